Background: an optimization exercise with open tools, aiming at small area. Do not read the settings as production practice.
The RTL was checked by simulation tests, not by an equivalence proof against the original design.
The runs stand in the order in which they began. Some may have run side by side, so a run need not build on the results above it, and the first need not be the original design.
Some runs may be left out. An edit can pass the tests and still lose a function that they never use.
No driver is modelled on the clock port, so clocking that relies on it looks cheaper here than on a real chip.
Power is estimated from default activity; no workload was simulated.

**flow/run.sh**
```bash
#!/bin/bash
# synth_recipe.tcl (not shown) runs the flow's synth.tcl, then flattens the netlist and writes it again
# the make line also repeats each setting of config.mk as NAME=value (left out here)
make -C /OpenROAD-flow-scripts/flow DESIGN_CONFIG=/design/flow/config.mk WORK_HOME=/design/flow/orfs CLKGATE_MAP_FILE= SYNTH_SCRIPT=/design/flow/synth_recipe.tcl finish
```
**flow/config.mk**
```make
export PLATFORM = sky130hd
export DESIGN_NAME = topROM
export DESIGN_NICKNAME = topROM
export VERILOG_FILES = /design/flow/design.v
export SDC_FILE = /design/flow/constraint.sdc
export NUM_CORES = 4
export LEC_CHECK = 0
export CAP_MARGIN = 20
export CORE_MARGIN = 2
export CORE_UTILIZATION = 40
export SLEW_MARGIN = 20
```
**flow/constraint.sdc**
```tcl
create_clock -name core_clock -period 20.0 [get_ports {CLK}]
set_input_delay 4.0000 -clock core_clock [delete_from_list [all_inputs] [get_ports {CLK}]]
set_output_delay 4.0000 -clock core_clock [all_outputs]
set_load 0.01 [all_outputs]
```
**flow/design.v**
```verilog
module cntdiv_n #(TOPVALUE = 50_000_000) (clk, rst, clkout, rise);
	input logic clk, rst;
	output logic clkout;
	output logic rise;  
	localparam BITS = (TOPVALUE/2 > 1) ? $clog2(TOPVALUE/2) : 1;
	logic [BITS - 1 : 0] rCounter;
	assign rise = (rCounter == TOPVALUE/2-1) && !clkout;
	always @(posedge clk, posedge rst) begin
		if (rst) begin
			rCounter <= 0;
			clkout <= 0;
		end else begin
			rCounter <= rCounter + 1'b1;
			if (rCounter == TOPVALUE/2-1) begin
				clkout <= ~clkout;
				rCounter <= 0;
			end	
		end	
	end	
endmodule
module vga_ctrl_640x480_60Hz (rst, clk,rgb_in,HS, VS, hcount,vcount,rgb_out,blank);
	input logic rst, clk;
   input logic [11:0] rgb_in;
   output logic HS, VS;
	output logic [10:0] hcount;
	output logic [10:0] vcount;
	output logic [11:0] rgb_out;  
	output logic blank;
	localparam logic [10:0] HMAX  = 11'd800;  
	localparam logic [10:0] VMAX  = 11'd525;  
	localparam logic [10:0] HLINES = 11'd640;  
	localparam logic [10:0] HFP   = 11'd655;  
	localparam logic [10:0] HSP   = 11'd751;  
	localparam logic [10:0] VLINES = 11'd480;  
	localparam logic [10:0] VFP   = 11'd489;  
	localparam logic [10:0] VSP   = 11'd491;  
	localparam logic SPP = 1'b0;
	logic [10:0] hcounter;
	logic [10:0] vcounter;
	logic video_enable;
	logic clk_25MHz;
	logic pix_en;
	cntdiv_n #(2) cntdiv_0 (clk,rst, clk_25MHz, pix_en);
	assign hcount = hcounter;
	assign vcount = vcounter;
	always_ff @(posedge clk) begin
		 if (pix_en) blank <= ~video_enable;
	end
	always_ff @(posedge clk, posedge rst) begin
		 if (rst == 1'b1) begin
			  hcounter <= 11'b0;
		 end else if (!pix_en) begin
		 end else if (hcounter == HMAX) begin
			  hcounter <= 11'b0;
		 end else begin
			  hcounter <= hcounter + 1'b1;
		 end
	end
	always_ff @(posedge clk, posedge rst) begin
		 if (rst == 1'b1) begin
			  vcounter <= 11'b0;
		 end else if (pix_en && hcounter == HMAX) begin
			  if (vcounter == VMAX) begin
					vcounter <= 11'b0;
			  end else begin
					vcounter <= vcounter + 1'b1;
			  end
		 end
	end
	always_ff @(posedge clk) begin
		 if (!pix_en) begin
		 end else if (hcounter >= HFP && hcounter < HSP) begin
			  HS <= SPP;
		 end else begin
			  HS <= ~SPP;
		 end
	end
	always_ff @(posedge clk) begin
		 if (!pix_en) begin
		 end else if (vcounter >= VFP && vcounter < VSP) begin
			  VS <= SPP;
		 end else begin
			  VS <= ~SPP;
		 end
	end
	assign video_enable = (hcounter < HLINES && vcounter < VLINES) ? 1'b1 : 1'b0;
	always_ff @(posedge clk) begin
		 if (!pix_en) begin
		 end else if (video_enable == 1'b0) begin
			  rgb_out <= 12'b000000000000;
		 end else begin
			  rgb_out <= rgb_in;
		 end
	end
endmodule
module display #(
    parameter logic [10:0] LW = 10,
    parameter logic [10:0] DW = 50,
    parameter logic [10:0] DL = 100,
    parameter logic [10:0] POSX = 0,
    parameter logic [10:0] POSY = 0
)(
    input logic [10:0] HCOUNT,
    input logic [10:0] VCOUNT,
    input logic [3:0] VALUE,
    output logic PAINT
);
logic [7:0] segments;
localparam logic [10:0] SHX1 = POSX;
localparam logic [10:0] SHX2 = POSX + DW;
localparam logic [10:0] SHY1 = POSY;
localparam logic [10:0] SHY2 = POSY + LW;
localparam logic [10:0] SHY3 = POSY + DL / 11'd2 - LW / 11'd2;
localparam logic [10:0] SHY4 = POSY + DL / 11'd2 + LW / 11'd2;
localparam logic [10:0] SHY5 = POSY + DL - LW;
localparam logic [10:0] SHY6 = POSY + DL;
localparam logic [10:0] SVY1 = POSY;
localparam logic [10:0] SVY2 = POSY + DL / 11'd2 + LW / 11'd2;
localparam logic [10:0] SVY3 = POSY + DL / 11'd2 - LW / 11'd2;
localparam logic [10:0] SVY4 = POSY + DL;
localparam logic [10:0] SVX1 = POSX;
localparam logic [10:0] SVX2 = POSX + LW;
localparam logic [10:0] SVX3 = POSX + DW - LW;
localparam logic [10:0] SVX4 = POSX + DW;
always_comb begin
  case (VALUE)					 
		4'b0000: segments = 8'b11111100;
		4'b0001: segments = 8'b01100000;
		4'b0010: segments = 8'b11011010;
		4'b0011: segments = 8'b11110010;
		4'b0100: segments = 8'b01100110;
		4'b0101: segments = 8'b10110110;
		4'b0110: segments = 8'b10111110;
		4'b0111: segments = 8'b11100000;
		4'b1000: segments = 8'b11111110;
		4'b1001: segments = 8'b11100110;
		4'b1010: segments = 8'b11101110;
		4'b1011: segments = 8'b00111100;
		4'b1100: segments = 8'b10011100;
		4'b1101: segments = 8'b01111100;
		4'b1110: segments = 8'b10011110;
		4'b1111: segments = 8'b10001110;
		default: segments = 8'b00000000;
  endcase
end
always_comb begin
  PAINT = 1'b0;
  if (segments[7] == 1'b1 && HCOUNT >= SHX1 && HCOUNT <= SHX2 && VCOUNT >= SHY1 && VCOUNT <= SHY2)
		PAINT = 1'b1;
  else if (segments[1] == 1'b1 && HCOUNT >= SHX1 && HCOUNT <= SHX2 && VCOUNT >= SHY3 && VCOUNT <= SHY4)
		PAINT = 1'b1;
  else if (segments[4] == 1'b1 && HCOUNT >= SHX1 && HCOUNT <= SHX2 && VCOUNT >= SHY5 && VCOUNT <= SHY6)
		PAINT = 1'b1;
  else if (segments[6] == 1'b1 && HCOUNT >= SVX3 && HCOUNT <= SVX4 && VCOUNT >= SVY1 && VCOUNT <= SVY2)
		PAINT = 1'b1;
  else if (segments[5] == 1'b1 && HCOUNT >= SVX3 && HCOUNT <= SVX4 && VCOUNT >= SVY3 && VCOUNT <= SVY4)
		PAINT = 1'b1;
  else if (segments[2] == 1'b1 && HCOUNT >= SVX1 && HCOUNT <= SVX2 && VCOUNT >= SVY1 && VCOUNT <= SVY2)
		PAINT = 1'b1;
  else if (segments[3] == 1'b1 && HCOUNT >= SVX1 && HCOUNT <= SVX2 && VCOUNT >= SVY3 && VCOUNT <= SVY4)
		PAINT = 1'b1;
end
endmodule
module display34segm #(
    parameter logic [10:0] SG_WD = 5,  
    parameter logic [10:0] DL = 100    
)(
    input  logic [10:0] posx,        
    input  logic [10:0] posy,        
    input  logic [33:0] segments,    
    input  logic [10:0] HCOUNT,      
    input  logic [10:0] VCOUNT,      
    output logic PAINT               
);
localparam logic [10:0] v_bar = (DL - 11'd5 * SG_WD) / 11'd4;  
localparam logic [10:0] h_bar = v_bar + SG_WD;         
localparam logic [10:0] DIAG_SZ = v_bar;               
logic [10:0] RX1, RX2, RX3, RX4, RX5, RX6;
logic [10:0] RY1, RY2, RY3, RY4, RY5, RY6, RY7, RY8, RY9, RY10;
always_comb begin
  RX1 = posx;
  RX2 = RX1 + SG_WD;
  RX3 = RX2 + h_bar;
  RX4 = RX3 + SG_WD;
  RX5 = RX4 + h_bar;
  RX6 = RX5 + SG_WD;
  RY1 = posy;
  RY2 = RY1 + SG_WD;
  RY3 = RY2 + v_bar;
  RY4 = RY3 + SG_WD;
  RY5 = RY4 + v_bar;
  RY6 = RY5 + SG_WD;
  RY7 = RY6 + v_bar;
  RY8 = RY7 + SG_WD;
  RY9 = RY8 + v_bar;
  RY10 = RY9 + SG_WD;
end
always_comb begin
    PAINT = 1'b0;  
    if ((segments[33] && (HCOUNT >= RX2) && (HCOUNT <= RX3) && (VCOUNT > RY1) && (VCOUNT < RY2)) ||
        (segments[32] && (HCOUNT >= RX4) && (HCOUNT <= RX5) && (VCOUNT > RY1) && (VCOUNT < RY2)) ||
        (segments[31] && (HCOUNT >= RX2) && (HCOUNT <= RX3) && (VCOUNT > RY5) && (VCOUNT < RY6)) ||
        (segments[30] && (HCOUNT >= RX4) && (HCOUNT <= RX5) && (VCOUNT > RY5) && (VCOUNT < RY6)) ||
        (segments[29] && (HCOUNT >= RX2) && (HCOUNT <= RX3) && (VCOUNT > RY9) && (VCOUNT < RY10)) ||
        (segments[28] && (HCOUNT >= RX4) && (HCOUNT <= RX5) && (VCOUNT > RY9) && (VCOUNT < RY10))) begin
        PAINT = 1'b1;
    end
    else if ((segments[27] && (HCOUNT > RX1) && (HCOUNT < RX2) && (VCOUNT >= RY2) && (VCOUNT <= RY3)) ||
             (segments[26] && (HCOUNT > RX1) && (HCOUNT < RX2) && (VCOUNT >= RY4) && (VCOUNT <= RY5)) ||
             (segments[25] && (HCOUNT > RX1) && (HCOUNT < RX2) && (VCOUNT >= RY6) && (VCOUNT <= RY7)) ||
             (segments[24] && (HCOUNT > RX1) && (HCOUNT < RX2) && (VCOUNT >= RY8) && (VCOUNT <= RY9)) ||
             (segments[23] && (HCOUNT > RX3) && (HCOUNT < RX4) && (VCOUNT >= RY2) && (VCOUNT <= RY3)) ||
             (segments[22] && (HCOUNT > RX3) && (HCOUNT < RX4) && (VCOUNT >= RY4) && (VCOUNT <= RY5)) ||
             (segments[21] && (HCOUNT > RX3) && (HCOUNT < RX4) && (VCOUNT >= RY6) && (VCOUNT <= RY7)) ||
             (segments[20] && (HCOUNT > RX3) && (HCOUNT < RX4) && (VCOUNT >= RY8) && (VCOUNT <= RY9)) ||
             (segments[19] && (HCOUNT > RX5) && (HCOUNT < RX6) && (VCOUNT >= RY2) && (VCOUNT <= RY3)) ||
             (segments[18] && (HCOUNT > RX5) && (HCOUNT < RX6) && (VCOUNT >= RY4) && (VCOUNT <= RY5)) ||
             (segments[17] && (HCOUNT > RX5) && (HCOUNT < RX6) && (VCOUNT >= RY6) && (VCOUNT <= RY7)) ||
             (segments[16] && (HCOUNT > RX5) && (HCOUNT < RX6) && (VCOUNT >= RY8) && (VCOUNT <= RY9))) begin
        PAINT = 1'b1;
    end
    else if ((segments[15] && ((VCOUNT - RY2) <= (HCOUNT - RX2)) && ((VCOUNT - RY2) > ((HCOUNT - RX2) - SG_WD)) &&
              (HCOUNT > RX2) && (VCOUNT <= RY2 + DIAG_SZ) && (VCOUNT > RY2)) ||
             (segments[14] && ((VCOUNT - RY2) <= (HCOUNT - RX4)) && ((VCOUNT - RY2) > ((HCOUNT - RX4) - SG_WD)) &&
              (HCOUNT >= RX4) && (VCOUNT <= RY2 + DIAG_SZ) && (VCOUNT > RY2)) ||
             (segments[13] && ((VCOUNT - RY4) <= (HCOUNT - RX2)) && ((VCOUNT - RY4) > ((HCOUNT - RX2) - SG_WD)) &&
              (HCOUNT > RX2) && (VCOUNT < RY4 + DIAG_SZ) && (VCOUNT > RY4)) ||
             (segments[12] && ((VCOUNT - RY4) <= (HCOUNT - RX4)) && ((VCOUNT - RY4) > ((HCOUNT - RX4) - SG_WD)) &&
              (HCOUNT >= RX4) && (VCOUNT <= RY4 + DIAG_SZ) && (VCOUNT > RY4)) ||
             (segments[11] && ((VCOUNT - RY6) <= (HCOUNT - RX2)) && ((VCOUNT - RY6) > ((HCOUNT - RX2) - SG_WD)) &&
              (HCOUNT >= RX2) && (VCOUNT <= RY6 + DIAG_SZ) && (VCOUNT > RY6)) ||
             (segments[10] && ((VCOUNT - RY6) <= (HCOUNT - RX4)) && ((VCOUNT - RY6) > ((HCOUNT - RX4) - SG_WD)) &&
              (HCOUNT >= RX4) && (VCOUNT <= RY6 + DIAG_SZ) && (VCOUNT > RY6)) ||
             (segments[9] && ((VCOUNT - RY8) <= (HCOUNT - RX2)) && ((VCOUNT - RY8) > ((HCOUNT - RX2) - SG_WD)) &&
              (HCOUNT >= RX2) && (VCOUNT <= RY8 + DIAG_SZ) && (VCOUNT > RY8)) ||
             (segments[8] && ((VCOUNT - RY8) <= (HCOUNT - RX4)) && ((VCOUNT - RY8) > ((HCOUNT - RX4) - SG_WD)) &&
              (HCOUNT >= RX4) && (VCOUNT <= RY8 + DIAG_SZ) && (VCOUNT > RY8))) begin
        PAINT = 1'b1;
    end
    else if ((segments[7] && (((VCOUNT - RY2) - DIAG_SZ) >= -((HCOUNT - RX2))) &&
              (((VCOUNT - RY2) - DIAG_SZ - SG_WD) < -((HCOUNT - RX2))) && (VCOUNT > RY2) && (VCOUNT <= (RY2 + DIAG_SZ))) ||
             (segments[6] && (((VCOUNT - RY2) - DIAG_SZ) >= -((HCOUNT - RX4))) &&
              (((VCOUNT - RY2) - DIAG_SZ - SG_WD) < -((HCOUNT - RX4))) && (VCOUNT > RY2) && (VCOUNT <= (RY2 + DIAG_SZ))) ||
             (segments[5] && (((VCOUNT - RY4) - DIAG_SZ) >= -((HCOUNT - RX2))) &&
              (((VCOUNT - RY4) - DIAG_SZ - SG_WD) < -((HCOUNT - RX2))) && (VCOUNT > RY4) && (VCOUNT <= (RY4 + DIAG_SZ))) ||
             (segments[4] && (((VCOUNT - RY4) - DIAG_SZ) >= -((HCOUNT - RX4))) &&
              (((VCOUNT - RY4) - DIAG_SZ - SG_WD) < -((HCOUNT - RX4))) && (VCOUNT > RY4) && (VCOUNT <= (RY4 + DIAG_SZ))) ||
             (segments[3] && (((VCOUNT - RY6) - DIAG_SZ) >= -((HCOUNT - RX2))) &&
              (((VCOUNT - RY6) - DIAG_SZ - SG_WD) < -((HCOUNT - RX2))) && (VCOUNT > RY6) && (VCOUNT <= (RY6 + DIAG_SZ))) ||
             (segments[2] && (((VCOUNT - RY6) - DIAG_SZ) >= -((HCOUNT - RX4))) &&
              (((VCOUNT - RY6) - DIAG_SZ - SG_WD) < -((HCOUNT - RX4))) && (VCOUNT > RY6) && (VCOUNT <= (RY6 + DIAG_SZ))) ||
             (segments[1] && (((VCOUNT - RY8) - DIAG_SZ) >= -((HCOUNT - RX2))) &&
              (((VCOUNT - RY8) - DIAG_SZ - SG_WD) < -((HCOUNT - RX2))) && (VCOUNT > RY8) && (VCOUNT <= (RY8 + DIAG_SZ))) ||
             (segments[0] && (((VCOUNT - RY8) - DIAG_SZ) >= -((HCOUNT - RX4))) &&
              (((VCOUNT - RY8) - DIAG_SZ - SG_WD) < -((HCOUNT - RX4))) && (VCOUNT > RY8) && (VCOUNT <= (RY8 + DIAG_SZ)))) begin
        PAINT = 1'b1;
    end
end
endmodule
module ROM0 (
    input logic [3:0] addRom,
    output logic [31:0] dataRom
);
    logic [31:0] rom [15:0];
    initial begin
        rom[0]  = 32'b00000000000000000000000000000000;
        rom[1]  = 32'b00000000000000000000000000000000;
        rom[2]  = 32'b00000000000000000000000000000000;
        rom[3]  = 32'b00000000000111111110000000000000;
        rom[4]  = 32'b00000000001111111111000000000000;
        rom[5]  = 32'b00000000000111111110000000000000;
        rom[6]  = 32'b00000000000000000000000000000000;
        rom[7]  = 32'b00000000000000000000000000000000;
        rom[8]  = 32'b00000000000000000000000000000000;
        rom[9]  = 32'b00000000000000000000000000000000;
        rom[10] = 32'b00000000000000000000000000000000;
        rom[11] = 32'b00000000000000000000000000000000;
        rom[12] = 32'b00000000000000000000000000000000;
        rom[13] = 32'b00000000000000000000000000000000;
        rom[14] = 32'b00000000000000000000000000000000;
        rom[15] = 32'b00000000000000000000000000000000;
    end
    assign dataRom = rom[addRom];
endmodule
module ROM1 (
    input logic [3:0] addRom,
    output logic [31:0] dataRom
);
    logic [31:0] rom [15:0];
    initial begin
        rom[0]  = 32'b00000000000000000000000000000000;
        rom[1]  = 32'b00000000000000000000000000000000;
        rom[2]  = 32'b00000000000000000000000000000000;
        rom[3]  = 32'b00000000000111111110000000000000;
        rom[4]  = 32'b00000000001111111111000000000000;
        rom[5]  = 32'b00000000000111111110000000000000;
        rom[6]  = 32'b00000000000000000000000000000000;
        rom[7]  = 32'b00000000000000000000000000000000;
        rom[8]  = 32'b00000000000000000000000000000000;
        rom[9]  = 32'b00000000000000000000000000000000;
        rom[10] = 32'b00000000000000000000000000000000;
        rom[11] = 32'b00000000000000000000000000000000;
        rom[12] = 32'b00000000000000000000000000000000;
        rom[13] = 32'b00000000000000000000000000000000;
        rom[14] = 32'b00000000000000000000000000000000;
        rom[15] = 32'b00000000000000000000000000000000;
    end
    assign dataRom = rom[addRom];
endmodule
module ROM2 (
    input logic [3:0] addRom,
    output logic [31:0] dataRom
);
    logic [31:0] rom [15:0];
    initial begin
        rom[0]  = 32'b00000000000000000000000000000000;
        rom[1]  = 32'b00000000000000000000000000000000;
        rom[2]  = 32'b00000000000011111111000000000000;
        rom[3]  = 32'b00000000011111111111111000000000;
        rom[4]  = 32'b00000000111111111111111100000000;
        rom[5]  = 32'b00000000111111111111110000000000;
        rom[6]  = 32'b00000000001111111111000000000000;
        rom[7]  = 32'b01111111110011111111000000000000;
        rom[8]  = 32'b01111111111111111111000000000000;
        rom[9]  = 32'b00000111011111111110000000000000;
        rom[10] = 32'b00000000011110011110000000000000;
        rom[11] = 32'b00000000011110011110000000000000;
        rom[12] = 32'b00000000011110011110000000000000;
        rom[13] = 32'b00000000011110011110000000000000;
        rom[14] = 32'b00000011111100111111100000000000;
        rom[15] = 32'b00000000000000000000000000000000;
    end
    assign dataRom = rom[addRom];
endmodule
module ROM3 (
    input logic [3:0] addRom,
    output logic [31:0] dataRom
);
    logic [31:0] rom [15:0];
    initial begin
        rom[0]  = 32'b00000000000000000000000000000000;
        rom[1]  = 32'b00000000000000000000000000000000;
        rom[2]  = 32'b00000000000011111111000000000000;
        rom[3]  = 32'b00000000011111111111111000000000;
        rom[4]  = 32'b00000000111111111111111100000000;
        rom[5]  = 32'b00000000111111111111110000000000;
        rom[6]  = 32'b00000000001111111111000000000000;
        rom[7]  = 32'b00000000000011111111011111111100;
        rom[8]  = 32'b00000000011111111111111111111100;
        rom[9]  = 32'b00000000011111111110111100000000;
        rom[10] = 32'b00000000011110011110000000000000;
        rom[11] = 32'b00000000011110011110000000000000;
        rom[12] = 32'b00000000011110011110000000000000;
        rom[13] = 32'b00000000011110011110000000000000;
        rom[14] = 32'b00000011111100111111100000000000;
        rom[15] = 32'b00000000000000000000000000000000;
    end
    assign dataRom = rom[addRom];
endmodule
module image #(
    parameter logic [10:0] POSX = 0,
    parameter logic [10:0] POSY = 0
)(
    input logic [10:0] pix_x,
    input logic [10:0] pix_y,
    output logic paint
);
    logic [3:0] addRom_sig;  
    logic [31:0] dataRom_sig;  
    localparam int sizeColRom = 32;
    localparam int sizeRowRom = 16;
   ROM0 img0 (addRom_sig,dataRom_sig);
    always_comb begin
		  addRom_sig = 4'b0000;
		  paint = 1'b0;
        if ((pix_y >= POSY) && (pix_y < (POSY + sizeRowRom)) && 
            (pix_x >= POSX) && (pix_x < (POSX + sizeColRom))) 
        begin
            addRom_sig = 4'(pix_y - POSY);
            paint = dataRom_sig[5'(~(pix_x - POSX))];
        end
    end
endmodule
module imageROM1 #(
    parameter logic [10:0] POSX = 0,
    parameter logic [10:0] POSY = 0
)(
    input logic [10:0] pix_x,
    input logic [10:0] pix_y,
    output logic paint
);
    logic [3:0] addRom_sig;  
    logic [31:0] dataRom_sig;  
    localparam int sizeColRom = 32;
    localparam int sizeRowRom = 16;
    ROM1 img1 (addRom_sig,dataRom_sig);
    always_comb begin
		  addRom_sig = 4'b0000;
		  paint = 1'b0;
        if ((pix_y >= POSY) && (pix_y < (POSY + sizeRowRom)) && 
            (pix_x >= POSX) && (pix_x < (POSX + sizeColRom))) 
        begin
            addRom_sig = 4'(pix_y - POSY);
            paint = dataRom_sig[5'(~(pix_x - POSX))];
        end
    end
endmodule
module imageROM2 #(
    parameter logic [10:0] POSX = 0,
    parameter logic [10:0] POSY = 0
)(
    input logic [10:0] pix_x,
    input logic [10:0] pix_y,
    output logic paint
);
    logic [3:0] addRom_sig;  
    logic [31:0] dataRom_sig;  
    localparam int sizeColRom = 32;
    localparam int sizeRowRom = 16;
    ROM2 img2 (addRom_sig,dataRom_sig);
    always_comb begin
		  addRom_sig = 4'b0000;
		  paint = 1'b0;
        if ((pix_y >= POSY) && (pix_y < (POSY + sizeRowRom)) && 
            (pix_x >= POSX) && (pix_x < (POSX + sizeColRom))) 
        begin
            addRom_sig = 4'(pix_y - POSY);
            paint = dataRom_sig[5'(~(pix_x - POSX))];
        end
    end
endmodule
module imageROM3 #(
    parameter logic [10:0] POSX = 0,
    parameter logic [10:0] POSY = 0
)(
    input logic [10:0] pix_x,
    input logic [10:0] pix_y,
    output logic paint
);
    logic [3:0] addRom_sig;  
    logic [31:0] dataRom_sig;  
    localparam int sizeColRom = 32;
    localparam int sizeRowRom = 16;
    ROM3 img3 (addRom_sig,dataRom_sig);
    always_comb begin
		  addRom_sig = 4'b0000;
		  paint = 1'b0;
        if ((pix_y >= POSY) && (pix_y < (POSY + sizeRowRom)) && 
            (pix_x >= POSX) && (pix_x < (POSX + sizeColRom))) 
        begin
            addRom_sig = 4'(pix_y - POSY);
            paint = dataRom_sig[5'(~(pix_x - POSX))];
        end
    end
endmodule
module topROM #(FPGAFREQ = 2_000)(
    input logic CLK,
    input logic nRST,
    input logic nPBTON,
    output logic HS,
    output logic VS,
    output logic [11:0] RGB
);
    logic RST;
    logic PBTON;
    assign RST = ~nRST;
    assign PBTON = ~nPBTON;
    logic clkdiv0;
    logic tick0;
    logic [9:0] counter;
    logic [3:0] units, tens, hundreds;
    logic [11:0] rgb_aux;
    logic [10:0] hcount, vcount;
    logic blank;
    logic PAINTU, PAINTD, PAINTC,PAINTS, PAINT34SEG,PAINT134SEG, PAINT234SEG,PAINT334SEG,PAINT434SEG,paintImg1,paintImg2,paintImg3,paintImg4;
    cntdiv_n #(FPGAFREQ) cntDiv0(CLK, RST, clkdiv0, tick0);
    vga_ctrl_640x480_60Hz vga_ctrl_inst (
        .rst(RST),
        .clk(CLK),
        .rgb_in(rgb_aux),  
        .HS(HS),
        .VS(VS),
        .hcount(hcount),
        .vcount(vcount),
        .rgb_out(RGB),
        .blank(blank)
    );
    display #(5, 30, 40, 10, 5) displayU(hcount, vcount, units, PAINTU);
    display #(5, 30, 40, 50, 5)  displayD(hcount, vcount, tens, PAINTD);
    display #(5, 30, 40, 550, 5) displayC(hcount, vcount, hundreds, PAINTC);
	 display #(5, 30, 40, 600, 5) displayS(hcount, vcount, hundreds, PAINTS);
    display34segm #(4, 80) display134(60, 10, 34'hFFFFFFFFF, hcount, vcount, PAINT134SEG);
	 display34segm #(4, 80) display234(140, 5, 34'hFFFFFFFFF, hcount, vcount, PAINT234SEG);
	 display34segm #(4, 80) display334(400, 5, 34'hFFFFFFFFF, hcount, vcount, PAINT334SEG);
	 display34segm #(4, 80) display434(480, 5, 34'hFFFFFFFFF, hcount, vcount, PAINT434SEG);
    image #(.POSX(300), .POSY(100)) drawImg1 (
        .pix_x(hcount),
        .pix_y(vcount),
        .paint(paintImg1)
    );
	 imageROM1 #(.POSX(300), .POSY(50)) drawImg2 (
        .pix_x(hcount),
        .pix_y(vcount),
        .paint(paintImg2)
    );
	 imageROM2 #(.POSX(300), .POSY(20)) drawImg3 (
        .pix_x(hcount),
        .pix_y(vcount),
        .paint(paintImg3)
    );
	 imageROM3 #(.POSX(300), .POSY(10)) drawImg4 (
        .pix_x(hcount),
        .pix_y(vcount),
        .paint(paintImg4)
    );
    always_comb begin
        rgb_aux = 12'h020;  
        if (PAINTC)
            rgb_aux = 12'hFF0;  
        else if (PAINTD)
            rgb_aux = 12'h00F;  
		  else if (PAINTS)
            rgb_aux = 12'h00F;  
        else if (PAINTU)
            rgb_aux = 12'hF00;  
        else if (PAINT134SEG)
            rgb_aux = 12'h00F;  
		  else if (PAINT234SEG)
            rgb_aux = 12'h00F;  
		  else if (PAINT334SEG)
            rgb_aux = 12'h00F;  
		  else if (PAINT434SEG)
            rgb_aux = 12'h00F;  
        else if (paintImg1)
            rgb_aux = 12'hB4A;  
		  else if (paintImg2)
            rgb_aux = 12'hB4A;  
		  else if (paintImg3)
            rgb_aux = 12'hB4A;  
		  else if (paintImg4)
            rgb_aux = 12'hB4A;  
    end
    always_ff @(posedge CLK, posedge RST) begin
        if (RST)
            counter <= 0;
        else if (tick0 && PBTON)
            counter <= (counter == 999) ? 0 : counter + 1;
    end
    always_comb begin
        units    = 4'(counter % 10);
        tens     = 4'((counter / 10) % 10);
        hundreds = 4'(counter / 100);
    end
endmodule
```
==> results of run 1 <==
## final cells by class
class	count	area, um2
inverters	169	634
well taps	1265	1580
clock buffers	6	139
clock inverters	2	17.5
fillers	9608	53400
diodes	3	7.51
multi-input cells	4679	36200
repair buffers	195	1500
flip-flops and latches	53	1370
## sequential cells by signal, summed over array words and instances, names as in the netlist
| name | flops |
|---|---|
| cntDiv0.clkout | 1 |
| cntDiv0.rCounter | 10 |
| counter | 10 |
| vga_ctrl_inst.HS | 1 |
| vga_ctrl_inst.VS | 1 |
| vga_ctrl_inst.cntdiv_0.clkout | 1 |
| vga_ctrl_inst.hcounter | 11 |
| vga_ctrl_inst.rgb_out | 7 |
| vga_ctrl_inst.vcounter | 11 |
## critical path: cells and delay by family (launching register included)
family	cells	cell delay, ns
buffers and inverters	2	1.24
adder cells (fa/ha/maj)	2	0.80
AO/OA/AOI/OAI	7	2.33
flip-flops	1	0.91
AND/OR/NAND/NOR	9	2.71
XOR/XNOR	3	1.73
## worst max-delay path by stage
stage,startpoint,endpoint,slack (ns),depth (start not counted)
after floorplan,counter[8]$_DFFE_PN0P_,vga_ctrl_inst.rgb_out[2]$_SDFFCE_PP0N_,12.53,32
after global placement,vga_ctrl_inst.vcounter[1]$_DFFE_PN0P_,vga_ctrl_inst.rgb_out[1]$_SDFFCE_PP0N_,10.32,24
after detailed placement,vga_ctrl_inst.vcounter[1]$_DFFE_PN0P_,vga_ctrl_inst.rgb_out[1]$_SDFFCE_PP0N_,10.37,24
after CTS,vga_ctrl_inst.vcounter[1]$_DFFE_PN0P_,vga_ctrl_inst.rgb_out[1]$_SDFFCE_PP0N_,10.33,24
after global routing,vga_ctrl_inst.vcounter[1]$_DFFE_PN0P_,vga_ctrl_inst.rgb_out[1]$_SDFFCE_PP0N_,9.76,23
final,vga_ctrl_inst.vcounter[1]$_DFFE_PN0P_,vga_ctrl_inst.rgb_out[1]$_SDFFCE_PP0N_,10.03,23
## cell usage after synthesis (145+ instances only)
library cell     n
a21o_1         251
a21oi_1        432
ha_1          1148
inv_1          154
nand2_1        305
nand2b_1       210
nand3_1        145
nand4_1        159
nor2_1         292
nor2b_1        247
nor3_1         166
o21ai_0        374
xnor2_1        244
## stage by stage
step           utilization (%)  area (um2)  hold slack, ns  setup WS [ns]  cells
6_report                  43.7       41400           0.497          10.03   6372
3_5_place_dp              43.5       41300           0.484          10.37   6361
5_1_grt                   43.7       41400           0.518           9.76   6369
4_1_cts                   43.7       41400           0.496          10.33   6369
2_1_floorplan                -       38200           0.455          12.53   5026
3_3_place_gp              43.5       41200           0.484          10.32   6360
## cells by family (layout without fill, tap and decap cells)
family	Yosys count	count (layout)
AO/OA/AOI/OAI	1419	1419
buffers and inverters	294	372
XOR/XNOR	368	368
other	0	3
multiplexers	17	17
adder cells (fa/ha/maj)	1152	1152
flip-flops	53	53
AND/OR/NAND/NOR	1723	1723
## cell usage in the layout, fill, tap and decap left out, types with 11 or more instances in the layout
cell type           n
o41ai_1            12
a211oi_1           16
inv_1             154
xnor2_1           213
nor3b_1            12
nand4_1           159
and2_1             18
nand2_1           305
and3_1             20
xnor2_2            29
o31ai_1            22
nor4_1             43
a31oi_1            33
nor2b_1           247
o21bai_1           39
o21a_1             30
nand2b_1          210
a21oi_1           432
a21o_1            251
clkdlybuf4s50_1    15
or3_1              24
a41oi_1            18
buf_4             178
xor2_2             14
o22ai_1            19
nor2_1            291
mux2i_1            14
a221oi_1           34
dfrtp_1            43
ha_1             1148
o21ai_0           374
xor2_1            108
nand3b_1           22
nor3_1            165
nand3_1           145
or2_2              11
or4_1              11
## per-layer routing
metal	vias to the layer above	GRT usage, %	part of all wire, %
met2	2226	51.5	41
met1	19000	45.6	42
li1	19000	-	-
met4	2	19.7	7.0
met5	-	0	0.0075
met3	571	6.07	10
==> results.json, run 1 <==
{
  "grt_max_degree": 45,
  "final_nets": 6254,
  "synth_cells": 5026,
  "syn_area_per_cell_um2": 7.61,
  "relSlewSlack_pct": 21.5,
  "synth_top_area_cell": "ha_1",
  "cts.root.buffer_cell": "clkbuf_16",
  "r2r_start": "vga_ctrl_inst.vcounter[1]$_DFFE_PN0P_",
  "grt.overflow.total": 0,
  "hp-start": "cntDiv0.rCounter[0]$_DFF_PN0_",
  "synthAdderAreaFrac_pct": 37.7,
  "dp_hpwl_um": 134000,
  "syn2layout_area_growth_pct": 8.32,
  "cts.sinks": 53,
  "drive_gt1_share_pct": 5.53,
  "die_x_um": 313,
  "antenna_found_initial": 3,
  "std_cell_rows": 113,
  "cp_data_arrival_time_ns": 10.03,
  "critPathKind": "flop to flop",
  "min_period_ns": 9.97,
  "firstDrtPassIters": 8,
  "fp.dieH_um": 313,
  "vias": 40700,
  "synth_area_um2": 38200,
  "clk_pin_slew_ns": 0.08,
  "avgViaCountPerCell": 6.39,
  "ctsResizeCount": 0,
  "cts.path.max_buffers": 2,
  "ys_ff_latch": 53,
  "cp_common_cell": "nor2_1",
  "synth-edff-count": 9,
  "synthSimpleGateAreaFrac_pct": 23.7,
  "grt.total_usage_pct": 34.2,
  "coreArea_um2": 94900,
  "synthArstFlopShare_pct": 83.0,
  "synth_top_family_by_area": "adder cells",
  "path_cells": "clkinv_1 > ha_1 > a21oi_1 > nor2_1 > xnor2_1 > inv_1 > or3_1 > nor3_1 > xor2_1 > xor2_1 > ha_1 > o21ai_0 > nand2b_1 > a221oi_1 > nor2_1 > o41a_1 > a21oi_1 > a2111oi_1 > nand4_1 > nor4_2 > and3_1 > nor2_1 > o31a_1",
  "min_to": "cntDiv0.rCounter[0]$_DFF_PN0_",
  "hold_buffers": 0,
  "synth-xor-area-share_pct": 8.43,
  "critPathMaxStageDelay_ns": 1.08,
  "ys.warnings.count": 29,
  "fin_setup_tns_ns": 0,
  "yosysSeqAreaShare_pct": 3.59,
  "wl_per_cell_um": 27.2,
  "synth_mux_area_share_pct": 0.455,
  "start_util_pct": 40.3,
  "cpMaxStageDelayCell": "a2111oi_1",
  "dieArea_um2": 98100,
  "max_freq_mhz": 100,
  "synth.top_cell.area_share_pct": 37.6,
  "ant_nets": 0,
  "synth-compound-area-share_pct": 23.2,
  "ioPinCount": 17,
  "globalplace.congestion": 1.06,
  "synthTopCellsByArea": "ha_1 (38%), a21oi_1 (5.7%), xnor2_1 (5.6%), a21o_1 (4.9%), o21ai_0 (4.9%)",
  "setup_viol": 0,
  "cp_max_fo": 23,
  "startpoint_type": "flop",
  "worstMarginPinSlew_ns": 1.16,
  "syn_nets": 6177,
  "reg2reg_depth": 23,
  "r2r_slack_ns": 10.03,
  "fin_skew_ns": 0.0103,
  "cts_tree": "done",
  "grt_first_pass_wirelength_um": 255000,
  "hold_path.class": "flop to flop",
  "port_buffers": 16,
  "status": "finished clean",
  "drt-initial-drc-count": 4789,
  "cts_setup_buffers": 0,
  "grt_pass1_vias": 38100,
  "finalWirelength_um": 174000,
  "min_path_cells": 1,
  "htree_levels": 2,
  "cts_buffers": 5,
  "worstReg2RegEnd": "vga_ctrl_inst.rgb_out[1]$_SDFFCE_PP0N_",
  "drv_slew": 0,
  "cp-end-kind": "flop",
  "drc": 0,
  "clk_latency_ns": 0.31,
  "drv_cap": 0,
  "ys.flop_type": "dfrtp_1",
  "finalCritPeriodShare_pct": 49.8,
  "finalHoldViolations": 0,
  "cp.required_ns": 20.06,
  "synth_cell_type_count": 93,
  "rsz0062_at_grt": "false"
}
Power of run 1 is not shown: the default activity estimate is doubtful for this run.
==> run 2: changes to the inputs <==
==> flow/design.v (replaced) <==
module topROM #(parameter FPGAFREQ = 2_000)(
    input logic CLK,
    input logic nRST,
    input logic nPBTON,
    output logic HS,
    output logic VS,
    output logic [11:0] RGB
);
    logic [10:0] c;
    logic [9:0] v;
    logic [9:0] p;
    logic cwrap, vwrap;
    assign p = c[10:1];
    assign cwrap = c[10] & c[9] & c[6] & c[0];    
    assign vwrap = v[9] & v[3] & v[2] & v[0];     
    always_ff @(posedge CLK, negedge nRST) begin
        if (!nRST)
            c <= 11'd1601;
        else if (cwrap)
            c <= 11'd0;
        else
            c <= c + 11'd1;
    end
    always_ff @(posedge CLK, negedge nRST) begin
        if (!nRST)
            v <= 10'd525;
        else if (cwrap)
            v <= vwrap ? 10'd0 : v + 10'd1;
    end
    logic btn;       
    logic inc;       
    always_ff @(posedge CLK)
        btn <= ~nPBTON;
    generate
        if (FPGAFREQ == 2000) begin : g_lfsr
            logic [10:0] s;
            logic det;
            assign det = (s[9:0] == 10'b1111111100);
            always_ff @(posedge CLK, negedge nRST) begin
                if (!nRST)
                    s <= 11'd40;
                else
                    s <= {s[9:0], s[10] ^ s[1] ^ det};
            end
            assign inc = det & btn;
        end else begin : g_cnt
            localparam int HALF = FPGAFREQ / 2;
            localparam int PER = (HALF > 0) ? 2 * HALF : 2;
            logic [$clog2(PER+1)-1:0] k;
            logic pend;
            logic tick;
            assign tick = (k == PER'(HALF - 1));
            always_ff @(posedge CLK, negedge nRST) begin
                if (!nRST) begin
                    k <= '0;
                    pend <= 1'b0;
                end else begin
                    k <= (k == PER - 1) ? '0 : k + 1'b1;
                    if (tick)
                        pend <= ~nPBTON;
                    else if (c[0])
                        pend <= 1'b0;
                end
            end
            assign inc = pend & c[0] & ~tick;
        end
    endgenerate
    logic [3:0] d0, d1, d2;
    logic w0, w1, w2;
    assign w0 = d0[3] & d0[0];
    assign w1 = d1[3] & d1[0];
    assign w2 = d2[3] & d2[0];
    always_ff @(posedge CLK, negedge nRST) begin
        if (!nRST) begin
            d0 <= 4'd0;
            d1 <= 4'd0;
            d2 <= 4'd0;
        end else if (inc) begin
            d0 <= w0 ? 4'd0 : d0 + 4'd1;
            if (w0) begin
                d1 <= w1 ? 4'd0 : d1 + 4'd1;
                if (w1)
                    d2 <= w2 ? 4'd0 : d2 + 4'd1;
            end
        end
    end
    logic [3:0] dg;
    logic sa, sb, sc, sd, se, sf, sg;
    logic xf, xl, xr;
    logic ya, yg, yd, yu, yl;
    logic paint7;
    always_comb begin
        if (p < 10'd48)
            dg = d0;
        else if (p < 10'd96)
            dg = d1;
        else
            dg = d2;
    end
    assign sa = dg[3] | dg[1] | (dg[2] ~^ dg[0]);
    assign sb = ~dg[2] | (dg[1] ~^ dg[0]);
    assign sc = dg[2] | ~dg[1] | dg[0];
    assign sd = (~dg[2] & ~dg[0]) | (dg[1] & ~dg[0]) | (~dg[2] & dg[1]) | (dg[2] & ~dg[1] & dg[0]);
    assign se = ~dg[0] & (~dg[2] | dg[1]);
    assign sf = dg[3] | (~dg[1] & ~dg[0]) | (dg[2] & ~dg[1]) | (dg[2] & ~dg[0]);
    assign sg = dg[3] | (dg[2] ^ dg[1]) | (dg[1] & ~dg[0]);
    function automatic logic inr(input logic [9:0] x, input int lo, input int hi);
        logic ge, le;
        logic [9:0] kl, kh;
        kl = 10'(lo);
        kh = 10'(hi);
        ge = 1'b1;
        le = 1'b1;
        for (int i = 0; i < 10; i++) begin
            ge = kl[i] ? (x[i] & ge) : (x[i] | ge);
            le = kh[i] ? (~x[i] | le) : (~x[i] & le);
        end
        inr = ge & le;
    endfunction
    assign xf = inr(p, 10, 40) | inr(p, 50, 80) | inr(p, 550, 580) | inr(p, 600, 630);
    assign xl = inr(p, 10, 15) | inr(p, 50, 55) | inr(p, 550, 555) | inr(p, 600, 605);
    assign xr = inr(p, 35, 40) | inr(p, 75, 80) | inr(p, 575, 580) | inr(p, 625, 630);
    assign ya = inr(v, 5, 10);
    assign yg = inr(v, 23, 27);
    assign yd = inr(v, 40, 45);
    assign yu = inr(v, 5, 27);
    assign yl = inr(v, 23, 45);
    assign paint7 = (xf & ((sa & ya) | (sg & yg) | (sd & yd))) |
                    (xr & ((sb & yu) | (sc & yl))) |
                    (xl & ((sf & yu) | (se & yl)));
    logic b1, b2, b3, b4, band, yok;
    logic [5:0] lx;
    logic [6:0] ly;
    logic s34;
    assign b1 = inr(p, 60, 110);
    assign b2 = inr(p, 140, 190);
    assign b3 = inr(p, 400, 450);
    assign b4 = inr(p, 480, 530);
    assign band = b1 | b2 | b3 | b4;
    always_comb begin
        if (b1)
            lx = p[5:0] - 6'd60;
        else if (b2)
            lx = p[5:0] - 6'd12;
        else if (b3)
            lx = p[5:0] - 6'd16;
        else
            lx = p[5:0] - 6'd32;
    end
    assign ly = b1 ? v[6:0] - 7'd10 : v[6:0] - 7'd5;
    assign yok = b1 ? inr(v, 10, 90) : inr(v, 5, 85);
    always_comb begin
        logic hb, vb, dd;
        logic [4:0] a;
        logic [3:0] b;
        logic ca, cb, r0, r1, r2, r3;
        hb = ((lx >= 4 && lx <= 23) || (lx >= 27 && lx <= 46)) &&
             ((ly >= 1 && ly <= 3) || (ly >= 39 && ly <= 41) || (ly >= 77 && ly <= 79));
        vb = ((lx >= 1 && lx <= 3) || (lx >= 24 && lx <= 26) || (lx >= 47 && lx <= 49)) &&
             ((ly >= 4 && ly <= 19) || (ly >= 23 && ly <= 38) || (ly >= 42 && ly <= 57) || (ly >= 61 && ly <= 76));
        ca = lx >= 4 && lx <= 23;
        cb = lx >= 27 && lx <= 46;
        a = ca ? 5'(lx - 6'd4) : 5'(lx - 6'd27);
        r0 = ly >= 5 && ly <= 19;
        r1 = ly >= 24 && ly <= 38;
        r2 = ly >= 43 && ly <= 57;
        r3 = ly >= 62 && ly <= 76;
        b = r0 ? 4'(ly - 7'd4) : r1 ? 4'(ly - 7'd23) : r2 ? 4'(ly - 7'd42) : 4'(ly - 7'd61);
        dd = (ca | cb) && (r0 | r1 | r2 | r3) &&
             (((b <= a) && (a <= b + 5'd3) && (a >= 4) && !(ca && r1 && b == 15)) ||
              ((a + b >= 15) && (a + b <= 18) && (b <= 14)));
        s34 = band && yok && (hb || vb || dd);
    end
    logic [4:0] ix;
    logic img;
    assign ix = 5'(p - 10'd300);
    function automatic logic [31:0] row01(input logic [3:0] r);
        case (r)
            4'd3: row01 = 32'b00000000000111111110000000000000;
            4'd4: row01 = 32'b00000000001111111111000000000000;
            4'd5: row01 = 32'b00000000000111111110000000000000;
            default: row01 = 32'b0;
        endcase
    endfunction
    function automatic logic [31:0] row2(input logic [3:0] r);
        case (r)
            4'd2:  row2 = 32'b00000000000011111111000000000000;
            4'd3:  row2 = 32'b00000000011111111111111000000000;
            4'd4:  row2 = 32'b00000000111111111111111100000000;
            4'd5:  row2 = 32'b00000000111111111111110000000000;
            4'd6:  row2 = 32'b00000000001111111111000000000000;
            4'd7:  row2 = 32'b01111111110011111111000000000000;
            4'd8:  row2 = 32'b01111111111111111111000000000000;
            4'd9:  row2 = 32'b00000111011111111110000000000000;
            4'd10: row2 = 32'b00000000011110011110000000000000;
            4'd11: row2 = 32'b00000000011110011110000000000000;
            4'd12: row2 = 32'b00000000011110011110000000000000;
            4'd13: row2 = 32'b00000000011110011110000000000000;
            4'd14: row2 = 32'b00000011111100111111100000000000;
            default: row2 = 32'b0;
        endcase
    endfunction
    function automatic logic [31:0] row3(input logic [3:0] r);
        case (r)
            4'd2:  row3 = 32'b00000000000011111111000000000000;
            4'd3:  row3 = 32'b00000000011111111111111000000000;
            4'd4:  row3 = 32'b00000000111111111111111100000000;
            4'd5:  row3 = 32'b00000000111111111111110000000000;
            4'd6:  row3 = 32'b00000000001111111111000000000000;
            4'd7:  row3 = 32'b00000000000011111111011111111100;
            4'd8:  row3 = 32'b00000000011111111111111111111100;
            4'd9:  row3 = 32'b00000000011111111110111100000000;
            4'd10: row3 = 32'b00000000011110011110000000000000;
            4'd11: row3 = 32'b00000000011110011110000000000000;
            4'd12: row3 = 32'b00000000011110011110000000000000;
            4'd13: row3 = 32'b00000000011110011110000000000000;
            4'd14: row3 = 32'b00000011111100111111100000000000;
            default: row3 = 32'b0;
        endcase
    endfunction
    always_comb begin
        logic [31:0] w;
        w = 32'b0;
        if (inr(v, 100, 115))
            w = w | row01(4'(v - 10'd100));
        if (inr(v, 50, 65))
            w = w | row01(4'(v - 10'd50));
        if (inr(v, 20, 35))
            w = w | row2(4'(v - 10'd20));
        if (inr(v, 10, 25))
            w = w | row3(4'(v - 10'd10));
        img = inr(p, 300, 331) && w[~ix];
    end
    logic vis, red, yel, blue, bg;
    assign vis = (p < 10'd640) && (v < 10'd480);
    assign red = paint7 & (p < 10'd48);
    assign yel = paint7 & (p >= 10'd512) & (p < 10'd592);
    assign blue = s34 | (paint7 & ~(p < 10'd48) & ~((p >= 10'd512) & (p < 10'd592)));
    assign bg = ~(red | yel | blue | img);
    assign RGB[11] = vis & (red | yel | img);
    assign RGB[10] = vis & (red | yel);
    assign RGB[9]  = vis & (red | yel | img);
    assign RGB[8]  = vis & (red | yel | img);
    assign RGB[7]  = vis & yel;
    assign RGB[6]  = vis & (yel | img);
    assign RGB[5]  = vis & (yel | bg);
    assign RGB[4]  = vis & yel;
    assign RGB[3]  = vis & (blue | img);
    assign RGB[2]  = vis & blue;
    assign RGB[1]  = vis & (blue | img);
    assign RGB[0]  = vis & blue;
    assign HS = ~((p >= 10'd655) && (p <= 10'd750));
    assign VS = ~((v >= 10'd489) && (v <= 10'd490));
endmodule
==> results.json, run 2 <==
{
  "status": "finished clean",
  "finalHoldViolations": 0,
  "reg2reg_depth": 5,
  "avgViaCountPerCell": 6.31,
  "start_util_pct": 41.1,
  "startpoint_type": "flop",
  "final_nets": 927,
  "clk_pin_slew_ns": 0.07,
  "ant_nets": 0,
  "wl_per_cell_um": 18.1,
  "regArea_um2": 1130,
  "firstDrtPassIters": 5,
  "ys.warnings.count": 1,
  "ctsResizeCount": 0,
  "cts_tree": "done",
  "synth-edff-count": 0,
  "cp-end-kind": "primary output",
  "die_x_um": 132,
  "grt.overflow.total": 0,
  "worstMarginPinSlew_ns": 1.05,
  "synth_top_area_cell": "ha_1",
  "synth_cells": 876,
  "cts.root.buffer_cell": "clkbuf_16",
  "synth.top_cell.area_share_pct": 14.5,
  "cp_num_buf_inv": 4,
  "grt-busiest-layer": "met1",
  "dieArea_um2": 17400,
  "coreArea_um2": 15900,
  "drv_cap": 0,
  "final_common_cell": "nand2_1",
  "yosysSeqAreaShare_pct": 17.3,
  "reg_top3": "c x11, g_lfsr.s x11, v x10",
  "grt_first_pass_wirelength_um": 31800,
  "critPathMaxStageDelay_ns": 0.82,
  "ioPinCount": 17,
  "htree_levels": 2,
  "synth_cell_type_count": 86,
  "syn_nets": 955,
  "grt_pass1_vias": 5938,
  "synth_area_um2": 6560,
  "drc": 0,
  "grt.total_usage_pct": 21.6,
  "cts.sinks": 45,
  "ys.flop_type": "dfrtp_1",
  "grtUsageMet1_pct": 32.5,
  "finalCritPeriodShare_pct": 61.7,
  "grt_max_degree": 45,
  "critPathCapture": "RGB[1]",
  "synth.most_common_cell": "nand2_1",
  "syn_area_per_cell_um2": 7.49,
  "whs_ns": 0.374,
  "cts_setup_buffers": 0,
  "rsz0062_at_grt": "false",
  "final_cell_mix": "nand2_1 (91), ha_1 (76), nor2_1 (65)",
  "cts_buffers": 5,
  "yosys-top-cells-count": "nand2_1 (91), ha_1 (76), nor2_1 (65), o21ai_0 (57), a21oi_1 (54)",
  "cp.required_ns": 16.00,
  "fillCellCount": 1582,
  "std_cell_rows": 46,
  "fin_setup_tns_ns": 0,
  "synthTopCellsByArea": "ha_1 (15%), dfrtp_1 (13%), nand2_1 (5.2%), o21ai_0 (4.4%), a21oi_1 (4.1%)",
  "finalWirelength_um": 19300,
  "clk_latency_ns": 0.29,
  "dp_hpwl_um": 14200,
  "setup_viol": 0,
  "hold_path.class": "flop to flop",
  "startpoint": "c[1]$_DFF_PN0_",
  "cp_data_arrival_time_ns": 8.34,
  "max_freq_mhz": 81.0,
  "cpMaxStageDelayCell": "dfrtp_1",
  "globalplace.congestion": 0.991,
  "fp.dieH_um": 132,
  "drt-initial-drc-count": 964,
  "cts.path.max_buffers": 2,
  "antenna_found_initial": 0,
  "placed_cells": 1057,
  "port_buffers": 16,
  "multi_input_area_um2": 4990,
  "fin_util_pct": 43.6,
  "syn2layout_area_growth_pct": 5.93,
  "min_period_ns": 12.34,
  "hold_buffers": 0,
  "use_met3_pct": 3.04,
  "use_met2_pct": 32.3,
  "ys_ff_latch": 45,
  "cp_common_cell": "ha_1",
  "drv_slew": 0,
  "vias": 6721,
  "crit_cells": 28,
  "antenna_cells": 0,
  "crit_family": "compound AO/OA/AOI/OAI gates",
  "r2r_slack_ns": 17.37,
  "critPathKind": "flop to primary output",
  "worstReg2RegEnd": "v[7]$_DFFE_PN0P_",
  "fin_skew_ns": 0.00730,
  "r2r_start": "c[6]$_DFF_PN1_",
  "synthArstFlopShare_pct": 97.8,
  "fin_cells": 1065,
  "cp_max_fo": 23,
  "drive_gt1_share_pct": 6.36,
  "relSlewSlack_pct": 28.3
}
-- run 2: through the flow --
step | setup WS [ns] | cell area, um2
3_5_place_dp | 8.13 | 6770
5_1_grt | 7.00 | 6950
2_1_floorplan | 9.88 | 6560
6_report | 7.66 | 6950
4_1_cts | 7.76 | 6940
3_3_place_gp | 8.30 | 6770
-- run 2: area by class of cell --
class | count | share of cell area, %
Multi-Input combinational cell | 726 | 71.8
Clock buffer | 6 | 2.00
Clock inverter | 2 | 0.540
Inverter | 49 | 2.65
Timing Repair Buffer | 21 | 2.81
Sequential cell | 45 | 16.3
Tap cell | 216 | 3.89
-- run 2: cells by family (layout without fill, tap and decap cells) --
| logic type | after synthesis | after routing | share of synthesized area (%) |
|---|---|---|---|
| flops | 45 | 45 | 17.3 |
| fa+ha+maj | 76 | 76 | 14.5 |
| simple gates | 329 | 329 | 25.4 |
| buf+inv | 105 | 78 | 6.66 |
| compound gates | 272 | 272 | 29.0 |
| mux | 18 | 18 | 3.01 |
| xor+xnor | 31 | 31 | 4.14 |
-- run 2: worst min path at each step --
stage	start	endpoint	slack, ns	depth (start not counted)
after floorplan	g_lfsr.s[8]$_DFF_PN0_	g_lfsr.s[9]$_DFF_PN0_	0.35	0
after detailed placement	g_lfsr.s[4]$_DFF_PN0_	g_lfsr.s[5]$_DFF_PN1_	0.36	0
final	g_lfsr.s[7]$_DFF_PN0_	g_lfsr.s[8]$_DFF_PN0_	0.37	0
after global placement	g_lfsr.s[9]$_DFF_PN0_	g_lfsr.s[10]$_DFF_PN0_	0.36	0
after global routing	g_lfsr.s[7]$_DFF_PN0_	g_lfsr.s[8]$_DFF_PN0_	0.39	0
after CTS	g_lfsr.s[7]$_DFF_PN0_	g_lfsr.s[8]$_DFF_PN0_	0.38	0
-- run 2: routing by layer --
| metal | up-vias | wire length (um) | share of wire [%] |
|---|---|---|---|
| met1 | 3137 | 9300 | 48 |
| met2 | 343 | 8140 | 42 |
| met3 | 39 | 1440 | 7.5 |
| met5 | - | 0 | 0 |
| met4 | 0 | 415 | 2.2 |
| li1 | 3202 | - | - |
Power of run 2 is not shown: the default activity estimate is doubtful for this run.
==> run 3: changes to the inputs <==
==> flow/design.v (replaced) <==
module topROM #(parameter FPGAFREQ = 2_000)(
    input logic CLK,
    input logic nRST,
    input logic nPBTON,
    output logic HS,
    output logic VS,
    output logic [11:0] RGB
);
    logic [10:0] c;
    logic [9:0] v;
    logic [9:0] p;
    logic cwrap, vwrap;
    assign p = c[10:1];
    assign cwrap = c[10] & c[9] & c[6] & c[0];    
    assign vwrap = v[9] & v[3] & v[2] & v[0];     
    always_ff @(posedge CLK, negedge nRST) begin
        if (!nRST)
            c <= 11'd1601;
        else if (cwrap)
            c <= 11'd0;
        else
            c <= c + 11'd1;
    end
    always_ff @(posedge CLK, negedge nRST) begin
        if (!nRST)
            v <= 10'd525;
        else if (cwrap)
            v <= vwrap ? 10'd0 : v + 10'd1;
    end
    logic btn;       
    logic inc;       
    always_ff @(posedge CLK)
        btn <= ~nPBTON;
    generate
        if (FPGAFREQ == 2000) begin : g_lfsr
            logic [10:0] s;
            logic det;
            assign det = (s[9:0] == 10'b1111111100);
            always_ff @(posedge CLK, negedge nRST) begin
                if (!nRST)
                    s <= 11'd40;
                else
                    s <= {s[9:0], s[10] ^ s[1] ^ det};
            end
            assign inc = det & btn;
        end else begin : g_cnt
            localparam int HALF = FPGAFREQ / 2;
            localparam int PER = (HALF > 0) ? 2 * HALF : 2;
            logic [$clog2(PER+1)-1:0] k;
            logic pend;
            logic tick;
            assign tick = (k == PER'(HALF - 1));
            always_ff @(posedge CLK, negedge nRST) begin
                if (!nRST) begin
                    k <= '0;
                    pend <= 1'b0;
                end else begin
                    k <= (k == PER - 1) ? '0 : k + 1'b1;
                    if (tick)
                        pend <= ~nPBTON;
                    else if (c[0])
                        pend <= 1'b0;
                end
            end
            assign inc = pend & c[0] & ~tick;
        end
    endgenerate
    logic [3:0] d0, d1, d2;
    logic w0, w1, w2;
    assign w0 = d0[3] & d0[0];
    assign w1 = d1[3] & d1[0];
    assign w2 = d2[3] & d2[0];
    always_ff @(posedge CLK, negedge nRST) begin
        if (!nRST) begin
            d0 <= 4'd0;
            d1 <= 4'd0;
            d2 <= 4'd0;
        end else if (inc) begin
            d0 <= w0 ? 4'd0 : d0 + 4'd1;
            if (w0) begin
                d1 <= w1 ? 4'd0 : d1 + 4'd1;
                if (w1)
                    d2 <= w2 ? 4'd0 : d2 + 4'd1;
            end
        end
    end
    function automatic logic inr(input logic [9:0] x, input int lo, input int hi);
        logic ge, le;
        logic [9:0] kl, kh;
        kl = 10'(lo);
        kh = 10'(hi);
        ge = 1'b1;
        le = 1'b1;
        for (int i = 0; i < 10; i++) begin
            ge = kl[i] ? (x[i] & ge) : (x[i] | ge);
            le = kh[i] ? (~x[i] | le) : (~x[i] & le);
        end
        inr = ge & le;
    endfunction
    function automatic logic inr5(input logic [4:0] x, input int lo, input int hi);
        logic ge, le;
        logic [4:0] kl, kh;
        kl = 5'(lo);
        kh = 5'(hi);
        ge = 1'b1;
        le = 1'b1;
        for (int i = 0; i < 5; i++) begin
            ge = kl[i] ? (x[i] & ge) : (x[i] | ge);
            le = kh[i] ? (~x[i] | le) : (~x[i] & le);
        end
        inr5 = ge & le;
    endfunction
    logic [4:0] k, a;
    logic i1;            
    always_comb begin
        i1 = 1'b0;
        if (p < 10'd48)
            k = 5'd10;               
        else if (p < 10'd86)
            k = 5'd0;                
        else if (p < 10'd128) begin
            k = 5'd23;               
            i1 = 1'b1;
        end else if (p < 10'd164)
            k = 5'd16;               
        else if (p < 10'd256) begin
            k = 5'd7;                
            i1 = 1'b1;
        end else if (p < 10'd384)
            k = 5'd12;               
        else if (p < 10'd424)
            k = 5'd20;               
        else if (p < 10'd464) begin
            k = 5'd11;               
            i1 = 1'b1;
        end else if (p < 10'd504)
            k = 5'd4;                
        else if (p < 10'd544) begin
            k = 5'd27;               
            i1 = 1'b1;
        end else if (p < 10'd592)
            k = 5'd6;                
        else
            k = 5'd24;               
        a = p[4:0] - k;
    end
    logic [3:0] dg;
    logic sa, sb, sc, sd, se, sf, sg;
    logic xf, xl, xr, b7;
    logic ya, yg, yd, yu, yl;
    logic paint7;
    always_comb begin
        if (p < 10'd48)
            dg = d0;
        else if (p < 10'd96)
            dg = d1;
        else
            dg = d2;
    end
    assign sa = dg[3] | dg[1] | (dg[2] ~^ dg[0]);
    assign sb = ~dg[2] | (dg[1] ~^ dg[0]);
    assign sc = dg[2] | ~dg[1] | dg[0];
    assign sd = (~dg[2] & ~dg[0]) | (dg[1] & ~dg[0]) | (~dg[2] & dg[1]) | (dg[2] & ~dg[1] & dg[0]);
    assign se = ~dg[0] & (~dg[2] | dg[1]);
    assign sf = dg[3] | (~dg[1] & ~dg[0]) | (dg[2] & ~dg[1]) | (dg[2] & ~dg[0]);
    assign sg = dg[3] | (dg[2] ^ dg[1]) | (dg[1] & ~dg[0]);
    assign b7 = inr(p, 9, 41) | inr(p, 549, 581) | inr(p, 599, 631);
    assign xf = (b7 & (a != 5'd31)) | inr(p, 50, 80);
    assign xl = (b7 & (a <= 5'd5)) | inr(p, 50, 55);
    assign xr = (b7 & inr5(a, 25, 30)) | inr(p, 75, 80);
    assign ya = inr(v, 5, 10);
    assign yg = inr(v, 23, 27);
    assign yd = inr(v, 40, 45);
    assign yu = inr(v, 5, 27);
    assign yl = inr(v, 23, 45);
    assign paint7 = (xf & ((sa & ya) | (sg & yg) | (sd & yd))) |
                    (xr & ((sb & yu) | (sc & yl))) |
                    (xl & ((sf & yu) | (se & yl)));
    logic band, yok, y10;
    logic [6:0] vy;
    logic j0, j1, j3;
    logic [4:0] ky, b, e, f;
    logic cellcol, vbarcol, hrow, vrow, cellrow, dg1, dg2, s34;
    assign band = inr(p, 56, 111) | inr(p, 136, 191) | inr(p, 400, 455) | inr(p, 480, 535);
    assign y10 = p < 10'd128;                    
    assign yok = v < 10'd96;
    assign vy = y10 ? v[6:0] - 7'd5 : v[6:0];    
    always_comb begin
        j0 = 1'b0;
        j1 = 1'b0;
        j3 = 1'b0;
        if (vy < 7'd28) begin
            ky = 5'd9;           
            j0 = 1'b1;
        end else if (vy < 7'd47) begin
            ky = 5'd28;          
            j1 = 1'b1;
        end else if (vy < 7'd64)
            ky = 5'd15;          
        else begin
            ky = 5'd2;           
            j3 = 1'b1;
        end
        b = vy[4:0] - ky;
    end
    assign cellcol = a < 5'd20;
    assign vbarcol = inr5(a, 20, 22) | (a >= 5'd29);
    assign hrow = (j0 & (b >= 5'd29)) | ((j1 | j3) & inr5(b, 16, 18));
    assign vrow = ~b[4];
    assign cellrow = ~b[4] & (b[3:0] != 4'd0);
    assign e = a - b;
    assign f = a + b;
    assign dg1 = (e < 5'd4) & (a >= 5'd4) & ~(~i1 & j1 & (b == 5'd15));
    assign dg2 = inr5(f, 15, 18) & (b[3:0] != 4'd15);
    assign s34 = band & yok & ((cellcol & hrow) | (vbarcol & vrow) | (cellrow & (dg1 | dg2)));
    logic img;
    logic [4:0] ix;
    assign ix = a;
    assign img = inr(p, 300, 331) & (
            (((v == 10'd12)) & (inr5(ix, 12, 19))) |
            (((v == 10'd13) | (v == 10'd23)) & (inr5(ix, 9, 22))) |
            (((v == 10'd14)) & (inr5(ix, 8, 23))) |
            (((v == 10'd15) | (v == 10'd25)) & (inr5(ix, 8, 21))) |
            (((v == 10'd16) | (v == 10'd26) | (v == 10'd54) | (v == 10'd104)) & (inr5(ix, 10, 19))) |
            (((v == 10'd17)) & (inr5(ix, 12, 19) | inr5(ix, 21, 29))) |
            (((v == 10'd18)) & (inr5(ix, 9, 29))) |
            (((v == 10'd19)) & (inr5(ix, 9, 18) | inr5(ix, 20, 23))) |
            (((v == 10'd20) | (v == 10'd21) | (v == 10'd30) | (v == 10'd31) | (v == 10'd32) | (v == 10'd33)) & (inr5(ix, 9, 12) | inr5(ix, 15, 18))) |
            (((v == 10'd22)) & (inr5(ix, 9, 19))) |
            (((v == 10'd24)) & (inr5(ix, 6, 23))) |
            (((v == 10'd27)) & (inr5(ix, 1, 9) | inr5(ix, 12, 19))) |
            (((v == 10'd28)) & (inr5(ix, 1, 19))) |
            (((v == 10'd29)) & (inr5(ix, 5, 7) | inr5(ix, 9, 18))) |
            (((v == 10'd34)) & (inr5(ix, 6, 11) | inr5(ix, 14, 20))) |
            (((v == 10'd53) | (v == 10'd55) | (v == 10'd103) | (v == 10'd105)) & (inr5(ix, 11, 18))));
    logic vis, red, yel, blue, bg;
    assign vis = (p < 10'd640) && (v < 10'd480);
    assign red = paint7 & (p < 10'd48);
    assign yel = paint7 & (p >= 10'd512) & (p < 10'd592);
    assign blue = s34 | (paint7 & ~(p < 10'd48) & ~((p >= 10'd512) & (p < 10'd592)));
    assign bg = ~(red | yel | blue | img);
    assign RGB[11] = vis & (red | yel | img);
    assign RGB[10] = vis & (red | yel);
    assign RGB[9]  = vis & (red | yel | img);
    assign RGB[8]  = vis & (red | yel | img);
    assign RGB[7]  = vis & yel;
    assign RGB[6]  = vis & (yel | img);
    assign RGB[5]  = vis & (yel | bg);
    assign RGB[4]  = vis & yel;
    assign RGB[3]  = vis & (blue | img);
    assign RGB[2]  = vis & blue;
    assign RGB[1]  = vis & (blue | img);
    assign RGB[0]  = vis & blue;
    assign HS = ~((p >= 10'd655) && (p <= 10'd750));
    assign VS = ~((v >= 10'd489) && (v <= 10'd490));
endmodule
==> flow/flow/run.sh (new file) <==
#!/bin/bash
# Standard ORFS layout, with the combinational logic of the standard
# synthesis re-mapped by ABC for area. Registers (names, count, cell types)
# are left exactly as the standard synthesis made them.
set -euo pipefail
W=$(pwd)
F=$W/flow
LIB=$FLOW_HOME/platforms/$FLOW_PLATFORM/lib/sky130_fd_sc_hd__tt_025C_1v80.lib
R=$W/orfs/results/$FLOW_PLATFORM/topROM/base
YOSYS=$(command -v yosys || echo $FLOW_HOME/../tools/install/yosys/bin/yosys)

# 1. the standard synthesis, unchanged
bash standard.sh synth > $W/log_std_synth.txt 2>&1

# 2. re-map the combinational cells: each library cell is replaced by its
#    logic function, then ABC maps the logic again with an area script
python3 $F/gen_combmap.py $LIB $W/comb_map.v > $W/log_combmap.txt 2>&1
cp $R/1_2_yosys.v $W/std_1_2_yosys.v
$YOSYS -l $W/log_remap.txt -p "read_liberty -lib $LIB; read_verilog $W/std_1_2_yosys.v; hierarchy -top $FLOW_TOP; techmap -map $W/comb_map.v; techmap; opt -purge; abc -liberty $LIB $(cat $F/dontuse.txt) -script $F/remap.abc; opt_clean -purge; hilomap -singleton -hicell sky130_fd_sc_hd__conb_1 HI -locell sky130_fd_sc_hd__conb_1 LO; insbuf -buf sky130_fd_sc_hd__buf_4 A X; check -assert -mapped; tee -o $W/remap_stat.txt stat -liberty $LIB; write_verilog -noattr -nohex -nodec $W/remap_1_2_yosys.v" > /dev/null
cp $W/remap_1_2_yosys.v $R/1_2_yosys.v
rm -f $R/1_synth.odb

# 3. the rest of the standard layout from the re-mapped netlist
bash standard.sh finish > $W/log_std_finish.txt 2>&1
==> flow/flow/dontuse.txt (new file) <==
-dont_use sky130_fd_sc_hd__lpflow_bleeder_1 -dont_use sky130_fd_sc_hd__lpflow_clkbufkapwr_1 -dont_use sky130_fd_sc_hd__lpflow_clkbufkapwr_16 -dont_use sky130_fd_sc_hd__lpflow_clkbufkapwr_2 -dont_use sky130_fd_sc_hd__lpflow_clkbufkapwr_4 -dont_use sky130_fd_sc_hd__lpflow_clkbufkapwr_8 -dont_use sky130_fd_sc_hd__lpflow_clkinvkapwr_1 -dont_use sky130_fd_sc_hd__lpflow_clkinvkapwr_16 -dont_use sky130_fd_sc_hd__lpflow_clkinvkapwr_2 -dont_use sky130_fd_sc_hd__lpflow_clkinvkapwr_4 -dont_use sky130_fd_sc_hd__lpflow_clkinvkapwr_8 -dont_use sky130_fd_sc_hd__lpflow_decapkapwr_12 -dont_use sky130_fd_sc_hd__lpflow_decapkapwr_3 -dont_use sky130_fd_sc_hd__lpflow_decapkapwr_4 -dont_use sky130_fd_sc_hd__lpflow_decapkapwr_6 -dont_use sky130_fd_sc_hd__lpflow_decapkapwr_8 -dont_use sky130_fd_sc_hd__lpflow_inputiso0n_1 -dont_use sky130_fd_sc_hd__lpflow_inputiso0p_1 -dont_use sky130_fd_sc_hd__lpflow_inputiso1n_1 -dont_use sky130_fd_sc_hd__lpflow_inputiso1p_1 -dont_use sky130_fd_sc_hd__lpflow_inputisolatch_1 -dont_use sky130_fd_sc_hd__lpflow_isobufsrc_1 -dont_use sky130_fd_sc_hd__lpflow_isobufsrc_16 -dont_use sky130_fd_sc_hd__lpflow_isobufsrc_2 -dont_use sky130_fd_sc_hd__lpflow_isobufsrc_4 -dont_use sky130_fd_sc_hd__lpflow_isobufsrc_8 -dont_use sky130_fd_sc_hd__lpflow_isobufsrckapwr_16 -dont_use sky130_fd_sc_hd__lpflow_lsbuf_lh_hl_isowell_tap_1 -dont_use sky130_fd_sc_hd__lpflow_lsbuf_lh_hl_isowell_tap_2 -dont_use sky130_fd_sc_hd__lpflow_lsbuf_lh_hl_isowell_tap_4 -dont_use sky130_fd_sc_hd__lpflow_lsbuf_lh_isowell_4 -dont_use sky130_fd_sc_hd__lpflow_lsbuf_lh_isowell_tap_1 -dont_use sky130_fd_sc_hd__lpflow_lsbuf_lh_isowell_tap_2 -dont_use sky130_fd_sc_hd__lpflow_lsbuf_lh_isowell_tap_4 -dont_use sky130_fd_sc_hd__probe_p_8 -dont_use sky130_fd_sc_hd__probec_p_8 
==> flow/flow/gen_combmap.py (new file) <==
import re, sys
lib = open(sys.argv[1]).read()
out = []
# split into cells
for m in re.finditer(r'\n\s*cell\s*\(\s*"?([A-Za-z0-9_]+)"?\s*\)\s*\{', lib):
    name = m.group(1)
    start = m.end()
    depth = 1; i = start
    while depth:
        c = lib[i]
        if c == '{': depth += 1
        elif c == '}': depth -= 1
        i += 1
    body = lib[start:i]
    if re.search(r'\b(ff|latch|statetable|ff_bank)\s*\(', body): continue
    pins = []
    for pm in re.finditer(r'\n\s*pin\s*\(\s*"?([A-Za-z0-9_]+)"?\s*\)\s*\{', body):
        pn = pm.group(1); s = pm.end(); d = 1; j = s
        while d:
            c = body[j]
            if c == '{': d += 1
            elif c == '}': d -= 1
            j += 1
        pb = body[s:j]
        dm = re.search(r'direction\s*:\s*"?(\w+)"?', pb)
        fm = re.search(r'\bfunction\s*:\s*"([^"]*)"', pb)
        pins.append((pn, dm.group(1) if dm else None, fm.group(1) if fm else None))
    outs = [p for p in pins if p[1] == 'output']
    ins = [p for p in pins if p[1] == 'input']
    if not outs or any(p[2] is None for p in outs): continue
    if any(p[1] not in ('input','output') for p in pins): continue
    def conv(f):
        f = f.replace('!', '~').replace('+', '|').replace('*', '&')
        # juxtaposition AND: identifiers/parens separated by spaces without operator
        f = re.sub(r'([A-Za-z0-9_\)])\s+(?=[A-Za-z0-9_\(~])', r'\1 & ', f)
        return f
    ports = [p[0] for p in ins] + [p[0] for p in outs]
    s = 'module %s(%s);\n' % (name, ', '.join(ports))
    for p in ins: s += '  input %s;\n' % p[0]
    for p in outs: s += '  output %s;\n  assign %s = %s;\n' % (p[0], p[0], conv(p[2]))
    s += 'endmodule\n'
    out.append(s)
open(sys.argv[2], 'w').write(''.join(out))
print(len(out), 'cells')
==> flow/flow/remap.abc (new file) <==
strash
dc2
balance
rewrite
refactor
balance
rewrite
rewrite -z
balance
refactor -z
rewrite -z
balance
&get -n
&deepsyn -T 10
&put
dch -f
amap
topo
==> flow/standard.sh (new file) <==
#!/bin/bash
# synth_recipe.tcl (not shown) runs the flow's synth.tcl, then flattens the netlist and writes it again
# the make line also repeats each setting of config.mk as NAME=value (left out here)
make -C /OpenROAD-flow-scripts/flow DESIGN_CONFIG=/design/flow/config.mk WORK_HOME=/design/flow/orfs CLKGATE_MAP_FILE= SYNTH_SCRIPT=/design/flow/synth_recipe.tcl "${@:-finish}"
removed: flow/run.sh
==> results.json, run 3 <==
{
  "start_util_pct": 40.9,
  "std_cell_rows": 33,
  "coreArea_um2": 8180,
  "status": "finished clean",
  "cp-end-kind": "primary output",
  "syn_nets": 493,
  "max_freq_mhz": 86.8,
  "drv_slew": 0,
  "wl_met1_um": 4600,
  "finalHoldViolations": 0,
  "grt.overflow.total": 0,
  "grt_first_pass_wirelength_um": 16300,
  "grt_max_degree": 45,
  "final_common_cell": "nor2_1",
  "setup_viol": 0,
  "port_buffers": 16,
  "reg2reg_depth": 13,
  "cts.root.buffer_cell": "clkbuf_8",
  "finalWirelength_um": 9700,
  "drv_cap": 0,
  "wl_met2_um": 4080,
  "highest_layer": "met4",
  "grt_pass1_vias": 3369,
  "clk_latency_ns": 0.30,
  "ant_nets": 0,
  "cts_tree": "done",
  "synth_cells": 490,
  "wl_per_cell_um": 15.8,
  "ys.warnings.count": 1,
  "final_nets": 512,
  "ioPinCount": 17,
  "final_cell_mix": "nor2_1 (109), clkinv_1 (63), nand2_1 (52)",
  "critPathKind": "flop to primary output",
  "clk_pin_slew_ns": 0.09,
  "cp_max_fo": 10,
  "r2r_slack_ns": 17.08,
  "firstDrtPassIters": 6,
  "die_x_um": 95.4,
  "cp_data_arrival_time_ns": 7.52,
  "fin_setup_tns_ns": 0,
  "startpoint_type": "flop",
  "globalplace.congestion": 0.985,
  "cp_common_cell": "o21ai_0",
  "rsz0062_at_grt": "false",
  "dieArea_um2": 9100,
  "dp_hpwl_um": 7770,
  "synth_area_um2": 3340,
  "met3WireLength_um": 548,
  "syn_area_per_cell_um2": 6.82,
  "drive_gt1_share_pct": 3.92,
  "antenna_found_initial": 0,
  "cts_setup_buffers": 0,
  "fp.dieH_um": 95.4,
  "grt.total_usage_pct": 22.8,
  "reg_top3": "c x11, g_lfsr.s x11, v x10",
  "drt-initial-drc-count": 282,
  "critPathCapture": "RGB[5]",
  "antenna_cells": 0,
  "cpMaxStageDelayCell": "a2111oi_0",
  "hold_buffers": 0,
  "finalCritPeriodShare_pct": 57.6,
  "r2r_start": "c[10]$_DFF_PN1_",
  "path_cells": "clkinv_1 > nor2_1 > o21ai_0 > or3_1 > a31oi_1 > a31oi_1 > nor3_1 > nand2_1 > o21ai_0 > o21ai_0 > o21ai_0 > clkinv_1 > nor2_1 > o2111ai_1 > or4_1 > o2111ai_1 > o41a_1 > nor3_1 > nand2_1 > a21oi_1 > a2111oi_0 > nor4b_1 > or2_0 > clkdlybuf4s50_1",
  "min_period_ns": 11.52,
  "cp.required_ns": 16.00,
  "worstMarginPinSlew_ns": 1.05,
  "startpoint": "c[6]$_DFF_PN1_",
  "cts.sinks": 45,
  "cts.path.max_buffers": 2,
  "relSlewSlack_pct": 28.3,
  "vias": 3613,
  "fin_skew_ns": 0.00502,
  "drc": 0,
  "cts_buffers": 5,
  "worstReg2RegEnd": "v[9]$_DFFE_PN1P_",
  "syn2layout_area_growth_pct": 11.3,
  "ctsResizeCount": 0,
  "avgViaCountPerCell": 5.87,
  "hold_path.class": "flop to flop",
  "htree_levels": 2,
  "critPathMaxStageDelay_ns": 0.83
}
-- run 3: worst min path at each step --
stage / start / end / slack [ns] / cells after the start
2_1_floorplan: g_lfsr.s[0]$_DFF_PN0_ / g_lfsr.s[1]$_DFF_PN0_ / 0.35 / 0
3_3_place_gp: g_lfsr.s[8]$_DFF_PN0_ / g_lfsr.s[9]$_DFF_PN0_ / 0.36 / 0
3_5_place_dp: g_lfsr.s[0]$_DFF_PN0_ / g_lfsr.s[1]$_DFF_PN0_ / 0.36 / 0
4_1_cts: g_lfsr.s[0]$_DFF_PN0_ / g_lfsr.s[1]$_DFF_PN0_ / 0.38 / 0
5_1_grt: g_lfsr.s[0]$_DFF_PN0_ / g_lfsr.s[1]$_DFF_PN0_ / 0.39 / 0
6_report: g_lfsr.s[0]$_DFF_PN0_ / g_lfsr.s[1]$_DFF_PN0_ / 0.38 / 0
-- run 3: area by class of cell --
type	count	area [um2]
repair buffers	17	165
clock inverters	3	48.8
clock buffers	5	68.8
fillers	856	4460
inverters	63	236
well taps	105	131
flip-flops and latches	45	1130
multi-input cells	377	1930
-- run 3: metrics by stage --
step                      setup WS [ns]  util [%]  cells  instance area (um2)  hold slack [ns]
final                              8.48      45.5    615                 3720            0.378
after CTS                          8.52      45.5    615                 3720            0.380
after global routing               7.92      45.5    615                 3720            0.392
after detailed placement           8.87      44.0    607                 3600            0.362
after global placement             8.67      44.0    607                 3600            0.358
after floorplan                   10.91         -    490                 3340            0.345
-- run 3: critical path: cells and delay by family, from the launching register on --
family          cells  cell delay [ns]
flops               1             0.59
simple gates       10             2.62
compound gates     11             2.81
buf+inv             3             1.19
-- run 3: metal layers --
metal | vias up | track usage [%]
met2 | 142 | 33.2
met1 | 1666 | 33.1
met4 | 0 | 10.7
met5 | - | 0
met3 | 39 | 3.40
li1 | 1766 | -
Power of run 3 is not shown: the default activity estimate is doubtful for this run.
==> run 4: changes to the inputs <==
--- a/flow/design.v
+++ b/flow/design.v
@@ -13,7 +13,7 @@
     assign p = c[10:1];
     assign cwrap = c[10] & c[9] & c[6] & c[0];    
     assign vwrap = v[9] & v[3] & v[2] & v[0];     
-    always_ff @(posedge CLK, negedge nRST) begin
+    always_ff @(posedge CLK) begin
         if (!nRST)
             c <= 11'd1601;
         else if (cwrap)
@@ -21,7 +21,7 @@
         else
             c <= c + 11'd1;
     end
-    always_ff @(posedge CLK, negedge nRST) begin
+    always_ff @(posedge CLK) begin
         if (!nRST)
             v <= 10'd525;
         else if (cwrap)
@@ -36,7 +36,7 @@
             logic [10:0] s;
             logic det;
             assign det = (s[9:0] == 10'b1111111100);
-            always_ff @(posedge CLK, negedge nRST) begin
+            always_ff @(posedge CLK) begin
                 if (!nRST)
                     s <= 11'd40;
                 else
@@ -50,7 +50,7 @@
             logic pend;
             logic tick;
             assign tick = (k == PER'(HALF - 1));
-            always_ff @(posedge CLK, negedge nRST) begin
+            always_ff @(posedge CLK) begin
                 if (!nRST) begin
                     k <= '0;
                     pend <= 1'b0;
@@ -70,7 +70,7 @@
     assign w0 = d0[3] & d0[0];
     assign w1 = d1[3] & d1[0];
     assign w2 = d2[3] & d2[0];
-    always_ff @(posedge CLK, negedge nRST) begin
+    always_ff @(posedge CLK) begin
         if (!nRST) begin
             d0 <= 4'd0;
             d1 <= 4'd0;
==> flow/flow/run.sh (replaced) <==
#!/bin/bash
# Standard ORFS layout, with the combinational logic of the standard
# synthesis re-mapped by ABC for area. Registers (names, count, cell types)
# are left exactly as the standard synthesis made them.
set -euo pipefail
W=$(pwd)
F=$W/flow
LIB=$FLOW_HOME/platforms/$FLOW_PLATFORM/lib/sky130_fd_sc_hd__tt_025C_1v80.lib
R=$W/orfs/results/$FLOW_PLATFORM/topROM/base
YOSYS=$(command -v yosys || echo $FLOW_HOME/../tools/install/yosys/bin/yosys)

# 1. the standard synthesis, unchanged
bash standard.sh synth > $W/log_std_synth.txt 2>&1

# 2. re-map the combinational cells: each library cell is replaced by its
#    logic function, then ABC maps the logic again with an area script;
#    four runs with different seeds, keeping the smallest netlist
python3 $F/gen_combmap.py $LIB $W/comb_map.v > $W/log_combmap.txt 2>&1
cp $R/1_2_yosys.v $W/std_1_2_yosys.v
for s in 1 2 3 4; do
  sed "s/SEED/$s/" $F/remap.abc > $W/remap_$s.abc
  $YOSYS -l $W/log_remap_$s.txt -p "read_liberty -lib $LIB; read_verilog $W/std_1_2_yosys.v; hierarchy -top $FLOW_TOP; techmap -map $W/comb_map.v; techmap; opt -purge; abc -liberty $LIB $(cat $F/dontuse.txt) -script $W/remap_$s.abc; opt_clean -purge; hilomap -singleton -hicell sky130_fd_sc_hd__conb_1 HI -locell sky130_fd_sc_hd__conb_1 LO; insbuf -buf sky130_fd_sc_hd__buf_4 A X; check -assert -mapped; tee -o $W/remap_stat_$s.txt stat -liberty $LIB; write_verilog -noattr -nohex -nodec $W/remap_$s.v" > /dev/null 2>&1 &
done
wait
best=$(for s in 1 2 3 4; do [ -s $W/remap_$s.v ] && echo "$(grep 'Chip area' $W/remap_stat_$s.txt | awk '{print $NF}') $s"; done | sort -g | head -1 | awk '{print $2}')
echo "best seed $best" > $W/log_remap_best.txt
cp $W/remap_$best.v $R/1_2_yosys.v
rm -f $R/1_synth.odb

# 3. the rest of the standard layout from the re-mapped netlist, with the
#    smallest buffer on each port and no dummy loads in the clock tree
export BUFFER_PORTS_ARGS="-buffer_cell sky130_fd_sc_hd__buf_1"
export CTS_ARGS="-sink_clustering_enable -repair_clock_nets -dont_use_dummy_load"
bash standard.sh finish > $W/log_std_finish.txt 2>&1
==> flow/flow/remap.abc (replaced) <==
strash
dc2
balance
rewrite
refactor
balance
rewrite
rewrite -z
balance
refactor -z
rewrite -z
balance
&get -n
&deepsyn -T 60 -S SEED
&put
dch -f
amap
topo
==> results.json, run 4 <==
{
  "status": "finished clean",
  "hold_buffers": 0,
  "cts_setup_buffers": 0,
  "coreArea_um2": 7730,
  "fp.dieH_um": 93.5,
  "avgViaCountPerCell": 5.86,
  "critPathKind": "flop to primary output",
  "reg_top3": "c x11, g_lfsr.s x11, v x10",
  "start_util_pct": 41.5,
  "syn_area_per_cell_um2": 6.27,
  "fin_skew_ns": 0.0163,
  "globalplace.congestion": 0.976,
  "critPathMaxStageDelay_ns": 0.67,
  "port_buffers": 16,
  "ir_worst_vdd_uv": 40.0,
  "ioPinCount": 17,
  "cp_max_fo": 10,
  "min_period_ns": 10.19,
  "vias": 3689,
  "cp-end-kind": "primary output",
  "std_cell_rows": 32,
  "clk_latency_ns": 0.30,
  "syn2layout_area_growth_pct": 7.06,
  "final_common_cell": "nor2_1",
  "place_ws_ns": 10.35,
  "finalHoldViolations": 0,
  "drc": 0,
  "firstDrtPassIters": 5,
  "startpoint_type": "flop",
  "setup_viol": 0,
  "relSlewSlack_pct": 39.6,
  "antenna_cells": 0,
  "drv_cap": 0,
  "fin_util_pct": 44.4,
  "power_density_nw_per_um2": 86.6,
  "fin_setup_tns_ns": 0,
  "cts.sinks": 45,
  "cts.path.max_buffers": 2,
  "cts_tree": "done",
  "cp_data_arrival_time_ns": 6.19,
  "dieArea_um2": 8750,
  "drt-initial-drc-count": 383,
  "grt_max_degree": 17,
  "dp_hpwl_um": 7080,
  "grt.total_usage_pct": 21.6,
  "ctsResizeCount": 0,
  "power.leakage_nw": 1.10,
  "ys.warnings.count": 1,
  "drive_gt1_share_pct": 1.14,
  "cts_buffers": 5,
  "worstMarginPinSlew_ns": 0.897,
  "finalCritPeriodShare_pct": 51.0,
  "rsz0062_at_grt": "false",
  "syn_nets": 514,
  "clk_pin_slew_ns": 0.09,
  "grt.overflow.total": 0,
  "cp_num_buf_inv": 3,
  "wl_per_cell_um": 14.4,
  "power_w": 0.000297,
  "ant_nets": 0,
  "drv_slew": 0,
  "htree_levels": 2,
  "grt_first_pass_wirelength_um": 15500,
  "crit_family": "compound AO/OA/AOI/OAI gates",
  "synth_cells": 511,
  "setup_ws_ns": 9.81,
  "finalWirelength_um": 9090,
  "antenna_found_initial": 0,
  "cp.required_ns": 16.00,
  "hold_path.class": "flop to flop",
  "cpMaxStageDelayCell": "a2111oi_0",
  "cts.root.buffer_cell": "clkbuf_8",
  "final_cell_mix": "nor2_1 (125), clkinv_1 (68), nand2_1 (47)",
  "final_nets": 533,
  "max_freq_mhz": 98.1,
  "grt_pass1_vias": 3324,
  "synth_area_um2": 3210,
  "die_x_um": 93.5
}
run 4: stage by stage:
step / hold slack (ns) / instance area, um2 / instances
4_1_cts: 0.430 / 3430 / 630
3_3_place_gp: 0.412 / 3360 / 625
2_1_floorplan: 0.382 / 3210 / 511
3_5_place_dp: 0.412 / 3360 / 625
6_report: 0.426 / 3430 / 630
5_1_grt: 0.442 / 3430 / 630
run 4: worst paths after layout:
| check | slack [ns] | cells after the start | from | endpoint |
|---|---|---|---|---|
| max | 9.81 | 26 | c[6]$_SDFF_PN1_ | RGB[3] |
| min | 0.43 | 2 | g_lfsr.s[0]$_SDFF_PN0_ | g_lfsr.s[1]$_SDFF_PN0_ |
| max reg2reg | 17.02 | 14 | c[6]$_SDFF_PN1_ | v[8]$_SDFFE_PN0P_ |
| min reg2reg | 0.43 | 2 | g_lfsr.s[0]$_SDFF_PN0_ | g_lfsr.s[1]$_SDFF_PN0_ |
run 4: cell type report:
cell class                 instances  area, um2
clock buffer                       5       68.8
fill                             811       4300
inverter                          68        255
multi-input combinational        393       2010
sequential                        45        901
tap                              102        128
timing repair buffer              17       67.6
run 4: layer usage:
layer,wire (um),vias to the layer above,global-route usage (%),share of wire [%]
met1,4180,1633,29.1,46
li1,-,1852,-,-
met5,0,-,0,0
met3,652,24,3.63,7.2
met2,3990,180,34.1,44
met4,267,0,9.07,2.9
run 4: where the power goes:
| part | switching, W | internal [W] |
|---|---|---|
| registers | 0.0000106 | 0.0000957 |
| logic | 0.0000979 | 0.0000419 |
| clock network | 0.0000284 | 0.0000226 |
| total | 0.000137 | 0.000160 |
run 4: tightest hold or removal path, cell delays in order (launching register included):
cell and delay, ns:
dfxtp_1 0.31, clkinv_1 0.05, nor2_1 0.03
==> run 5: changes to the inputs <==
--- a/flow/flow/run.sh
+++ b/flow/flow/run.sh
@@ -30,5 +30,5 @@
 # 3. the rest of the standard layout from the re-mapped netlist, with the
 #    smallest buffer on each port and no dummy loads in the clock tree
 export BUFFER_PORTS_ARGS="-buffer_cell sky130_fd_sc_hd__buf_1"
-export CTS_ARGS="-sink_clustering_enable -repair_clock_nets -dont_use_dummy_load"
+export CTS_ARGS="-sink_clustering_enable -repair_clock_nets -dont_use_dummy_load -sink_clustering_size 50 -sink_clustering_max_diameter 500 -buf_list sky130_fd_sc_hd__clkbuf_8"
 bash standard.sh finish > $W/log_std_finish.txt 2>&1
==> results.json, run 5 <==
{
  "status": "finished clean",
  "coreArea_um2": 7730,
  "met3WireLength_um": 652,
  "avgViaCountPerCell": 5.86,
  "final_cell_mix": "nor2_1 (125), clkinv_1 (68), nand2_1 (47)",
  "cts_buffers": 5,
  "drt-initial-drc-count": 383,
  "finalHoldViolations": 0,
  "place_ws_ns": 10.35,
  "die_x_um": 93.5,
  "wl_met2_um": 3990,
  "final_common_cell": "nor2_1",
  "fin_setup_tns_ns": 0,
  "syn_nets": 514,
  "design_area_um2": 3430,
  "finalCritPeriodShare_pct": 51.0,
  "rsz0062_at_grt": "false",
  "power_density_nw_per_um2": 86.6,
  "synth_area_um2": 3210,
  "setup_viol": 0,
  "drive_gt1_share_pct": 1.14,
  "startpoint_type": "flop",
  "antenna_cells": 0,
  "highest_layer": "met4",
  "grt_first_pass_wirelength_um": 15500,
  "dieArea_um2": 8750,
  "min_path_cells": 2,
  "htree_levels": 2,
  "grt_max_degree": 17,
  "cts.root.buffer_cell": "clkbuf_8",
  "min_period_ns": 10.19,
  "ioPinCount": 17,
  "cts_tree": "done",
  "hold_path.class": "flop to flop",
  "cts.sinks": 45,
  "cp.required_ns": 16.00,
  "cts.path.max_buffers": 2,
  "drc": 0,
  "cp_max_fo": 10,
  "hold_buffers": 0,
  "drv_cap": 0,
  "wl_met1_um": 4180,
  "grt_pass1_vias": 3324,
  "grt.total_usage_pct": 21.6,
  "clk_pin_slew_ns": 0.09,
  "wl_per_cell_um": 14.4,
  "std_cell_rows": 32,
  "clk_latency_ns": 0.30,
  "reg_top3": "c x11, g_lfsr.s x11, v x10",
  "max_freq_mhz": 98.1,
  "ctsResizeCount": 0,
  "ys.warnings.count": 1,
  "vias": 3689,
  "critPathKind": "flop to primary output",
  "fin_util_pct": 44.4,
  "dp_hpwl_um": 7080,
  "power.leakage_nw": 1.10,
  "synth_cells": 511,
  "port_buffers": 16,
  "whs_ns": 0.426,
  "firstDrtPassIters": 5,
  "setup_ws_ns": 9.81,
  "drv_slew": 0,
  "r2r_slack_ns": 17.02,
  "globalplace.congestion": 0.976,
  "syn2layout_area_growth_pct": 7.06,
  "cts_setup_buffers": 0,
  "ir_worst_vdd_uv": 40.0,
  "dpl_cell_area_um2": 3360,
  "ant_nets": 0,
  "final_nets": 533,
  "relSlewSlack_pct": 39.6,
  "finalWirelength_um": 9090,
  "fillCellCount": 811,
  "start_util_pct": 41.5,
  "cp-end-kind": "primary output",
  "cp_data_arrival_time_ns": 6.19,
  "grt.overflow.total": 0,
  "antenna_found_initial": 0,
  "fin_skew_ns": 0.0163,
  "fp.dieH_um": 93.5,
  "reg2reg_depth": 14,
  "worstMarginPinSlew_ns": 0.897,
  "syn_area_per_cell_um2": 6.27
}
[run 5: cell counts in the layout (fill, tap and decap cells not counted)]
No cell type changed its count.
[run 5: where the power goes]
part / switching [W] / internal [W]
logic: 0.0000979 / 0.0000419
clock network: 0.0000284 / 0.0000226
registers: 0.0000106 / 0.0000957
[run 5: stage by stage]
step	instances	power, W
after floorplan	511	0.000209
after global placement	625	0.000244
after detailed placement	625	0.000243
after CTS	630	0.000294
after global routing	630	0.000319
final	630	0.000297
[run 5: area by class of cell]
type,count,area [um2],area share [%]
Multi-Input combinational cell,393,2010,58.6
Timing Repair Buffer,17,67.6,1.97
Tap cell,102,128,3.72
Sequential cell,45,901,26.2
Inverter,68,255,7.44
Clock buffer,5,68.8,2.01
[run 5: per-layer routing]
layer,up-vias,global-route usage [%]
met3,24,3.63
met1,1633,29.1
met5,-,0
met4,0,9.07
met2,180,34.1
li1,1852,-
[run 5: critical path: stages (launching register included)]
cell and delay, ns:
dfxtp_1 0.49, clkinv_1 0.35, nor2_1 0.28, nor2_1 0.07, a2111oi_0 0.67, nor2_1 0.19, a21oi_1 0.37, nor2_1 0.07
a21oi_1 0.16, nand2_1 0.08, o21ai_0 0.10, nand2_1 0.09, o21ai_0 0.11, nand2_1 0.10, o21ai_0 0.10, nand2_1 0.07
o21ai_0 0.11, nor2_1 0.06, a21oi_1 0.41, clkinv_1 0.31, a2111o_1 0.47, o221ai_1 0.21, a311oi_1 0.12, or4_1 0.44
o21ai_0 0.14, or2_0 0.17, buf_1 0.16
[run 5: final timing paths]
path | endpoint | start
worst max-delay path | RGB[3] | c[6]$_SDFF_PN1_
worst min-delay path | g_lfsr.s[1]$_SDFF_PN0_ | g_lfsr.s[0]$_SDFF_PN0_
worst max register to register | v[8]$_SDFFE_PN0P_ | c[6]$_SDFF_PN1_
worst min register to register | g_lfsr.s[1]$_SDFF_PN0_ | g_lfsr.s[0]$_SDFF_PN0_
==> run 6: changes to the inputs <==
--- a/flow/flow/run.sh
+++ b/flow/flow/run.sh
@@ -30,5 +30,5 @@
 # 3. the rest of the standard layout from the re-mapped netlist, with the
 #    smallest buffer on each port and no dummy loads in the clock tree
 export BUFFER_PORTS_ARGS="-buffer_cell sky130_fd_sc_hd__buf_1"
-export CTS_ARGS="-sink_clustering_enable -repair_clock_nets -dont_use_dummy_load -sink_clustering_size 50 -sink_clustering_max_diameter 500 -buf_list sky130_fd_sc_hd__clkbuf_8"
+export CTS_ARGS="-sink_clustering_enable -repair_clock_nets -dont_use_dummy_load -sink_clustering_size 50 -sink_clustering_max_diameter 500 -buf_list sky130_fd_sc_hd__clkbuf_16"
 bash standard.sh finish > $W/log_std_finish.txt 2>&1
==> results.json, run 6 <==
{
  "status": "finished clean",
  "finalHoldViolations": 0,
  "drv_cap": 0,
  "grt-busiest-layer": "met2",
  "startpoint_type": "flop",
  "clk_pin_slew_ns": 0.06,
  "synth_area_um2": 3210,
  "syn_nets": 514,
  "final_nets": 533,
  "pwr-share-seq_pct": 33.1,
  "synth_cells": 511,
  "hold_buffers": 0,
  "drc": 0,
  "cts.sinks": 45,
  "combPwrFrac_pct": 43.5,
  "ys.warnings.count": 1,
  "fin_skew_ns": 0.00930,
  "use_met3_pct": 3.87,
  "switching_share_pct": 43.3,
  "cp.required_ns": 16.00,
  "ant_nets": 0,
  "min_period_ns": 10.06,
  "finalWirelength_um": 9090,
  "cp_data_arrival_time_ns": 6.06,
  "fp.dieH_um": 93.5,
  "grt_pass1_vias": 3331,
  "worstMarginPinSlew_ns": 0.880,
  "cts_setup_buffers": 0,
  "grt_first_pass_wirelength_um": 15500,
  "grt.overflow.total": 0,
  "ir_worst_vdd_uv": 42.0,
  "antenna_cells": 0,
  "coreArea_um2": 7730,
  "drive_gt1_share_pct": 1.14,
  "ctsResizeCount": 0,
  "internal-power_w": 0.000182,
  "cts_buffers": 5,
  "globalplace.congestion": 0.976,
  "dp_hpwl_um": 7080,
  "power_density_nw_per_um2": 92.0,
  "final_cell_mix": "nor2_1 (125), clkinv_1 (68), nand2_1 (47)",
  "cts.root.buffer_cell": "clkbuf_16",
  "cp_max_fo": 10,
  "htree_levels": 2,
  "grt_max_degree": 17,
  "r2r_slack_ns": 17.05,
  "setup_ws_ns": 9.94,
  "grtUsageMet1_pct": 29.2,
  "drt-initial-drc-count": 478,
  "vias": 3669,
  "rsz0062_at_grt": "false",
  "power.leakage_nw": 1.13,
  "firstDrtPassIters": 7,
  "wl_per_cell_um": 14.4,
  "dieArea_um2": 8750,
  "drv_slew": 0,
  "max_freq_mhz": 99.4,
  "hold_path.class": "flop to flop",
  "cp-end-kind": "primary output",
  "final_common_cell": "nor2_1",
  "p_switching_w": 0.000139,
  "syn2layout_area_growth_pct": 8.82,
  "grt.total_usage_pct": 21.8,
  "reg_top3": "c x11, g_lfsr.s x11, v x10",
  "syn_area_per_cell_um2": 6.27,
  "port_buffers": 16,
  "fin_setup_tns_ns": 0,
  "die_x_um": 93.5,
  "antenna_found_initial": 0,
  "setup_viol": 0,
  "relSlewSlack_pct": 40.7,
  "place_ws_ns": 10.35,
  "clk_latency_ns": 0.28,
  "finalCritPeriodShare_pct": 50.3,
  "start_util_pct": 41.5,
  "critPathKind": "flop to primary output",
  "use_met2_pct": 34.2,
  "cts_tree": "done",
  "avgViaCountPerCell": 5.82,
  "cts.path.max_buffers": 2,
  "std_cell_rows": 32,
  "ioPinCount": 17,
  "p_clk_share_pct": 23.4
}
## run 6: worst paths after layout
path,startpoint,endpoint,cells after the start
setup reg to reg,c[6]$_SDFF_PN1_,v[8]$_SDFFE_PN0P_,14
hold / removal,g_lfsr.s[0]$_SDFF_PN0_,g_lfsr.s[1]$_SDFF_PN0_,2
hold reg to reg,g_lfsr.s[0]$_SDFF_PN0_,g_lfsr.s[1]$_SDFF_PN0_,2
setup / recovery,c[6]$_SDFF_PN1_,RGB[3],26
## run 6: layer usage
metal,vias up,share of wire (%)
met5,-,0
met1,1642,47
met3,22,6.5
li1,1847,-
met4,0,3.1
met2,158,44
## run 6: metrics by stage
| stage | instance area [um2] | std cells | hold WS, ns | power [W] | util, % |
|---|---|---|---|---|---|
| floorplan | 3210 | 511 | 0.382 | 0.000209 | - |
| global placement | 3360 | 625 | 0.412 | 0.000244 | 43.5 |
| detailed placement | 3360 | 625 | 0.412 | 0.000243 | 43.5 |
| CTS | 3490 | 630 | 0.425 | 0.000319 | 45.1 |
| global route | 3490 | 630 | 0.438 | 0.000345 | 45.1 |
| finish | 3490 | 630 | 0.422 | 0.000321 | 45.1 |
## run 6: power by group through the flow
stage / logic, W / registers, W / clock network (W)
finish: 0.000140 / 0.000106 / 0.0000750
global route: 0.000157 / 0.000107 / 0.0000798
CTS: 0.000136 / 0.000106 / 0.0000769
detailed placement: 0.000135 / 0.000108 / 0
global placement: 0.000136 / 0.000108 / 0
floorplan: 0.000105 / 0.000105 / 0
## run 6: critical path, stage by stage (launching register included)
cell and delay [ns]:
dfxtp_1 0.47, clkinv_1 0.33, nor2_1 0.28, nor2_1 0.07
a2111oi_0 0.63, nor2_1 0.18, a21oi_1 0.36, nor2_1 0.07
a21oi_1 0.16, nand2_1 0.08, o21ai_0 0.10, nand2_1 0.09
o21ai_0 0.11, nand2_1 0.10, o21ai_0 0.10, nand2_1 0.07
o21ai_0 0.11, nor2_1 0.06, a21oi_1 0.41, clkinv_1 0.30
a2111o_1 0.46, o221ai_1 0.20, a311oi_1 0.11, or4_1 0.44
o21ai_0 0.14, or2_0 0.17, buf_1 0.15
## run 6: area by class of cell
class                      instances  area (um2)
inverter                          68         255
timing repair buffer              17        67.6
tap                              102         128
fill                             803        4240
sequential                        45         901
clock buffer                       5         125
multi-input combinational        393        2010
==> run 7: changes to the inputs <==
--- a/flow/design.v
+++ b/flow/design.v
@@ -177,41 +177,38 @@
                     (xr & ((sb & yu) | (sc & yl))) |
                     (xl & ((sf & yu) | (se & yl)));
     logic band, yok, y10;
-    logic [6:0] vy;
     logic j0, j1, j3;
-    logic [4:0] ky, b, e, f;
+    logic [4:0] ky, b;
     logic cellcol, vbarcol, hrow, vrow, cellrow, dg1, dg2, s34;
     assign band = inr(p, 56, 111) | inr(p, 136, 191) | inr(p, 400, 455) | inr(p, 480, 535);
     assign y10 = p < 10'd128;                    
     assign yok = v < 10'd96;
-    assign vy = y10 ? v[6:0] - 7'd5 : v[6:0];    
     always_comb begin
         j0 = 1'b0;
         j1 = 1'b0;
         j3 = 1'b0;
-        if (vy < 7'd28) begin
-            ky = 5'd9;           
+        if (y10 ? (v < 10'd32) : (v < 10'd28)) begin
+            ky = y10 ? 5'd14 : 5'd9;         
             j0 = 1'b1;
-        end else if (vy < 7'd47) begin
-            ky = 5'd28;          
+        end else if (y10 ? (v < 10'd52) : (v < 10'd47)) begin
+            ky = y10 ? 5'd1 : 5'd28;         
             j1 = 1'b1;
-        end else if (vy < 7'd64)
-            ky = 5'd15;          
+        end else if (y10 ? (v < 10'd68) : (v < 10'd64))
+            ky = y10 ? 5'd20 : 5'd15;        
         else begin
-            ky = 5'd2;           
+            ky = y10 ? 5'd7 : 5'd2;          
             j3 = 1'b1;
         end
-        b = vy[4:0] - ky;
+        b = v[4:0] - ky;
     end
     assign cellcol = a < 5'd20;
     assign vbarcol = inr5(a, 20, 22) | (a >= 5'd29);
     assign hrow = (j0 & (b >= 5'd29)) | ((j1 | j3) & inr5(b, 16, 18));
     assign vrow = ~b[4];
     assign cellrow = ~b[4] & (b[3:0] != 4'd0);
-    assign e = a - b;
-    assign f = a + b;
-    assign dg1 = (e < 5'd4) & (a >= 5'd4) & ~(~i1 & j1 & (b == 5'd15));
-    assign dg2 = inr5(f, 15, 18) & (b[3:0] != 4'd15);
+    localparam logic [1023:0] DIAG = 1024'h40026006700e781e3c3c1e780ff007e003c007e00ff01e783c3c781e700060004000000000000000000000000000000000000000000000000000000000008000c002e006f00e781e3c3c1e780ff007e003c007e00ff01e783c3c781e7000600040000000;
+    assign dg1 = DIAG[{~i1 & j1, a, b[3:0]}];
+    assign dg2 = 1'b0;
     assign s34 = band & yok & ((cellcol & hrow) | (vbarcol & vrow) | (cellrow & (dg1 | dg2)));
     logic img;
     logic [4:0] ix;
==> flow/flow/run.sh (replaced) <==
#!/bin/bash
# Standard ORFS layout, with the combinational logic of the standard
# synthesis re-mapped by ABC for area. Registers (names, count, cell types)
# are left exactly as the standard synthesis made them.
set -euo pipefail
W=$(pwd)
F=$W/flow
LIB=$FLOW_HOME/platforms/$FLOW_PLATFORM/lib/sky130_fd_sc_hd__tt_025C_1v80.lib
R=$W/orfs/results/$FLOW_PLATFORM/topROM/base
YOSYS=$(command -v yosys || echo $FLOW_HOME/../tools/install/yosys/bin/yosys)

# 1. the standard synthesis, unchanged
bash standard.sh synth > $W/log_std_synth.txt 2>&1

# 2. re-map the combinational cells: each library cell is replaced by its
#    logic function, then ABC maps the logic again with an area script;
#    eight runs with different seeds, four at a time, keeping the smallest
#    netlist
python3 $F/gen_combmap.py $LIB $W/comb_map.v > $W/log_combmap.txt 2>&1
cp $R/1_2_yosys.v $W/std_1_2_yosys.v
for s in 1 2 3 4 5 6 7 8; do
  sed "s/SEED/$s/" $F/remap.abc > $W/remap_$s.abc
  $YOSYS -l $W/log_remap_$s.txt -p "read_liberty -lib $LIB; read_verilog $W/std_1_2_yosys.v; hierarchy -top $FLOW_TOP; techmap -map $W/comb_map.v; techmap; opt -purge; abc -liberty $LIB $(cat $F/dontuse.txt) -script $W/remap_$s.abc; opt_clean -purge; hilomap -singleton -hicell sky130_fd_sc_hd__conb_1 HI -locell sky130_fd_sc_hd__conb_1 LO; insbuf -buf sky130_fd_sc_hd__buf_4 A X; check -assert -mapped; tee -o $W/remap_stat_$s.txt stat -liberty $LIB; write_verilog -noattr -nohex -nodec $W/remap_$s.v" > /dev/null 2>&1 &
  if [ $s = 4 ]; then wait; fi
done
wait
best=$(for s in 1 2 3 4 5 6 7 8; do [ -s $W/remap_$s.v ] && echo "$(grep 'Chip area' $W/remap_stat_$s.txt | awk '{print $NF}') $s"; done | sort -g | head -1 | awk '{print $2}')
echo "best seed $best" > $W/log_remap_best.txt
cp $W/remap_$best.v $R/1_2_yosys.v
rm -f $R/1_synth.odb

# 3. the rest of the standard layout from the re-mapped netlist, with the
#    smallest buffer on each port and no dummy loads in the clock tree
export BUFFER_PORTS_ARGS="-buffer_cell sky130_fd_sc_hd__buf_1"
export CTS_ARGS="-sink_clustering_enable -repair_clock_nets -dont_use_dummy_load -buf_list {sky130_fd_sc_hd__clkbuf_4 sky130_fd_sc_hd__clkbuf_8}"
bash standard.sh finish > $W/log_std_finish.txt 2>&1
==> results.json, run 7 <==
{
  "grt.overflow.total": 0,
  "ir_worst_vdd_uv": 43.2,
  "grt_first_pass_wirelength_um": 14900,
  "fp.dieH_um": 92.4,
  "ctsResizeCount": 0,
  "final_common_cell": "nor2_1",
  "drv_slew": 0,
  "final_cell_mix": "nor2_1 (109), clkinv_1 (63), nand2_1 (56)",
  "std_cell_rows": 32,
  "critPathMaxStageDelay_ns": 0.58,
  "cp_common_cell": "nor2_1",
  "hold_buffers": 0,
  "rsz0062_at_grt": "false",
  "cts_tree": "done",
  "ys.warnings.count": 1,
  "avgViaCountPerCell": 5.87,
  "grt.total_usage_pct": 21.1,
  "fin_skew_ns": 0.0189,
  "wl_per_cell_um": 14.4,
  "cts_buffers": 5,
  "relSlewSlack_pct": 48.1,
  "fillCellCount": 823,
  "design_area_um2": 3350,
  "setup_viol": 0,
  "syn_nets": 494,
  "syn2layout_area_growth_pct": 7.25,
  "coreArea_um2": 7650,
  "ioPinCount": 17,
  "firstDrtPassIters": 7,
  "drc": 0,
  "dp_hpwl_um": 6890,
  "cts.path.max_buffers": 2,
  "drt-initial-drc-count": 326,
  "synth_cells": 491,
  "cpMaxStageDelayCell": "dfxtp_1",
  "globalplace.congestion": 0.957,
  "die_x_um": 92.4,
  "antenna_found_initial": 0,
  "finalWirelength_um": 8760,
  "max_freq_mhz": 108,
  "regArea_um2": 901,
  "hold_path.class": "flop to flop",
  "final_nets": 513,
  "clk_pin_slew_ns": 0.08,
  "cts.root.buffer_cell": "clkbuf_8",
  "fin_setup_tns_ns": 0,
  "cp-end-kind": "primary output",
  "cp_max_fo": 11,
  "cp_data_arrival_time_ns": 5.22,
  "cts_setup_buffers": 0,
  "status": "finished clean",
  "drive_gt1_share_pct": 1.18,
  "cp.required_ns": 16.00,
  "vias": 3582,
  "port_buffers": 16,
  "cp_num_buf_inv": 3,
  "drv_cap": 0,
  "cts.sinks": 45,
  "critPathKind": "flop to primary output",
  "path_cells": "clkinv_1 > nor2_1 > clkinv_1 > nand2_1 > a31oi_1 > nor3_1 > nor2_1 > o21ai_0 > nor2_1 > a21oi_1 > nand2_1 > o21ai_0 > nand2_1 > a31oi_1 > nor2_1 > o21a_1 > o32a_1 > o221ai_1 > a21oi_1 > o21ai_0 > or2_0 > nor2_1 > buf_1",
  "worstMarginPinSlew_ns": 0.770,
  "dpl_cell_area_um2": 3280,
  "synth_area_um2": 3120,
  "dieArea_um2": 8530,
  "ant_nets": 0,
  "power.leakage_nw": 1.08,
  "antenna_cells": 0,
  "crit_family": "compound AO/OA/AOI/OAI gates",
  "startpoint_type": "flop",
  "min_period_ns": 9.22,
  "clk_latency_ns": 0.29,
  "reg_top3": "c x11, g_lfsr.s x11, v x10",
  "multi_input_area_um2": 1950,
  "finalCritPeriodShare_pct": 46.1,
  "power_w": 0.000295,
  "grt_max_degree": 16,
  "finalHoldViolations": 0,
  "grt_pass1_vias": 3195,
  "power_density_nw_per_um2": 88.1,
  "htree_levels": 2,
  "syn_area_per_cell_um2": 6.36,
  "start_util_pct": 40.8
}
[run 7: layer usage]
metal / track usage (%) / vias to the layer above / wire [um]
li1: - / 1785 / -
met1: 28.1 / 1628 / 4060
met2: 35.5 / 148 / 3970
met3: 2.69 / 21 / 528
met4: 6.97 / 0 / 206
met5: 0 / - / 0
[run 7: layout make-up]
class	instances	share of cell area, %
clock buffers	5	2.05
inverters	63	7.06
multi-input cells	378	58.2
flip-flops and latches	45	26.9
well taps	102	3.81
repair buffers	17	2.02
[run 7: worst paths after layout]
check,endpoint,cells after the start,slack [ns],startpoint
max,RGB[5],23,10.78,v[3]$_SDFFE_PN1P_
min reg2reg,c[0]$_SDFF_PN1_,1,0.39,c[0]$_SDFF_PN1_
min,c[0]$_SDFF_PN1_,1,0.39,c[0]$_SDFF_PN1_
max reg2reg,v[8]$_SDFFE_PN0P_,10,16.95,c[10]$_SDFF_PN1_
[run 7: report_power, final]
part           switching, W  total (W)  internal (W)  leakage [nW]
Clock             0.0000270  0.0000496     0.0000225        0.0359
Combinational     0.0000960   0.000140     0.0000444         0.676
Sequential        0.0000103   0.000105     0.0000950         0.367
Total              0.000133   0.000295      0.000162          1.08
[run 7: worst reg2reg max path, cell delays in order (launching register included)]
cell and delay (ns):
dfxtp_1 0.51, clkinv_1 0.27, nor4_1 0.58, clkinv_1 0.30, nor2_1 0.20, clkinv_1 0.15
nor2_1 0.27, nand2_1 0.19, nor3b_1 0.31, nor2_1 0.07, nor3_1 0.12
[run 7: metrics by stage]
step           util, %  setup WS (ns)  hold slack (ns)  instances
2_1_floorplan        -          11.80            0.362        491
6_report          43.8          10.78            0.395        610
5_1_grt           43.8          10.27            0.428        610
3_5_place_dp      42.9          11.25            0.377        605
3_3_place_gp      42.9          11.15            0.371        605
4_1_cts           43.8          10.87            0.398        610
==> run 8: changes to the inputs <==
--- a/flow/flow/run.sh
+++ b/flow/flow/run.sh
@@ -24,7 +24,7 @@
   if [ $s = 4 ]; then wait; fi
 done
 wait
-best=$(for s in 1 2 3 4 5 6 7 8; do [ -s $W/remap_$s.v ] && echo "$(grep 'Chip area' $W/remap_stat_$s.txt | awk '{print $NF}') $s"; done | sort -g | head -1 | awk '{print $2}')
+best=$(for s in 1 2 3 4 5 6 7 8; do if [ -s $W/remap_$s.v ]; then echo "$(grep 'Chip area' $W/remap_stat_$s.txt | awk '{print $NF}') $s"; fi; done | sort -g | awk 'NR==1{print $2}')
 echo "best seed $best" > $W/log_remap_best.txt
 cp $W/remap_$best.v $R/1_2_yosys.v
 rm -f $R/1_synth.odb
==> results.json, run 8 <==
{
  "critPathKind": "flop to primary output",
  "grt_first_pass_wirelength_um": 15100,
  "final_nets": 522,
  "cts_buffers": 5,
  "fin_setup_tns_ns": 0,
  "finalHoldViolations": 0,
  "coreArea_um2": 7650,
  "pwr-share-seq_pct": 36.1,
  "avgViaCountPerCell": 5.80,
  "ir_worst_vdd_uv": 34.2,
  "ioPinCount": 17,
  "drive_gt1_share_pct": 1.16,
  "min_period_ns": 10.13,
  "ys.warnings.count": 1,
  "switching_share_pct": 45.4,
  "synth_cells": 500,
  "cp-end-kind": "primary output",
  "drv_cap": 0,
  "drt-initial-drc-count": 347,
  "cp.required_ns": 16.00,
  "synth_area_um2": 3140,
  "grt.overflow.total": 0,
  "die_x_um": 92.6,
  "htree_levels": 2,
  "grt.total_usage_pct": 21.4,
  "grt_max_degree": 18,
  "wl_per_cell_um": 14.2,
  "dieArea_um2": 8570,
  "power_density_nw_per_um2": 86.8,
  "reg_top3": "c x11, g_lfsr.s x11, v x10",
  "relSlewSlack_pct": 50.3,
  "status": "finished clean",
  "cp_data_arrival_time_ns": 6.13,
  "min_path_cells": 1,
  "syn2layout_area_growth_pct": 7.22,
  "combPwrFrac_pct": 46.8,
  "grt_pass1_vias": 3301,
  "hold_path.class": "flop to flop",
  "syn_nets": 503,
  "fp.dieH_um": 92.6,
  "cts.path.max_buffers": 2,
  "cts_setup_buffers": 0,
  "antenna_cells": 0,
  "p_switching_w": 0.000133,
  "final_cell_mix": "nor2_1 (111), clkinv_1 (68), nand2_1 (50)",
  "final_common_cell": "nor2_1",
  "ant_nets": 0,
  "start_util_pct": 41.0,
  "worstMarginPinSlew_ns": 0.746,
  "vias": 3590,
  "cts_tree": "done",
  "antenna_found_initial": 0,
  "ctsResizeCount": 0,
  "clk_latency_ns": 0.30,
  "std_cell_rows": 32,
  "finalCritPeriodShare_pct": 50.7,
  "syn_area_per_cell_um2": 6.28,
  "rsz0062_at_grt": "false",
  "drv_slew": 0,
  "cp_common_cell": "a21oi_1",
  "hold_buffers": 0,
  "startpoint_type": "flop",
  "max_freq_mhz": 98.7,
  "drc": 0,
  "internal-power_w": 0.000159,
  "p_clk_share_pct": 17.0,
  "reg2reg_depth": 10,
  "critPathMaxStageDelay_ns": 0.55,
  "dp_hpwl_um": 7010,
  "finalWirelength_um": 8800,
  "port_buffers": 16,
  "clk_pin_slew_ns": 0.09,
  "fin_skew_ns": 0.0340,
  "setup_viol": 0,
  "firstDrtPassIters": 5,
  "cts.sinks": 45,
  "cts.root.buffer_cell": "clkbuf_8",
  "power.leakage_nw": 1.12,
  "cpMaxStageDelayCell": "dfxtp_1",
  "power_w": 0.000292,
  "cp_max_fo": 10,
  "globalplace.congestion": 0.925
}
run 8: worst max-delay path: cells and delay by family, from the launching register on:
family | cells | cell delay (ns)
buf+inv | 4 | 0.88
flops | 1 | 0.55
compound gates | 15 | 2.96
simple gates | 10 | 1.47
run 8: layer usage:
metal / routed length (um) / track usage [%]
met5: 0 / 0
met4: 273 / 10.8
met3: 536 / 3.01
met2: 3910 / 33.6
met1: 4080 / 28.8
run 8: final timing paths:
path / start / to / slack [ns]
worst min register to register: c[0]$_SDFF_PN1_ / c[0]$_SDFF_PN1_ / 0.39
worst max register to register: c[10]$_SDFF_PN1_ / v[9]$_SDFFE_PN1P_ / 16.47
worst min-delay path: c[0]$_SDFF_PN1_ / c[0]$_SDFF_PN1_ / 0.39
worst max-delay path: v[3]$_SDFFE_PN1P_ / RGB[5] / 9.87
run 8: power by group through the flow:
stage	clock, W	sequential, W	combinational, W
floorplan	0	0.000104	0.000104
global placement	0	0.000107	0.000133
detailed placement	0	0.000107	0.000133
CTS	0.0000516	0.000105	0.000134
global route	0.0000550	0.000107	0.000155
finish	0.0000498	0.000106	0.000137
run 8: cell type report:
class	instances	area, um2
fill	848	4280
clock buffer	5	68.8
sequential	45	901
tap	102	128
inverter	68	255
multi-input combinational	382	1940
timing repair buffer	17	67.6
run 8: metrics by stage:
| stage | instances | hold WS [ns] | utilization (%) | setup slack [ns] | cell area, um2 |
|---|---|---|---|---|---|
| 2_1_floorplan | 500 | 0.362 | - | 11.28 | 3140 |
| 3_3_place_gp | 614 | 0.368 | 43.1 | 10.42 | 3300 |
| 3_5_place_dp | 614 | 0.375 | 43.1 | 10.33 | 3300 |
| 4_1_cts | 619 | 0.396 | 44.0 | 9.99 | 3360 |
| 5_1_grt | 619 | 0.407 | 44.0 | 9.17 | 3360 |
| 6_report | 619 | 0.393 | 44.0 | 9.87 | 3360 |
==> run 9: changes to the inputs <==
--- a/flow/design.v
+++ b/flow/design.v
@@ -117,26 +117,26 @@
         if (p < 10'd48)
             k = 5'd10;               
         else if (p < 10'd86)
+            k = 5'd9;                
+        else if (p < 10'd128) begin
             k = 5'd0;                
-        else if (p < 10'd128) begin
-            k = 5'd23;               
             i1 = 1'b1;
         end else if (p < 10'd164)
+            k = 5'd25;               
+        else if (p < 10'd256) begin
             k = 5'd16;               
-        else if (p < 10'd256) begin
-            k = 5'd7;                
             i1 = 1'b1;
         end else if (p < 10'd384)
             k = 5'd12;               
         else if (p < 10'd424)
+            k = 5'd29;               
+        else if (p < 10'd464) begin
             k = 5'd20;               
-        else if (p < 10'd464) begin
-            k = 5'd11;               
             i1 = 1'b1;
         end else if (p < 10'd504)
+            k = 5'd13;               
+        else if (p < 10'd544) begin
             k = 5'd4;                
-        else if (p < 10'd544) begin
-            k = 5'd27;               
             i1 = 1'b1;
         end else if (p < 10'd592)
             k = 5'd6;                
@@ -201,13 +201,20 @@
         end
         b = v[4:0] - ky;
     end
-    assign cellcol = a < 5'd20;
-    assign vbarcol = inr5(a, 20, 22) | (a >= 5'd29);
+    logic [4:0] u;
+    logic [2:0] m;
+    logic [3:0] t;
+    assign cellcol = (a >= 5'd23) | (a <= 5'd10);
+    assign vbarcol = inr5(a, 11, 13) | inr5(a, 20, 22);
     assign hrow = (j0 & (b >= 5'd29)) | ((j1 | j3) & inr5(b, 16, 18));
     assign vrow = ~b[4];
     assign cellrow = ~b[4] & (b[3:0] != 4'd0);
-    localparam logic [1023:0] DIAG = 1024'h40026006700e781e3c3c1e780ff007e003c007e00ff01e783c3c781e700060004000000000000000000000000000000000000000000000000000000000008000c002e006f00e781e3c3c1e780ff007e003c007e00ff01e783c3c781e7000600040000000;
-    assign dg1 = DIAG[{~i1 & j1, a, b[3:0]}];
+    assign u = a[4] ? 5'd0 - a : a;
+    assign m = b[2:0] ^ {3{~b[3]}};
+    assign t = u[3:0] - {1'b0, m};
+    assign dg1 = ((t == 4'd15) | (t <= 4'd2)) & cellcol &
+                 ~(inr5(a, 23, 26) & ((b[3:0] <= 4'd3) | (b[3:0] == 4'd15))) &
+                 ~(~i1 & j1 & (b[3:0] == 4'd15));
     assign dg2 = 1'b0;
     assign s34 = band & yok & ((cellcol & hrow) | (vbarcol & vrow) | (cellrow & (dg1 | dg2)));
     logic img;
==> results.json, run 9 <==
{
  "port_buffers": 16,
  "cts_tree": "done",
  "drc": 0,
  "cp.required_ns": 16.00,
  "final_common_cell": "nor2_1",
  "firstDrtPassIters": 5,
  "coreArea_um2": 7650,
  "finalHoldViolations": 0,
  "finalWirelength_um": 9130,
  "placed_cells": 619,
  "cp_data_arrival_time_ns": 6.00,
  "hold_path.class": "flop to flop",
  "drive_gt1_share_pct": 1.34,
  "synth_cells": 504,
  "ctsResizeCount": 0,
  "hold_buffers": 0,
  "ant_nets": 0,
  "cts_setup_buffers": 0,
  "min_to": "c[0]$_SDFF_PN1_",
  "cp_max_fo": 9,
  "vias": 3606,
  "grt_first_pass_wirelength_um": 15600,
  "fin_cells": 624,
  "startpoint_type": "flop",
  "fin_skew_ns": 0.0231,
  "antenna_cells": 0,
  "avgViaCountPerCell": 5.78,
  "htree_levels": 2,
  "grt_pass1_vias": 3320,
  "worstMarginPinSlew_ns": 0.731,
  "die_x_um": 92.6,
  "std_cell_rows": 32,
  "cts_buffers": 5,
  "hp-start": "c[0]$_SDFF_PN1_",
  "grt.overflow.total": 0,
  "drv_slew": 0,
  "power.leakage_nw": 1.12,
  "grt.total_usage_pct": 22.3,
  "critPathKind": "flop to primary output",
  "ioPinCount": 17,
  "min_path_cells": 1,
  "antenna_found_initial": 0,
  "wl_per_cell_um": 14.6,
  "syn2layout_area_growth_pct": 7.45,
  "relSlewSlack_pct": 51.1,
  "critPathMaxStageDelay_ns": 0.57,
  "cts.sinks": 45,
  "r2r_start": "c[6]$_SDFF_PN1_",
  "status": "finished clean",
  "drv_cap": 0,
  "fp.dieH_um": 92.6,
  "max_freq_mhz": 100,
  "reg2reg_depth": 12,
  "ir_worst_vdd_uv": 39.1,
  "power_density_nw_per_um2": 78.0,
  "final_cell_mix": "nor2_1 (115), clkinv_1 (71), o21ai_0 (49)",
  "start_util_pct": 41.1,
  "cp-end-kind": "primary output",
  "grt_max_degree": 16,
  "dieArea_um2": 8570,
  "synth_area_um2": 3140,
  "clk_pin_slew_ns": 0.08,
  "globalplace.congestion": 0.953,
  "syn_nets": 507,
  "final_nets": 527,
  "rsz0062_at_grt": "false",
  "syn_area_per_cell_um2": 6.23,
  "drt-initial-drc-count": 342,
  "setup_viol": 0,
  "fin_setup_tns_ns": 0,
  "min_period_ns": 10.00,
  "cts.root.buffer_cell": "clkbuf_8",
  "reg_top3": "c x11, g_lfsr.s x11, v x10",
  "cpMaxStageDelayCell": "nor2_1",
  "r2r_slack_ns": 17.00,
  "worstReg2RegEnd": "v[3]$_SDFFE_PN1P_",
  "finalCritPeriodShare_pct": 50.0,
  "cts.path.max_buffers": 2,
  "cp_common_cell": "nor2_1",
  "clk_latency_ns": 0.29,
  "ys.warnings.count": 1,
  "dp_hpwl_um": 7260
}
## run 9: where the power goes
group | switching (W) | total [W] | internal (W)
Combinational | 0.0000769 | 0.000111 | 0.0000342
Sequential | 0.00000833 | 0.000103 | 0.0000947
Clock | 0.0000263 | 0.0000489 | 0.0000225
Total | 0.000112 | 0.000263 | 0.000151
## run 9: critical path: cells and delay by family, from the launching register on
kind	cells	cell delay (ns)
AND/OR/NAND/NOR	11	2.22
AO/OA/AOI/OAI	13	1.98
buffers and inverters	6	1.09
flip-flops	1	0.40
## run 9: worst max path at each step
stage	to	slack [ns]	startpoint
6_report	RGB[3]	10.0	c[8]$_SDFF_PP0_
5_1_grt	RGB[1]	9.14	c[8]$_SDFF_PP0_
4_1_cts	RGB[3]	10.01	c[8]$_SDFF_PP0_
3_5_place_dp	RGB[3]	10.34	c[8]$_SDFF_PP0_
3_3_place_gp	RGB[3]	10.56	c[8]$_SDFF_PP0_
2_1_floorplan	RGB[3]	11.29	v[8]$_SDFFE_PN0P_
## run 9: per-layer routing
layer | global-route usage, % | wire [um] | vias up
li1 | - | - | 1821
met1 | 30.4 | 4320 | 1636
met2 | 36.3 | 4100 | 137
met3 | 3.42 | 584 | 12
met4 | 6.84 | 124 | 0
met5 | 0 | 0 | -
## run 9: area by class of cell
class                           instances  area (um2)
Fill cell                             835        4270
Multi-Input combinational cell        383        1930
Timing Repair Buffer                   18        75.1
Inverter                               71         267
Clock buffer                            5        68.8
Sequential cell                        45         901
Tap cell                              102         128
## run 9: stage by stage
step / total power (W) / hold slack, ns / util (%) / setup WS, ns / instance area [um2]
global route: 0.000285 / 0.416 / 44.1 / 9.14 / 3370
finish: 0.000263 / 0.403 / 44.1 / 10.0 / 3370
detailed placement: 0.000213 / 0.388 / 43.2 / 10.34 / 3300
floorplan: 0.000185 / 0.362 / - / 11.29 / 3140
CTS: 0.000263 / 0.407 / 44.1 / 10.01 / 3370
global placement: 0.000213 / 0.370 / 43.2 / 10.56 / 3300
==> run 10: changes to the inputs <==
==> flow/flow/run.sh (replaced) <==
#!/bin/bash
# Standard ORFS layout, with the combinational logic of the standard
# synthesis re-mapped by ABC for area. Registers (names, count, cell types)
# are left exactly as the standard synthesis made them.
set -euo pipefail
W=$(pwd)
F=$W/flow
LIB=$FLOW_HOME/platforms/$FLOW_PLATFORM/lib/sky130_fd_sc_hd__tt_025C_1v80.lib
R=$W/orfs/results/$FLOW_PLATFORM/topROM/base
YOSYS=$(command -v yosys || echo $FLOW_HOME/../tools/install/yosys/bin/yosys)

# 1. the standard synthesis, unchanged
bash standard.sh synth > $W/log_std_synth.txt 2>&1

# 2. re-map the combinational cells: each library cell is replaced by its
#    logic function, then ABC maps the logic again with an area script.
#    Runs with different seeds, four at a time; the first twelve start from
#    the standard netlist, the last four from the smallest of those. The
#    smallest netlist is kept.
python3 $F/gen_combmap.py $LIB $W/comb_map.v > $W/log_combmap.txt 2>&1
cp $R/1_2_yosys.v $W/std_1_2_yosys.v

remap() {  # remap SEED INPUT
  sed "s/SEED/$1/" $F/remap.abc > $W/remap_$1.abc
  $YOSYS -l $W/log_remap_$1.txt -p "read_liberty -lib $LIB; read_verilog $2; hierarchy -top $FLOW_TOP; techmap -map $W/comb_map.v; techmap; opt -purge; abc -liberty $LIB $(cat $F/dontuse.txt) -script $W/remap_$1.abc; opt_clean -purge; hilomap -singleton -hicell sky130_fd_sc_hd__conb_1 HI -locell sky130_fd_sc_hd__conb_1 LO; insbuf -buf sky130_fd_sc_hd__buf_4 A X; check -assert -mapped; tee -o $W/remap_stat_$1.txt stat -liberty $LIB; write_verilog -noattr -nohex -nodec $W/remap_$1.v" > /dev/null 2>&1 || true
}
smallest() {  # smallest SEEDS...
  for s in "$@"; do
    if [ -s $W/remap_$s.v ] && [ -s $W/remap_stat_$s.txt ]; then
      echo "$(grep 'Chip area' $W/remap_stat_$s.txt | awk '{print $NF}') $s"
    fi
  done | sort -g | awk 'NR==1{print $2}'
}

for batch in "1 2 3 4" "5 6 7 8" "9 10 11 12"; do
  for s in $batch; do remap $s $W/std_1_2_yosys.v & done
  wait
done
b1=$(smallest $(seq 1 12))
for s in 13 14 15 16; do remap $s $W/remap_$b1.v & done
wait
best=$(smallest $(seq 1 16))
echo "best of first twelve $b1, best $best" > $W/log_remap_best.txt
cp $W/remap_$best.v $R/1_2_yosys.v
rm -f $R/1_synth.odb

# 3. the rest of the standard layout from the re-mapped netlist, with the
#    smallest buffer on each port and no dummy loads in the clock tree
export BUFFER_PORTS_ARGS="-buffer_cell sky130_fd_sc_hd__buf_1"
export CTS_ARGS="-sink_clustering_enable -repair_clock_nets -dont_use_dummy_load -buf_list {sky130_fd_sc_hd__clkbuf_4 sky130_fd_sc_hd__clkbuf_8}"
bash standard.sh finish > $W/log_std_finish.txt 2>&1
==> flow/flow/remap.abc (replaced) <==
strash
dc2
balance
rewrite
refactor
balance
rewrite
rewrite -z
balance
refactor -z
rewrite -z
balance
&get -n
&deepsyn -T 40 -S SEED
&put
dch -f
amap
topo
==> results.json, run 10 <==
{
  "ioPinCount": 17,
  "placed_cells": 595,
  "grt_first_pass_wirelength_um": 14900,
  "cp.required_ns": 16.00,
  "wl_per_cell_um": 14.6,
  "synth_area_um2": 3100,
  "firstDrtPassIters": 5,
  "cp_max_fo": 12,
  "status": "finished clean",
  "ant_nets": 0,
  "drv_slew": 0,
  "drc": 0,
  "hold_path.class": "flop to flop",
  "coreArea_um2": 7610,
  "avgViaCountPerCell": 5.79,
  "synth_cells": 482,
  "port_buffers": 16,
  "critPathKind": "flop to primary output",
  "ctsResizeCount": 0,
  "relSlewSlack_pct": 44.5,
  "drt-initial-drc-count": 346,
  "fin_setup_tns_ns": 0,
  "start_util_pct": 40.7,
  "final_common_cell": "nor2_1",
  "dp_hpwl_um": 6900,
  "cts.path.max_buffers": 2,
  "cts_buffers": 5,
  "min_period_ns": 10.26,
  "drv_cap": 0,
  "power_density_nw_per_um2": 91.5,
  "syn_area_per_cell_um2": 6.42,
  "setup_viol": 0,
  "htree_levels": 2,
  "worstMarginPinSlew_ns": 0.826,
  "drive_gt1_share_pct": 1.00,
  "power.leakage_nw": 1.13,
  "vias": 3475,
  "reg_top3": "c x11, g_lfsr.s x11, v x10",
  "clk_latency_ns": 0.30,
  "antenna_cells": 0,
  "final_cell_mix": "nor2_1 (112), clkinv_1 (65), dfxtp_1 (45)",
  "cts.root.buffer_cell": "clkbuf_8",
  "cts.sinks": 45,
  "cts_setup_buffers": 0,
  "std_cell_rows": 32,
  "cp-end-kind": "primary output",
  "syn2layout_area_growth_pct": 7.07,
  "cp_data_arrival_time_ns": 6.26,
  "rsz0062_at_grt": "false",
  "finalWirelength_um": 8770,
  "fin_skew_ns": 0.0228,
  "syn_nets": 485,
  "clk_pin_slew_ns": 0.08,
  "grt_pass1_vias": 3115,
  "fin_cells": 600,
  "grt.total_usage_pct": 21.6,
  "antenna_found_initial": 0,
  "fin_util_pct": 43.6,
  "grt.overflow.total": 0,
  "finalCritPeriodShare_pct": 51.3,
  "fp.dieH_um": 92.0,
  "max_freq_mhz": 97.4,
  "ys.warnings.count": 1,
  "ir_worst_vdd_uv": 41.3,
  "power_w": 0.000303,
  "grt_max_degree": 21,
  "dieArea_um2": 8460,
  "globalplace.congestion": 0.975,
  "startpoint_type": "flop",
  "final_nets": 503,
  "die_x_um": 92.0,
  "hold_buffers": 0,
  "whs_ns": 0.413,
  "cts_tree": "done",
  "finalHoldViolations": 0
}
## run 10: changes by cell type in the layout (fill, tap and decap cells not counted), sizes merged, moves of 6 or more
cell and delta:
o21ai -16, o22ai -11, a21oi -9, a211oi +8, clkinv -6
## run 10: path summary, 6_finish.rpt
check                                      start           endpoint  slack [ns]  cells after the start
worst max-delay path             c[9]$_SDFF_PN1_             RGB[3]        9.74                     23
worst max register to register  c[10]$_SDFF_PN1_  v[8]$_SDFFE_PN0P_       17.18                      9
worst min register to register   c[0]$_SDFF_PN1_    c[0]$_SDFF_PN1_        0.41                      1
worst min-delay path             c[0]$_SDFF_PN1_    c[0]$_SDFF_PN1_        0.41                      1
## run 10: critical path: stages (launching register included)
cell and delay (ns):
dfxtp_1 0.36, nor2_1 0.16, clkinv_1 0.10, nor2_1 0.22
clkinv_1 0.36, nor3_1 0.74, nor2b_1 0.25, a22oi_1 0.25
nand2_1 0.14, clkinv_1 0.09, a22oi_1 0.10, o21ai_0 0.57
clkinv_1 0.26, o21ai_0 0.28, clkinv_1 0.18, a21oi_1 0.18
nor3_1 0.06, nor4_1 0.27, nor2_1 0.07, o22a_1 0.21
a2111oi_0 0.57, o21bai_1 0.24, or2_0 0.16, buf_1 0.15
## run 10: per-layer routing
metal	track usage (%)	vias up	share of wire [%]
met5	0	-	0
met4	10.7	0	3.7
met3	3.86	24	5.7
met2	34.7	131	46
met1	28.0	1563	45
li1	-	1757	-
## run 10: layout make-up
class	count	area [um2]
tap	102	128
fill	813	4290
timing repair buffer	16	60.1
inverter	65	244
sequential	45	901
clock buffer	5	68.8
multi-input combinational	367	1910
## run 10: per-stage QoR
step	instance area, um2	setup WS, ns
finish	3310	9.74
global route	3310	8.97
CTS	3310	9.88
detailed placement	3250	10.23
global placement	3250	10.31
floorplan	3100	11.20
## run 10: power breakdown
group | switching, W | internal (W)
registers | 0.0000106 | 0.0000966
clock network | 0.0000287 | 0.0000226
logic | 0.0000973 | 0.0000476
==> run 11: changes to the inputs <==
--- a/flow/flow/run.sh
+++ b/flow/flow/run.sh
@@ -14,9 +14,9 @@
 
 # 2. re-map the combinational cells: each library cell is replaced by its
 #    logic function, then ABC maps the logic again with an area script.
-#    Runs with different seeds, four at a time; the first twelve start from
-#    the standard netlist, the last four from the smallest of those. The
-#    smallest netlist is kept.
+#    Runs with different seeds, four at a time: eight start from the standard
+#    netlist, then four rounds of four start from the smallest netlist so
+#    far. The smallest netlist is kept.
 python3 $F/gen_combmap.py $LIB $W/comb_map.v > $W/log_combmap.txt 2>&1
 cp $R/1_2_yosys.v $W/std_1_2_yosys.v
 
@@ -32,15 +32,19 @@
   done | sort -g | awk 'NR==1{print $2}'
 }
 
-for batch in "1 2 3 4" "5 6 7 8" "9 10 11 12"; do
+for batch in "1 2 3 4" "5 6 7 8"; do
   for s in $batch; do remap $s $W/std_1_2_yosys.v & done
   wait
 done
-b1=$(smallest $(seq 1 12))
-for s in 13 14 15 16; do remap $s $W/remap_$b1.v & done
-wait
-best=$(smallest $(seq 1 16))
-echo "best of first twelve $b1, best $best" > $W/log_remap_best.txt
+best=$(smallest $(seq 1 8))
+echo "round 1: $best" > $W/log_remap_best.txt
+for round in 2 3 4 5; do
+  start=$best
+  for i in 1 2 3 4; do remap $((round * 10 + i)) $W/remap_$start.v & done
+  wait
+  best=$(smallest $start $((round * 10 + 1)) $((round * 10 + 2)) $((round * 10 + 3)) $((round * 10 + 4)))
+  echo "round $round: $best" >> $W/log_remap_best.txt
+done
 cp $W/remap_$best.v $R/1_2_yosys.v
 rm -f $R/1_synth.odb
 
==> results.json, run 11 <==
{
  "status": "finished clean",
  "wl_met1_um": 4410,
  "power.leakage_nw": 1.11,
  "synth_cells": 492,
  "min_period_ns": 10.26,
  "finalHoldViolations": 0,
  "cts.sinks": 45,
  "std_cell_rows": 32,
  "grt.overflow.total": 0,
  "drv_cap": 0,
  "final_cell_mix": "nor2_1 (125), clkinv_1 (71), o21ai_0 (45), dfxtp_1 (45), nand2_1 (40)",
  "cp-end-kind": "primary output",
  "drc": 0,
  "die_x_um": 92.5,
  "port_buffers": 16,
  "met3WireLength_um": 585,
  "grt_max_degree": 17,
  "ys.warnings.count": 1,
  "synth_area_um2": 3130,
  "placed_cells": 607,
  "dp_hpwl_um": 7610,
  "antenna_cells": 0,
  "syn_area_per_cell_um2": 6.36,
  "switching_share_pct": 42.3,
  "fp.dieH_um": 92.5,
  "drive_gt1_share_pct": 1.37,
  "clk_pin_slew_ns": 0.10,
  "grt_pass1_vias": 3237,
  "rsz0062_at_grt": "false",
  "dieArea_um2": 8550,
  "cp_data_arrival_time_ns": 6.26,
  "cts.path.max_buffers": 2,
  "cts_tree": "done",
  "start_util_pct": 40.9,
  "fin_cells": 612,
  "hold_buffers": 0,
  "avgViaCountPerCell": 5.88,
  "highest_layer": "met4",
  "fillCellCount": 860,
  "reg_top3": "c x11, g_lfsr.s x11, v x10",
  "cts_setup_buffers": 0,
  "hold_path.class": "flop to flop",
  "vias": 3601,
  "pwr-share-seq_pct": 38.9,
  "ctsResizeCount": 0,
  "fin_skew_ns": 0.0302,
  "relSlewSlack_pct": 53.6,
  "internal-power_w": 0.000157,
  "wl_per_cell_um": 15.5,
  "drt-initial-drc-count": 381,
  "ir_worst_vdd_uv": 47.2,
  "critPathKind": "flop to primary output",
  "coreArea_um2": 7650,
  "grt.total_usage_pct": 22.3,
  "setup_viol": 0,
  "cts_buffers": 5,
  "startpoint_type": "flop",
  "cp_max_fo": 12,
  "cp.required_ns": 16.00,
  "grt_first_pass_wirelength_um": 15500,
  "fin_setup_tns_ns": 0,
  "antenna_found_initial": 0,
  "drv_slew": 0,
  "final_nets": 515,
  "max_freq_mhz": 97.5,
  "clk_latency_ns": 0.30,
  "ant_nets": 0,
  "finalWirelength_um": 9510,
  "cts.root.buffer_cell": "clkbuf_8",
  "syn2layout_area_growth_pct": 7.48,
  "power_density_nw_per_um2": 80.8,
  "p_switching_w": 0.000115,
  "finalCritPeriodShare_pct": 51.3,
  "final_common_cell": "nor2_1",
  "wl_met2_um": 4260,
  "p_clk_share_pct": 17.9,
  "combPwrFrac_pct": 43.2,
  "ioPinCount": 17,
  "globalplace.congestion": 0.965,
  "firstDrtPassIters": 7,
  "worstMarginPinSlew_ns": 0.689,
  "syn_nets": 495,
  "htree_levels": 2
}
==> run 11: worst max-delay path, cell delays in order, from the launching register on <==
cell and delay (ns):
dfxtp_1 0.38, clkinv_1 0.14, nand2_1 0.16, nor2_1 0.43, clkinv_1 0.50, o21ai_0 0.46
nand2_1 0.12, o22a_1 0.19, nor2_1 0.18, a21oi_1 0.12, nand2_1 0.10, o221a_1 0.19
nor2_1 0.05, a21oi_1 0.49, clkinv_1 0.27, o21ai_0 0.26, o22ai_1 0.13, or4b_1 0.51
a311oi_1 0.27, a31oi_1 0.05, or4_1 0.45, o21ai_0 0.16, or2_0 0.18, buf_1 0.16
==> run 11: per-layer routing <==
| layer | vias to the layer above | global-route usage (%) |
|---|---|---|
| met5 | - | 0 |
| met4 | 0 | 7.71 |
| met3 | 26 | 2.85 |
| met2 | 159 | 36.6 |
| met1 | 1642 | 30.2 |
| li1 | 1774 | - |
==> run 11: final timing paths <==
kind / slack, ns / start / depth (start not counted) / end
max: 9.74 / c[9]$_SDFF_PN1_ / 23 / RGB[1]
min: 0.41 / g_lfsr.s[0]$_SDFF_PN0_ / 2 / g_lfsr.s[1]$_SDFF_PN0_
min reg2reg: 0.41 / g_lfsr.s[0]$_SDFF_PN0_ / 2 / g_lfsr.s[1]$_SDFF_PN0_
max reg2reg: 16.85 / c[10]$_SDFF_PN1_ / 15 / v[9]$_SDFFE_PN1P_
==> run 11: power by group through the flow <==
stage	sequential (W)	clock, W	combinational, W
floorplan	0.000104	0	0.0000857
global placement	0.000107	0	0.000114
detailed placement	0.000107	0	0.000113
CTS	0.000105	0.0000523	0.000113
global route	0.000107	0.0000548	0.000129
finish	0.000106	0.0000487	0.000117
==> run 11: stage by stage <==
step                util [%]  hold WS, ns  power [W]  instance area [um2]  setup WS [ns]
global placement        43.1        0.390   0.000221                 3290          10.46
floorplan                  -        0.375   0.000189                 3130          10.92
global route            44.0        0.421   0.000291                 3360           9.25
finish                  44.0        0.407   0.000272                 3360           9.74
detailed placement      43.1        0.391   0.000220                 3290          10.24
CTS                     44.0        0.413   0.000271                 3360           9.89
==> run 11: area by class of cell <==
type	count	area, um2	area share (%)
Timing Repair Buffer	18	75.1	2.23
Sequential cell	45	901	26.8
Clock buffer	5	68.8	2.05
Tap cell	102	128	3.79
Inverter	71	267	7.92
Multi-Input combinational cell	371	1920	57.2
==> run 12: changes to the inputs <==
--- a/flow/flow/run.sh
+++ b/flow/flow/run.sh
@@ -14,14 +14,15 @@
 
 # 2. re-map the combinational cells: each library cell is replaced by its
 #    logic function, then ABC maps the logic again with an area script.
-#    Runs with different seeds, four at a time: eight start from the standard
-#    netlist, then four rounds of four start from the smallest netlist so
-#    far. The smallest netlist is kept.
+#    Runs with different seeds, four at a time: sixteen start from the
+#    standard netlist, then four rounds of four start from the smallest
+#    netlist so far, half of them with another pre-optimisation script
+#    (remap2.abc). The smallest netlist is kept.
 python3 $F/gen_combmap.py $LIB $W/comb_map.v > $W/log_combmap.txt 2>&1
 cp $R/1_2_yosys.v $W/std_1_2_yosys.v
 
-remap() {  # remap SEED INPUT
-  sed "s/SEED/$1/" $F/remap.abc > $W/remap_$1.abc
+remap() {  # remap SEED INPUT [SCRIPT]
+  sed "s/SEED/$1/" $F/${3:-remap.abc} > $W/remap_$1.abc
   $YOSYS -l $W/log_remap_$1.txt -p "read_liberty -lib $LIB; read_verilog $2; hierarchy -top $FLOW_TOP; techmap -map $W/comb_map.v; techmap; opt -purge; abc -liberty $LIB $(cat $F/dontuse.txt) -script $W/remap_$1.abc; opt_clean -purge; hilomap -singleton -hicell sky130_fd_sc_hd__conb_1 HI -locell sky130_fd_sc_hd__conb_1 LO; insbuf -buf sky130_fd_sc_hd__buf_4 A X; check -assert -mapped; tee -o $W/remap_stat_$1.txt stat -liberty $LIB; write_verilog -noattr -nohex -nodec $W/remap_$1.v" > /dev/null 2>&1 || true
 }
 smallest() {  # smallest SEEDS...
@@ -32,15 +33,18 @@
   done | sort -g | awk 'NR==1{print $2}'
 }
 
-for batch in "1 2 3 4" "5 6 7 8"; do
+for batch in "1 2 3 4" "5 6 7 8" "9 10 11 12" "13 14 15 16"; do
   for s in $batch; do remap $s $W/std_1_2_yosys.v & done
   wait
 done
-best=$(smallest $(seq 1 8))
+best=$(smallest $(seq 1 16))
 echo "round 1: $best" > $W/log_remap_best.txt
 for round in 2 3 4 5; do
   start=$best
-  for i in 1 2 3 4; do remap $((round * 10 + i)) $W/remap_$start.v & done
+  remap $((round * 10 + 1)) $W/remap_$start.v &
+  remap $((round * 10 + 2)) $W/remap_$start.v remap2.abc &
+  remap $((round * 10 + 3)) $W/remap_$start.v &
+  remap $((round * 10 + 4)) $W/remap_$start.v remap2.abc &
   wait
   best=$(smallest $start $((round * 10 + 1)) $((round * 10 + 2)) $((round * 10 + 3)) $((round * 10 + 4)))
   echo "round $round: $best" >> $W/log_remap_best.txt
==> flow/flow/remap2.abc (new file) <==
strash
&get -n
&synch2
&dc2
&put
&get -n
&deepsyn -T 40 -S SEED
&put
dch -f
amap
topo
==> results.json, run 12 <==
{
  "cts_buffers": 5,
  "cts_setup_buffers": 0,
  "cts.root.buffer_cell": "clkbuf_8",
  "path_cells": "clkinv_1 > nor2_1 > o211ai_1 > a31oi_1 > o22ai_1 > a31oi_1 > clkinv_1 > nor2_1 > o21ai_0 > o21ai_0 > clkinv_1 > nand2_1 > nor2_1 > clkinv_1 > nor2_1 > o311ai_0 > o21ai_0 > o21ai_0 > nand2_1 > a2111oi_0 > nor2_1 > a21o_1 > buf_1",
  "ys.warnings.count": 1,
  "cts_tree": "done",
  "drt-initial-drc-count": 316,
  "globalplace.congestion": 0.934,
  "cpMaxStageDelayCell": "a2111oi_0",
  "reg2reg_depth": 12,
  "avgViaCountPerCell": 5.86,
  "wl_per_cell_um": 14.4,
  "vias": 3568,
  "clk_latency_ns": 0.30,
  "drc": 0,
  "clk_pin_slew_ns": 0.08,
  "critPathKind": "flop to primary output",
  "drv_slew": 0,
  "antenna_cells": 0,
  "design_area_um2": 3340,
  "drive_gt1_share_pct": 0.986,
  "min_period_ns": 10.15,
  "final_nets": 512,
  "syn_area_per_cell_um2": 6.36,
  "htree_levels": 2,
  "cp_common_cell": "nor2_1",
  "fin_cells": 609,
  "r2r_slack_ns": 16.94,
  "startpoint_type": "flop",
  "finalCritPeriodShare_pct": 50.8,
  "synth_cells": 491,
  "fin_util_pct": 43.7,
  "crit_family": "compound AO/OA/AOI/OAI gates",
  "cp.required_ns": 16.00,
  "worstMarginPinSlew_ns": 1.12,
  "relSlewSlack_pct": 23.2,
  "synth_area_um2": 3120,
  "grt_first_pass_wirelength_um": 15000,
  "r2r_start": "c[10]$_SDFF_PN1_",
  "coreArea_um2": 7650,
  "drv_cap": 0,
  "worstReg2RegEnd": "v[7]$_SDFFE_PN0P_",
  "status": "finished clean",
  "fp.dieH_um": 92.3,
  "max_freq_mhz": 98.5,
  "ctsResizeCount": 0,
  "syn2layout_area_growth_pct": 7.01,
  "ir_worst_vdd_uv": 36.6,
  "dpl_cell_area_um2": 3270,
  "min_to": "c[0]$_SDFF_PN1_",
  "cp-end-kind": "primary output",
  "port_buffers": 16,
  "setup_viol": 0,
  "final_common_cell": "nor2_1",
  "syn_nets": 494,
  "cts.path.max_buffers": 2,
  "power_density_nw_per_um2": 82.8,
  "min_path_cells": 1,
  "dp_hpwl_um": 6830,
  "std_cell_rows": 32,
  "reg_top3": "c x11, g_lfsr.s x11, v x10",
  "power.leakage_nw": 1.10,
  "cp_data_arrival_time_ns": 6.15,
  "finalWirelength_um": 8740,
  "antenna_found_initial": 0,
  "grt_max_degree": 18,
  "cp_max_fo": 10,
  "hold_path.class": "flop to flop",
  "finalHoldViolations": 0,
  "grt.total_usage_pct": 21.4,
  "placed_cells": 604,
  "ant_nets": 0,
  "rsz0062_at_grt": "false",
  "ioPinCount": 17,
  "cp_num_buf_inv": 5,
  "hold_buffers": 0,
  "hp-start": "c[0]$_SDFF_PN1_",
  "critPathMaxStageDelay_ns": 0.98,
  "grt_pass1_vias": 3242,
  "final_cell_mix": "nor2_1 (110), clkinv_1 (62), o21ai_0 (45), dfxtp_1 (45), nand2_1 (40)",
  "fin_skew_ns": 0.0140,
  "cts.sinks": 45,
  "die_x_um": 92.3,
  "dieArea_um2": 8530,
  "grt.overflow.total": 0,
  "fin_setup_tns_ns": 0,
  "start_util_pct": 40.8,
  "firstDrtPassIters": 5
}
[run 12: cell count changes in the layout (fill, tap and decap cells not counted), moves of 3 or more]
| cell | before | now |
|---|---|---|
| a31oi_1 | 7 | 13 |
| nor4_1 | 10 | 4 |
| nor3_1 | 22 | 25 |
| clkinv_1 | 71 | 62 |
| a21oi_1 | 25 | 33 |
| a2111oi_0 | 1 | 4 |
| a222oi_1 | 3 | 0 |
| nand3_1 | 8 | 11 |
| and2_0 | 0 | 5 |
| o211ai_1 | 2 | 5 |
| nor2_1 | 125 | 110 |
| o22a_1 | 5 | 1 |
| o22ai_1 | 6 | 14 |
[run 12: area by class of cell]
cell class	instances	area [um2]
clock buffer	5	68.8
fill	853	4310
inverter	62	233
multi-input combinational	379	1950
sequential	45	901
tap	102	128
timing repair buffer	16	60.1
[run 12: power breakdown]
part | total, W | internal, W | switching (W)
Clock | 0.0000511 | 0.0000226 | 0.0000285
Sequential | 0.000107 | 0.0000958 | 0.0000109
Combinational | 0.000119 | 0.0000386 | 0.0000802
Total | 0.000277 | 0.000157 | 0.000120
[run 12: worst max path at each step]
stage          cells after the start            start      to  slack (ns)
2_1_floorplan                     27  c[9]$_SDFF_PN1_  RGB[3]       11.60
3_3_place_gp                      23  c[6]$_SDFF_PN1_  RGB[5]       10.37
3_5_place_dp                      23  c[6]$_SDFF_PN1_  RGB[5]       10.44
4_1_cts                           23  c[6]$_SDFF_PN1_  RGB[5]       10.04
5_1_grt                           23  c[5]$_SDFF_PP0_  RGB[5]        9.20
6_report                          23  c[6]$_SDFF_PN1_  RGB[5]        9.85
[run 12: routing by layer]
| metal | up-vias | part of all wire (%) | track usage (%) | wire length [um] |
|---|---|---|---|---|
| met4 | 0 | 2.0 | 8.21 | 179 |
| met3 | 20 | 5.3 | 2.60 | 465 |
| met5 | - | 0 | 0 | 0 |
| li1 | 1790 | - | - | - |
| met1 | 1631 | 48 | 30.0 | 4160 |
| met2 | 127 | 45 | 33.6 | 3930 |
[run 12: per-stage QoR]
step / worst slack [ns] / power (W) / hold WS (ns)
after CTS: 10.04 / 0.000276 / 0.401
after global placement: 10.37 / 0.000225 / 0.379
after detailed placement: 10.44 / 0.000224 / 0.382
final: 9.85 / 0.000277 / 0.403
after global routing: 9.20 / 0.000299 / 0.406
after floorplan: 11.60 / 0.000197 / 0.369
==> run 13: changes to the inputs <==
--- a/flow/flow/run.sh
+++ b/flow/flow/run.sh
@@ -53,7 +53,10 @@
 rm -f $R/1_synth.odb
 
 # 3. the rest of the standard layout from the re-mapped netlist, with the
-#    smallest buffer on each port and no dummy loads in the clock tree
+#    smallest buffer on each port and a clock tree built by hand before the
+#    CTS step (flow/pre_cts.tcl): the clock port drives one root buffer, so
+#    the CTS step finds no clock net to buffer
 export BUFFER_PORTS_ARGS="-buffer_cell sky130_fd_sc_hd__buf_1"
-export CTS_ARGS="-sink_clustering_enable -repair_clock_nets -dont_use_dummy_load -buf_list {sky130_fd_sc_hd__clkbuf_4 sky130_fd_sc_hd__clkbuf_8}"
+export PRE_CTS_TCL=$F/pre_cts.tcl
+export CTS_ARGS="-clk_nets CLK -dont_use_dummy_load"
 bash standard.sh finish > $W/log_std_finish.txt 2>&1
==> flow/flow/pre_cts.tcl (new file) <==
# Clock tree by hand: the clock port drives one small root buffer, which
# drives three leaf buffers; the registers are split among the leaves into
# three strips of equal count by their x position, and each leaf buffer is
# placed at the centre of its registers (detailed placement legalises them).
set block [ord::get_db_block]
set db [ord::get_db]
set clk [$block findNet CLK]
set sinks {}
foreach it [$clk getITerms] {
  set loc [[$it getInst] getLocation]
  lappend sinks [list [lindex $loc 0] [lindex $loc 1] $it]
}
set sinks [lsort -integer -index 0 $sinks]
set n [llength $sinks]
set nleaf 3
set root [odb::dbInst_create $block [$db findMaster sky130_fd_sc_hd__clkbuf_1] clkroot]
set rootnet [odb::dbNet_create $block clknet_root]
$rootnet setSigType CLOCK
[$root findITerm A] connect $clk
[$root findITerm X] connect $rootnet
set rx 0; set ry 0
for {set k 0} {$k < $nleaf} {incr k} {
  set lo [expr {$k * $n / $nleaf}]
  set hi [expr {($k + 1) * $n / $nleaf}]
  set leaf [odb::dbInst_create $block [$db findMaster sky130_fd_sc_hd__clkbuf_8] clkleaf$k]
  set net [odb::dbNet_create $block clknet_leaf$k]
  $net setSigType CLOCK
  [$leaf findITerm A] connect $rootnet
  [$leaf findITerm X] connect $net
  set xs 0; set ys 0
  foreach s [lrange $sinks $lo [expr {$hi - 1}]] {
    set it [lindex $s 2]
    $it disconnect
    $it connect $net
    set xs [expr {$xs + [lindex $s 0]}]; set ys [expr {$ys + [lindex $s 1]}]
  }
  set cx [expr {int($xs / ($hi - $lo))}]; set cy [expr {int($ys / ($hi - $lo))}]
  $leaf setLocation $cx $cy
  $leaf setPlacementStatus PLACED
  set rx [expr {$rx + $cx}]; set ry [expr {$ry + $cy}]
}
$root setLocation [expr {int($rx / $nleaf)}] [expr {int($ry / $nleaf)}]
$root setPlacementStatus PLACED
global_connect
puts "clock tree by hand: $n registers, $nleaf leaf buffers"
==> results.json, run 13 <==
{
  "fin_setup_tns_ns": 0,
  "rsz0062_at_grt": "false",
  "min_period_ns": 10.27,
  "hold_path.class": "flop to flop",
  "drc": 0,
  "synth_cells": 491,
  "worstMarginPinSlew_ns": 1.05,
  "reg2reg_depth": 12,
  "drv_slew": 0,
  "cp_max_fo": 10,
  "grt_max_degree": 18,
  "relSlewSlack_pct": 28.4,
  "std_cell_rows": 32,
  "dpl_cell_area_um2": 3270,
  "cp-end-kind": "primary output",
  "place_ws_ns": 10.44,
  "ys.warnings.count": 1,
  "grt.total_usage_pct": 20.5,
  "ant_nets": 0,
  "globalplace.congestion": 0.934,
  "r2r_start": "c[10]$_SDFF_PN1_",
  "cp_data_arrival_time_ns": 6.27,
  "cp_common_cell": "nor2_1",
  "setup_viol": 0,
  "power.leakage_nw": 1.09,
  "startpoint_type": "flop",
  "synth_area_um2": 3120,
  "design_area_um2": 3320,
  "fin_skew_ns": 0.00958,
  "clk_pin_slew_ns": 0.11,
  "die_x_um": 92.3,
  "cts_setup_buffers": 0,
  "drive_gt1_share_pct": 0.593,
  "vias": 3541,
  "startpoint": "c[6]$_SDFF_PN1_",
  "finalWirelength_um": 8720,
  "dieArea_um2": 8530,
  "critPathKind": "flop to primary output",
  "power_density_nw_per_um2": 80.4,
  "fillCellCount": 854,
  "worstReg2RegEnd": "v[7]$_SDFFE_PN0P_",
  "grt_first_pass_wirelength_um": 15000,
  "final_cell_mix": "nor2_1 (110), clkinv_1 (62), o21ai_0 (45), dfxtp_1 (45), nand2_1 (40)",
  "coreArea_um2": 7650,
  "cp.required_ns": 16.00,
  "path_cells": "clkinv_1 > nor2_1 > o211ai_1 > a31oi_1 > o22ai_1 > a31oi_1 > clkinv_1 > nor2_1 > o21ai_0 > o21ai_0 > clkinv_1 > nand2_1 > nor2_1 > clkinv_1 > nor2_1 > o311ai_0 > o21ai_0 > o21ai_0 > nand2_1 > a2111oi_0 > nor2_1 > a21o_1 > buf_1",
  "avgViaCountPerCell": 5.82,
  "port_buffers": 16,
  "grt.overflow.total": 0,
  "hold_buffers": 0,
  "whs_ns": 0.408,
  "start_util_pct": 40.8,
  "reg_top3": "c x11, g_lfsr.s x11, v x10",
  "drt-initial-drc-count": 346,
  "critPathMaxStageDelay_ns": 0.92,
  "status": "finished clean",
  "antenna_found_initial": 0,
  "fin_util_pct": 43.4,
  "syn2layout_area_growth_pct": 6.25,
  "drv_cap": 0,
  "r2r_slack_ns": 16.93,
  "clk_latency_ns": 0.45,
  "ioPinCount": 17,
  "syn_area_per_cell_um2": 6.36,
  "wl_per_cell_um": 14.3,
  "syn_nets": 494,
  "setup_ws_ns": 9.73,
  "ctsResizeCount": 0,
  "antenna_cells": 0,
  "firstDrtPassIters": 6,
  "dp_hpwl_um": 6830,
  "finalHoldViolations": 0,
  "cpMaxStageDelayCell": "a2111oi_0",
  "critPathCapture": "RGB[5]",
  "finalCritPeriodShare_pct": 51.4,
  "max_freq_mhz": 97.4,
  "fp.dieH_um": 92.3,
  "ir_worst_vdd_uv": 65.7,
  "grt_pass1_vias": 3229,
  "final_common_cell": "nor2_1",
  "final_nets": 511
}
[run 13: power by group]
| part | switching (W) | internal, W | leakage (nW) |
|---|---|---|---|
| Sequential | 0.0000108 | 0.0000958 | 0.368 |
| Clock | 0.0000271 | 0.0000142 | 0.0228 |
| Combinational | 0.0000802 | 0.0000386 | 0.697 |
[run 13: worst min path at each step]
stage,start,to,depth (start not counted)
finish,c[0]$_SDFF_PN1_,c[0]$_SDFF_PN1_,1
global route,c[0]$_SDFF_PN1_,c[0]$_SDFF_PN1_,1
detailed placement,c[0]$_SDFF_PN1_,c[0]$_SDFF_PN1_,1
global placement,c[0]$_SDFF_PN1_,c[0]$_SDFF_PN1_,1
CTS,c[0]$_SDFF_PN1_,c[0]$_SDFF_PN1_,1
floorplan,c[0]$_SDFF_PN1_,c[0]$_SDFF_PN1_,1
[run 13: critical path: cells and delay by family, from the launching register on]
family                 cells  cell delay (ns)
AO/OA/AOI/OAI             11             3.27
AND/OR/NAND/NOR            7             1.07
buffers and inverters      5             0.93
flip-flops                 1             0.54
[run 13: layout make-up]
type                            instances  area, um2  share of cell area (%)
Inverter                               62        233                    7.02
Tap cell                              102        128                    3.85
Timing Repair Buffer                   16       60.1                    1.81
Multi-Input combinational cell        379       1950                    58.8
Buffer                                  4       45.0                    1.36
Sequential cell                        45        901                    27.2
[run 13: through the flow]
stage               power [W]  cells
global placement     0.000225    604
detailed placement   0.000224    604
global route         0.000291    608
floorplan            0.000197    491
finish               0.000267    608
CTS                  0.000255    608
[run 13: per-layer routing]
metal / GRT usage, % / up-vias / share of wire [%]
met2: 34.1 / 135 / 45
li1: - / 1787 / -
met1: 30.1 / 1603 / 48
met5: 0 / - / 0
met4: 3.36 / 0 / 1.7
met3: 0.976 / 16 / 5.3
==> run 14: changes to the inputs <==
--- a/flow/design.v
+++ b/flow/design.v
@@ -179,7 +179,7 @@
     logic band, yok, y10;
     logic j0, j1, j3;
     logic [4:0] ky, b;
-    logic cellcol, vbarcol, hrow, vrow, cellrow, dg1, dg2, s34;
+    logic cellcol, vbarcol, hrow, vrow, cellrow, diag, s34;
     assign band = inr(p, 56, 111) | inr(p, 136, 191) | inr(p, 400, 455) | inr(p, 480, 535);
     assign y10 = p < 10'd128;                    
     assign yok = v < 10'd96;
@@ -212,11 +212,10 @@
     assign u = a[4] ? 5'd0 - a : a;
     assign m = b[2:0] ^ {3{~b[3]}};
     assign t = u[3:0] - {1'b0, m};
-    assign dg1 = ((t == 4'd15) | (t <= 4'd2)) & cellcol &
-                 ~(inr5(a, 23, 26) & ((b[3:0] <= 4'd3) | (b[3:0] == 4'd15))) &
-                 ~(~i1 & j1 & (b[3:0] == 4'd15));
-    assign dg2 = 1'b0;
-    assign s34 = band & yok & ((cellcol & hrow) | (vbarcol & vrow) | (cellrow & (dg1 | dg2)));
+    assign diag = ((t == 4'd15) | (t <= 4'd2)) & cellcol &
+                  ~(inr5(a, 23, 26) & ((b[3:0] <= 4'd3) | (b[3:0] == 4'd15))) &
+                  ~(~i1 & j1 & (b[3:0] == 4'd15));
+    assign s34 = band & yok & ((cellcol & hrow) | (vbarcol & vrow) | (cellrow & diag));
     logic img;
     logic [4:0] ix;
     assign ix = a;
==> results.json, run 14 <==
{
  "finalHoldViolations": 0,
  "grt_max_degree": 20,
  "dieArea_um2": 8370,
  "relSlewSlack_pct": 42.5,
  "final_common_cell": "nor2_1",
  "ant_nets": 0,
  "drc": 0,
  "ys.warnings.count": 1,
  "antenna_found_initial": 1,
  "ir_worst_vdd_uv": 53.0,
  "drv_cap": 0,
  "fillCellCount": 777,
  "die_x_um": 91.5,
  "start_util_pct": 41.8,
  "wl_per_cell_um": 14.7,
  "coreArea_um2": 7330,
  "drv_slew": 0,
  "globalplace.congestion": 0.991,
  "fin_setup_tns_ns": 0,
  "drt-initial-drc-count": 276,
  "min_to": "c[0]$_SDFF_PN1_",
  "design_area_um2": 3260,
  "min_period_ns": 10.86,
  "clk_latency_ns": 0.47,
  "ctsResizeCount": 0,
  "port_buffers": 16,
  "grt_pass1_vias": 3021,
  "cp_data_arrival_time_ns": 6.86,
  "setup_viol": 0,
  "syn_area_per_cell_um2": 6.50,
  "worstReg2RegEnd": "v[9]$_SDFFE_PN1P_",
  "met3WireLength_um": 545,
  "cp-end-kind": "primary output",
  "r2r_start": "c[6]$_SDFF_PN1_",
  "reg_top3": "c x11, g_lfsr.s x11, v x10",
  "synth_cells": 471,
  "ioPinCount": 17,
  "finalCritPeriodShare_pct": 54.3,
  "grt.total_usage_pct": 20.4,
  "cp_max_fo": 10,
  "syn2layout_area_growth_pct": 6.58,
  "synth_area_um2": 3060,
  "critPathKind": "flop to primary output",
  "max_freq_mhz": 92.1,
  "startpoint_type": "flop",
  "final_cell_mix": "nor2_1 (102), clkinv_1 (66), dfxtp_1 (45)",
  "dpl_cell_area_um2": 3220,
  "highest_layer": "met4",
  "wl_met1_um": 3930,
  "wl_met2_um": 4020,
  "firstDrtPassIters": 5,
  "fin_skew_ns": 0.0185,
  "clk_pin_slew_ns": 0.11,
  "status": "finished clean",
  "grt_first_pass_wirelength_um": 14400,
  "power.leakage_nw": 1.08,
  "hold_path.class": "flop to flop",
  "min_path_cells": 1,
  "avgViaCountPerCell": 5.70,
  "hold_buffers": 0,
  "grt.overflow.total": 0,
  "vias": 3346,
  "final_nets": 492,
  "cp.required_ns": 16.00,
  "std_cell_rows": 31,
  "r2r_slack_ns": 16.85,
  "reg2reg_depth": 12,
  "worstMarginPinSlew_ns": 0.840,
  "hp-start": "c[0]$_SDFF_PN1_",
  "drive_gt1_share_pct": 0.821,
  "cts_setup_buffers": 0,
  "multi_input_area_um2": 1880,
  "fp.dieH_um": 91.5,
  "finalWirelength_um": 8660,
  "rsz0062_at_grt": "false",
  "power_w": 0.000288,
  "power_density_nw_per_um2": 88.1,
  "syn_nets": 474,
  "dp_hpwl_um": 6800,
  "regArea_um2": 901
}
[run 14: worst max-delay path by stage]
stage	slack, ns	to	cells past startpoint	from
6_report	9.14	RGB[5]	26	c[9]$_SDFF_PN1_
5_1_grt	8.23	RGB[8]	26	c[9]$_SDFF_PN1_
4_1_cts	9.74	RGB[5]	26	c[9]$_SDFF_PN1_
3_5_place_dp	9.77	RGB[5]	26	c[9]$_SDFF_PN1_
3_3_place_gp	9.87	RGB[5]	26	c[9]$_SDFF_PN1_
2_1_floorplan	10.89	RGB[3]	33	c[9]$_SDFF_PN1_
[run 14: stage by stage]
stage	setup slack, ns	utilization, %	std cells	hold slack [ns]
4_1_cts	9.74	44.5	586	0.390
6_report	9.14	44.5	587	0.410
3_5_place_dp	9.77	43.9	582	0.389
3_3_place_gp	9.87	43.9	582	0.378
2_1_floorplan	10.89	-	471	0.369
5_1_grt	8.23	44.5	587	0.433
[run 14: final cells by class]
cell class                      instances  area share [%]
Antenna cell                            1          0.0767
Buffer                                  4            1.38
Timing Repair Buffer                   17            2.07
Inverter                               66            7.59
Tap cell                               99            3.79
Multi-Input combinational cell        355            57.5
Sequential cell                        45            27.6
[run 14: layer usage]
layer,vias up,track usage [%]
li1,1708,-
met1,1493,27.7
met2,131,35.2
met3,14,1.99
met4,0,3.79
met5,-,0
[run 14: worst max-delay path, stage by stage (launching register included)]
cell       delay (ns)
dfxtp_1          0.38
nor2_1           0.15
clkinv_1         0.12
nor2_1           0.44
clkinv_1         0.34
o21ai_0          0.50
clkinv_1         0.16
nor2_1           0.15
o22ai_1          0.11
nor2_1           0.19
nand2_1          0.10
o21ai_0          0.12
nand2_1          0.12
a31oi_1          0.70
clkinv_1         0.52
nor2_1           0.28
nor2_1           0.08
o21ai_0          0.12
a31oi_1          0.11
o21ai_0          0.17
a22oi_1          0.10
nor2_1           0.11
nor3b_1          0.08
a2111oi_0        0.67
clkinv_1         0.19
a41o_1           0.27
buf_1            0.12
[run 14: where the power goes]
part	internal, W	switching, W
registers	0.0000981	0.0000132
logic	0.0000477	0.0000878
clock network	0.0000141	0.0000267
total	0.000160	0.000128
==> run 15: changes to the inputs <==
--- a/flow/design.v
+++ b/flow/design.v
@@ -112,32 +112,47 @@
     endfunction
     logic [4:0] k, a;
     logic i1;            
+    logic band;          
     always_comb begin
         i1 = 1'b0;
-        if (p < 10'd48)
+        band = 1'b0;
+        k = 5'd0;
+        if (p < 10'd56)
             k = 5'd10;               
-        else if (p < 10'd86)
+        else if (p < 10'd86) begin
             k = 5'd9;                
-        else if (p < 10'd128) begin
+            band = 1'b1;
+        end else if (p < 10'd112) begin
             k = 5'd0;                
             i1 = 1'b1;
-        end else if (p < 10'd164)
+            band = 1'b1;
+        end else if (p < 10'd136)
+            k = 5'd0;                
+        else if (p < 10'd164) begin
             k = 5'd25;               
-        else if (p < 10'd256) begin
+            band = 1'b1;
+        end else if (p < 10'd192) begin
             k = 5'd16;               
             i1 = 1'b1;
-        end else if (p < 10'd384)
+            band = 1'b1;
+        end else if (p < 10'd400)
             k = 5'd12;               
-        else if (p < 10'd424)
+        else if (p < 10'd424) begin
             k = 5'd29;               
-        else if (p < 10'd464) begin
+            band = 1'b1;
+        end else if (p < 10'd456) begin
             k = 5'd20;               
             i1 = 1'b1;
-        end else if (p < 10'd504)
+            band = 1'b1;
+        end else if (p < 10'd480)
+            k = 5'd0;                
+        else if (p < 10'd504) begin
             k = 5'd13;               
-        else if (p < 10'd544) begin
+            band = 1'b1;
+        end else if (p < 10'd536) begin
             k = 5'd4;                
             i1 = 1'b1;
+            band = 1'b1;
         end else if (p < 10'd592)
             k = 5'd6;                
         else
@@ -176,11 +191,10 @@
     assign paint7 = (xf & ((sa & ya) | (sg & yg) | (sd & yd))) |
                     (xr & ((sb & yu) | (sc & yl))) |
                     (xl & ((sf & yu) | (se & yl)));
-    logic band, yok, y10;
+    logic yok, y10;
     logic j0, j1, j3;
     logic [4:0] ky, b;
     logic cellcol, vbarcol, hrow, vrow, cellrow, diag, s34;
-    assign band = inr(p, 56, 111) | inr(p, 136, 191) | inr(p, 400, 455) | inr(p, 480, 535);
     assign y10 = p < 10'd128;                    
     assign yok = v < 10'd96;
     always_comb begin
==> results.json, run 15 <==
{
  "status": "finished clean",
  "final_nets": 493,
  "fin_skew_ns": 0.0235,
  "finalHoldViolations": 0,
  "wl_per_cell_um": 15.1,
  "drv_cap": 0,
  "setup_viol": 0,
  "cp.required_ns": 16.00,
  "use_met3_pct": 1.24,
  "finalCritPeriodShare_pct": 49.2,
  "critPathMaxStageDelay_ns": 0.51,
  "final_common_cell": "nor2_1",
  "relSlewSlack_pct": 49.5,
  "ctsResizeCount": 0,
  "grt_max_degree": 17,
  "clk_latency_ns": 0.48,
  "critPathKind": "flop to primary output",
  "grt-busiest-layer": "met2",
  "use_met2_pct": 34.1,
  "port_buffers": 16,
  "grt_first_pass_wirelength_um": 14900,
  "min_path_cells": 1,
  "hold_path.class": "flop to flop",
  "fin_util_pct": 44.4,
  "whs_ns": 0.411,
  "dp_hpwl_um": 6950,
  "grt_pass1_vias": 3061,
  "fin_setup_tns_ns": 0,
  "globalplace.congestion": 0.936,
  "power.leakage_nw": 1.02,
  "clk_pin_slew_ns": 0.12,
  "final_cell_mix": "nor2_1 (102), clkinv_1 (55), o21ai_0 (51)",
  "cts_setup_buffers": 0,
  "finalWirelength_um": 8880,
  "vias": 3430,
  "cp_data_arrival_time_ns": 5.84,
  "syn_area_per_cell_um2": 6.48,
  "worstMarginPinSlew_ns": 0.752,
  "grtUsageMet1_pct": 29.9,
  "start_util_pct": 41.8,
  "antenna_cells": 0,
  "drive_gt1_share_pct": 0.615,
  "startpoint_type": "flop",
  "antenna_found_initial": 0,
  "ant_nets": 0,
  "hold_buffers": 0,
  "syn2layout_area_growth_pct": 6.25,
  "ys.warnings.count": 1,
  "fp.dieH_um": 91.5,
  "ir_worst_vdd_uv": 66.4,
  "coreArea_um2": 7330,
  "drv_slew": 0,
  "die_x_um": 91.5,
  "reg_top3": "c x11, g_lfsr.s x11, v x10",
  "ioPinCount": 17,
  "cp_max_fo": 12,
  "synth_area_um2": 3060,
  "drt-initial-drc-count": 454,
  "avgViaCountPerCell": 5.84,
  "rsz0062_at_grt": "false",
  "drc": 0,
  "cpMaxStageDelayCell": "a31oi_1",
  "cp-end-kind": "primary output",
  "dpl_cell_area_um2": 3210,
  "std_cell_rows": 31,
  "dieArea_um2": 8380,
  "min_period_ns": 9.84,
  "max_freq_mhz": 102,
  "power_density_nw_per_um2": 86.4,
  "grt.total_usage_pct": 20.9,
  "design_area_um2": 3260,
  "synth_cells": 473,
  "syn_nets": 476,
  "reg2reg_depth": 9,
  "firstDrtPassIters": 5,
  "grt.overflow.total": 0
}
## run 15: area by class of cell
cell class,count,area (um2)
Multi-Input combinational cell,368,1920
Tap cell,99,124
Sequential cell,45,901
Timing Repair Buffer,16,60.1
Inverter,55,206
Fill cell,800,4080
Buffer,4,45.0
## run 15: through the flow
stage	setup WS, ns	total power [W]	std cells
floorplan	11.56	0.000206	473
global placement	11.08	0.000238	583
detailed placement	10.79	0.000237	583
CTS	10.79	0.000268	587
global route	9.62	0.000304	587
finish	10.16	0.000281	587
## run 15: final timing paths
path | start | to | slack, ns
setup / recovery | c[9]$_SDFF_PN1_ | RGB[1] | 10.16
hold / removal | c[0]$_SDFF_PN1_ | c[0]$_SDFF_PN1_ | 0.41
setup reg to reg | c[6]$_SDFF_PN1_ | v[3]$_SDFFE_PN1P_ | 16.97
hold reg to reg | c[0]$_SDFF_PN1_ | c[0]$_SDFF_PN1_ | 0.41
## run 15: worst max-delay path: cells and delay by family (launching register included)
family / cells / cell delay (ns)
and+or+nand+nor: 8 / 1.21
buffers and inverters: 4 / 1.01
AOI/OAI and AO/OA: 13 / 2.63
DFF: 1 / 0.49
## run 15: metal layers
layer	vias up	share of wire [%]
li1	1733	-
met1	1545	46
met2	133	45
met3	19	6.4
met4	0	2.4
met5	-	0
## run 15: where the power goes
| part | leakage [nW] | switching [W] | total, W | internal, W |
|---|---|---|---|---|
| clock network | 0.0228 | 0.0000283 | 0.0000425 | 0.0000142 |
| logic | 0.631 | 0.0000903 | 0.000133 | 0.0000427 |
| registers | 0.367 | 0.00000999 | 0.000106 | 0.0000956 |
| total | 1.02 | 0.000129 | 0.000281 | 0.000153 |
==> run 16: changes to the inputs <==
--- a/flow/design.v
+++ b/flow/design.v
@@ -179,10 +179,12 @@
     assign se = ~dg[0] & (~dg[2] | dg[1]);
     assign sf = dg[3] | (~dg[1] & ~dg[0]) | (dg[2] & ~dg[1]) | (dg[2] & ~dg[0]);
     assign sg = dg[3] | (dg[2] ^ dg[1]) | (dg[1] & ~dg[0]);
+    logic bt;
     assign b7 = inr(p, 9, 41) | inr(p, 549, 581) | inr(p, 599, 631);
-    assign xf = (b7 & (a != 5'd31)) | inr(p, 50, 80);
+    assign bt = inr(p, 56, 80);
+    assign xf = (b7 & (a != 5'd31)) | bt | inr(p, 50, 55);
     assign xl = (b7 & (a <= 5'd5)) | inr(p, 50, 55);
-    assign xr = (b7 & inr5(a, 25, 30)) | inr(p, 75, 80);
+    assign xr = (b7 & inr5(a, 25, 30)) | (bt & inr5(a, 2, 7));
     assign ya = inr(v, 5, 10);
     assign yg = inr(v, 23, 27);
     assign yd = inr(v, 40, 45);
==> flow/flow/remap.abc (replaced) <==
strash
dc2
balance
rewrite
refactor
balance
rewrite
rewrite -z
balance
refactor -z
rewrite -z
balance
&get -n
&deepsyn -T 60 -S SEED
&put
dch -f
amap
topo
==> flow/flow/remap2.abc (replaced) <==
strash
&get -n
&synch2
&dc2
&put
&get -n
&deepsyn -T 60 -S SEED
&put
dch -f
amap
topo
==> results.json, run 16 <==
{
  "status": "finished clean",
  "die_x_um": 91.2,
  "ctsResizeCount": 0,
  "fin_setup_tns_ns": 0,
  "ioPinCount": 17,
  "internal-power_w": 0.000159,
  "switching_share_pct": 46.2,
  "rsz0062_at_grt": "false",
  "final_cell_mix": "nor2_1 (103), clkinv_1 (67), nand2_1 (52)",
  "final_common_cell": "nor2_1",
  "port_buffers": 16,
  "ys.warnings.count": 1,
  "syn_area_per_cell_um2": 6.39,
  "fp.dieH_um": 91.2,
  "grt_pass1_vias": 3158,
  "critPathMaxStageDelay_ns": 0.61,
  "cp_max_fo": 12,
  "critPathKind": "flop to primary output",
  "synth_cells": 476,
  "clk_pin_slew_ns": 0.11,
  "globalplace.congestion": 1.04,
  "drv_cap": 0,
  "fin_skew_ns": 0.0205,
  "power.leakage_nw": 1.05,
  "ir_worst_vdd_uv": 62.2,
  "avgViaCountPerCell": 5.81,
  "setup_viol": 0,
  "p_clk_share_pct": 14.2,
  "cp_num_buf_inv": 5,
  "pwr-share-seq_pct": 38.1,
  "drive_gt1_share_pct": 0.611,
  "grt_first_pass_wirelength_um": 15400,
  "drt-initial-drc-count": 404,
  "std_cell_rows": 31,
  "fin_util_pct": 44.4,
  "power_w": 0.000295,
  "dp_hpwl_um": 7130,
  "start_util_pct": 41.7,
  "dieArea_um2": 8320,
  "grt.total_usage_pct": 21.7,
  "syn_nets": 479,
  "drc": 0,
  "hold_buffers": 0,
  "cp_common_cell": "o21ai_0",
  "grt.overflow.total": 0,
  "finalCritPeriodShare_pct": 52.3,
  "cp-end-kind": "primary output",
  "grt_max_degree": 23,
  "cp_data_arrival_time_ns": 6.46,
  "hp-start": "c[0]$_SDFF_PN1_",
  "p_switching_w": 0.000136,
  "cts_setup_buffers": 0,
  "ant_nets": 0,
  "crit_family": "compound AO/OA/AOI/OAI gates",
  "synth_area_um2": 3040,
  "final_nets": 496,
  "syn2layout_area_growth_pct": 6.29,
  "wl_per_cell_um": 15.4,
  "antenna_found_initial": 0,
  "antenna_cells": 0,
  "drv_slew": 0,
  "firstDrtPassIters": 5,
  "combPwrFrac_pct": 47.7,
  "vias": 3425,
  "worstMarginPinSlew_ns": 0.808,
  "startpoint": "c[8]$_SDFF_PP0_",
  "finalHoldViolations": 0,
  "r2r_start": "c[6]$_SDFF_PN1_",
  "max_freq_mhz": 95.6,
  "relSlewSlack_pct": 45.5,
  "cpMaxStageDelayCell": "a2111oi_0",
  "hold_path.class": "flop to flop",
  "min_period_ns": 10.46,
  "fillCellCount": 804,
  "reg_top3": "c x11, g_lfsr.s x11, v x10",
  "power_density_nw_per_um2": 91.2,
  "cp.required_ns": 16.00,
  "design_area_um2": 3230,
  "coreArea_um2": 7290,
  "startpoint_type": "flop",
  "clk_latency_ns": 0.49,
  "dpl_cell_area_um2": 3190,
  "finalWirelength_um": 9070
}
## run 16: worst reg2reg max path, stage by stage, from the launching register on
cell,delay [ns]
dfxtp_1,0.51
clkinv_1,0.25
nor4_1,0.44
clkinv_1,0.28
nor2_1,0.23
clkinv_1,0.13
nor3_1,0.23
nand2_1,0.15
nor2_1,0.19
nand3_1,0.12
o211a_1,0.13
## run 16: area by class of cell
type	count	area [um2]	share of cell area, %
Buffer	4	45.0	1.39
Timing Repair Buffer	16	60.1	1.86
Tap cell	99	124	3.83
Sequential cell	45	901	27.9
Inverter	67	251	7.78
Multi-Input combinational cell	359	1850	57.3
## run 16: per-stage QoR
step,hold slack (ns),instances,worst slack (ns)
2_1_floorplan,0.369,476,11.38
3_3_place_gp,0.379,586,10.52
3_5_place_dp,0.387,586,10.22
4_1_cts,0.387,590,10.20
5_1_grt,0.420,590,8.81
6_report,0.411,590,9.54
## run 16: final timing paths
path / depth (start not counted) / end / slack [ns]
max: 28 / RGB[3] / 9.54
min: 1 / c[0]$_SDFF_PN1_ / 0.41
max reg2reg: 10 / v[7]$_SDFFE_PN0P_ / 17.21
min reg2reg: 1 / c[0]$_SDFF_PN1_ / 0.41
## run 16: power groups by stage
stage	clock network (W)	registers, W	logic, W
global route	0.0000479	0.000114	0.000158
CTS	0.0000302	0.000114	0.000138
global placement	0	0.000114	0.000137
finish	0.0000419	0.000112	0.000141
floorplan	0	0.000109	0.000107
detailed placement	0	0.000114	0.000137
## run 16: metal layers
layer	track usage, %	vias up	wire (um)
met5	0	-	0
met1	29.6	1551	4150
met3	1.24	22	508
met2	37.5	137	4160
met4	5.05	0	252
li1	-	1715	-

## port drivers added, routing unchanged
No port has a modelled driver above. Below, the same layouts with a new extraction and two added sets of constraints. Step 1 assumes that a clkbuf_16 drives the clock port and a buf_2 every other input. Step 2 adds t to the input delays and takes it off the output delays; t is the mean of the earliest and latest rising clock arrival at the registers after step 1. Input paths then give back, and output paths get back, about the clock's delay inside the block. Three values: ideal ports, drivers, drivers and shift; two values: the first two.
| run | shift t [ns] | slack for setup (ns) | hold WS [ns] | latest minus earliest clock arrival (ns) | worst register clock-pin slew, ns |
|---|---|---|---|---|---|
| run 1 | 0.346 | 10.034 / 10.034 / 10.034 | 0.497 / 0.497 / 0.497 | 0.010 / 0.010 | 0.09 / 0.09 |
| run 2 | 0.323 | 7.661 / 7.627 / 7.950 | 0.374 / 0.374 / 0.374 | 0.008 / 0.008 | 0.07 / 0.07 |
| run 3 | 0.333 | 8.484 / 8.453 / 8.785 | 0.378 / 0.378 / 0.378 | 0.009 / 0.009 | 0.09 / 0.09 |
| run 4 | 0.319 | 9.808 / 9.777 / 10.096 | 0.426 / 0.426 / 0.426 | 0.017 / 0.016 | 0.09 / 0.09 |
| run 5 | 0.319 | 9.808 / 9.777 / 10.096 | 0.426 / 0.426 / 0.426 | 0.017 / 0.016 | 0.09 / 0.09 |
| run 6 | 0.312 | 9.941 / 9.905 / 10.217 | 0.422 / 0.422 / 0.422 | 0.011 / 0.011 | 0.06 / 0.06 |
| run 7 | 0.315 | 10.781 / 10.752 / 11.067 | 0.395 / 0.395 / 0.395 | 0.021 / 0.020 | 0.08 / 0.08 |
| run 8 | 0.308 | 9.869 / 9.839 / 10.147 | 0.393 / 0.393 / 0.393 | 0.034 / 0.034 | 0.09 / 0.09 |
| run 9 | 0.311 | 9.996 / 9.964 / 10.276 | 0.403 / 0.403 / 0.403 | 0.023 / 0.023 | 0.09 / 0.09 |
| run 10 | 0.326 | 9.736 / 9.702 / 10.028 | 0.413 / 0.413 / 0.413 | 0.023 / 0.023 | 0.09 / 0.09 |
| run 11 | 0.312 | 9.739 / 9.711 / 10.024 | 0.407 / 0.407 / 0.407 | 0.030 / 0.031 | 0.10 / 0.10 |
| run 12 | 0.323 | 9.847 / 9.819 / 10.142 | 0.403 / 0.403 / 0.403 | 0.014 / 0.014 | 0.09 / 0.09 |
| run 13 | 0.467 | 9.729 / 9.705 / 10.172 | 0.408 / 0.408 / 0.408 | 0.015 / 0.014 | 0.11 / 0.11 |
| run 14 | 0.485 | 9.137 / 9.112 / 9.598 | 0.410 / 0.410 / 0.410 | 0.019 / 0.019 | 0.11 / 0.11 |
| run 15 | 0.492 | 10.159 / 10.137 / 10.629 | 0.411 / 0.411 / 0.411 | 0.029 / 0.028 | 0.12 / 0.12 |
| run 16 | 0.508 | 9.538 / 9.512 / 10.020 | 0.411 / 0.411 / 0.411 | 0.020 / 0.021 | 0.11 / 0.11 |
After both steps setup and hold are still met in every run listed.
